From an optimization exercise on the open Yosys and OpenROAD flow, aimed at small area; shortcuts taken in it are not production practice.
The RTL was checked by simulation tests, not by an equivalence proof against the original design.
The runs stand in the order in which they began. Some may have run side by side, so a run need not build on the results above it, and the first need not be the original design.
The series may have gaps, and a smaller design here may also do less where the tests do not look.
Power and IR drop assume default switching activity.

$ cat design/flow/design.v
module tv80n ( 
  m1_n, mreq_n, iorq_n, rd_n, wr_n, rfsh_n, halt_n, busak_n, A, dout, pc,
  reset_n, clk, wait_n, int_n, nmi_n, busrq_n, di
  );
  parameter Mode = 0;     
  parameter T2Write = 0;  
  parameter IOWait  = 1;  
  input         reset_n; 
  input         clk; 
  input         wait_n; 
  input         int_n; 
  input         nmi_n; 
  input         busrq_n; 
  output        m1_n; 
  output        mreq_n; 
  output        iorq_n; 
  output        rd_n; 
  output        wr_n; 
  output        rfsh_n; 
  output        halt_n; 
  output        busak_n; 
  output [15:0] A;
  input [7:0]   di;
  output [7:0]  dout;
  output [15:0] pc;
  reg           mreq_n; 
  reg           iorq_n; 
  reg           rd_n; 
  reg           wr_n; 
  reg           nxt_mreq_n; 
  reg           nxt_iorq_n; 
  reg           nxt_rd_n; 
  reg           nxt_wr_n; 
  wire          cen;
  wire          intcycle_n;
  wire          no_read;
  wire          write;
  wire          iorq;
  reg [7:0]     di_reg;
  wire [6:0]    mcycle;
  wire [6:0]    tstate;
  assign    cen = 1;
  tv80_core #(Mode, IOWait) i_tv80_core
    (
     .cen (cen),
     .m1_n (m1_n),
     .iorq (iorq),
     .no_read (no_read),
     .write (write),
     .rfsh_n (rfsh_n),
     .halt_n (halt_n),
     .wait_n (wait_n),
     .int_n (int_n),
     .nmi_n (nmi_n),
     .reset_n (reset_n),
     .busrq_n (busrq_n),
     .busak_n (busak_n),
     .clk (clk),
     .IntE (),
     .stop (),
     .A (A),
     .dinst (di),
     .di (di_reg),
     .dout (dout),
     .mc (mcycle),
     .ts (tstate),
     .intcycle_n (intcycle_n),
     .pc(pc)
     );  
  always @*
    begin
      nxt_mreq_n = 1;
      nxt_rd_n   = 1;
      nxt_iorq_n = 1;
      nxt_wr_n   = 1;
      if (mcycle[0])
        begin
	  if (tstate[1] || tstate[2])
            begin
	      nxt_rd_n = ~ intcycle_n;
	      nxt_mreq_n = ~ intcycle_n;
	      nxt_iorq_n = intcycle_n;
	    end
        end  
      else
        begin
	  if ((tstate[1] || tstate[2]) && !no_read && !write)
            begin
	      nxt_rd_n = 1'b0;
	      nxt_iorq_n = ~ iorq;
	      nxt_mreq_n = iorq;
	    end
	  if (T2Write == 0)
            begin                          
	      if (tstate[2] && write)
                begin
		  nxt_wr_n = 1'b0;
		  nxt_iorq_n = ~ iorq;
		  nxt_mreq_n = iorq;
                end
            end
	  else
            begin
	      if ((tstate[1] || (tstate[2] && !wait_n)) && write)
                begin
		  nxt_wr_n = 1'b0;
		  nxt_iorq_n = ~ iorq;
		  nxt_mreq_n = iorq;
		end
	    end  
	end  
    end  
  always @(negedge clk)
    begin
      if (!reset_n)
        begin
	  rd_n   <= 1'b1;
	  wr_n   <= 1'b1;
	  iorq_n <= 1'b1;
	  mreq_n <= 1'b1;
        end
      else
        begin
	  rd_n <= nxt_rd_n;
	  wr_n <= nxt_wr_n;
	  iorq_n <= nxt_iorq_n;
	  mreq_n <= nxt_mreq_n;
	end  
    end  
  always @(posedge clk)
    begin
      if (!reset_n)
        begin
	  di_reg <= 0;
        end
      else
        begin
	  if (tstate[2] && wait_n == 1'b1)
	    di_reg <= di;
	end  
    end  
endmodule  
module tv80_core ( 
  m1_n, iorq, no_read, write, rfsh_n, halt_n, busak_n, A, dout, mc, ts, 
  intcycle_n, IntE, stop, pc, 
  reset_n, clk, cen, wait_n, int_n, nmi_n, busrq_n, dinst, di
  );
  parameter Mode = 1;    
  parameter IOWait = 1;  
  parameter Flag_C = 0;
  parameter Flag_N = 1;
  parameter Flag_P = 2;
  parameter Flag_X = 3;
  parameter Flag_H = 4;
  parameter Flag_Y = 5;
  parameter Flag_Z = 6;
  parameter Flag_S = 7;
  input     reset_n;            
  input     clk;                
  input     cen;                
  input     wait_n;             
  input     int_n;              
  input     nmi_n;              
  input     busrq_n;            
  output    m1_n;               
  output    iorq;               
  output    no_read;            
  output    write;              
  output    rfsh_n;             
  output    halt_n;             
  output    busak_n;            
  output [15:0] A; 
  input [7:0]   dinst;  
  input [7:0]   di;     
  output [7:0]  dout;     
  output [6:0]  mc;     
  output [6:0]  ts;     
  output        intcycle_n;     
  output        IntE;           
  output        stop;        
  output [15:0] pc;  
  reg    m1_n;          
  reg    iorq;          
  reg    rfsh_n;                
  reg    halt_n;                
  reg    busak_n;               
  reg [15:0] A; 
  reg [7:0]  dout;        
  reg [6:0]  mc;        
  reg [6:0]  ts;        
  reg   intcycle_n;     
  reg   IntE;           
  reg   stop;           
  parameter     aNone    = 3'b111;
  parameter     aBC      = 3'b000;
  parameter     aDE      = 3'b001;
  parameter     aXY      = 3'b010;
  parameter     aIOA     = 3'b100;
  parameter     aSP      = 3'b101;
  parameter     aZI      = 3'b110;
  reg [7:0]     ACC, F;
  reg [7:0]     Ap, Fp;
  reg [7:0]     I;
  reg [7:0]     R;
  reg [15:0]    SP, PC;
  reg [7:0]     RegDIH;
  reg [7:0]     RegDIL;
  wire [15:0]   RegBusA;
  wire [15:0]   RegBusB;
  wire [15:0]   RegBusC;
  reg [2:0]     RegAddrA_r;
  reg [2:0]     RegAddrA;
  reg [2:0]     RegAddrB_r;
  reg [2:0]     RegAddrB;
  reg [2:0]     RegAddrC;
  reg           RegWEH;
  reg           RegWEL;
  reg           Alternate;
  reg [15:0]    TmpAddr;         
  reg [7:0]     IR;              
  reg [1:0]     ISet;            
  reg [15:0]    RegBusA_r;
  reg [15:0]    ID16;
  reg [7:0]     Save_Mux;
  reg [6:0]     tstate;
  reg [6:0]     mcycle;
  reg           last_mcycle, last_tstate;
  reg           IntE_FF1;
  reg           IntE_FF2;
  reg           Halt_FF;
  reg           BusReq_s;
  reg           BusAck;
  reg           ClkEn;
  reg           NMI_s;
  reg           INT_s;
  reg [1:0]     IStatus;
  reg [7:0]     DI_Reg;
  reg           T_Res;
  reg [1:0]     XY_State;
  reg [2:0]     Pre_XY_F_M;
  reg           NextIs_XY_Fetch;
  reg           XY_Ind;
  reg           No_BTR;
  reg           BTR_r;
  reg           Auto_Wait;
  reg           Auto_Wait_t1;
  reg           Auto_Wait_t2;
  reg           IncDecZ;
  reg [7:0]     BusB;
  reg [7:0]     BusA;
  wire [7:0]    ALU_Q;
  wire [7:0]    F_Out;
  reg [4:0]     Read_To_Reg_r;
  reg           Arith16_r;
  reg           Z16_r;
  reg [3:0]     ALU_Op_r;
  reg           Save_ALU_r;
  reg           PreserveC_r;
  reg [2:0]     mcycles;
  wire [2:0]    mcycles_d;
  wire [2:0]    tstates;
  reg           IntCycle;
  reg           NMICycle;
  wire          Inc_PC;
  wire          Inc_WZ;
  wire [3:0]    IncDec_16;
  wire [1:0]    Prefix;
  wire          Read_To_Acc;
  wire          Read_To_Reg;
  wire [3:0]     Set_BusB_To;
  wire [3:0]     Set_BusA_To;
  wire [3:0]     ALU_Op;
  wire           Save_ALU;
  wire           PreserveC;
  wire           Arith16;
  wire [2:0]     Set_Addr_To;
  wire           Jump;
  wire           JumpE;
  wire           JumpXY;
  wire           Call;
  wire           RstP;
  wire           LDZ;
  wire           LDW;
  wire           LDSPHL;
  wire           iorq_i;
  wire [2:0]     Special_LD;
  wire           ExchangeDH;
  wire           ExchangeRp;
  wire           ExchangeAF;
  wire           ExchangeRS;
  wire           I_DJNZ;
  wire           I_CPL;
  wire           I_CCF;
  wire           I_SCF;
  wire           I_RETN;
  wire           I_BT;
  wire           I_BC;
  wire           I_BTR;
  wire           I_RLD;
  wire           I_RRD;
  wire           I_INRC;
  wire           SetDI;
  wire           SetEI;
  wire [1:0]     IMode;
  wire           Halt;
  reg [15:0]     PC16;
  reg [15:0]     PC16_B;
  reg [15:0]     SP16, SP16_A, SP16_B;
  reg [15:0]     ID16_B;
  reg            Oldnmi_n;
  assign pc = PC16;
  tv80_mcode #(Mode, Flag_C, Flag_N, Flag_P, Flag_X, Flag_H, Flag_Y, Flag_Z, Flag_S) i_mcode
    (
     .IR                   (IR),
     .ISet                 (ISet),
     .MCycle               (mcycle),
     .F                    (F),
     .NMICycle             (NMICycle),
     .IntCycle             (IntCycle),
     .MCycles              (mcycles_d),
     .TStates              (tstates),
     .Prefix               (Prefix),
     .Inc_PC               (Inc_PC),
     .Inc_WZ               (Inc_WZ),
     .IncDec_16            (IncDec_16),
     .Read_To_Acc          (Read_To_Acc),
     .Read_To_Reg          (Read_To_Reg),
     .Set_BusB_To          (Set_BusB_To),
     .Set_BusA_To          (Set_BusA_To),
     .ALU_Op               (ALU_Op),
     .Save_ALU             (Save_ALU),
     .PreserveC            (PreserveC),
     .Arith16              (Arith16),
     .Set_Addr_To          (Set_Addr_To),
     .IORQ                 (iorq_i),
     .Jump                 (Jump),
     .JumpE                (JumpE),
     .JumpXY               (JumpXY),
     .Call                 (Call),
     .RstP                 (RstP),
     .LDZ                  (LDZ),
     .LDW                  (LDW),
     .LDSPHL               (LDSPHL),
     .Special_LD           (Special_LD),
     .ExchangeDH           (ExchangeDH),
     .ExchangeRp           (ExchangeRp),
     .ExchangeAF           (ExchangeAF),
     .ExchangeRS           (ExchangeRS),
     .I_DJNZ               (I_DJNZ),
     .I_CPL                (I_CPL),
     .I_CCF                (I_CCF),
     .I_SCF                (I_SCF),
     .I_RETN               (I_RETN),
     .I_BT                 (I_BT),
     .I_BC                 (I_BC),
     .I_BTR                (I_BTR),
     .I_RLD                (I_RLD),
     .I_RRD                (I_RRD),
     .I_INRC               (I_INRC),
     .SetDI                (SetDI),
     .SetEI                (SetEI),
     .IMode                (IMode),
     .Halt                 (Halt),
     .NoRead               (no_read),
     .Write                (write)
     );
  tv80_alu #(Mode, Flag_C, Flag_N, Flag_P, Flag_X, Flag_H, Flag_Y, Flag_Z, Flag_S) i_alu
    (
     .Arith16              (Arith16_r),
     .Z16                  (Z16_r),
     .ALU_Op               (ALU_Op_r),
     .IR                   (IR[5:0]),
     .ISet                 (ISet),
     .BusA                 (BusA),
     .BusB                 (BusB),
     .F_In                 (F),
     .Q                    (ALU_Q),
     .F_Out                (F_Out)
     );
  function [6:0] number_to_bitvec;
    input [2:0] num;
    begin
      case (num)
        1 : number_to_bitvec = 7'b0000001;
        2 : number_to_bitvec = 7'b0000010;
        3 : number_to_bitvec = 7'b0000100;
        4 : number_to_bitvec = 7'b0001000;
        5 : number_to_bitvec = 7'b0010000;
        6 : number_to_bitvec = 7'b0100000;
        7 : number_to_bitvec = 7'b1000000;
        default : number_to_bitvec = 7'bx;
      endcase  
    end
  endfunction  
  always @( mcycle or mcycles or tstate or tstates)
    begin
      case (mcycles)
        1 : last_mcycle = mcycle[0];
        2 : last_mcycle = mcycle[1];
        3 : last_mcycle = mcycle[2];
        4 : last_mcycle = mcycle[3];
        5 : last_mcycle = mcycle[4];
        6 : last_mcycle = mcycle[5];
        7 : last_mcycle = mcycle[6];
        default : last_mcycle = 1'bx;
      endcase  
      case (tstates)
        0 : last_tstate = tstate[0];
        1 : last_tstate = tstate[1];
        2 : last_tstate = tstate[2];
        3 : last_tstate = tstate[3];
        4 : last_tstate = tstate[4];
        5 : last_tstate = tstate[5];
        6 : last_tstate = tstate[6];
        default : last_tstate = 1'bx;
      endcase
    end  
  always @( ALU_Q or BusAck or BusB or DI_Reg
           or ExchangeRp or IR or Save_ALU_r or Set_Addr_To or XY_Ind
           or XY_State or cen or last_tstate or mcycle)
    begin
      ClkEn = cen && ~ BusAck;
      if (last_tstate)
        T_Res = 1'b1;
      else T_Res = 1'b0;
      if (XY_State != 2'b00 && XY_Ind == 1'b0 &&
          ((Set_Addr_To == aXY) ||
           (mcycle[0] && IR == 8'b11001011) ||
           (mcycle[0] && IR == 8'b00110110)))
        NextIs_XY_Fetch = 1'b1;
      else 
        NextIs_XY_Fetch = 1'b0;
      if (ExchangeRp)
        Save_Mux = BusB;
      else if (!Save_ALU_r)
        Save_Mux = DI_Reg;
      else
        Save_Mux = ALU_Q;
    end  
  always @ (posedge clk)
    begin
      if (reset_n == 1'b0 ) 
        begin
          PC <= 0;   
          A <= 0;
          TmpAddr <= 0;
          IR <= 8'b00000000;
          ISet <= 2'b00;
          XY_State <= 2'b00;
          IStatus <= 2'b00;
          mcycles <= 3'b000;
          dout <= 8'b00000000;
          ACC <= 8'hFF;
          F <= 8'hFF;
          Ap <= 8'hFF;
          Fp <= 8'hFF;
          I <= 0;
          R <= 0;
          SP <= 16'hFFFF;
          Alternate <= 1'b0;
          Read_To_Reg_r <= 5'b00000;
          Arith16_r <= 1'b0;
          BTR_r <= 1'b0;
          Z16_r <= 1'b0;
          ALU_Op_r <= 4'b0000;
          Save_ALU_r <= 1'b0;
          PreserveC_r <= 1'b0;
          XY_Ind <= 1'b0;
        end 
      else 
        begin
          if (ClkEn == 1'b1 ) 
            begin
              ALU_Op_r <= 4'b0000;
              Save_ALU_r <= 1'b0;
              Read_To_Reg_r <= 5'b00000;
              mcycles <= mcycles_d;
              if (IMode != 2'b11 ) 
                begin
                  IStatus <= IMode;
                end
              Arith16_r <= Arith16;
              PreserveC_r <= PreserveC;
              if (ISet == 2'b10 && ALU_Op[2] == 1'b0 && ALU_Op[0] == 1'b1 && mcycle[2] ) 
                begin
                  Z16_r <= 1'b1;
                end 
              else 
                begin
                  Z16_r <= 1'b0;
                end
              if (mcycle[0] && (tstate[1] | tstate[2] | tstate[3] )) 
                begin
                  if (tstate[2] && wait_n == 1'b1 ) 
                    begin
                      if (Mode < 2 ) 
                        begin
                          A[7:0] <= R;
                          A[15:8] <= I;
                          R[6:0] <= R[6:0] + 1;
                        end
                      if (Jump == 1'b0 && Call == 1'b0 && NMICycle == 1'b0 && IntCycle == 1'b0 && ~ (Halt_FF == 1'b1 || Halt == 1'b1) ) 
                        begin
                          PC <= PC16;
                        end
                      if (IntCycle == 1'b1 && IStatus == 2'b01 ) 
                        begin
                          IR <= 8'b11111111;
                        end 
                      else if (Halt_FF == 1'b1 || (IntCycle == 1'b1 && IStatus == 2'b10) || NMICycle == 1'b1 ) 
                        begin
                          IR <= 8'b00000000;
                        end 
                      else 
                        begin
                          IR <= dinst;
                        end
                      ISet <= 2'b00;
                      if (Prefix != 2'b00 ) 
                        begin
                          if (Prefix == 2'b11 ) 
                            begin
                              if (IR[5] == 1'b1 ) 
                                begin
                                  XY_State <= 2'b10;
                                end 
                              else 
                                begin
                                  XY_State <= 2'b01;
                                end
                            end 
                          else 
                            begin
                              if (Prefix == 2'b10 ) 
                                begin
                                  XY_State <= 2'b00;
                                  XY_Ind <= 1'b0;
                                end
                              ISet <= Prefix;
                            end
                        end 
                      else 
                        begin
                          XY_State <= 2'b00;
                          XY_Ind <= 1'b0;
                        end
                    end  
                end 
              else 
                begin
                  if (mcycle[5] ) 
                    begin
                      XY_Ind <= 1'b1;
                      if (Prefix == 2'b01 ) 
                        begin
                          ISet <= 2'b01;
                        end
                    end
                  if (T_Res == 1'b1 ) 
                    begin
                      BTR_r <= (I_BT || I_BC || I_BTR) && ~ No_BTR;
                      if (Jump == 1'b1 ) 
                        begin
                          A[15:8] <= DI_Reg;
                          A[7:0] <= TmpAddr[7:0];
                          PC[15:8] <= DI_Reg;
                          PC[7:0] <= TmpAddr[7:0];
                        end 
                      else if (JumpXY == 1'b1 ) 
                        begin
                          A <= RegBusC;
                          PC <= RegBusC;
                        end else if (Call == 1'b1 || RstP == 1'b1 ) 
                          begin
                            A <= TmpAddr;
                            PC <= TmpAddr;
                          end 
                        else if (last_mcycle && NMICycle == 1'b1 ) 
                          begin
                            A <= 16'b0000000001100110;
                            PC <= 16'b0000000001100110;
                          end 
                        else if (mcycle[2] && IntCycle == 1'b1 && IStatus == 2'b10 ) 
                          begin
                            A[15:8] <= I;
                            A[7:0] <= TmpAddr[7:0];
                            PC[15:8] <= I;
                            PC[7:0] <= TmpAddr[7:0];
                          end 
                        else 
                          begin
                            case (Set_Addr_To)
                              aXY :
                                begin
                                  if (XY_State == 2'b00 ) 
                                    begin
                                      A <= RegBusC;
                                    end 
                                  else 
                                    begin
                                      if (NextIs_XY_Fetch == 1'b1 )
                                        begin
                                          A <= PC;
                                        end 
                                      else 
                                        begin
                                          A <= TmpAddr;
                                        end
                                    end  
                                end  
                              aIOA :
                                begin
                                  if (Mode == 3 ) 
                                    begin
                                      A[15:8] <= 8'hFF;
                                    end 
                                  else if (Mode == 2 ) 
                                    begin
                                      A[15:8] <= DI_Reg;
                                    end 
                                  else 
                                    begin
                                      A[15:8] <= ACC;
                                    end
                                  A[7:0] <= DI_Reg;
                                end  
                              aSP :
                                begin
                                  A <= SP;
                                end
                              aBC :
                                begin
                                  if (Mode == 3 && iorq_i == 1'b1 ) 
                                    begin
                                      A[15:8] <= 8'hFF;
                                      A[7:0] <= RegBusC[7:0];
                                    end 
                                  else 
                                    begin
                                      A <= RegBusC;
                                    end
                                end  
                              aDE :
                                begin
                                  A <= RegBusC;
                                end
                              aZI :
                                begin                                  
                                  if (Inc_WZ == 1'b1 ) 
                                    begin
                                      A <= TmpAddr + 1;
                                    end 
                                  else 
                                    begin
                                      A[15:8] <= DI_Reg;
                                      A[7:0] <= TmpAddr[7:0];
                                    end
                                end  
                              default   :
                                begin                                    
                                  A <= PC;
                                end
                            endcase  
                          end  
                      Save_ALU_r <= Save_ALU;
                      ALU_Op_r <= ALU_Op;
                      if (I_CPL == 1'b1 ) 
                        begin
                          ACC <= ~ ACC;
                          F[Flag_Y] <= ~ ACC[5];
                          F[Flag_H] <= 1'b1;
                          F[Flag_X] <= ~ ACC[3];
                          F[Flag_N] <= 1'b1;
                        end
                      if (I_CCF == 1'b1 ) 
                        begin
                          F[Flag_C] <= ~ F[Flag_C];
                          F[Flag_Y] <= ACC[5];
                          F[Flag_H] <= F[Flag_C];
                          F[Flag_X] <= ACC[3];
                          F[Flag_N] <= 1'b0;
                        end
                      if (I_SCF == 1'b1 ) 
                        begin
                          F[Flag_C] <= 1'b1;
                          F[Flag_Y] <= ACC[5];
                          F[Flag_H] <= 1'b0;
                          F[Flag_X] <= ACC[3];
                          F[Flag_N] <= 1'b0;
                        end
                    end  
                  if (tstate[2] && wait_n == 1'b1 ) 
                    begin
                      if (ISet == 2'b01 && mcycle[6] ) 
                        begin
                          IR <= dinst;
                        end
                      if (JumpE == 1'b1 ) 
                        begin
                          PC <= PC16;
                        end 
                      else if (Inc_PC == 1'b1 ) 
                        begin
                          PC <= PC16;
                        end
                      if (BTR_r == 1'b1 ) 
                        begin
                          PC <= PC16;
                        end
                      if (RstP == 1'b1 ) 
                        begin
                          TmpAddr <= { 10'h0, IR[5:3], 3'h0 };
                        end
                    end
                  if (tstate[3] && mcycle[5] ) 
                    begin
                      TmpAddr <= SP16;
                    end
                  if ((tstate[2] && wait_n == 1'b1) || (tstate[4] && mcycle[0]) ) 
                    begin
                      if (IncDec_16[2:0] == 3'b111 ) 
                        begin
                          SP <= SP16;
                        end
                    end
                  if (LDSPHL == 1'b1 ) 
                    begin
                      SP <= RegBusC;
                    end
                  if (ExchangeAF == 1'b1 ) 
                    begin
                      Ap <= ACC;
                      ACC <= Ap;
                      Fp <= F;
                      F <= Fp;
                    end
                  if (ExchangeRS == 1'b1 ) 
                    begin
                      Alternate <= ~ Alternate;
                    end
                end  
              if (tstate[3] ) 
                begin
                  if (LDZ == 1'b1 ) 
                    begin
                      TmpAddr[7:0] <= DI_Reg;
                    end
                  if (LDW == 1'b1 ) 
                    begin
                      TmpAddr[15:8] <= DI_Reg;
                    end
                  if (Special_LD[2] == 1'b1 ) 
                    begin
                      case (Special_LD[1:0])
                        2'b00 :
                          begin
                            ACC <= I;
                            F[Flag_P] <= IntE_FF2;
                          end
                        2'b01 :
                          begin
                            ACC <= R;
                            F[Flag_P] <= IntE_FF2;
                          end
                        2'b10 :
                          I <= ACC;
                        default :
                          R <= ACC;
                      endcase
                    end
                end  
              if ((I_DJNZ == 1'b0 && Save_ALU_r == 1'b1) || ALU_Op_r == 4'b1001 ) 
                begin
                  if (Mode == 3 ) 
                    begin
                      F[6] <= F_Out[6];
                      F[5] <= F_Out[5];
                      F[7] <= F_Out[7];
                      if (PreserveC_r == 1'b0 ) 
                        begin
                          F[4] <= F_Out[4];
                        end
                    end 
                  else 
                    begin
                      F[7:1] <= F_Out[7:1];
                      if (PreserveC_r == 1'b0 ) 
                        begin
                          F[Flag_C] <= F_Out[0];
                        end
                    end
                end  
              if (T_Res == 1'b1 && I_INRC == 1'b1 ) 
                begin
                  F[Flag_H] <= 1'b0;
                  F[Flag_N] <= 1'b0;
                  if (DI_Reg[7:0] == 8'b00000000 ) 
                    begin
                      F[Flag_Z] <= 1'b1;
                    end 
                  else 
                    begin
                      F[Flag_Z] <= 1'b0;
                    end
                  F[Flag_S] <= DI_Reg[7];
                  F[Flag_P] <= ~ (^DI_Reg[7:0]);
                end  
              if (tstate[1] && Auto_Wait_t1 == 1'b0 ) 
                begin
                  dout <= BusB;
                  if (I_RLD == 1'b1 ) 
                    begin
                      dout[3:0] <= BusA[3:0];
                      dout[7:4] <= BusB[3:0];
                    end
                  if (I_RRD == 1'b1 ) 
                    begin
                      dout[3:0] <= BusB[7:4];
                      dout[7:4] <= BusA[3:0];
                    end
                end
              if (T_Res == 1'b1 ) 
                begin
                  Read_To_Reg_r[3:0] <= Set_BusA_To;
                  Read_To_Reg_r[4] <= Read_To_Reg;
                  if (Read_To_Acc == 1'b1 ) 
                    begin
                      Read_To_Reg_r[3:0] <= 4'b0111;
                      Read_To_Reg_r[4] <= 1'b1;
                    end
                end
              if (tstate[1] && I_BT == 1'b1 ) 
                begin
                  F[Flag_X] <= ALU_Q[3];
                  F[Flag_Y] <= ALU_Q[1];
                  F[Flag_H] <= 1'b0;
                  F[Flag_N] <= 1'b0;
                end
              if (I_BC == 1'b1 || I_BT == 1'b1 ) 
                begin
                  F[Flag_P] <= IncDecZ;
                end
              if ((tstate[1] && Save_ALU_r == 1'b0 && Auto_Wait_t1 == 1'b0) ||
                  (Save_ALU_r == 1'b1 && ALU_Op_r != 4'b0111) ) 
                begin
                  case (Read_To_Reg_r)
                    5'b10111 :
                      ACC <= Save_Mux;
                    5'b10110 :
                      dout <= Save_Mux;
                    5'b11000 :
                      SP[7:0] <= Save_Mux;
                    5'b11001 :
                      SP[15:8] <= Save_Mux;
                    5'b11011 :
                      F <= Save_Mux;
                  endcase
                end  
            end  
        end  
    end
  always @ (posedge clk)
    begin
      if (ClkEn == 1'b1 ) 
        begin
          RegAddrA_r <= { Alternate, Set_BusA_To[2:1] };
          if (XY_Ind == 1'b0 && XY_State != 2'b00 && Set_BusA_To[2:1] == 2'b10 ) 
            begin
              RegAddrA_r <= { XY_State[1],  2'b11 };
            end
          RegAddrB_r <= { Alternate, Set_BusB_To[2:1] };
          if (XY_Ind == 1'b0 && XY_State != 2'b00 && Set_BusB_To[2:1] == 2'b10 ) 
            begin
              RegAddrB_r <= { XY_State[1],  2'b11 };
            end
          RegAddrC <= { Alternate,  Set_Addr_To[1:0] };
          if ((JumpXY == 1'b1 || LDSPHL == 1'b1) ) 
            begin
              RegAddrC <= { Alternate, 2'b10 };
            end
          if (((JumpXY == 1'b1 || LDSPHL == 1'b1) && XY_State != 2'b00) || (mcycle[5]) ) 
            begin
              RegAddrC <= { XY_State[1],  2'b11 };
            end
          if (I_DJNZ == 1'b1 && Save_ALU_r == 1'b1 && Mode < 2 ) 
            begin
              IncDecZ <= F_Out[Flag_Z];
            end
          if ((tstate[2] || (tstate[3] && mcycle[0])) && IncDec_16[2:0] == 3'b100 ) 
            begin
              if (ID16 == 0 ) 
                begin
                  IncDecZ <= 1'b0;
                end 
              else 
                begin
                  IncDecZ <= 1'b1;
                end
            end
          RegBusA_r <= RegBusA;
        end
    end  
  always @( Alternate or ExchangeDH or IncDec_16
           or RegAddrA_r or RegAddrB_r or XY_State or mcycle or tstate)
    begin
      if ((tstate[2] || (tstate[3] && mcycle[0] && IncDec_16[2] == 1'b1)) && XY_State == 2'b00)
        RegAddrA = { Alternate, IncDec_16[1:0] };
      else if ((tstate[2] || (tstate[3] && mcycle[0] && IncDec_16[2] == 1'b1)) && IncDec_16[1:0] == 2'b10)
        RegAddrA = { XY_State[1], 2'b11 };
      else if (ExchangeDH == 1'b1 && tstate[3])
        RegAddrA = { Alternate, 2'b10 };
      else if (ExchangeDH == 1'b1 && tstate[4])
        RegAddrA = { Alternate, 2'b01 };
      else
        RegAddrA = RegAddrA_r;
      if (ExchangeDH == 1'b1 && tstate[3])
        RegAddrB = { Alternate, 2'b01 };
      else
        RegAddrB = RegAddrB_r;
    end  
  always @( ALU_Op_r or Auto_Wait_t1 or ExchangeDH
           or IncDec_16 or Read_To_Reg_r or Save_ALU_r or mcycle
           or tstate or wait_n)
    begin
      RegWEH = 1'b0;
      RegWEL = 1'b0;
      if ((tstate[1] && Save_ALU_r == 1'b0 && Auto_Wait_t1 == 1'b0) ||
          (Save_ALU_r == 1'b1 && ALU_Op_r != 4'b0111) ) 
        begin
          case (Read_To_Reg_r)
            5'b10000 , 5'b10001 , 5'b10010 , 5'b10011 , 5'b10100 , 5'b10101 :
              begin
                RegWEH = ~ Read_To_Reg_r[0];
                RegWEL = Read_To_Reg_r[0];
              end
          endcase  
        end  
      if (ExchangeDH == 1'b1 && (tstate[3] || tstate[4]) ) 
        begin
          RegWEH = 1'b1;
          RegWEL = 1'b1;
        end
      if (IncDec_16[2] == 1'b1 && ((tstate[2] && wait_n == 1'b1 && mcycle != 3'b001) || (tstate[3] && mcycle[0])) ) 
        begin
          case (IncDec_16[1:0])
            2'b00 , 2'b01 , 2'b10 :
              begin
                RegWEH = 1'b1;
                RegWEL = 1'b1;
              end
          endcase
        end
    end  
  always @( ExchangeDH or ID16 or IncDec_16 or RegBusA_r
           or RegBusB or Save_Mux or mcycle or tstate)
    begin
      RegDIH = Save_Mux;
      RegDIL = Save_Mux;
      if (ExchangeDH == 1'b1 && tstate[3] ) 
        begin
          RegDIH = RegBusB[15:8];
          RegDIL = RegBusB[7:0];
        end
      else if (ExchangeDH == 1'b1 && tstate[4] ) 
        begin
          RegDIH = RegBusA_r[15:8];
          RegDIL = RegBusA_r[7:0];
        end
      else if (IncDec_16[2] == 1'b1 && ((tstate[2] && mcycle != 3'b001) || (tstate[3] && mcycle[0])) ) 
        begin
          RegDIH = ID16[15:8];
          RegDIL = ID16[7:0];
        end
    end
  tv80_reg i_reg
    (
     .clk                  (clk),
     .CEN                  (ClkEn),
     .WEH                  (RegWEH),
     .WEL                  (RegWEL),
     .AddrA                (RegAddrA),
     .AddrB                (RegAddrB),
     .AddrC                (RegAddrC),
     .DIH                  (RegDIH),
     .DIL                  (RegDIL),
     .DOAH                 (RegBusA[15:8]),
     .DOAL                 (RegBusA[7:0]),
     .DOBH                 (RegBusB[15:8]),
     .DOBL                 (RegBusB[7:0]),
     .DOCH                 (RegBusC[15:8]),
     .DOCL                 (RegBusC[7:0])
     );
  always @ (posedge clk)
    begin
      if (ClkEn == 1'b1 ) 
        begin
          case (Set_BusB_To)
            4'b0111 :
              BusB <= ACC;
            4'b0000 , 4'b0001 , 4'b0010 , 4'b0011 , 4'b0100 , 4'b0101 :
              begin
                if (Set_BusB_To[0] == 1'b1 ) 
                  begin
                    BusB <= RegBusB[7:0];
                  end 
                else 
                  begin
                    BusB <= RegBusB[15:8];
                  end
              end
            4'b0110 :
              BusB <= DI_Reg;
            4'b1000 :
              BusB <= SP[7:0];
            4'b1001 :
              BusB <= SP[15:8];
            4'b1010 :
              BusB <= 8'b00000001;
            4'b1011 :
              BusB <= F;
            4'b1100 :
              BusB <= PC[7:0];
            4'b1101 :
              BusB <= PC[15:8];
            4'b1110 :
              BusB <= 8'b00000000;
            default :
              BusB <= 8'hxx;
          endcase
          case (Set_BusA_To)
            4'b0111 :
              BusA <= ACC;
            4'b0000 , 4'b0001 , 4'b0010 , 4'b0011 , 4'b0100 , 4'b0101 :
              begin
                if (Set_BusA_To[0] == 1'b1 )
                  begin
                    BusA <= RegBusA[7:0];
                  end 
                else 
                  begin
                    BusA <= RegBusA[15:8];
                  end
              end
            4'b0110 :
              BusA <= DI_Reg;
            4'b1000 :
              BusA <= SP[7:0];
            4'b1001 :
              BusA <= SP[15:8];
            4'b1010 :
              BusA <= 8'b00000000;
            default :
              BusB <= 8'hxx;
          endcase
        end
    end
  always @ (posedge clk)
    begin
      if (reset_n == 1'b0 ) 
        begin
          rfsh_n <= 1'b1;
        end 
      else
        begin
          if (cen == 1'b1 ) 
            begin
              if (mcycle[0] && ((tstate[2]  && wait_n == 1'b1) || tstate[3]) ) 
                begin
                  rfsh_n <= 1'b0;
                end 
              else 
                begin
                  rfsh_n <= 1'b1;
                end
            end
        end
    end
  always @( BusAck or Halt_FF or I_DJNZ or IntCycle
           or IntE_FF1 or di or iorq_i or mcycle or tstate)
    begin
      mc = mcycle;
      ts = tstate;
      DI_Reg = di;
      halt_n = ~ Halt_FF;
      busak_n = ~ BusAck;
      intcycle_n = ~ IntCycle;
      IntE = IntE_FF1;
      iorq = iorq_i;
      stop = I_DJNZ;
    end
  always @ (posedge clk)
    begin : sync_inputs
      if (reset_n == 1'b0 ) 
        begin
          BusReq_s <= 1'b0;
          INT_s <= 1'b0;
          NMI_s <= 1'b0;
          Oldnmi_n <= 1'b0;
        end 
      else
        begin
          if (cen == 1'b1 ) 
            begin
              BusReq_s <= ~ busrq_n;
              INT_s <= ~ int_n;
              if (NMICycle == 1'b1 ) 
                begin
                  NMI_s <= 1'b0;
                end 
              else if (nmi_n == 1'b0 && Oldnmi_n == 1'b1 ) 
                begin
                  NMI_s <= 1'b1;
                end
              Oldnmi_n <= nmi_n;
            end
        end
    end
  always @ (posedge clk)
    begin
      if (reset_n == 1'b0 ) 
        begin
          mcycle <= 7'b0000001;
          tstate <= 7'b0000001;
          Pre_XY_F_M <= 3'b000;
          Halt_FF <= 1'b0;
          BusAck <= 1'b0;
          NMICycle <= 1'b0;
          IntCycle <= 1'b0;
          IntE_FF1 <= 1'b0;
          IntE_FF2 <= 1'b0;
          No_BTR <= 1'b0;
          Auto_Wait_t1 <= 1'b0;
          Auto_Wait_t2 <= 1'b0;
          m1_n <= 1'b1;
        end 
      else
        begin
          if (cen == 1'b1 ) 
            begin
              if (T_Res == 1'b1 ) 
                begin
                  Auto_Wait_t1 <= 1'b0;
                end 
              else 
                begin
                  Auto_Wait_t1 <= Auto_Wait || iorq_i;
                end
              Auto_Wait_t2 <= Auto_Wait_t1;
              No_BTR <= (I_BT && (~ IR[4] || ~ F[Flag_P])) ||
                        (I_BC && (~ IR[4] || F[Flag_Z] || ~ F[Flag_P])) ||
                        (I_BTR && (~ IR[4] || F[Flag_Z]));
              if (tstate[2] ) 
                begin
                  if (SetEI == 1'b1 ) 
                    begin
                      IntE_FF1 <= 1'b1;
                      IntE_FF2 <= 1'b1;
                    end
                  if (I_RETN == 1'b1 ) 
                    begin
                      IntE_FF1 <= IntE_FF2;
                    end
                end
              if (tstate[3] ) 
                begin
                  if (SetDI == 1'b1 ) 
                    begin
                      IntE_FF1 <= 1'b0;
                      IntE_FF2 <= 1'b0;
                    end
                end
              if (IntCycle == 1'b1 || NMICycle == 1'b1 ) 
                begin
                  Halt_FF <= 1'b0;
                end
              if (mcycle[0] && tstate[2] && wait_n == 1'b1 ) 
                begin
                  m1_n <= 1'b1;
                end
              if (BusReq_s == 1'b1 && BusAck == 1'b1 ) 
                begin
                end 
              else 
                begin
                  BusAck <= 1'b0;
                  if (tstate[2] && wait_n == 1'b0 ) 
                    begin
                    end 
                  else if (T_Res == 1'b1 ) 
                    begin
                      if (Halt == 1'b1 ) 
                        begin
                          Halt_FF <= 1'b1;
                        end
                      if (BusReq_s == 1'b1 ) 
                        begin
                          BusAck <= 1'b1;
                        end 
                      else 
                        begin
                          tstate <= 7'b0000010;
                          if (NextIs_XY_Fetch == 1'b1 ) 
                            begin
                              mcycle <= 7'b0100000;
                              Pre_XY_F_M <= mcycle;
                              if (IR == 8'b00110110 && Mode == 0 ) 
                                begin
                                  Pre_XY_F_M <= 3'b010;
                                end
                            end 
                          else if ((mcycle[6]) || (mcycle[5] && Mode == 1 && ISet != 2'b01) ) 
                            begin
                              mcycle <= number_to_bitvec(Pre_XY_F_M + 1);
                            end 
                          else if ((last_mcycle) ||
                                   No_BTR == 1'b1 ||
                                   (mcycle[1] && I_DJNZ == 1'b1 && IncDecZ == 1'b1) ) 
                            begin
                              m1_n <= 1'b0;
                              mcycle <= 7'b0000001;
                              IntCycle <= 1'b0;
                              NMICycle <= 1'b0;
                              if (NMI_s == 1'b1 && Prefix == 2'b00 ) 
                                begin
                                  NMICycle <= 1'b1;
                                  IntE_FF1 <= 1'b0;
                                end 
                              else if ((IntE_FF1 == 1'b1 && INT_s == 1'b1) && Prefix == 2'b00 && SetEI == 1'b0 ) 
                                begin
                                  IntCycle <= 1'b1;
                                  IntE_FF1 <= 1'b0;
                                  IntE_FF2 <= 1'b0;
                                end
                            end 
                          else 
                            begin
                              mcycle <= { mcycle[5:0], mcycle[6] };
                            end
                        end
                    end 
                  else 
                    begin    
                      if ( ~(Auto_Wait == 1'b1 && Auto_Wait_t2 == 1'b0) &&
                           ~(IOWait == 1 && iorq_i == 1'b1 && Auto_Wait_t1 == 1'b0) ) 
                        begin
                          tstate <= { tstate[5:0], tstate[6] };
                        end
                    end
                end
              if (tstate[0]) 
                begin
                  m1_n <= 1'b0;
                end
            end
        end
    end
  always @( BTR_r or DI_Reg or IncDec_16 or JumpE or PC
           or RegBusA or RegBusC or SP or tstate)
    begin
      if (JumpE == 1'b1 ) 
        begin
          PC16_B = { {8{DI_Reg[7]}}, DI_Reg };
        end 
      else if (BTR_r == 1'b1 ) 
        begin
          PC16_B = -2;
        end
      else
        begin
          PC16_B = 1;
        end
      if (tstate[3])
        begin
          SP16_A = RegBusC;
          SP16_B = { {8{DI_Reg[7]}}, DI_Reg };
        end
      else
        begin
          SP16_A = SP;
          if (IncDec_16[3] == 1'b1)
            SP16_B = -1;
          else
            SP16_B = 1;
        end
      if (IncDec_16[3])  
        ID16_B = -1;
      else
        ID16_B = 1;
      ID16 = RegBusA + ID16_B;
      PC16 = PC + PC16_B;
      SP16 = SP16_A + SP16_B;
    end  
  always @( IntCycle or NMICycle or mcycle)
    begin
      Auto_Wait = 1'b0;
      if (IntCycle == 1'b1 || NMICycle == 1'b1 ) 
        begin
          if (mcycle[0] ) 
            begin
              Auto_Wait = 1'b1;
            end
        end
    end  
endmodule  
module tv80_mcode 
  ( 
   MCycles, TStates, Prefix, Inc_PC, Inc_WZ, IncDec_16, Read_To_Reg, 
   Read_To_Acc, Set_BusA_To, Set_BusB_To, ALU_Op, Save_ALU, PreserveC, 
   Arith16, Set_Addr_To, IORQ, Jump, JumpE, JumpXY, Call, RstP, LDZ, 
   LDW, LDSPHL, Special_LD, ExchangeDH, ExchangeRp, ExchangeAF, 
   ExchangeRS, I_DJNZ, I_CPL, I_CCF, I_SCF, I_RETN, I_BT, I_BC, I_BTR, 
   I_RLD, I_RRD, I_INRC, SetDI, SetEI, IMode, Halt, NoRead, Write, 
   IR, ISet, MCycle, F, NMICycle, IntCycle
   );
  parameter             Mode   = 0;
  parameter             Flag_C = 0;
  parameter             Flag_N = 1;
  parameter             Flag_P = 2;
  parameter             Flag_X = 3;
  parameter             Flag_H = 4;
  parameter             Flag_Y = 5;
  parameter             Flag_Z = 6;
  parameter             Flag_S = 7;
  input [7:0]           IR;
  input [1:0]           ISet                    ;
  input [6:0]           MCycle                  ;
  input [7:0]           F                       ;
  input                 NMICycle                ;
  input                 IntCycle                ;
  output [2:0]          MCycles                 ;
  output [2:0]          TStates                 ;
  output [1:0]          Prefix                  ;  
  output                Inc_PC                  ;
  output                Inc_WZ                  ;
  output [3:0]          IncDec_16               ;  
  output                Read_To_Reg             ;
  output                Read_To_Acc             ;
  output [3:0]          Set_BusA_To     ;  
  output [3:0]          Set_BusB_To     ;  
  output [3:0]          ALU_Op                  ;
  output                Save_ALU                ;
  output                PreserveC               ;
  output                Arith16                 ;
  output [2:0]          Set_Addr_To             ;  
  output                IORQ                    ;
  output                Jump                    ;
  output                JumpE                   ;
  output                JumpXY                  ;
  output                Call                    ;
  output                RstP                    ;
  output                LDZ                     ;
  output                LDW                     ;
  output                LDSPHL                  ;
  output [2:0]          Special_LD              ;  
  output                ExchangeDH              ;
  output                ExchangeRp              ;
  output                ExchangeAF              ;
  output                ExchangeRS              ;
  output                I_DJNZ                  ;
  output                I_CPL                   ;
  output                I_CCF                   ;
  output                I_SCF                   ;
  output                I_RETN                  ;
  output                I_BT                    ;
  output                I_BC                    ;
  output                I_BTR                   ;
  output                I_RLD                   ;
  output                I_RRD                   ;
  output                I_INRC                  ;
  output                SetDI                   ;
  output                SetEI                   ;
  output [1:0]          IMode                   ;
  output                Halt                    ;
  output                NoRead                  ;
  output                Write   ;                
  reg [2:0]             MCycles                 ;
  reg [2:0]             TStates                 ;
  reg [1:0]             Prefix                  ;  
  reg                   Inc_PC                  ;
  reg                   Inc_WZ                  ;
  reg [3:0]             IncDec_16               ;  
  reg                   Read_To_Reg             ;
  reg                   Read_To_Acc             ;
  reg [3:0]             Set_BusA_To     ;  
  reg [3:0]             Set_BusB_To     ;  
  reg [3:0]             ALU_Op                  ;
  reg                   Save_ALU                ;
  reg                   PreserveC               ;
  reg                   Arith16                 ;
  reg [2:0]             Set_Addr_To             ;  
  reg                   IORQ                    ;
  reg                   Jump                    ;
  reg                   JumpE                   ;
  reg                   JumpXY                  ;
  reg                   Call                    ;
  reg                   RstP                    ;
  reg                   LDZ                     ;
  reg                   LDW                     ;
  reg                   LDSPHL                  ;
  reg [2:0]             Special_LD              ;  
  reg                   ExchangeDH              ;
  reg                   ExchangeRp              ;
  reg                   ExchangeAF              ;
  reg                   ExchangeRS              ;
  reg                   I_DJNZ                  ;
  reg                   I_CPL                   ;
  reg                   I_CCF                   ;
  reg                   I_SCF                   ;
  reg                   I_RETN                  ;
  reg                   I_BT                    ;
  reg                   I_BC                    ;
  reg                   I_BTR                   ;
  reg                   I_RLD                   ;
  reg                   I_RRD                   ;
  reg                   I_INRC                  ;
  reg                   SetDI                   ;
  reg                   SetEI                   ;
  reg [1:0]             IMode                   ;
  reg                   Halt                    ;
  reg                   NoRead                  ;
  reg                   Write   ;                
  parameter             aNone   = 3'b111;
  parameter             aBC     = 3'b000;
  parameter             aDE     = 3'b001;
  parameter             aXY     = 3'b010;
  parameter             aIOA    = 3'b100;
  parameter             aSP     = 3'b101;
  parameter             aZI     = 3'b110;
  function is_cc_true;
    input [7:0] F;
    input [2:0] cc;
    begin
      if (Mode == 3 ) 
        begin
          case (cc)
            3'b000  : is_cc_true = F[7] == 1'b0;  
            3'b001  : is_cc_true = F[7] == 1'b1;  
            3'b010  : is_cc_true = F[4] == 1'b0;  
            3'b011  : is_cc_true = F[4] == 1'b1;  
            3'b100  : is_cc_true = 0;
            3'b101  : is_cc_true = 0;
            3'b110  : is_cc_true = 0;
            3'b111  : is_cc_true = 0;
          endcase
        end 
      else 
        begin
          case (cc)
            3'b000  : is_cc_true = F[6] == 1'b0;  
            3'b001  : is_cc_true = F[6] == 1'b1;  
            3'b010  : is_cc_true = F[0] == 1'b0;  
            3'b011  : is_cc_true = F[0] == 1'b1;  
            3'b100  : is_cc_true = F[2] == 1'b0;  
            3'b101  : is_cc_true = F[2] == 1'b1;  
            3'b110  : is_cc_true = F[7] == 1'b0;  
            3'b111  : is_cc_true = F[7] == 1'b1;  
          endcase
        end
    end
  endfunction  
  reg [2:0] DDD;
  reg [2:0] SSS;
  reg [1:0] DPAIR;
  reg [7:0] IRB;
  always @ ( F or IR or ISet or IntCycle or MCycle
            or NMICycle)
    begin
      DDD = IR[5:3];
      SSS = IR[2:0];
      DPAIR = IR[5:4];
      IRB = IR;
      MCycles = 3'b001;
      if (MCycle[0] ) 
        begin
          TStates = 3'b100;
        end 
      else 
        begin
          TStates = 3'b011;
        end
      Prefix = 2'b00;
      Inc_PC = 1'b0;
      Inc_WZ = 1'b0;
      IncDec_16 = 4'b0000;
      Read_To_Acc = 1'b0;
      Read_To_Reg = 1'b0;
      Set_BusB_To = 4'b0000;
      Set_BusA_To = 4'b0000;
      ALU_Op = { 1'b0, IR[5:3] };
      Save_ALU = 1'b0;
      PreserveC = 1'b0;
      Arith16 = 1'b0;
      IORQ = 1'b0;
      Set_Addr_To = aNone;
      Jump = 1'b0;
      JumpE = 1'b0;
      JumpXY = 1'b0;
      Call = 1'b0;
      RstP = 1'b0;
      LDZ = 1'b0;
      LDW = 1'b0;
      LDSPHL = 1'b0;
      Special_LD = 3'b000;
      ExchangeDH = 1'b0;
      ExchangeRp = 1'b0;
      ExchangeAF = 1'b0;
      ExchangeRS = 1'b0;
      I_DJNZ = 1'b0;
      I_CPL = 1'b0;
      I_CCF = 1'b0;
      I_SCF = 1'b0;
      I_RETN = 1'b0;
      I_BT = 1'b0;
      I_BC = 1'b0;
      I_BTR = 1'b0;
      I_RLD = 1'b0;
      I_RRD = 1'b0;
      I_INRC = 1'b0;
      SetDI = 1'b0;
      SetEI = 1'b0;
      IMode = 2'b11;
      Halt = 1'b0;
      NoRead = 1'b0;
      Write = 1'b0;
      case (ISet)
        2'b00  :
          begin
            casex (IRB)
              8'b01xxxxxx :
                begin
                  if (IRB[5:0] == 6'b110110)
                    Halt = 1'b1;
                  else if (IRB[2:0] == 3'b110)
                    begin
                      MCycles = 3'b010;
                      if (MCycle[0])
                        Set_Addr_To = aXY;
                      if (MCycle[1])
                        begin
                          Set_BusA_To[2:0] = DDD;
                          Read_To_Reg = 1'b1;
                        end
                    end  
                  else if (IRB[5:3] == 3'b110)
                    begin
                      MCycles = 3'b010;
                      if (MCycle[0])
                        begin
                          Set_Addr_To = aXY;
                          Set_BusB_To[2:0] = SSS;
                          Set_BusB_To[3] = 1'b0;
                        end
                      if (MCycle[1])
                        Write = 1'b1;
                    end  
                  else
                    begin
                      Set_BusB_To[2:0] = SSS;
                      ExchangeRp = 1'b1;
                      Set_BusA_To[2:0] = DDD;
                      Read_To_Reg = 1'b1;
                    end  
                end  
              8'b00xxx110 :
                begin
                  if (IRB[5:3] == 3'b110)
                    begin
                      MCycles = 3'b011;
                      if (MCycle[1])
                        begin
                          Inc_PC = 1'b1;
                          Set_Addr_To = aXY;
                          Set_BusB_To[2:0] = SSS;
                          Set_BusB_To[3] = 1'b0;
                        end
                      if (MCycle[2])
                        Write = 1'b1;
                    end  
                  else
                    begin
                      MCycles = 3'b010;
                      if (MCycle[1])
                        begin
                          Inc_PC = 1'b1;
                          Set_BusA_To[2:0] = DDD;
                          Read_To_Reg = 1'b1;
                        end
                    end
                end
              8'b00001010  :
                begin
                  MCycles = 3'b010;
                  if (MCycle[0])
                    Set_Addr_To = aBC;
                  if (MCycle[1])
                    Read_To_Acc = 1'b1;
                end  
              8'b00011010  :
                begin
                  MCycles = 3'b010;
                  if (MCycle[0])
                    Set_Addr_To = aDE;
                  if (MCycle[1])
                    Read_To_Acc = 1'b1;
                end  
              8'b00111010  :
                begin
                  if (Mode == 3 ) 
                    begin
                      MCycles = 3'b010;
                      if (MCycle[0])
                        Set_Addr_To = aXY;
                      if (MCycle[1])
                        begin
                          Read_To_Acc = 1'b1;
                          IncDec_16 = 4'b1110;
                        end
                    end 
                  else 
                    begin
                      MCycles = 3'b100;
                      if (MCycle[1])
                        begin
                          Inc_PC = 1'b1;
                          LDZ = 1'b1;
                        end
                      if (MCycle[2])
                        begin
                          Set_Addr_To = aZI;
                          Inc_PC = 1'b1;
                        end
                      if (MCycle[3])
                        begin
                          Read_To_Acc = 1'b1;
                        end
                    end  
                end  
              8'b00000010  :
                begin
                  MCycles = 3'b010;
                  if (MCycle[0])
                    begin
                      Set_Addr_To = aBC;
                      Set_BusB_To = 4'b0111;
                    end
                  if (MCycle[1])
                    begin
                      Write = 1'b1;
                    end
                end  
              8'b00010010  :
                begin
                  MCycles = 3'b010;
                  case (1'b1)  
                    MCycle[0] :
                      begin
                        Set_Addr_To = aDE;
                        Set_BusB_To = 4'b0111;
                      end
                    MCycle[1] :
                      Write = 1'b1;
                    default :;
                  endcase  
                end  
              8'b00110010  :
                begin
                  if (Mode == 3 ) 
                    begin
                      MCycles = 3'b010;
                      case (1'b1)  
                        MCycle[0] :
                          begin
                            Set_Addr_To = aXY;
                            Set_BusB_To = 4'b0111;
                          end
                        MCycle[1] :
                          begin
                            Write = 1'b1;
                            IncDec_16 = 4'b1110;
                          end
                        default :;
                      endcase  
                    end 
                  else 
                    begin
                      MCycles = 3'b100;
                      case (1'b1)  
                        MCycle[1] :
                          begin
                            Inc_PC = 1'b1;
                            LDZ = 1'b1;
                          end
                        MCycle[2] :
                          begin
                            Set_Addr_To = aZI;
                            Inc_PC = 1'b1;
                            Set_BusB_To = 4'b0111;
                          end
                        MCycle[3] :
                          begin
                            Write = 1'b1;
                          end
                        default :;
                      endcase
                    end  
                end  
              8'b00000001,8'b00010001,8'b00100001,8'b00110001  :
                begin
                  MCycles = 3'b011;
                  case (1'b1)  
                    MCycle[1] :
                      begin
                        Inc_PC = 1'b1;
                        Read_To_Reg = 1'b1;
                        if (DPAIR == 2'b11 ) 
                          begin
                            Set_BusA_To[3:0] = 4'b1000;
                          end 
                        else 
                          begin
                            Set_BusA_To[2:1] = DPAIR;
                            Set_BusA_To[0] = 1'b1;
                          end
                      end  
                    MCycle[2] :
                      begin
                        Inc_PC = 1'b1;
                        Read_To_Reg = 1'b1;
                        if (DPAIR == 2'b11 ) 
                          begin
                            Set_BusA_To[3:0] = 4'b1001;
                          end 
                        else 
                          begin
                            Set_BusA_To[2:1] = DPAIR;
                            Set_BusA_To[0] = 1'b0;
                          end
                      end  
                    default :;
                  endcase  
                end  
              8'b00101010  :
                begin
                  if (Mode == 3 ) 
                    begin
                      MCycles = 3'b010;
                      case (1'b1)  
                        MCycle[0] :
                          Set_Addr_To = aXY;
                        MCycle[1] :
                          begin
                            Read_To_Acc = 1'b1;
                            IncDec_16 = 4'b0110;
                          end
                        default :;
                      endcase
                    end 
                  else 
                    begin
                      MCycles = 3'b101;
                      case (1'b1)  
                        MCycle[1] :
                          begin
                            Inc_PC = 1'b1;
                            LDZ = 1'b1;
                          end
                        MCycle[2] :
                          begin
                            Set_Addr_To = aZI;
                            Inc_PC = 1'b1;
                            LDW = 1'b1;
                          end
                        MCycle[3] :
                          begin
                            Set_BusA_To[2:0] = 3'b101;  
                            Read_To_Reg = 1'b1;
                            Inc_WZ = 1'b1;
                            Set_Addr_To = aZI;
                          end
                        MCycle[4] :
                          begin
                            Set_BusA_To[2:0] = 3'b100;  
                            Read_To_Reg = 1'b1;
                          end
                        default :;
                      endcase
                    end  
                end  
              8'b00100010  :
                begin
                  if (Mode == 3 ) 
                    begin
                      MCycles = 3'b010;
                      case (1'b1)  
                        MCycle[0] :
                          begin
                            Set_Addr_To = aXY;
                            Set_BusB_To = 4'b0111;
                          end
                        MCycle[1] :
                          begin
                            Write = 1'b1;
                            IncDec_16 = 4'b0110;
                          end
                        default :;
                      endcase
                    end 
                  else 
                    begin
                      MCycles = 3'b101;
                      case (1'b1)  
                        MCycle[1] :
                          begin
                            Inc_PC = 1'b1;
                            LDZ = 1'b1;
                          end
                        MCycle[2] :
                          begin
                            Set_Addr_To = aZI;
                            Inc_PC = 1'b1;
                            LDW = 1'b1;
                            Set_BusB_To = 4'b0101;  
                          end
                        MCycle[3] :
                          begin
                            Inc_WZ = 1'b1;
                            Set_Addr_To = aZI;
                            Write = 1'b1;
                            Set_BusB_To = 4'b0100;  
                          end
                        MCycle[4] :                          
                          Write = 1'b1;
                        default :;
                      endcase
                    end  
                end  
              8'b11111001  :
                begin
                  TStates = 3'b110;
                  LDSPHL = 1'b1;
                end
              8'b11xx0101 :
                begin
                  MCycles = 3'b011;
                  case (1'b1)  
                    MCycle[0] :
                      begin
                        TStates = 3'b101;
                        IncDec_16 = 4'b1111;
                        Set_Addr_To = aSP;
                        if (DPAIR == 2'b11 ) 
                          begin
                            Set_BusB_To = 4'b0111;
                          end 
                        else
                          begin
                            Set_BusB_To[2:1] = DPAIR;
                            Set_BusB_To[0] = 1'b0;
                            Set_BusB_To[3] = 1'b0;
                          end
                      end  
                    MCycle[1] :
                      begin
                        IncDec_16 = 4'b1111;
                        Set_Addr_To = aSP;
                        if (DPAIR == 2'b11 ) 
                          begin
                            Set_BusB_To = 4'b1011;
                          end 
                        else 
                          begin
                            Set_BusB_To[2:1] = DPAIR;
                            Set_BusB_To[0] = 1'b1;
                            Set_BusB_To[3] = 1'b0;
                          end
                        Write = 1'b1;
                      end  
                    MCycle[2] :
                      Write = 1'b1;
                    default :;
                  endcase  
                end  
              8'b11xx0001 :
                begin
                  MCycles = 3'b011;
                  case (1'b1)  
                    MCycle[0] :
                      Set_Addr_To = aSP;
                    MCycle[1] :
                      begin
                        IncDec_16 = 4'b0111;
                        Set_Addr_To = aSP;
                        Read_To_Reg = 1'b1;
                        if (DPAIR == 2'b11 ) 
                          begin
                            Set_BusA_To[3:0] = 4'b1011;
                          end 
                        else 
                          begin
                            Set_BusA_To[2:1] = DPAIR;
                            Set_BusA_To[0] = 1'b1;
                          end
                      end  
                    MCycle[2] :
                      begin
                        IncDec_16 = 4'b0111;
                        Read_To_Reg = 1'b1;
                        if (DPAIR == 2'b11 ) 
                          begin
                            Set_BusA_To[3:0] = 4'b0111;
                          end 
                        else 
                          begin
                            Set_BusA_To[2:1] = DPAIR;
                            Set_BusA_To[0] = 1'b0;
                          end
                      end  
                    default :;
                  endcase  
                end  
              8'b11101011  :
                begin
                  if (Mode != 3 ) 
                    begin
                      ExchangeDH = 1'b1;
                    end
                end
              8'b00001000  :
                begin
                  if (Mode == 3 ) 
                    begin
                      MCycles = 3'b101;
                      case (1'b1)  
                        MCycle[1] :
                          begin
                            Inc_PC = 1'b1;
                            LDZ = 1'b1;
                          end
                        MCycle[2] :
                          begin
                            Set_Addr_To = aZI;
                            Inc_PC = 1'b1;
                            LDW = 1'b1;
                            Set_BusB_To = 4'b1000;
                          end
                        MCycle[3] :
                          begin
                            Inc_WZ = 1'b1;
                            Set_Addr_To = aZI;
                            Write = 1'b1;
                            Set_BusB_To = 4'b1001;
                          end
                        MCycle[4] :
                          Write = 1'b1;
                        default :;
                      endcase
                    end 
                  else if (Mode < 2 ) 
                    begin
                      ExchangeAF = 1'b1;
                    end
                end  
              8'b11011001  :
                begin
                  if (Mode == 3 ) 
                    begin
                      MCycles = 3'b011;
                      case (1'b1)  
                        MCycle[0] :
                          Set_Addr_To = aSP;
                        MCycle[1] :
                          begin
                            IncDec_16 = 4'b0111;
                            Set_Addr_To = aSP;
                            LDZ = 1'b1;
                          end
                        MCycle[2] :
                          begin
                            Jump = 1'b1;
                            IncDec_16 = 4'b0111;
                            I_RETN = 1'b1;
                            SetEI = 1'b1;
                          end
                        default :;
                      endcase
                    end 
                  else if (Mode < 2 ) 
                    begin
                      ExchangeRS = 1'b1;
                    end
                end  
              8'b11100011  :
                begin
                  if (Mode != 3 ) 
                    begin
                      MCycles = 3'b101;
                      case (1'b1)  
                        MCycle[0] :
                          Set_Addr_To = aSP;
                        MCycle[1] :
                          begin
                            Read_To_Reg = 1'b1;
                            Set_BusA_To = 4'b0101;
                            Set_BusB_To = 4'b0101;
                            Set_Addr_To = aSP;
                          end
                        MCycle[2] :
                          begin
                            IncDec_16 = 4'b0111;
                            Set_Addr_To = aSP;
                            TStates = 3'b100;
                            Write = 1'b1;
                          end
                        MCycle[3] :
                          begin
                            Read_To_Reg = 1'b1;
                            Set_BusA_To = 4'b0100;
                            Set_BusB_To = 4'b0100;
                            Set_Addr_To = aSP;
                          end
                        MCycle[4] :
                          begin
                            IncDec_16 = 4'b1111;
                            TStates = 3'b101;
                            Write = 1'b1;
                          end
                        default :;
                      endcase
                    end  
                end  
              8'b10xxxxxx :
                begin
                  if (IR[2:0] == 3'b110)
                    begin
                      MCycles = 3'b010;
                      case (1'b1)  
                        MCycle[0] :
                          Set_Addr_To = aXY;
                        MCycle[1] :
                          begin
                            Read_To_Reg = 1'b1;
                            Save_ALU = 1'b1;
                            Set_BusB_To[2:0] = SSS;
                            Set_BusA_To[2:0] = 3'b111;
                          end
                        default :;
                      endcase  
                    end  
                  else
                    begin
                      Set_BusB_To[2:0] = SSS;
                      Set_BusA_To[2:0] = 3'b111;
                      Read_To_Reg = 1'b1;
                      Save_ALU = 1'b1;
                    end  
                end  
              8'b11xxx110 :
                begin
                  MCycles = 3'b010;
                  if (MCycle[1] ) 
                    begin
                      Inc_PC = 1'b1;
                      Read_To_Reg = 1'b1;
                      Save_ALU = 1'b1;
                      Set_BusB_To[2:0] = SSS;
                      Set_BusA_To[2:0] = 3'b111;
                    end
                end
              8'b00xxx100 :
                begin
                  if (IRB[5:3] == 3'b110)
                    begin
                      MCycles = 3'b011;
                      case (1'b1)  
                        MCycle[0] :
                          Set_Addr_To = aXY;
                        MCycle[1] :
                          begin
                            TStates = 3'b100;
                            Set_Addr_To = aXY;
                            Read_To_Reg = 1'b1;
                            Save_ALU = 1'b1;
                            PreserveC = 1'b1;
                            ALU_Op = 4'b0000;
                            Set_BusB_To = 4'b1010;
                            Set_BusA_To[2:0] = DDD;
                          end  
                        MCycle[2] :
                          Write = 1'b1;
                        default :;
                      endcase  
                    end  
                  else
                    begin
                      Set_BusB_To = 4'b1010;
                      Set_BusA_To[2:0] = DDD;
                      Read_To_Reg = 1'b1;
                      Save_ALU = 1'b1;
                      PreserveC = 1'b1;
                      ALU_Op = 4'b0000;
                    end
                end
              8'b00xxx101 :
                begin               
                  if (IRB[5:3] == 3'b110)
                    begin
                      MCycles = 3'b011;
                      case (1'b1)  
                        MCycle[0] :
                          Set_Addr_To = aXY;
                        MCycle[1] :
                          begin
                            TStates = 3'b100;
                            Set_Addr_To = aXY;
                            ALU_Op = 4'b0010;
                            Read_To_Reg = 1'b1;
                            Save_ALU = 1'b1;
                            PreserveC = 1'b1;
                            Set_BusB_To = 4'b1010;
                            Set_BusA_To[2:0] = DDD;
                          end  
                        MCycle[2] :
                          Write = 1'b1;
                        default :;
                      endcase  
                    end
                  else
                    begin
                      Set_BusB_To = 4'b1010;
                      Set_BusA_To[2:0] = DDD;
                      Read_To_Reg = 1'b1;
                      Save_ALU = 1'b1;
                      PreserveC = 1'b1;
                      ALU_Op = 4'b0010;
                    end
                end
              8'b00100111  :
                begin
                  Set_BusA_To[2:0] = 3'b111;
                  Read_To_Reg = 1'b1;
                  ALU_Op = 4'b1100;
                  Save_ALU = 1'b1;
                end
              8'b00101111  :
                I_CPL = 1'b1;
              8'b00111111  :
                I_CCF = 1'b1;
              8'b00110111  :
                I_SCF = 1'b1;
              8'b00000000  :
                begin
                  if (NMICycle == 1'b1 ) 
                    begin
                      MCycles = 3'b011;
                      case (1'b1)  
                        MCycle[0] :
                          begin
                            TStates = 3'b101;
                            IncDec_16 = 4'b1111;
                            Set_Addr_To = aSP;
                            Set_BusB_To = 4'b1101;
                          end
                        MCycle[1] :
                          begin
                            TStates = 3'b100;
                            Write = 1'b1;
                            IncDec_16 = 4'b1111;
                            Set_Addr_To = aSP;
                            Set_BusB_To = 4'b1100;
                          end
                        MCycle[2] :
                          begin
                            TStates = 3'b100;
                            Write = 1'b1;
                          end
                        default :;
                      endcase  
                    end 
                  else if (IntCycle == 1'b1 ) 
                    begin
                      MCycles = 3'b101;
                      case (1'b1)  
                        MCycle[0] :
                          begin
                            LDZ = 1'b1;
                            TStates = 3'b101;
                            IncDec_16 = 4'b1111;
                            Set_Addr_To = aSP;
                            Set_BusB_To = 4'b1101;
                          end
                        MCycle[1] :
                          begin
                            TStates = 3'b100;
                            Write = 1'b1;
                            IncDec_16 = 4'b1111;
                            Set_Addr_To = aSP;
                            Set_BusB_To = 4'b1100;
                          end
                        MCycle[2] :
                          begin
                            TStates = 3'b100;
                            Write = 1'b1;
                          end
                        MCycle[3] :
                          begin
                            Inc_PC = 1'b1;
                            LDZ = 1'b1;
                          end
                        MCycle[4] :
                          Jump = 1'b1;
                        default :;
                      endcase
                    end
                end  
              8'b11110011  :
                SetDI = 1'b1;
              8'b11111011  :
                SetEI = 1'b1;
              8'b00001001,8'b00011001,8'b00101001,8'b00111001  :
                begin
                  MCycles = 3'b011;
                  case (1'b1)  
                    MCycle[1] :
                      begin
                        NoRead = 1'b1;
                        ALU_Op = 4'b0000;
                        Read_To_Reg = 1'b1;
                        Save_ALU = 1'b1;
                        Set_BusA_To[2:0] = 3'b101;
                        case (IR[5:4])
                          0,1,2  :
                            begin
                              Set_BusB_To[2:1] = IR[5:4];
                              Set_BusB_To[0] = 1'b1;
                            end
                          default :
                            Set_BusB_To = 4'b1000;
                        endcase  
                        TStates = 3'b100;
                        Arith16 = 1'b1;
                      end  
                    MCycle[2] :
                      begin
                        NoRead = 1'b1;
                        Read_To_Reg = 1'b1;
                        Save_ALU = 1'b1;
                        ALU_Op = 4'b0001;
                        Set_BusA_To[2:0] = 3'b100;
                        case (IR[5:4])
                          0,1,2  :
                            Set_BusB_To[2:1] = IR[5:4];
                          default :
                            Set_BusB_To = 4'b1001;
                        endcase
                        Arith16 = 1'b1;
                      end  
                    default :;
                  endcase  
                end  
              8'b00000011,8'b00010011,8'b00100011,8'b00110011  :
                begin
                  TStates = 3'b110;
                  IncDec_16[3:2] = 2'b01;
                  IncDec_16[1:0] = DPAIR;
                end
              8'b00001011,8'b00011011,8'b00101011,8'b00111011  :
                begin
                  TStates = 3'b110;
                  IncDec_16[3:2] = 2'b11;
                  IncDec_16[1:0] = DPAIR;
                end
              8'b00000111,
                  8'b00010111,
                  8'b00001111,
                  8'b00011111 :
                    begin
                      Set_BusA_To[2:0] = 3'b111;
                      ALU_Op = 4'b1000;
                      Read_To_Reg = 1'b1;
                      Save_ALU = 1'b1;
                    end  
              8'b11000011  :
                begin
                  MCycles = 3'b011;
                  if (MCycle[1])
                    begin
                      Inc_PC = 1'b1;
                      LDZ = 1'b1;
                    end
                  if (MCycle[2])
                    begin
                      Inc_PC = 1'b1;
                      Jump = 1'b1;
                    end
                end  
              8'b11000010,8'b11001010,8'b11010010,8'b11011010,8'b11100010,8'b11101010,8'b11110010,8'b11111010  :
                begin
                  if (IR[5] == 1'b1 && Mode == 3 ) 
                    begin
                      case (IRB[4:3])
                        2'b00  :
                          begin
                            MCycles = 3'b010;
                            case (1'b1)  
                              MCycle[0] :
                                begin
                                  Set_Addr_To = aBC;
                                  Set_BusB_To   = 4'b0111;
                                end
                              MCycle[1] :
                                begin
                                  Write = 1'b1;
                                  IORQ = 1'b1;
                                end
                              default :;
                            endcase  
                          end  
                        2'b01  :
                          begin
                            MCycles = 3'b100;
                            case (1'b1)  
                              MCycle[1] :
                                begin
                                  Inc_PC = 1'b1;
                                  LDZ = 1'b1;
                                end
                              MCycle[2] :
                                begin
                                  Set_Addr_To = aZI;
                                  Inc_PC = 1'b1;
                                  Set_BusB_To = 4'b0111;
                                end
                              MCycle[3] :
                                Write = 1'b1;
                              default :;
                            endcase  
                          end  
                        2'b10  :
                          begin
                            MCycles = 3'b010;
                            case (1'b1)  
                              MCycle[0] :
                                Set_Addr_To = aBC;
                              MCycle[1] :
                                begin
                                  Read_To_Acc = 1'b1;
                                  IORQ = 1'b1;
                                end
                              default :;
                            endcase  
                          end  
                        2'b11  :
                          begin
                            MCycles = 3'b100;
                            case (1'b1)  
                              MCycle[1] :
                                begin
                                  Inc_PC = 1'b1;
                                  LDZ = 1'b1;
                                end
                              MCycle[2] :
                                begin
                                  Set_Addr_To = aZI;
                                  Inc_PC = 1'b1;
                                end
                              MCycle[3] :
                                Read_To_Acc = 1'b1;
                              default :;
                            endcase  
                          end
                      endcase
                    end 
                  else 
                    begin
                      MCycles = 3'b011;
                      case (1'b1)  
                        MCycle[1] :
                          begin
                            Inc_PC = 1'b1;
                            LDZ = 1'b1;
                          end
                        MCycle[2] :
                          begin
                            Inc_PC = 1'b1;
                            if (is_cc_true(F, IR[5:3]) ) 
                              begin
                                Jump = 1'b1;
                              end
                          end
                        default :;
                      endcase
                    end  
                end  
              8'b00011000  :
                begin
                  if (Mode != 2 ) 
                    begin
                      MCycles = 3'b011;
                      case (1'b1)  
                        MCycle[1] :
                          Inc_PC = 1'b1;
                        MCycle[2] :
                          begin
                            NoRead = 1'b1;
                            JumpE = 1'b1;
                            TStates = 3'b101;
                          end
                        default :;
                      endcase
                    end  
                end  
              8'b00111000  :
                begin
                  if (Mode != 2 ) 
                    begin
                      MCycles = 3'b011;
                      case (1'b1)  
                        MCycle[1] :
                          begin
                            Inc_PC = 1'b1;
                            if (F[Flag_C] == 1'b0 ) 
                              begin
                                MCycles = 3'b010;
                              end
                          end
                        MCycle[2] :
                          begin
                            NoRead = 1'b1;
                            JumpE = 1'b1;
                            TStates = 3'b101;
                          end
                        default :;
                      endcase
                    end  
                end  
              8'b00110000  :
                begin
                  if (Mode != 2 ) 
                    begin
                      MCycles = 3'b011;
                      case (1'b1)  
                        MCycle[1] :
                          begin
                            Inc_PC = 1'b1;
                            if (F[Flag_C] == 1'b1 ) 
                              begin
                                MCycles = 3'b010;
                              end
                          end
                        MCycle[2] :
                          begin
                            NoRead = 1'b1;
                            JumpE = 1'b1;
                            TStates = 3'b101;
                          end
                        default :;
                      endcase
                    end  
                end  
              8'b00101000  :
                begin
                  if (Mode != 2 ) 
                    begin
                      MCycles = 3'b011;
                      case (1'b1)  
                        MCycle[1] :
                          begin
                            Inc_PC = 1'b1;
                            if (F[Flag_Z] == 1'b0 ) 
                              begin
                                MCycles = 3'b010;
                              end
                          end
                        MCycle[2] :
                          begin
                            NoRead = 1'b1;
                            JumpE = 1'b1;
                            TStates = 3'b101;
                          end
                        default :;
                      endcase
                    end  
                end  
              8'b00100000  :
                begin
                  if (Mode != 2 ) 
                    begin
                      MCycles = 3'b011;
                      case (1'b1)  
                        MCycle[1] :
                          begin
                            Inc_PC = 1'b1;
                            if (F[Flag_Z] == 1'b1 ) 
                              begin
                                MCycles = 3'b010;
                              end
                          end
                        MCycle[2] :
                          begin                            
                            NoRead = 1'b1;
                            JumpE = 1'b1;
                            TStates = 3'b101;
                          end
                        default :;
                      endcase
                    end  
                end  
              8'b11101001  :
                JumpXY = 1'b1;
              8'b00010000  :
                begin
                  if (Mode == 3 ) 
                    begin
                      I_DJNZ = 1'b1;
                    end 
                  else if (Mode < 2 ) 
                    begin
                      MCycles = 3'b011;
                      case (1'b1)  
                        MCycle[0] :
                          begin
                            TStates = 3'b101;
                            I_DJNZ = 1'b1;
                            Set_BusB_To = 4'b1010;
                            Set_BusA_To[2:0] = 3'b000;
                            Read_To_Reg = 1'b1;
                            Save_ALU = 1'b1;
                            ALU_Op = 4'b0010;
                          end
                        MCycle[1] :
                          begin
                            I_DJNZ = 1'b1;
                            Inc_PC = 1'b1;
                          end
                        MCycle[2] :
                          begin
                            NoRead = 1'b1;
                            JumpE = 1'b1;
                            TStates = 3'b101;
                          end
                        default :;
                      endcase
                    end  
                end  
              8'b11001101  :
                begin
                  MCycles = 3'b101;
                  case (1'b1)  
                    MCycle[1] :
                      begin
                        Inc_PC = 1'b1;
                        LDZ = 1'b1;
                      end
                    MCycle[2] :
                      begin
                        IncDec_16 = 4'b1111;
                        Inc_PC = 1'b1;
                        TStates = 3'b100;
                        Set_Addr_To = aSP;
                        LDW = 1'b1;
                        Set_BusB_To = 4'b1101;
                      end
                    MCycle[3] :
                      begin
                        Write = 1'b1;
                        IncDec_16 = 4'b1111;
                        Set_Addr_To = aSP;
                        Set_BusB_To = 4'b1100;
                      end
                    MCycle[4] :
                      begin
                        Write = 1'b1;
                        Call = 1'b1;
                      end
                    default :;
                  endcase  
                end  
              8'b11000100,8'b11001100,8'b11010100,8'b11011100,8'b11100100,8'b11101100,8'b11110100,8'b11111100  :
                begin
                  if (IR[5] == 1'b0 || Mode != 3 ) 
                    begin
                      MCycles = 3'b101;
                      case (1'b1)  
                        MCycle[1] :
                          begin
                            Inc_PC = 1'b1;
                            LDZ = 1'b1;
                          end
                        MCycle[2] :
                          begin
                            Inc_PC = 1'b1;
                            LDW = 1'b1;
                            if (is_cc_true(F, IR[5:3]) ) 
                              begin
                                IncDec_16 = 4'b1111;
                                Set_Addr_To = aSP;
                                TStates = 3'b100;
                                Set_BusB_To = 4'b1101;
                              end 
                            else 
                              begin
                                MCycles = 3'b011;
                              end  
                          end  
                        MCycle[3] :
                          begin
                            Write = 1'b1;
                            IncDec_16 = 4'b1111;
                            Set_Addr_To = aSP;
                            Set_BusB_To = 4'b1100;
                          end
                        MCycle[4] :
                          begin
                            Write = 1'b1;
                            Call = 1'b1;
                          end
                        default :;
                      endcase
                    end  
                end  
              8'b11001001  :
                begin
                  MCycles = 3'b011;
                  case (1'b1)  
                    MCycle[0] :
                      begin
                        TStates = 3'b101;
                        Set_Addr_To = aSP;
                      end
                    MCycle[1] :
                      begin
                        IncDec_16 = 4'b0111;
                        Set_Addr_To = aSP;
                        LDZ = 1'b1;
                      end
                    MCycle[2] :
                      begin
                        Jump = 1'b1;
                        IncDec_16 = 4'b0111;
                      end
                    default :;
                  endcase  
                end  
              8'b11000000,8'b11001000,8'b11010000,8'b11011000,8'b11100000,8'b11101000,8'b11110000,8'b11111000  :
                begin                  
                  if (IR[5] == 1'b1 && Mode == 3 ) 
                    begin
                      case (IRB[4:3])
                        2'b00  :
                          begin
                            MCycles = 3'b011;
                            case (1'b1)  
                              MCycle[1] :
                                begin
                                  Inc_PC = 1'b1;
                                  Set_Addr_To = aIOA;
                                  Set_BusB_To   = 4'b0111;
                                end
                              MCycle[2] :
                                Write = 1'b1;
                              default :;
                            endcase  
                          end  
                        2'b01  :
                          begin
                            MCycles = 3'b011;
                            case (1'b1)  
                              MCycle[1] :
                                begin
                                  ALU_Op = 4'b0000;
                                  Inc_PC = 1'b1;
                                  Read_To_Reg = 1'b1;
                                  Save_ALU = 1'b1;
                                  Set_BusA_To = 4'b1000;
                                  Set_BusB_To = 4'b0110;
                                end
                              MCycle[2] :
                                begin
                                  NoRead = 1'b1;
                                  Read_To_Reg = 1'b1;
                                  Save_ALU = 1'b1;
                                  ALU_Op = 4'b0001;
                                  Set_BusA_To = 4'b1001;
                                  Set_BusB_To = 4'b1110;         
                                end
                              default :;
                            endcase  
                          end  
                        2'b10  :
                          begin
                            MCycles = 3'b011;
                            case (1'b1)  
                              MCycle[1] :
                                begin
                                  Inc_PC = 1'b1;
                                  Set_Addr_To = aIOA;
                                end
                              MCycle[2] :
                                Read_To_Acc = 1'b1;
                              default :;
                            endcase  
                          end  
                        2'b11  :
                          begin
                            MCycles = 3'b101;
                            case (1'b1)  
                              MCycle[1] :
                                begin
                                  Inc_PC = 1'b1;
                                  LDZ = 1'b1;
                                end
                              MCycle[2] :
                                begin
                                  Set_Addr_To = aZI;
                                  Inc_PC = 1'b1;
                                  LDW = 1'b1;
                                end
                              MCycle[3] :
                                begin
                                  Set_BusA_To[2:0] = 3'b101;  
                                  Read_To_Reg = 1'b1;
                                  Inc_WZ = 1'b1;
                                  Set_Addr_To = aZI;
                                end
                              MCycle[4] :
                                begin
                                  Set_BusA_To[2:0] = 3'b100;  
                                  Read_To_Reg = 1'b1;
                                end
                              default :;
                            endcase  
                          end  
                      endcase  
                    end 
                  else 
                    begin
                      MCycles = 3'b011;
                      case (1'b1)  
                        MCycle[0] :
                          begin
                            if (is_cc_true(F, IR[5:3]) )                              
                              begin
                                Set_Addr_To = aSP;
                              end 
                            else 
                              begin
                                MCycles = 3'b001;
                              end
                            TStates = 3'b101;
                          end  
                        MCycle[1] :
                          begin
                            IncDec_16 = 4'b0111;
                            Set_Addr_To = aSP;
                            LDZ = 1'b1;
                          end
                        MCycle[2] :
                          begin
                            Jump = 1'b1;
                            IncDec_16 = 4'b0111;
                          end
                        default :;
                      endcase
                    end  
                end  
              8'b11000111,8'b11001111,8'b11010111,8'b11011111,8'b11100111,8'b11101111,8'b11110111,8'b11111111  :
                begin
                  MCycles = 3'b011;
                  case (1'b1)  
                    MCycle[0] :
                      begin
                        TStates = 3'b101;
                        IncDec_16 = 4'b1111;
                        Set_Addr_To = aSP;
                        Set_BusB_To = 4'b1101;
                      end
                    MCycle[1] :
                      begin
                        Write = 1'b1;
                        IncDec_16 = 4'b1111;
                        Set_Addr_To = aSP;
                        Set_BusB_To = 4'b1100;
                      end
                    MCycle[2] :
                      begin
                        Write = 1'b1;
                        RstP = 1'b1;
                      end
                    default :;
                  endcase  
                end  
              8'b11011011  :
                begin
                  if (Mode != 3 ) 
                    begin
                      MCycles = 3'b011;
                      case (1'b1)  
                        MCycle[1] :
                          begin
                            Inc_PC = 1'b1;
                            Set_Addr_To = aIOA;
                          end
                        MCycle[2] :
                          begin
                            Read_To_Acc = 1'b1;
                            IORQ = 1'b1;
                          end
                        default :;
                      endcase
                    end  
                end  
              8'b11010011  :
                begin
                  if (Mode != 3 ) 
                    begin
                      MCycles = 3'b011;
                      case (1'b1)  
                        MCycle[1] :
                          begin
                            Inc_PC = 1'b1;
                            Set_Addr_To = aIOA;
                            Set_BusB_To = 4'b0111;
                          end
                        MCycle[2] :
                          begin
                            Write = 1'b1;
                            IORQ = 1'b1;
                          end
                        default :;
                      endcase
                    end  
                end  
              8'b11001011  :
                begin
                  if (Mode != 2 ) 
                    begin
                      Prefix = 2'b01;
                    end
                end              
              8'b11101101  :
                begin
                  if (Mode < 2 ) 
                    begin
                      Prefix = 2'b10;
                    end
                end
              8'b11011101,8'b11111101  :
                begin
                  if (Mode < 2 ) 
                    begin
                      Prefix = 2'b11;
                    end
                end
            endcase  
          end  
        2'b01  :
          begin
            Set_BusA_To[2:0] = IR[2:0];
            Set_BusB_To[2:0] = IR[2:0];
            case (IRB)
              8'b00000000,8'b00000001,8'b00000010,8'b00000011,8'b00000100,8'b00000101,8'b00000111,
              8'b00010000,8'b00010001,8'b00010010,8'b00010011,8'b00010100,8'b00010101,8'b00010111,
              8'b00001000,8'b00001001,8'b00001010,8'b00001011,8'b00001100,8'b00001101,8'b00001111,
              8'b00011000,8'b00011001,8'b00011010,8'b00011011,8'b00011100,8'b00011101,8'b00011111,
              8'b00100000,8'b00100001,8'b00100010,8'b00100011,8'b00100100,8'b00100101,8'b00100111,
              8'b00101000,8'b00101001,8'b00101010,8'b00101011,8'b00101100,8'b00101101,8'b00101111,
              8'b00110000,8'b00110001,8'b00110010,8'b00110011,8'b00110100,8'b00110101,8'b00110111,
              8'b00111000,8'b00111001,8'b00111010,8'b00111011,8'b00111100,8'b00111101,8'b00111111 :
                begin
                  if (MCycle[0] ) begin
                    ALU_Op = 4'b1000;
                    Read_To_Reg = 1'b1;
                    Save_ALU = 1'b1;
                  end
                end  
              8'b00000110,8'b00010110,8'b00001110,8'b00011110,8'b00101110,8'b00111110,8'b00100110,8'b00110110  :
                begin
                  MCycles = 3'b011;
                  case (1'b1)  
                    MCycle[0], MCycle[6] :
                      Set_Addr_To = aXY;
                    MCycle[1] :
                      begin
                        ALU_Op = 4'b1000;
                        Read_To_Reg = 1'b1;
                        Save_ALU = 1'b1;
                        Set_Addr_To = aXY;
                        TStates = 3'b100;
                      end
                    MCycle[2] :
                      Write = 1'b1;
                    default :;
                  endcase  
                end  
              8'b01000000,8'b01000001,8'b01000010,8'b01000011,8'b01000100,8'b01000101,8'b01000111,
                  8'b01001000,8'b01001001,8'b01001010,8'b01001011,8'b01001100,8'b01001101,8'b01001111,
                  8'b01010000,8'b01010001,8'b01010010,8'b01010011,8'b01010100,8'b01010101,8'b01010111,
                  8'b01011000,8'b01011001,8'b01011010,8'b01011011,8'b01011100,8'b01011101,8'b01011111,
                  8'b01100000,8'b01100001,8'b01100010,8'b01100011,8'b01100100,8'b01100101,8'b01100111,
                  8'b01101000,8'b01101001,8'b01101010,8'b01101011,8'b01101100,8'b01101101,8'b01101111,
                  8'b01110000,8'b01110001,8'b01110010,8'b01110011,8'b01110100,8'b01110101,8'b01110111,
                  8'b01111000,8'b01111001,8'b01111010,8'b01111011,8'b01111100,8'b01111101,8'b01111111 :
                    begin
                      if (MCycle[0] )
                        begin
                          Set_BusB_To[2:0] = IR[2:0];
                          ALU_Op = 4'b1001;
                        end
                    end  
              8'b01000110,8'b01001110,8'b01010110,8'b01011110,8'b01100110,8'b01101110,8'b01110110,8'b01111110  :
                begin
                  MCycles = 3'b010;
                  case (1'b1)  
                    MCycle[0], MCycle[6] :
                      Set_Addr_To = aXY;
                    MCycle[1] :
                      begin
                        ALU_Op = 4'b1001;
                        TStates = 3'b100;
                      end
                    default :;
                  endcase  
                end  
              8'b11000000,8'b11000001,8'b11000010,8'b11000011,8'b11000100,8'b11000101,8'b11000111,
                  8'b11001000,8'b11001001,8'b11001010,8'b11001011,8'b11001100,8'b11001101,8'b11001111,
                  8'b11010000,8'b11010001,8'b11010010,8'b11010011,8'b11010100,8'b11010101,8'b11010111,
                  8'b11011000,8'b11011001,8'b11011010,8'b11011011,8'b11011100,8'b11011101,8'b11011111,
                  8'b11100000,8'b11100001,8'b11100010,8'b11100011,8'b11100100,8'b11100101,8'b11100111,
                  8'b11101000,8'b11101001,8'b11101010,8'b11101011,8'b11101100,8'b11101101,8'b11101111,
                  8'b11110000,8'b11110001,8'b11110010,8'b11110011,8'b11110100,8'b11110101,8'b11110111,
                  8'b11111000,8'b11111001,8'b11111010,8'b11111011,8'b11111100,8'b11111101,8'b11111111 :
                    begin
                      if (MCycle[0] ) 
                        begin
                          ALU_Op = 4'b1010;
                          Read_To_Reg = 1'b1;
                          Save_ALU = 1'b1;
                        end
                    end  
              8'b11000110,8'b11001110,8'b11010110,8'b11011110,8'b11100110,8'b11101110,8'b11110110,8'b11111110  :
                begin
                  MCycles = 3'b011;
                  case (1'b1)  
                    MCycle[0], MCycle[6] :
                      Set_Addr_To = aXY;
                    MCycle[1] :
                      begin
                        ALU_Op = 4'b1010;
                        Read_To_Reg = 1'b1;
                        Save_ALU = 1'b1;
                        Set_Addr_To = aXY;
                        TStates = 3'b100;
                      end
                    MCycle[2] :
                      Write = 1'b1;
                    default :;
                  endcase  
                end  
              8'b10000000,8'b10000001,8'b10000010,8'b10000011,8'b10000100,8'b10000101,8'b10000111,
                  8'b10001000,8'b10001001,8'b10001010,8'b10001011,8'b10001100,8'b10001101,8'b10001111,
                  8'b10010000,8'b10010001,8'b10010010,8'b10010011,8'b10010100,8'b10010101,8'b10010111,
                  8'b10011000,8'b10011001,8'b10011010,8'b10011011,8'b10011100,8'b10011101,8'b10011111,
                  8'b10100000,8'b10100001,8'b10100010,8'b10100011,8'b10100100,8'b10100101,8'b10100111,
                  8'b10101000,8'b10101001,8'b10101010,8'b10101011,8'b10101100,8'b10101101,8'b10101111,
                  8'b10110000,8'b10110001,8'b10110010,8'b10110011,8'b10110100,8'b10110101,8'b10110111,
                  8'b10111000,8'b10111001,8'b10111010,8'b10111011,8'b10111100,8'b10111101,8'b10111111 :
                    begin
                      if (MCycle[0] ) 
                        begin
                          ALU_Op = 4'b1011;
                          Read_To_Reg = 1'b1;
                          Save_ALU = 1'b1;
                        end
                    end  
              8'b10000110,8'b10001110,8'b10010110,8'b10011110,8'b10100110,8'b10101110,8'b10110110,8'b10111110  :
                begin
                  MCycles = 3'b011;
                  case (1'b1)  
                    MCycle[0], MCycle[6] :
                      Set_Addr_To = aXY;
                    MCycle[1] :
                      begin
                        ALU_Op = 4'b1011;
                        Read_To_Reg = 1'b1;
                        Save_ALU = 1'b1;
                        Set_Addr_To = aXY;
                        TStates = 3'b100;
                      end
                    MCycle[2] :
                      Write = 1'b1;
                    default :;
                  endcase  
                end  
            endcase  
          end  
        default :
          begin : default_ed_block
            case (IRB)
              8'b00000000,8'b00000001,8'b00000010,8'b00000011,8'b00000100,8'b00000101,8'b00000110,8'b00000111
                ,8'b00001000,8'b00001001,8'b00001010,8'b00001011,8'b00001100,8'b00001101,8'b00001110,8'b00001111
                  ,8'b00010000,8'b00010001,8'b00010010,8'b00010011,8'b00010100,8'b00010101,8'b00010110,8'b00010111
                    ,8'b00011000,8'b00011001,8'b00011010,8'b00011011,8'b00011100,8'b00011101,8'b00011110,8'b00011111
                      ,8'b00100000,8'b00100001,8'b00100010,8'b00100011,8'b00100100,8'b00100101,8'b00100110,8'b00100111
                        ,8'b00101000,8'b00101001,8'b00101010,8'b00101011,8'b00101100,8'b00101101,8'b00101110,8'b00101111
                          ,8'b00110000,8'b00110001,8'b00110010,8'b00110011,8'b00110100,8'b00110101,8'b00110110,8'b00110111
                            ,8'b00111000,8'b00111001,8'b00111010,8'b00111011,8'b00111100,8'b00111101,8'b00111110,8'b00111111
                              ,8'b10000000,8'b10000001,8'b10000010,8'b10000011,8'b10000100,8'b10000101,8'b10000110,8'b10000111
                                ,8'b10001000,8'b10001001,8'b10001010,8'b10001011,8'b10001100,8'b10001101,8'b10001110,8'b10001111
                                  ,8'b10010000,8'b10010001,8'b10010010,8'b10010011,8'b10010100,8'b10010101,8'b10010110,8'b10010111
                                    ,8'b10011000,8'b10011001,8'b10011010,8'b10011011,8'b10011100,8'b10011101,8'b10011110,8'b10011111
                                      ,                                            8'b10100100,8'b10100101,8'b10100110,8'b10100111
                                        ,                                            8'b10101100,8'b10101101,8'b10101110,8'b10101111
                                          ,                                            8'b10110100,8'b10110101,8'b10110110,8'b10110111
                                            ,                                            8'b10111100,8'b10111101,8'b10111110,8'b10111111
                                              ,8'b11000000,8'b11000001,8'b11000010,8'b11000011,8'b11000100,8'b11000101,8'b11000110,8'b11000111
                                                ,8'b11001000,8'b11001001,8'b11001010,8'b11001011,8'b11001100,8'b11001101,8'b11001110,8'b11001111
                                                  ,8'b11010000,8'b11010001,8'b11010010,8'b11010011,8'b11010100,8'b11010101,8'b11010110,8'b11010111
                                                    ,8'b11011000,8'b11011001,8'b11011010,8'b11011011,8'b11011100,8'b11011101,8'b11011110,8'b11011111
                                                      ,8'b11100000,8'b11100001,8'b11100010,8'b11100011,8'b11100100,8'b11100101,8'b11100110,8'b11100111
                                                        ,8'b11101000,8'b11101001,8'b11101010,8'b11101011,8'b11101100,8'b11101101,8'b11101110,8'b11101111
                                                          ,8'b11110000,8'b11110001,8'b11110010,8'b11110011,8'b11110100,8'b11110101,8'b11110110,8'b11110111
                                                            ,8'b11111000,8'b11111001,8'b11111010,8'b11111011,8'b11111100,8'b11111101,8'b11111110,8'b11111111 :
                                                              ;  
              8'b01111110,8'b01111111  :
                ;
              8'b01010111  :
                begin
                  Special_LD = 3'b100;
                  TStates = 3'b101;
                end
              8'b01011111  :
                begin
                  Special_LD = 3'b101;
                  TStates = 3'b101;
                end
              8'b01000111  :
                begin
                  Special_LD = 3'b110;
                  TStates = 3'b101;
                end
              8'b01001111  :
                begin
                  Special_LD = 3'b111;
                  TStates = 3'b101;
                end
              8'b01001011,8'b01011011,8'b01101011,8'b01111011  :
                begin
                  MCycles = 3'b101;
                  case (1'b1)  
                    MCycle[1] :
                      begin
                        Inc_PC = 1'b1;
                        LDZ = 1'b1;
                      end
                    MCycle[2] :
                      begin
                        Set_Addr_To = aZI;
                        Inc_PC = 1'b1;
                        LDW = 1'b1;
                      end
                    MCycle[3] :
                      begin
                        Read_To_Reg = 1'b1;
                        if (IR[5:4] == 2'b11 ) 
                          begin
                            Set_BusA_To = 4'b1000;
                          end 
                        else 
                          begin
                            Set_BusA_To[2:1] = IR[5:4];
                            Set_BusA_To[0] = 1'b1;
                          end
                        Inc_WZ = 1'b1;
                        Set_Addr_To = aZI;
                      end  
                    MCycle[4] :
                      begin
                        Read_To_Reg = 1'b1;
                        if (IR[5:4] == 2'b11 ) 
                          begin
                            Set_BusA_To = 4'b1001;
                          end 
                        else 
                          begin
                            Set_BusA_To[2:1] = IR[5:4];
                            Set_BusA_To[0] = 1'b0;
                          end
                      end  
                    default :;
                  endcase  
                end  
              8'b01000011,8'b01010011,8'b01100011,8'b01110011  :
                begin
                  MCycles = 3'b101;
                  case (1'b1)  
                    MCycle[1] :
                      begin
                        Inc_PC = 1'b1;
                        LDZ = 1'b1;
                      end
                    MCycle[2] :
                      begin
                        Set_Addr_To = aZI;
                        Inc_PC = 1'b1;
                        LDW = 1'b1;
                        if (IR[5:4] == 2'b11 ) 
                          begin
                            Set_BusB_To = 4'b1000;
                          end 
                        else 
                          begin
                            Set_BusB_To[2:1] = IR[5:4];
                            Set_BusB_To[0] = 1'b1;
                            Set_BusB_To[3] = 1'b0;
                          end
                      end  
                    MCycle[3] :
                      begin
                        Inc_WZ = 1'b1;
                        Set_Addr_To = aZI;
                        Write = 1'b1;
                        if (IR[5:4] == 2'b11 ) 
                          begin
                            Set_BusB_To = 4'b1001;
                          end 
                        else 
                          begin
                            Set_BusB_To[2:1] = IR[5:4];
                            Set_BusB_To[0] = 1'b0;
                            Set_BusB_To[3] = 1'b0;
                          end
                      end  
                    MCycle[4] :
                      begin
                        Write = 1'b1;
                      end
                    default :;
                  endcase  
                end  
              8'b10100000 , 8'b10101000 , 8'b10110000 , 8'b10111000  :
                begin
                  MCycles = 3'b100;
                  case (1'b1)  
                    MCycle[0] :
                      begin
                        Set_Addr_To = aXY;
                        IncDec_16 = 4'b1100;  
                      end
                    MCycle[1] :
                      begin
                        Set_BusB_To = 4'b0110;
                        Set_BusA_To[2:0] = 3'b111;
                        ALU_Op = 4'b0000;
                        Set_Addr_To = aDE;
                        if (IR[3] == 1'b0 ) 
                          begin
                            IncDec_16 = 4'b0110;  
                          end 
                        else 
                          begin
                            IncDec_16 = 4'b1110;
                          end
                      end  
                    MCycle[2] :
                      begin
                        I_BT = 1'b1;
                        TStates = 3'b101;
                        Write = 1'b1;
                        if (IR[3] == 1'b0 ) 
                          begin
                            IncDec_16 = 4'b0101;  
                          end 
                        else 
                          begin
                            IncDec_16 = 4'b1101;
                          end
                      end  
                    MCycle[3] :
                      begin
                        NoRead = 1'b1;
                        TStates = 3'b101;
                      end
                    default :;
                  endcase  
                end  
              8'b10100001 , 8'b10101001 , 8'b10110001 , 8'b10111001  :
                begin
                  MCycles = 3'b100;
                  case (1'b1)  
                    MCycle[0] :
                      begin
                        Set_Addr_To = aXY;
                        IncDec_16 = 4'b1100;  
                      end
                    MCycle[1] :
                      begin
                        Set_BusB_To = 4'b0110;
                        Set_BusA_To[2:0] = 3'b111;
                        ALU_Op = 4'b0111;
                        Save_ALU = 1'b1;
                        PreserveC = 1'b1;
                        if (IR[3] == 1'b0 ) 
                          begin
                            IncDec_16 = 4'b0110;
                          end 
                        else 
                          begin
                            IncDec_16 = 4'b1110;
                          end
                      end  
                    MCycle[2] :
                      begin
                        NoRead = 1'b1;
                        I_BC = 1'b1;
                        TStates = 3'b101;
                      end
                    MCycle[3] :
                      begin
                        NoRead = 1'b1;
                        TStates = 3'b101;
                      end
                    default :;
                  endcase  
                end  
              8'b01000100,8'b01001100,8'b01010100,8'b01011100,8'b01100100,8'b01101100,8'b01110100,8'b01111100  :
                begin
                  ALU_Op = 4'b0010;
                  Set_BusB_To = 4'b0111;
                  Set_BusA_To = 4'b1010;
                  Read_To_Acc = 1'b1;
                  Save_ALU = 1'b1;
                end
              8'b01000110,8'b01001110,8'b01100110,8'b01101110  :
                begin
                  IMode = 2'b00;
                end
              8'b01010110,8'b01110110  :
                IMode = 2'b01;
              8'b01011110,8'b01110111  :
                IMode = 2'b10;
              8'b01001010,8'b01011010,8'b01101010,8'b01111010  :
                begin
                  MCycles = 3'b011;
                  case (1'b1)  
                    MCycle[1] :
                      begin
                        NoRead = 1'b1;
                        ALU_Op = 4'b0001;
                        Read_To_Reg = 1'b1;
                        Save_ALU = 1'b1;
                        Set_BusA_To[2:0] = 3'b101;
                        case (IR[5:4])
                          0,1,2  :
                            begin
                              Set_BusB_To[2:1] = IR[5:4];
                              Set_BusB_To[0] = 1'b1;
                            end
                          default :
                            Set_BusB_To = 4'b1000;
                        endcase
                        TStates = 3'b100;
                      end  
                    MCycle[2] :
                      begin
                        NoRead = 1'b1;
                        Read_To_Reg = 1'b1;
                        Save_ALU = 1'b1;
                        ALU_Op = 4'b0001;
                        Set_BusA_To[2:0] = 3'b100;
                        case (IR[5:4])
                          0,1,2  :
                            begin
                              Set_BusB_To[2:1] = IR[5:4];
                              Set_BusB_To[0] = 1'b0;
                            end
                          default :
                            Set_BusB_To = 4'b1001;
                        endcase  
                      end  
                    default :;
                  endcase  
                end  
              8'b01000010,8'b01010010,8'b01100010,8'b01110010  :
                begin
                  MCycles = 3'b011;
                  case (1'b1)  
                    MCycle[1] :
                      begin
                        NoRead = 1'b1;
                        ALU_Op = 4'b0011;
                        Read_To_Reg = 1'b1;
                        Save_ALU = 1'b1;
                        Set_BusA_To[2:0] = 3'b101;
                        case (IR[5:4])
                          0,1,2  :
                            begin
                              Set_BusB_To[2:1] = IR[5:4];
                              Set_BusB_To[0] = 1'b1;
                            end
                          default :
                            Set_BusB_To = 4'b1000;
                        endcase
                        TStates = 3'b100;
                      end  
                    MCycle[2] :
                      begin
                        NoRead = 1'b1;
                        ALU_Op = 4'b0011;
                        Read_To_Reg = 1'b1;
                        Save_ALU = 1'b1;
                        Set_BusA_To[2:0] = 3'b100;
                        case (IR[5:4])
                          0,1,2  :
                            Set_BusB_To[2:1] = IR[5:4];
                          default :
                            Set_BusB_To = 4'b1001;
                        endcase
                      end  
                    default :;
                  endcase  
                end  
              8'b01101111  :
                begin
                  MCycles = 3'b100;
                  case (1'b1)  
                    MCycle[1] :
                      begin
                        NoRead = 1'b1;
                        Set_Addr_To = aXY;
                      end
                    MCycle[2] :
                      begin
                        Read_To_Reg = 1'b1;
                        Set_BusB_To[2:0] = 3'b110;
                        Set_BusA_To[2:0] = 3'b111;
                        ALU_Op = 4'b1101;
                        TStates = 3'b100;
                        Set_Addr_To = aXY;
                        Save_ALU = 1'b1;
                      end
                    MCycle[3] :
                      begin
                        I_RLD = 1'b1;
                        Write = 1'b1;
                      end
                    default :;
                  endcase  
                end  
              8'b01100111  :
                begin
                  MCycles = 3'b100;
                  case (1'b1)  
                    MCycle[1] :
                      Set_Addr_To = aXY;
                    MCycle[2] :
                      begin
                        Read_To_Reg = 1'b1;
                        Set_BusB_To[2:0] = 3'b110;
                        Set_BusA_To[2:0] = 3'b111;
                        ALU_Op = 4'b1110;
                        TStates = 3'b100;
                        Set_Addr_To = aXY;
                        Save_ALU = 1'b1;
                      end
                    MCycle[3] :
                      begin
                        I_RRD = 1'b1;
                        Write = 1'b1;
                      end
                    default :;
                  endcase  
                end  
              8'b01000101,8'b01001101,8'b01010101,8'b01011101,8'b01100101,8'b01101101,8'b01110101,8'b01111101  :
                begin
                  MCycles = 3'b011;
                  case (1'b1)  
                    MCycle[0] :
                      Set_Addr_To = aSP;
                    MCycle[1] :
                      begin
                        IncDec_16 = 4'b0111;
                        Set_Addr_To = aSP;
                        LDZ = 1'b1;
                      end
                    MCycle[2] :
                      begin
                        Jump = 1'b1;
                        IncDec_16 = 4'b0111;
                        I_RETN = 1'b1;
                      end
                    default :;
                  endcase  
                end  
              8'b01000000,8'b01001000,8'b01010000,8'b01011000,8'b01100000,8'b01101000,8'b01110000,8'b01111000  :
                begin
                  MCycles = 3'b010;
                  case (1'b1)  
                    MCycle[0] :
                      Set_Addr_To = aBC;
                    MCycle[1] :
                      begin
                        IORQ = 1'b1;
                        if (IR[5:3] != 3'b110 ) 
                          begin
                            Read_To_Reg = 1'b1;
                            Set_BusA_To[2:0] = IR[5:3];
                          end
                        I_INRC = 1'b1;
                      end
                    default :;
                  endcase  
                end  
              8'b01000001,8'b01001001,8'b01010001,8'b01011001,8'b01100001,8'b01101001,8'b01110001,8'b01111001  :
                begin
                  MCycles = 3'b010;
                  case (1'b1)  
                    MCycle[0] :
                      begin
                        Set_Addr_To = aBC;
                        Set_BusB_To[2:0]        = IR[5:3];
                        if (IR[5:3] == 3'b110 ) 
                          begin
                            Set_BusB_To[3] = 1'b1;
                          end
                      end
                    MCycle[1] :
                      begin
                        Write = 1'b1;
                        IORQ = 1'b1;
                      end
                    default :;
                  endcase  
                end  
              8'b10100010 , 8'b10101010 , 8'b10110010 , 8'b10111010  :
                begin
                  MCycles = 3'b100;
                  case (1'b1)  
                    MCycle[0] :
                      begin
                        Set_Addr_To = aBC;
                        Set_BusB_To = 4'b1010;
                        Set_BusA_To = 4'b0000;
                        Read_To_Reg = 1'b1;
                        Save_ALU = 1'b1;
                        ALU_Op = 4'b0010;
                      end
                    MCycle[1] :
                      begin
                        IORQ = 1'b1;
                        Set_BusB_To = 4'b0110;
                        Set_Addr_To = aXY;
                      end
                    MCycle[2] :
                      begin
                        if (IR[3] == 1'b0 ) 
                          begin
			    IncDec_16 = 4'b0110;
                          end 
                        else 
                          begin
			    IncDec_16 = 4'b1110;
                          end
                        TStates = 3'b100;
                        Write = 1'b1;
                        I_BTR = 1'b1;
                      end  
                    MCycle[3] :
                      begin
                        NoRead = 1'b1;
                        TStates = 3'b101;
                      end
                    default :;
                  endcase  
                end  
              8'b10100011 , 8'b10101011 , 8'b10110011 , 8'b10111011  :
                begin
                  MCycles = 3'b100;
                  case (1'b1)  
                    MCycle[0] :
                      begin
                        TStates = 3'b101;
                        Set_Addr_To = aXY;
                        Set_BusB_To = 4'b1010;
                        Set_BusA_To = 4'b0000;
                        Read_To_Reg = 1'b1;
                        Save_ALU = 1'b1;
                        ALU_Op = 4'b0010;
                      end
                    MCycle[1] :
                      begin
                        Set_BusB_To = 4'b0110;
                        Set_Addr_To = aBC;
                        if (IR[3] == 1'b0 ) 
                          begin
                            IncDec_16 = 4'b0110;
                          end 
                        else 
                          begin
                            IncDec_16 = 4'b1110;
                          end
                      end
                    MCycle[2] :
                      begin
                        if (IR[3] == 1'b0 ) 
                          begin
                            IncDec_16 = 4'b0010;
                          end 
                        else 
                          begin
                            IncDec_16 = 4'b1010;
                          end
                        IORQ = 1'b1;
                        Write = 1'b1;
                        I_BTR = 1'b1;
                      end  
                    MCycle[3] :
                      begin
                        NoRead = 1'b1;
                        TStates = 3'b101;
                      end
                    default :;
                  endcase  
                end  
            endcase  
          end  
      endcase  
      if (Mode == 1 ) 
        begin
          if (MCycle[0] ) 
            begin
            end 
          else 
            begin
              TStates = 3'b011;
            end
        end
      if (Mode == 3 ) 
        begin
          if (MCycle[0] ) 
            begin
            end 
          else 
            begin
              TStates = 3'b100;
            end
        end
      if (Mode < 2 ) 
        begin
          if (MCycle[5] ) 
            begin
              Inc_PC = 1'b1;
              if (Mode == 1 ) 
                begin
                  Set_Addr_To = aXY;
                  TStates = 3'b100;
                  Set_BusB_To[2:0] = SSS;
                  Set_BusB_To[3] = 1'b0;
                end
              if (IRB == 8'b00110110 || IRB == 8'b11001011 ) 
                begin
                  Set_Addr_To = aNone;
                end
            end
          if (MCycle[6] ) 
            begin
              if (Mode == 0 ) 
                begin
                  TStates = 3'b101;
                end
              if (ISet != 2'b01 ) 
                begin
                  Set_Addr_To = aXY;
                end
              Set_BusB_To[2:0] = SSS;
              Set_BusB_To[3] = 1'b0;
              if (IRB == 8'b00110110 || ISet == 2'b01 ) 
                begin
                  Inc_PC = 1'b1;
                end 
              else 
                begin
                  NoRead = 1'b1;
                end
            end
        end  
    end  
endmodule  
module tv80_reg ( 
  DOBH, DOAL, DOCL, DOBL, DOCH, DOAH, 
  AddrC, AddrA, AddrB, DIH, DIL, clk, CEN, WEH, WEL
  );
    input  [2:0] AddrC;
    output [7:0] DOBH;
    input  [2:0] AddrA;
    input  [2:0] AddrB;
    input  [7:0] DIH;
    output [7:0] DOAL;
    output [7:0] DOCL;
    input  [7:0] DIL;
    output [7:0] DOBL;
    output [7:0] DOCH;
    output [7:0] DOAH;
    input  clk, CEN, WEH, WEL;
  reg [7:0] RegsH [0:7];
  reg [7:0] RegsL [0:7];
  always @(posedge clk)
    begin
      if (CEN)
        begin
          if (WEH) RegsH[AddrA] <= DIH;
          if (WEL) RegsL[AddrA] <= DIL;
        end
    end
  assign DOAH = RegsH[AddrA];
  assign DOAL = RegsL[AddrA];
  assign DOBH = RegsH[AddrB];
  assign DOBL = RegsL[AddrB];
  assign DOCH = RegsH[AddrC];
  assign DOCL = RegsL[AddrC];
  wire [7:0] H = RegsH[2];
  wire [7:0] L = RegsL[2];
endmodule
module tv80_alu ( 
  Q, F_Out, 
  Arith16, Z16, ALU_Op, IR, ISet, BusA, BusB, F_In
  );
  parameter		Mode   = 0;
  parameter		Flag_C = 0;
  parameter		Flag_N = 1;
  parameter		Flag_P = 2;
  parameter		Flag_X = 3;
  parameter		Flag_H = 4;
  parameter		Flag_Y = 5;
  parameter		Flag_Z = 6;
  parameter		Flag_S = 7;
  input 		Arith16;
  input 		Z16;
  input [3:0]           ALU_Op ;
  input [5:0]           IR;
  input [1:0]           ISet;
  input [7:0]           BusA;
  input [7:0]           BusB;
  input [7:0]           F_In;
  output [7:0]          Q;
  output [7:0]          F_Out;
  reg [7:0]             Q;
  reg [7:0]             F_Out;
  function [4:0] AddSub4;
    input [3:0] A;
    input [3:0] B;
    input Sub;
    input Carry_In;
    begin
      AddSub4 = { 1'b0, A } + { 1'b0, (Sub)?~B:B } + Carry_In;
    end
  endfunction  
  function [3:0] AddSub3;
    input [2:0] A;
    input [2:0] B;
    input Sub;
    input Carry_In;
    begin
      AddSub3 = { 1'b0, A } + { 1'b0, (Sub)?~B:B } + Carry_In;
    end
  endfunction  
  function [1:0] AddSub1;
    input A;
    input B;
    input Sub;
    input Carry_In;
    begin
      AddSub1 = { 1'b0, A } + { 1'b0, (Sub)?~B:B } + Carry_In;
    end
  endfunction  
  reg UseCarry;
  reg Carry7_v;
  reg OverFlow_v;
  reg HalfCarry_v;
  reg Carry_v;
  reg [7:0] Q_v;
  reg [7:0] BitMask;
  always @( ALU_Op or BusA or BusB or F_In or IR)
    begin
      case (IR[5:3])
        3'b000 : BitMask = 8'b00000001;
        3'b001 : BitMask = 8'b00000010;
        3'b010 : BitMask = 8'b00000100; 
        3'b011 : BitMask = 8'b00001000; 
        3'b100 : BitMask = 8'b00010000; 
        3'b101 : BitMask = 8'b00100000; 
        3'b110 : BitMask = 8'b01000000; 
        default: BitMask = 8'b10000000; 
      endcase  
      UseCarry = ~ ALU_Op[2] && ALU_Op[0];
      { HalfCarry_v, Q_v[3:0] } = AddSub4(BusA[3:0], BusB[3:0], ALU_Op[1], ALU_Op[1] ^ (UseCarry && F_In[Flag_C]) );
      { Carry7_v, Q_v[6:4]  } = AddSub3(BusA[6:4], BusB[6:4], ALU_Op[1], HalfCarry_v);
      { Carry_v, Q_v[7] } = AddSub1(BusA[7], BusB[7], ALU_Op[1], Carry7_v);
      OverFlow_v = Carry_v ^ Carry7_v;
    end  
  reg [7:0] Q_t;
  reg [8:0] DAA_Q;
  always @ ( ALU_Op or Arith16 or BitMask or BusA or BusB
	    or Carry_v or F_In or HalfCarry_v or IR or ISet
	    or OverFlow_v or Q_v or Z16)
    begin
      Q_t = 8'hxx;
      DAA_Q = {9{1'bx}};
      F_Out = F_In;
      case (ALU_Op)
	4'b0000, 4'b0001,  4'b0010, 4'b0011, 4'b0100, 4'b0101, 4'b0110, 4'b0111 :
          begin
	    F_Out[Flag_N] = 1'b0;
	    F_Out[Flag_C] = 1'b0;
	    case (ALU_Op[2:0])
	      3'b000, 3'b001 :  
                begin
		  Q_t = Q_v;
		  F_Out[Flag_C] = Carry_v;
		  F_Out[Flag_H] = HalfCarry_v;
		  F_Out[Flag_P] = OverFlow_v;
                end
	      3'b010, 3'b011, 3'b111 :  
                begin
		  Q_t = Q_v;
		  F_Out[Flag_N] = 1'b1;
		  F_Out[Flag_C] = ~ Carry_v;
		  F_Out[Flag_H] = ~ HalfCarry_v;
		  F_Out[Flag_P] = OverFlow_v;
                end
	      3'b100 :  
                begin
		  Q_t[7:0] = BusA & BusB;
		  F_Out[Flag_H] = 1'b1;
                end
	      3'b101 :  
                begin
		  Q_t[7:0] = BusA ^ BusB;
		  F_Out[Flag_H] = 1'b0;
                end
	      default :  
                begin
		  Q_t[7:0] = BusA | BusB;
		  F_Out[Flag_H] = 1'b0;
                end
	    endcase  
	    if (ALU_Op[2:0] == 3'b111 ) 
              begin  
		F_Out[Flag_X] = BusB[3];
		F_Out[Flag_Y] = BusB[5];
	      end 
            else 
              begin
		F_Out[Flag_X] = Q_t[3];
		F_Out[Flag_Y] = Q_t[5];
	      end
	    if (Q_t[7:0] == 8'b00000000 ) 
              begin
		F_Out[Flag_Z] = 1'b1;
		if (Z16 == 1'b1 ) 
                  begin
		    F_Out[Flag_Z] = F_In[Flag_Z];	 
		  end
	      end 
            else 
              begin
		F_Out[Flag_Z] = 1'b0;
	      end  
	    F_Out[Flag_S] = Q_t[7];
	    case (ALU_Op[2:0])
	      3'b000, 3'b001, 3'b010, 3'b011, 3'b111 :  
                ;
	      default :
	        F_Out[Flag_P] = ~(^Q_t);                    
	    endcase  
	    if (Arith16 == 1'b1 ) 
              begin
		F_Out[Flag_S] = F_In[Flag_S];
		F_Out[Flag_Z] = F_In[Flag_Z];
		F_Out[Flag_P] = F_In[Flag_P];
	      end
          end  
	4'b1100 :
          begin
	    F_Out[Flag_H] = F_In[Flag_H];
	    F_Out[Flag_C] = F_In[Flag_C];
	    DAA_Q[7:0] = BusA;
	    DAA_Q[8] = 1'b0;
	    if (F_In[Flag_N] == 1'b0 ) 
              begin
		if (DAA_Q[3:0] > 9 || F_In[Flag_H] == 1'b1 ) 
                  begin
		    if ((DAA_Q[3:0] > 9) ) 
                      begin
			F_Out[Flag_H] = 1'b1;
		      end 
                    else 
                      begin
			F_Out[Flag_H] = 1'b0;
		      end
		    DAA_Q = DAA_Q + 6;
		  end  
		if (DAA_Q[8:4] > 9 || F_In[Flag_C] == 1'b1 ) 
                  begin
		    DAA_Q = DAA_Q + 96;  
		  end
	      end 
            else 
              begin
		if (DAA_Q[3:0] > 9 || F_In[Flag_H] == 1'b1 ) 
                  begin
		    if (DAA_Q[3:0] > 5 ) 
                      begin
			F_Out[Flag_H] = 1'b0;
		      end
		    DAA_Q[7:0] = DAA_Q[7:0] - 6;
		  end
		if (BusA > 153 || F_In[Flag_C] == 1'b1 ) 
                  begin
		    DAA_Q = DAA_Q - 352;  
		  end
	      end  
	    F_Out[Flag_X] = DAA_Q[3];
	    F_Out[Flag_Y] = DAA_Q[5];
	    F_Out[Flag_C] = F_In[Flag_C] || DAA_Q[8];
	    Q_t = DAA_Q[7:0];
	    if (DAA_Q[7:0] == 8'b00000000 ) 
              begin
		F_Out[Flag_Z] = 1'b1;
	      end 
            else 
              begin
		F_Out[Flag_Z] = 1'b0;
	      end
	    F_Out[Flag_S] = DAA_Q[7];
	    F_Out[Flag_P] = ~ (^DAA_Q);
          end  
	4'b1101, 4'b1110 :
          begin
	    Q_t[7:4] = BusA[7:4];
	    if (ALU_Op[0] == 1'b1 ) 
              begin
		Q_t[3:0] = BusB[7:4];
	      end 
            else 
              begin
		Q_t[3:0] = BusB[3:0];
	      end
	    F_Out[Flag_H] = 1'b0;
	    F_Out[Flag_N] = 1'b0;
	    F_Out[Flag_X] = Q_t[3];
	    F_Out[Flag_Y] = Q_t[5];
	    if (Q_t[7:0] == 8'b00000000 ) 
              begin
		F_Out[Flag_Z] = 1'b1;
	      end 
            else 
              begin
		F_Out[Flag_Z] = 1'b0;
	      end
	    F_Out[Flag_S] = Q_t[7];
            F_Out[Flag_P] = ~(^Q_t);
          end  
	4'b1001 :
          begin
	    Q_t[7:0] = BusB & BitMask;
	    F_Out[Flag_S] = Q_t[7];
	    if (Q_t[7:0] == 8'b00000000 ) 
              begin
		F_Out[Flag_Z] = 1'b1;
		F_Out[Flag_P] = 1'b1;
	      end 
            else 
              begin
		F_Out[Flag_Z] = 1'b0;
		F_Out[Flag_P] = 1'b0;
	      end
	    F_Out[Flag_H] = 1'b1;
	    F_Out[Flag_N] = 1'b0;
	    F_Out[Flag_X] = 1'b0;
	    F_Out[Flag_Y] = 1'b0;
	    if (IR[2:0] != 3'b110 ) 
              begin
		F_Out[Flag_X] = BusB[3];
		F_Out[Flag_Y] = BusB[5];
	      end
          end  
	4'b1010 :
	  Q_t[7:0] = BusB | BitMask;
	4'b1011 :
	  Q_t[7:0] = BusB & ~ BitMask;
	4'b1000 :
          begin
	    case (IR[5:3])
	      3'b000 :  
                begin
		  Q_t[7:1] = BusA[6:0];
		  Q_t[0] = BusA[7];
		  F_Out[Flag_C] = BusA[7];
                end
	      3'b010 :  
                begin
		  Q_t[7:1] = BusA[6:0];
		  Q_t[0] = F_In[Flag_C];
		  F_Out[Flag_C] = BusA[7];
                end
	      3'b001 :  
                begin
		  Q_t[6:0] = BusA[7:1];
		  Q_t[7] = BusA[0];
		  F_Out[Flag_C] = BusA[0];
                end
	      3'b011 :  
                begin                        
		  Q_t[6:0] = BusA[7:1];
		  Q_t[7] = F_In[Flag_C];
		  F_Out[Flag_C] = BusA[0];
                end
	      3'b100 :  
                begin
		  Q_t[7:1] = BusA[6:0];
		  Q_t[0] = 1'b0;
		  F_Out[Flag_C] = BusA[7];
                end
	      3'b110 :  
                begin
		  if (Mode == 3 ) 
                    begin
		      Q_t[7:4] = BusA[3:0];
		      Q_t[3:0] = BusA[7:4];
		      F_Out[Flag_C] = 1'b0;                            
		    end 
                  else 
                    begin
		      Q_t[7:1] = BusA[6:0];
		      Q_t[0] = 1'b1;
		      F_Out[Flag_C] = BusA[7];
		    end  
                end  
	      3'b101 :  
                begin
		  Q_t[6:0] = BusA[7:1];
		  Q_t[7] = BusA[7];
		  F_Out[Flag_C] = BusA[0];
                end
	      default :  
                begin
		  Q_t[6:0] = BusA[7:1];
		  Q_t[7] = 1'b0;
		  F_Out[Flag_C] = BusA[0];
                end
	    endcase  
	    F_Out[Flag_H] = 1'b0;
	    F_Out[Flag_N] = 1'b0;
	    F_Out[Flag_X] = Q_t[3];
	    F_Out[Flag_Y] = Q_t[5];
	    F_Out[Flag_S] = Q_t[7];
	    if (Q_t[7:0] == 8'b00000000 ) 
              begin
		F_Out[Flag_Z] = 1'b1;
	      end 
            else 
              begin
		F_Out[Flag_Z] = 1'b0;
	      end
            F_Out[Flag_P] = ~(^Q_t);
	    if (ISet == 2'b00 ) 
              begin
		F_Out[Flag_P] = F_In[Flag_P];
		F_Out[Flag_S] = F_In[Flag_S];
		F_Out[Flag_Z] = F_In[Flag_Z];
	      end
          end  
	default :
	  ;
      endcase  
      Q = Q_t;
    end  
endmodule  
$ cat design/flow/run.sh
#!/bin/bash
# synth_recipe.tcl (not shown) runs the flow's synth.tcl, then flattens the netlist and writes it again
# the make line also repeats each setting of config.mk as NAME=value (left out here)
make -C /OpenROAD-flow-scripts/flow DESIGN_CONFIG=/design/flow/config.mk WORK_HOME=/design/flow/orfs CLKGATE_MAP_FILE= SYNTH_SCRIPT=/design/flow/synth_recipe.tcl finish
$ cat design/flow/config.mk
export PLATFORM = sky130hd
export DESIGN_NAME = tv80n
export DESIGN_NICKNAME = tv80n
export VERILOG_FILES = /design/flow/design.v
export SDC_FILE = /design/flow/constraint.sdc
export NUM_CORES = 4
export LEC_CHECK = 0
export CAP_MARGIN = 20
export CORE_MARGIN = 2
export CORE_UTILIZATION = 40
export SLEW_MARGIN = 20
$ cat design/flow/constraint.sdc
create_clock -name core_clock -period 12.0 [get_ports {clk}]
set_input_delay 2.4000 -clock core_clock [delete_from_list [all_inputs] [get_ports {clk}]]
set_output_delay 2.4000 -clock core_clock [all_outputs]
set_load 0.01 [all_outputs]
==> results by group, run 1 <==
Route
  • Total iterations of the first detailed-routing run: 10
  • Starting DRT DRC Count: 8782
  • Remaining DRCs: 0
  • Final ANT Viol Nets: 0
  • Vias: ~46000
  • Post-DR vias/cell: 7.521
  • Routed wire length: 246100 µm
  • Wire per inst: 40.16 µm

Synthesis
  • Syn avg cell area: 7.383 µm²
  • Yosys cell types: 119
  • Post-Synthesis Cell Area: 36580 µm²
  • Syn nets: 5075
  • Ys flop type: dfxtp_1
  • Synth warnings: 5
  • Seq cells post-synth: ~370
  • Sequential element share of the synthesized area: 0.2473
  • Post-Syn Instances: 4955
  • Post-synth EDFFs: 170
  • Async set-reset flop share out of synthesis: 0

Worst setup path
  • Crit path launch type: flop
  • Max FO, Critical Path: 60
  • Arrival time worst endpoint: approximately 11 ns
  • Sum of buffers and inverters on the critical path: 1
  • Slowest cell delay on critical path: roughly 1.2 ns
  • Critical Path RT: around 12 ns
  • Slowest CP cell: o311ai_1
  • Most frequent CP cell: o21ai_0
  • Crit. End Element: flop
  • Crit path max-delay family: compound AO/OA/AOI/OAI gates
  • Worst Path Class, Setup: flop to flop

Outcome
  • Run status: timing/DRC/antenna clean

CTS
  • CTS max path bufs: 3
  • Resized cells post-CTS: 0
  • Clock-pin slew on the worst setup and hold paths: 0.06 ns
  • Number of buffers created by CTS: 45
  • CTS tree: yes
  • Clock sink count: 367
  • Post-CTS setup buffers: 0
  • Root Driver: clkbuf_16
  • CTS hold repair buffers: 0
  • H-tree level count: 2
  • Worst skew pair latency: 0.66 ns

Die
  • Num rows: 110
  • Io pins: 62
  • Die X: around 310 µm
  • Die Area: 93890 µm²
  • Starting Density: 0.4052
  • Die height: 306.4 µm
  • Core area: 90290 µm²

Timing
  • Worst rel slew slack: 0.06721
  • Final setup violation count: 0
  • Clock skew: between 0.02 and 0.03 ns
  • Final period utilization: 0.9074
  • Worst Max-Slew Pin Slew: 1.382 ns
  • Max frequency: approximately 90 MHz
  • Hold Vio Cnt, Final: 0
  • Setup repair after global routing missed its margin: false
  • Final Max Slew Viols: 0
  • Setup TNS: 0 ns
  • Tmin final: about 11 ns
  • Hold WS: 0.4560 ns

Placement
  • Buffers on Ports: 61
  • Final GP Congestion: 1.125
  • Hpwl dp: 185200 µm

Min path
  • HP Class: flop to flop

GRT
  • Initial antenna violation count: 23
  • Tot GR Track Use: 0.5043
  • Largest net degree at the start of global routing: 81
  • Grt ovf: 0
  • Vias in the first global route: about 42000
  • First-pass GRT wire length: 338100 µm

Job
  • Max Cap Viol: 0

Pwr
  • PD cells: roughly 170 nW/µm²
  • Lkg Pwr: 14.81 nW
  • Peak VDD IR: between 0.00015 and 0.0002 V

Finish
  • Fraction of layout instances using a drive strength above 1: 0.1146
  • Top Registers: i_tv80_core.i_reg.RegsH x64, i_tv80_core.i_reg.RegsL x64
  • Nets@finish: 5015
  • P&R area growth vs syn: 11.44%
==> layout make-up <==
| cell class | instances | area, µm² |
|---|---|---|
| clock buffers | 59 | 1230 |
| diodes | 19 | 47.55 |
| clock inverters | 29 | 306.5 |
| inverters | 123 | 464.2 |
| fillers | 9210 | 49520 |
| repair buffers | 344 | 2743 |
| well taps | 1176 | 1471 |
| multi-input cells | 4010 | 25430 |
| flip-flops and latches | 367 | 9075 |
==> stage by stage <==
step	instances	utilization	area, µm²	power (mW)	setup slack [ns]
6_report	6127	0.4515	40770	7.131	1.112
5_1_grt	6108	0.4510	40720	7.327	1.049
4_1_cts	6105	0.4503	40660	6.909	1.594
3_5_place_dp	6018	0.4333	39120	5.460	1.592
3_3_place_gp	6018	0.4331	39110	5.424	1.500
2_1_floorplan	4955	-	36580	4.015	2.484
==> layer usage <==
metal / wire length (µm) / track usage / share of wire / up-vias
li1: - / - / - / 18646
met1: 92510 / 0.6313 / 0.38 / 22214
met3: 37530 / 0.2261 / 0.15 / 1025
met5: 345 / 0.01550 / 0.0014 / -
met2: 96590 / 0.7008 / 0.39 / 4171
met4: 19110 / 0.3102 / 0.078 / 26
==> worst register-to-register path, delay by kind of cell, from the launching register on <==
kind | cells | cell delay, ns
AO/OA/AOI/OAI | 18 | 5.21
adder cells (fa/ha/maj) | 1 | 0.46
buffers and inverters | 1 | 0.50
flip-flops | 1 | 0.85
multiplexers | 1 | 0.53
AND/OR/NAND/NOR | 9 | 3.07
==> synth_stat cells (18+ instances only) <==
cell type	n	area share
dfxtp_1	197	0.11
nand2_1	608	0.062
inv_1	114	0.012
a2111oi_0	22	0.0053
nor3_1	131	0.018
and2_1	29	0.0050
nor4_1	32	0.0055
edfxtp_1	170	0.14
o21a_1	25	0.0051
mux4_2	33	0.020
a21oi_1	451	0.062
a221oi_1	65	0.016
nand2b_1	27	0.0046
mux2i_1	122	0.033
buf_2	59	0.0081
o31ai_1	22	0.0045
and3_1	40	0.0068
a211oi_1	102	0.021
o21ai_0	365	0.050
a22o_1	21	0.0050
a31oi_1	71	0.012
nor2_1	487	0.050
nand4_1	54	0.0092
a32oi_1	18	0.0043
o22ai_1	100	0.017
or3_1	35	0.0060
o221ai_1	37	0.0089
a22oi_1	76	0.016
xnor2_1	66	0.016
mux2_2	37	0.011
o2111ai_1	24	0.0057
nand3_1	173	0.024
xor2_1	24	0.0057
o211ai_1	107	0.022
clkbuf_1	323	0.033
ha_1	98	0.034
a21o_1	36	0.0074
nor2b_1	59	0.010
a311oi_1	19	0.0045
buf_1	46	0.0047
==> logic make-up after synthesis <==
family,count (synthesis),share of synthesized area
buf+inv,578,0.06474
simple gates,1831,0.2392
xor+xnor,90,0.02155
flops,367,0.2473
mux,192,0.06509
compound gates,1790,0.3239
fa+ha+maj,107,0.03817
==> cells in the final DEF, fill, tap and decap left out, drive strengths merged, types with 40 or more instances in the layout <==
master / count
a221oi: 65
nor2b: 59
nand2: 608
ha: 98
inv: 119
clkbuf: 60
nand3: 174
a21oi: 453
o21ai: 379
clkdlybuf4s50: 60
dfxtp: 197
o211ai: 108
a31oi: 71
a22oi: 77
buf: 283
nor2: 487
a211oi: 104
edfxtp: 170
nor3: 133
xnor2: 66
and3: 40
mux2i: 122
o22ai: 100
nand4: 55
==> worst paths after layout <==
check	slack (ns)	depth (start not counted)	start	endpoint
worst max register to register	1.11	30	i_tv80_core.IR[4]$_SDFFE_PN0P_	i_tv80_core.i_reg.RegsH[5][6]$_DFFE_PP_
worst min-delay path	0.46	2	i_tv80_core.tstate[2]$_SDFFE_PN0P_	i_tv80_core.tstate[3]$_SDFFE_PN0P_
worst min register to register	0.46	2	i_tv80_core.tstate[2]$_SDFFE_PN0P_	i_tv80_core.tstate[3]$_SDFFE_PN0P_
worst max-delay path	1.11	30	i_tv80_core.IR[4]$_SDFFE_PN0P_	i_tv80_core.i_reg.RegsH[5][6]$_DFFE_PP_
==> where the power goes <==
part	leakage [nW]	switching (mW)	internal, mW
Clock	0.741	0.617	0.836
Combinational	10.8	2.53	1.37
Sequential	3.24	0.288	1.50
--- run 2: outline of the changes from run 1 ---
design/flow/design.v: 3978 -> 10018 lines; modules unchanged: 0
  tv80n: edited, 142 -> 10018 lines, shown in part
  removed: tv80_core, tv80_mcode, tv80_reg, tv80_alu
==> module tv80n, changes in run 2, first 72 of 10158 lines <==
@@ -1,142 +1,10018 @@
-module tv80n ( 
-  m1_n, mreq_n, iorq_n, rd_n, wr_n, rfsh_n, halt_n, busak_n, A, dout, pc,
-  reset_n, clk, wait_n, int_n, nmi_n, busrq_n, di
-  );
-  parameter Mode = 0;     
-  parameter T2Write = 0;  
-  parameter IOWait  = 1;  
-  input         reset_n; 
-  input         clk; 
-  input         wait_n; 
-  input         int_n; 
-  input         nmi_n; 
-  input         busrq_n; 
-  output        m1_n; 
-  output        mreq_n; 
-  output        iorq_n; 
-  output        rd_n; 
-  output        wr_n; 
-  output        rfsh_n; 
-  output        halt_n; 
-  output        busak_n; 
+module tv80n(m1_n, mreq_n, iorq_n, rd_n, wr_n, rfsh_n, halt_n, busak_n, A, dout, pc, reset_n, clk, wait_n, int_n, nmi_n, busrq_n, di);
+  output m1_n;
+  reg m1_n;
+  output mreq_n;
+  reg mreq_n;
+  output iorq_n;
+  reg iorq_n;
+  output rd_n;
+  reg rd_n;
+  output wr_n;
+  reg wr_n;
+  output rfsh_n;
+  reg rfsh_n;
+  output halt_n;
+  wire halt_n;
+  output busak_n;
+  wire busak_n;
   output [15:0] A;
-  input [7:0]   di;
-  output [7:0]  dout;
+  reg [15:0] A;
+  output [7:0] dout;
+  reg [7:0] dout;
   output [15:0] pc;
-  reg           mreq_n; 
-  reg           iorq_n; 
-  reg           rd_n; 
-  reg           wr_n; 
-  reg           nxt_mreq_n; 
-  reg           nxt_iorq_n; 
-  reg           nxt_rd_n; 
-  reg           nxt_wr_n; 
-  wire          cen;
-  wire          intcycle_n;
-  wire          no_read;
-  wire          write;
-  wire          iorq;
-  reg [7:0]     di_reg;
-  wire [6:0]    mcycle;
-  wire [6:0]    tstate;
-  assign    cen = 1;
-  tv80_core #(Mode, IOWait) i_tv80_core
-    (
-     .cen (cen),
-     .m1_n (m1_n),
-     .iorq (iorq),
-     .no_read (no_read),
-     .write (write),
-     .rfsh_n (rfsh_n),
-     .halt_n (halt_n),
--- a/design/flow/config.mk
+++ b/design/flow/config.mk
@@ -7,2 +7,3 @@
 export LEC_CHECK = 0
+export ABC_AREA = 1
 export CAP_MARGIN = 20
==> results by group, run 2 <==
Worst setup path
  • Crit. End Element: output port
  • Worst R2R Setup Slack: 2.27 ns
  • Slowest cell delay on critical path: 0.95 ns
  • FF-to-FF End: i_tv80_core.i_reg.RegsH[6][6]$_DFFE_PN_
  • Worst Path Class, Setup: flop to output port
  • Most frequent CP cell: inv_1
  • Max FO, Critical Path: 15
  • Crit path launch type: flop
  • Critical Path RT: 9.60 ns
  • Setup crit start: i_tv80_core.IR[4]$_SDFFE_PN0P_
  • Arrival time worst endpoint: 7.73 ns
  • Crit path to: pc[15]
  • Worst r2r src: i_tv80_core.ISet[1]$_SDFFE_PN0P_
  • Slowest CP cell: dfxtp_1
  • Reg2reg path depth: 40

CTS
  • Clock-pin slew on the worst setup and hold paths: about 0.07 ns
  • Resized cells post-CTS: 0
  • CTS max path bufs: 3
  • Clock sink count: 367
  • Worst skew pair latency: 0.64 ns
  • Number of buffers created by CTS: 46
  • Post-CTS setup buffers: 0
  • CTS tree: yes
  • H-tree level count: 2
  • Root Driver: clkbuf_16
  • CTS hold repair buffers: 0

Finish
  • Top Registers: i_tv80_core.i_reg.RegsH x64, i_tv80_core.i_reg.RegsL x64
  • P&R area growth vs syn: 11.47%
  • Most frequent cells in the layout: nand2_1 (758), inv_1 (533), nor2_1 (393), o21ai_0 (348), a21oi_1 (300)
  • Fraction of layout instances using a drive strength above 1: 0.07159
  • Leading cell type in the layout, fill and taps excluded: nand2_1
  • Nets@finish: between 4000 and 5000
  • Fillers: about 7300
  • Non-Filler Instances: 5014

Timing
  • Hold WS: 0.4637 ns
  • Setup TNS: 0 ns
  • Hold Vio Cnt, Final: 0
  • Final setup violation count: 0
  • Worst rel slew slack: 0.1281
  • Setup repair after global routing missed its margin: false
  • Max frequency: 98.67 MHz
  • Final Max Slew Viols: 0
  • Clock skew: 0.05163 ns
  • Worst Max-Slew Pin Slew: 1.299 ns
  • Tmin final: between 10 and 15 ns
  • Final period utilization: 0.8445

Die
  • Io pins: 62
  • Die X: roughly 270 µm
  • Starting Density: 0.4060
  • Num rows: 96
  • Core area: 68830 µm²
  • Die height: 268.3 µm
  • Die Area: slightly above 70000 µm²

Placement
  • Buffers on Ports: 61
  • Dpl cells: 4922
  • Hpwl dp: 130700 µm
  • Final GP Congestion: 1.136

GRT
  • Vias in the first global route: between 30000 and 40000
  • Largest net degree at the start of global routing: 59
  • Grt ovf: 0
  • First-pass GRT wire length: 233800 µm
  • Initial antenna violation count: 7
  • Tot GR Track Use: 0.4593

Route
  • Wire per inst: 33.66 µm
  • Routed wire length: 168800 µm
  • Final ANT Viol Nets: 0
  • Starting DRT DRC Count: 5436
  • Remaining DRCs: 0
  • Vias: 33138
  • Total iterations of the first detailed-routing run: 7
  • Post-DR vias/cell: 6.609

Outcome
  • Run status: timing/DRC/antenna clean

Synthesis
  • Syn nets: 4127
  • Area leader, netlist: edfxtp_1
  • Synth area leaders: edfxtp_1 (18%), dfxtp_1 (14%), nand2_1 (10%)
  • Post-synth EDFFs: 170
  • Commonest cells in the netlist: nand2_1 (758), inv_1 (532), nor2_1 (394), o21ai_0 (349), a21oi_1 (300)
  • Post-Syn Instances: 4026
  • Yosys cell types: 82
  • Synth warnings: 1
  • Seq cells post-synth: between 300 and 400
  • Most frequent cell after synthesis: nand2_1
  • Yosys top cell area share: 0.1827
  • Ys flop type: dfxtp_1
  • Post-Synthesis Cell Area: 27940 µm²
  • Syn avg cell area: 6.941 µm²
  • Async set-reset flop share out of synthesis: 0
  • Sequential element share of the synthesized area: 0.3238

Min path
  • HP Class: flop to flop
  • HP Start: i_tv80_core.Fp[5]$_SDFFE_PN1P_

Pwr
  • Lkg Pwr: 12.91 nW
  • Peak VDD IR: 0.0001873 V
  • PD cells: 296.5 nW/µm²

Job
  • Max Cap Viol: 0
[run 2: changes by cell type after synthesis, moves of 42 or more]
cell      change
inv_1       +418
clkbuf_1    -209
a21oi_1     -151
nand2_1     +150
mux2i_1     -120
nor2_1       -93
a211oi_1     -78
a22oi_1      -60
nor2b_1      -59
xnor2_1      -51
nor3_1       -48
o211ai_1     -47
buf_2        -42
[run 2: final cells by class]
type                            instances  area, µm²  share of cell area
Antenna cell                            4      10.01           0.0003213
Inverter                              591       2232             0.07166
Multi-Input combinational cell       2917      16050              0.5152
Clock buffer                           56       1249             0.04009
Sequential cell                       367       9052              0.2906
Timing Repair Buffer                  115       1013             0.03254
Tap cell                              931       1165             0.03740
Clock inverter                         33      379.1             0.01217
[run 2: worst min-delay path by stage]
stage | slack, ns | depth (start not counted) | end
final | 0.46 | 2 | i_tv80_core.Fp[5]$_SDFFE_PN1P_
after global routing | 0.49 | 2 | i_tv80_core.Fp[3]$_SDFFE_PN1P_
after CTS | 0.46 | 2 | i_tv80_core.Fp[3]$_SDFFE_PN1P_
after detailed placement | 0.45 | 2 | i_tv80_core.Fp[3]$_SDFFE_PN1P_
after global placement | 0.45 | 2 | i_tv80_core.Fp[5]$_SDFFE_PN1P_
after floorplan | 0.43 | 2 | i_tv80_core.Fp[5]$_SDFFE_PN1P_
[run 2: kinds of logic (layout without fill, tap and decap cells)]
logic type | count (synthesis) | after routing | synth area share
flops | 367 | 367 | 0.3238
fa+ha+maj | 87 | 87 | 0.04406
buf+inv | 742 | 795 | 0.1029
compound gates | 1205 | 1205 | 0.2692
xor+xnor | 53 | 53 | 0.01661
other cells | 0 | 4 | 0
mux | 2 | 2 | 0.0007165
simple gates | 1570 | 1570 | 0.2427
[run 2: power breakdown]
part	switching [mW]	internal, mW	leakage, nW
sequential	0.350	1.62	3.23
combinational	4.22	1.54	8.88
clock	0.638	0.863	0.792
[run 2: worst max-delay path, delay by kind of cell (launching register included)]
family	cells	cell delay [ns]
and+or+nand+nor	9	1.98
xor gates and xnor gates	1	0.23
buffers and inverters	10	1.58
AOI/OAI and AO/OA	2	0.65
adders and majority gates	6	1.75
DFF	1	0.95
[run 2: metrics by stage]
step / total power, mW / area, µm² / setup WS, ns / utilization
2_1_floorplan: 5.120 / 27940 / 2.774 / -
4_1_cts: 8.869 / 31130 / 2.116 / 0.4524
3_3_place_gp: 7.414 / 29500 / 2.565 / 0.4286
3_5_place_dp: 7.369 / 29510 / 2.571 / 0.4288
6_report: 9.236 / 31150 / 1.865 / 0.4526
5_1_grt: 9.537 / 31140 / 1.566 / 0.4525
[run 2: layer usage]
layer	track usage	part of all wire
met3	0.1254	0.12
met2	0.6945	0.42
met1	0.5630	0.37
met5	0	0.000065
met4	0.3311	0.089
--- run 3: outline of the changes from run 2 ---
design/flow/design.v: 10018 -> 9470 lines; modules unchanged: 0
  tv80n: edited, 10018 -> 9470 lines, shown in part
==> module tv80n as of run 3, first 110 of 9470 lines <==
module tv80n(m1_n, mreq_n, iorq_n, rd_n, wr_n, rfsh_n, halt_n, busak_n, A, dout, pc, reset_n, clk, wait_n, int_n, nmi_n, busrq_n, di);
  output m1_n;
  reg m1_n;
  output mreq_n;
  reg mreq_n;
  output iorq_n;
  reg iorq_n;
  output rd_n;
  reg rd_n;
  output wr_n;
  reg wr_n;
  output rfsh_n;
  reg rfsh_n;
  output halt_n;
  wire halt_n;
  output busak_n;
  wire busak_n;
  output [15:0] A;
  reg [15:0] A;
  output [7:0] dout;
  reg [7:0] dout;
  output [15:0] pc;
  wire [15:0] pc;
  input reset_n;
  wire reset_n;
  input clk;
  wire clk;
  input wait_n;
  wire wait_n;
  input int_n;
  wire int_n;
  input nmi_n;
  wire nmi_n;
  input busrq_n;
  wire busrq_n;
  input [7:0] di;
  wire [7:0] di;
  wire _0000_;
  wire _0001_;
  wire _0002_;
  wire _0003_;
  wire _0004_;
  wire _0005_;
  wire _0006_;
  wire _0007_;
  wire _0008_;
  wire _0009_;
  wire _0010_;
  wire _0011_;
  wire _0012_;
  wire _0013_;
  wire _0014_;
  wire _0015_;
  wire _0016_;
  wire _0017_;
  wire _0018_;
  wire _0019_;
  wire _0020_;
  wire _0021_;
  wire _0022_;
  wire _0023_;
  wire _0024_;
  wire _0025_;
  wire _0026_;
  wire _0027_;
  wire _0028_;
  wire _0029_;
  wire _0030_;
  wire _0031_;
  wire _0032_;
  wire _0033_;
  wire _0034_;
  wire _0035_;
  wire _0036_;
  wire _0037_;
  wire _0038_;
  wire _0039_;
  wire _0040_;
  wire _0041_;
  wire _0042_;
  wire _0043_;
  wire _0044_;
  wire _0045_;
  wire _0046_;
  wire _0047_;
  wire _0048_;
  wire _0049_;
  wire _0050_;
  wire _0051_;
  wire _0052_;
  wire _0053_;
  wire _0054_;
  wire _0055_;
  wire _0056_;
  wire _0057_;
  wire _0058_;
  wire _0059_;
  wire _0060_;
  wire _0061_;
  wire _0062_;
  wire _0063_;
  wire _0064_;
  wire _0065_;
  wire _0066_;
  wire _0067_;
  wire _0068_;
  wire _0069_;
  wire _0070_;
  wire _0071_;
  wire _0072_;
removed: design/flow/run.sh
==> design/flow/flow/run.sh (new file) <==
#!/bin/bash
# Own layout flow: the standard ORFS flow (standard.sh) with three changes
#  1. synthesis: the standard synthesis script, except that ABC maps the logic with
#     flow/nf.abc (&nf, area-oriented) instead of ORFS's abc script; flip-flops are
#     mapped by the standard dfflibmap step, so the registers are the standard ones
#  2. port buffers use sky130_fd_sc_hd__buf_1 (every port still gets its buffer)
#  3. CTS: clkbuf_8 leaf clusters of at most 12 sinks, no dummy loads
# Each step's full output goes to a log file in the work folder.
set -euo pipefail
W=$(pwd)
{
  cat <<'TCL'
proc abc {args} {
  set i [lsearch -exact $args -script]
  if {$i >= 0} { lset args [expr {$i + 1}] $::env(MY_ABC_SCRIPT) }
  yosys abc {*}$args
}
TCL
  cat "$W/synth_recipe.tcl"
} > "$W/own_synth.tcl"
export MY_ABC_SCRIPT="$W/flow/nf.abc"
bash "$W/standard.sh" "SYNTH_SCRIPT=$W/own_synth.tcl" synth > "$W/synth.log" 2>&1
bash "$W/standard.sh" "SYNTH_SCRIPT=$W/own_synth.tcl" \
  "BUFFER_PORTS_ARGS=-buffer_cell sky130_fd_sc_hd__buf_1" \
  "CTS_ARGS=-sink_clustering_enable -repair_clock_nets -dont_use_dummy_load -buf_list sky130_fd_sc_hd__clkbuf_8 -sink_clustering_size 12 -sink_clustering_max_diameter 60" \
  finish > "$W/layout.log" 2>&1
==> design/flow/flow/nf.abc (new file) <==
strash
&get -n
&st
&dch
&nf -R 1000
&put
==> design/flow/standard.sh (new file) <==
#!/bin/bash
# synth_recipe.tcl (not shown) runs the flow's synth.tcl, then flattens the netlist and writes it again
# the make line also repeats each setting of config.mk as NAME=value (left out here)
make -C /OpenROAD-flow-scripts/flow DESIGN_CONFIG=/design/flow/config.mk WORK_HOME=/design/flow/orfs CLKGATE_MAP_FILE= SYNTH_SCRIPT=/design/flow/synth_recipe.tcl "${@:-finish}"
--- a/design/flow/config.mk
+++ b/design/flow/config.mk
@@ -7,6 +7,5 @@
 export LEC_CHECK = 0
-export ABC_AREA = 1
 export CAP_MARGIN = 20
 export CORE_MARGIN = 2
-export CORE_UTILIZATION = 40
+export CORE_UTILIZATION = 70
 export SLEW_MARGIN = 20
==> results by group, run 3 <==
Synthesis
  • Area leader, netlist: edfxtp_1
  • Ys flop type: dfxtp_1
  • Post-Syn Instances: 3060
  • Yosys top cell area share: 0.1920
  • Sequential element share of the synthesized area: 0.3471
  • Most frequent cell after synthesis: nand2_1
  • Syn nets: 3172
  • Post-Synthesis Cell Area: 24390 µm²
  • Post-synth EDFFs: about 160
  • Seq cells post-synth: 345
  • Commonest cells in the netlist: nand2_1 (423), nor2_1 (408), o21ai_0 (287), a21oi_1 (241), dfxtp_1 (189)
  • Async set-reset flop share out of synthesis: 0
  • Syn avg cell area: 7.972 µm²
  • Synth area leaders: edfxtp_1 (19%), dfxtp_1 (16%), nand2_1 (6.5%)
  • Yosys cell types: 64
  • Synth warnings: 1

Outcome
  • Stop stage: global routing (5_1_grt)
  • Log Error: [ERROR GRT-0116] Global routing finished with congestion. Check the congestion regions in the DRC Viewer.
  • Run status: aborted with a tool error

CTS
  • CTS max path bufs: 3
  • Resized cells post-CTS: 0
  • Post-CTS setup buffers: 0
  • H-tree level count: 2
  • Clock sink count: 345
  • Root Driver: clkbuf_8
  • Number of buffers created by CTS: 37
  • CTS hold repair buffers: 0

Placement
  • Cell Area, Placed: 25760 µm²
  • Final GP Congestion: 1.692
  • Buffers on Ports: 61
  • Hpwl dp: 83080 µm
  • Place WS: slightly above 0.9 ns
  • Dpl cells: 3643

GRT
  • Largest net degree at the start of global routing: just over 80

Die
  • Io pins: 62
  • Num rows: 68
  • Die height: 190.7 µm
  • Starting Density: 0.7080
  • Die X: 190.7 µm
[run 3: cell types whose count changed after synthesis, sizes merged, moves of 29 or more]
cell | before | now
a222oi | 0 | 46
nand2 | 788 | 423
clkbuf | 114 | 0
o21ai | 374 | 287
xnor2 | 15 | 45
a22oi | 17 | 69
clkinv | 23 | 95
a21oi | 304 | 241
nor2b | 0 | 29
nand3 | 190 | 106
inv | 569 | 0
nand2b | 0 | 37
buf | 36 | 0
[run 3: how the worst min path moves through the flow]
stage / from / to / depth (start not counted)
after global placement: i_tv80_core.Fp[2]$_SDFFE_PN1P_ / i_tv80_core.Fp[2]$_SDFFE_PN1P_ / 2
after CTS: i_tv80_core.Fp[6]$_SDFFE_PN1P_ / i_tv80_core.Fp[6]$_SDFFE_PN1P_ / 2
after detailed placement: i_tv80_core.Fp[6]$_SDFFE_PN1P_ / i_tv80_core.Fp[6]$_SDFFE_PN1P_ / 2
after floorplan: i_tv80_core.Ap[2]$_SDFFE_PN1P_ / i_tv80_core.Ap[2]$_SDFFE_PN1P_ / 2
[run 3: cell families after synthesis]
kind of cell / Yosys count / share of synthesized area
buffers and inverters: 95 / 0.01462
AND/OR/NAND/NOR: 1259 / 0.2280
multiplexers: 34 / 0.01487
AO/OA/AOI/OAI: 1152 / 0.3128
flip-flops: 345 / 0.3471
adder cells (fa/ha/maj): 99 / 0.05529
XOR/XNOR: 76 / 0.02729
[run 3: power by group through the flow]
| stage | logic [mW] | clock network (mW) | registers, mW |
|---|---|---|---|
| after detailed placement | 3.61 | 0.00268 | 1.71 |
| after floorplan | 2.37 | 0.00268 | 1.65 |
| after global placement | 3.53 | 0.00268 | 1.70 |
| after CTS | 3.64 | 0.680 | 1.69 |
==> run 4: changes to the inputs <==
==> design/flow/run.sh (new file) <==
#!/bin/bash
# synth_recipe.tcl (not shown) runs the flow's synth.tcl, then flattens the netlist and writes it again
# the make line also repeats each setting of config.mk as NAME=value (left out here)
make -C /OpenROAD-flow-scripts/flow DESIGN_CONFIG=/design/flow/config.mk WORK_HOME=/design/flow/orfs CLKGATE_MAP_FILE= SYNTH_SCRIPT=/design/flow/synth_recipe.tcl finish
--- a/design/flow/config.mk
+++ b/design/flow/config.mk
@@ -7,5 +7,9 @@
 export LEC_CHECK = 0
+export ABC_AREA = 1
 export CAP_MARGIN = 20
 export CORE_MARGIN = 2
-export CORE_UTILIZATION = 70
+export CORE_UTILIZATION = 50
+export CTS_BUF_LIST = sky130_fd_sc_hd__clkbuf_8
+export CTS_CLUSTER_DIAMETER = 60
+export CTS_CLUSTER_SIZE = 12
 export SLEW_MARGIN = 20
removed: design/flow/flow/run.sh
removed: design/flow/flow/nf.abc
removed: design/flow/standard.sh
==> results by group, run 4 <==
GRT
  • Vias in the first global route: 30325
  • Grt ovf: 0
  • Largest net degree at the start of global routing: 92
  • Tot GR Track Use: 0.5234
  • Initial antenna violation count: 16
  • First-pass GRT wire length: 212200 µm

Timing
  • Worst rel slew slack: 0.09048
  • Setup repair after global routing missed its margin: false
  • Clock skew: just under 0.05 ns
  • Final Max Slew Viols: 0
  • Hold WS: about 0.47 ns
  • Worst setup margin: 1.946 ns
  • Tmin final: 10.05 ns
  • Final setup violation count: 0
  • Max frequency: 99.46 MHz
  • Setup TNS: 0 ns
  • Final period utilization: 0.8378
  • Worst Max-Slew Pin Slew: 1.350 ns
  • Hold Vio Cnt, Final: 0

Synthesis
  • Yosys top cell area share: 0.1749
  • Yosys cell types: 82
  • Sequential element share of the synthesized area: 0.3161
  • Ys flop type: dfxtp_1
  • Post-Syn Instances: 3795
  • Synth area leaders: edfxtp_1 (17%), dfxtp_1 (14%), nand2_1 (9.8%)
  • Seq cells post-synth: approximately 350
  • Most frequent cell after synthesis: nand2_1
  • Post-Synthesis Cell Area: 26790 µm²
  • Commonest cells in the netlist: nand2_1 (696), inv_1 (488), nor2_1 (397), o21ai_0 (303), a21oi_1 (254)
  • Syn nets: 3907
  • Async set-reset flop share out of synthesis: 0
  • Area leader, netlist: edfxtp_1
  • Post-synth EDFFs: 156
  • Synth warnings: 1
  • Syn avg cell area: 7.058 µm²

CTS
  • H-tree level count: 2
  • Clock sink count: ~350
  • Post-CTS setup buffers: 0
  • CTS max path bufs: 3
  • Clock-pin slew on the worst setup and hold paths: 0.09 ns
  • Number of buffers created by CTS: 41
  • Worst skew pair latency: 0.71 ns
  • Root Driver: clkbuf_8
  • CTS hold repair buffers: 0
  • CTS tree: yes
  • Resized cells post-CTS: 0

Route
  • Routed wire length: 149800 µm
  • Starting DRT DRC Count: between 6000 and 7000
  • Wire per inst: approximately 33 µm
  • Total iterations of the first detailed-routing run: 12
  • Final ANT Viol Nets: 0
  • Remaining DRCs: 0
  • Post-DR vias/cell: around 7.3
  • Vias: 33029

Die
  • Die height: 235.5 µm
  • Io pins: 62
  • Starting Density: 0.5077
  • Die Area: 55440 µm²
  • Die X: 235.5 µm
  • Core area: 52760 µm²
  • Num rows: 84

Placement
  • Buffers on Ports: 61
  • Hpwl dp: 111300 µm
  • Place WS: 2.215 ns
  • Final GP Congestion: roughly 1.1
  • Cell Area, Placed: 27920 µm²

Finish
  • Most frequent cells in the layout: nand2_1 (696), inv_1 (492), nor2_1 (391), o21ai_0 (302), a21oi_1 (254)
  • Seq. cell area: about 8500 µm²
  • Nets@finish: between 3000 and 4000
  • Finished Cell Area: 28780 µm²
  • Area of the multi-input gates: 15650 µm²
  • P&R area growth vs syn: 7.451%
  • Fillers: 5081
  • Leading cell type in the layout, fill and taps excluded: nand2_1
  • Fraction of layout instances using a drive strength above 1: 0.07650
  • Top Registers: i_tv80_core.i_reg.RegsH x64, i_tv80_core.i_reg.RegsL x64

Worst setup path
  • Most frequent CP cell: inv_1
  • Critical Path RT: about 9.6 ns
  • Crit path launch type: flop
  • Max FO, Critical Path: 17
  • Slowest CP cell: nor2_2
  • Arrival time worst endpoint: 7.65 ns
  • Worst Path Class, Setup: flop to output port
  • Crit. End Element: output port
  • Sum of buffers and inverters on the critical path: 9
  • Crit path max-delay family: simple AND/OR/NAND/NOR gates
  • Slowest cell delay on critical path: around 0.62 ns

Outcome
  • Run status: timing/DRC/antenna clean

Pwr
  • PD cells: between 200 and 250 nW/µm²
  • Peak VDD IR: 0.0001684 V
  • Lkg Pwr: 11.78 nW

Min path
  • HP Class: flop to flop

Job
  • Max Cap Viol: 0
-- run 4: cell count changes after synthesis, sizes merged, moves of 50 or more --
cell / before / now
clkinv: 95 / 12
buf: 0 / 50
nand3: 106 / 185
inv: 0 / 528
nand2: 423 / 735
o21ai: 287 / 342
clkbuf: 0 / 89
-- run 4: cells by family after synthesis --
family | count (synthesis) | synth area share
AOI/OAI and AO/OA | 1138 | 0.2739
xor gates and xnor gates | 48 | 0.01569
adders and majority gates | 98 | 0.04998
buffers and inverters | 679 | 0.1024
DFF | 345 | 0.3161
muxes | 1 | 0.0004204
and+or+nand+nor | 1486 | 0.2415
-- run 4: metrics by stage --
step                std cells  power [mW]    util
CTS                      4516       6.615  0.5437
detailed placement       4451       5.758  0.5292
global placement         4450       5.673  0.5289
global route             4522       7.187  0.5452
floorplan                3795       4.150       -
finish                   4529       7.048  0.5455
-- run 4: final timing paths --
check / start / to / slack [ns] / cells after the start
setup / recovery: i_tv80_core.ISet[1]$_SDFFE_PN0P_ / pc[15] / 1.95 / 26
hold / removal: i_tv80_core.PC[2]$_SDFFE_PN0P_ / i_tv80_core.PC[2]$_SDFFE_PN0P_ / 0.47 / 2
setup reg to reg: i_tv80_core.IR[7]$_SDFFE_PN0P_ / iorq_n$_SDFF_NN1_ / 2.30 / 13
hold reg to reg: i_tv80_core.PC[2]$_SDFFE_PN0P_ / i_tv80_core.PC[2]$_SDFFE_PN0P_ / 0.47 / 2
-- run 4: report_power, final --
| group | internal, mW | switching (mW) |
|---|---|---|
| clock network | 0.356 | 0.531 |
| logic | 1.22 | 3.27 |
| registers | 1.43 | 0.251 |
-- run 4: area by class of cell --
| type | count | area share |
|---|---|---|
| flip-flops and latches | 345 | 0.2944 |
| multi-input cells | 2771 | 0.5436 |
| clock buffers | 41 | 0.01961 |
| well taps | 688 | 0.02991 |
| clock inverters | 25 | 0.007043 |
| repair buffers | 109 | 0.03369 |
| inverters | 539 | 0.07086 |
| diodes | 11 | 0.0009564 |
-- run 4: routing by layer --
metal	routed length, µm	GRT usage	vias up	part of all wire
met5	296	0.01732	-	0.0020
met4	14930	0.3837	22	0.10
met3	25220	0.2341	1030	0.17
met2	59040	0.7394	3393	0.39
met1	50300	0.6251	15235	0.34
li1	-	-	13349	-
-- run 4: tightest hold or removal path, stage by stage (launching register included) --
cell	delay (ns)
dfxtp_1	0.32
nand2_1	0.06
a21oi_1	0.06
==> run 5: changes to the inputs <==
==> design/flow/flow/run.sh (new file) <==
#!/bin/bash
# Own layout flow: the standard ORFS flow (standard.sh) with three changes
#  1. synthesis: the standard synthesis script, except that ABC maps the logic with
#     flow/nf.abc (&nf, area-oriented) instead of ORFS's abc script; flip-flops are
#     mapped by the standard dfflibmap step, so the registers are the standard ones
#  2. port buffers use sky130_fd_sc_hd__buf_1 (every port still gets its buffer)
#  3. CTS: clkbuf_8 leaf clusters of at most 12 sinks, no dummy loads
# Each step's full output goes to a log file in the work folder.
set -euo pipefail
W=$(pwd)
{
  cat <<'TCL'
proc abc {args} {
  set i [lsearch -exact $args -script]
  if {$i >= 0} { lset args [expr {$i + 1}] $::env(MY_ABC_SCRIPT) }
  yosys abc {*}$args
}
TCL
  cat "$W/synth_recipe.tcl"
} > "$W/own_synth.tcl"
export MY_ABC_SCRIPT="$W/flow/nf.abc"
bash "$W/standard.sh" "SYNTH_SCRIPT=$W/own_synth.tcl" synth > "$W/synth.log" 2>&1
bash "$W/standard.sh" "SYNTH_SCRIPT=$W/own_synth.tcl" \
  "BUFFER_PORTS_ARGS=-buffer_cell sky130_fd_sc_hd__buf_1" \
  "CTS_ARGS=-sink_clustering_enable -repair_clock_nets -dont_use_dummy_load -buf_list sky130_fd_sc_hd__clkbuf_8 -sink_clustering_size 12 -sink_clustering_max_diameter 60" \
  finish > "$W/layout.log" 2>&1
==> design/flow/flow/nf.abc (new file) <==
strash
&get -n
&st
&dch
&nf -R 1000
&put
==> design/flow/standard.sh (new file) <==
#!/bin/bash
# synth_recipe.tcl (not shown) runs the flow's synth.tcl, then flattens the netlist and writes it again
# the make line also repeats each setting of config.mk as NAME=value (left out here)
make -C /OpenROAD-flow-scripts/flow DESIGN_CONFIG=/design/flow/config.mk WORK_HOME=/design/flow/orfs CLKGATE_MAP_FILE= SYNTH_SCRIPT=/design/flow/synth_recipe.tcl "${@:-finish}"
==> design/flow/config.mk (replaced) <==
export PLATFORM = sky130hd
export DESIGN_NAME = tv80n
export DESIGN_NICKNAME = tv80n
export VERILOG_FILES = /design/flow/design.v
export SDC_FILE = /design/flow/constraint.sdc
export NUM_CORES = 4
export LEC_CHECK = 0
export CAP_MARGIN = 20
export CORE_MARGIN = 2
export CORE_UTILIZATION = 40
export GPL_TIMING_DRIVEN = 0
export SLEW_MARGIN = 20
removed: design/flow/run.sh
==> results by group, run 5 <==
GRT
  • Tot GR Track Use: 0.4404
  • Largest net degree at the start of global routing: 69
  • Grt ovf: 0
  • Initial antenna violation count: 5
  • First-pass GRT wire length: 201800 µm
  • Vias in the first global route: ~27000

Die
  • Die height: 251.0 µm
  • Starting Density: 0.4042
  • Num rows: 90
  • Core area: about 60000 µm²
  • Io pins: 62
  • Die X: 251.0 µm
  • Die Area: 62980 µm²

Worst setup path
  • Worst R2R Setup Slack: approximately 0.36 ns
  • Most frequent CP cell: fa_1
  • Slowest cell delay on critical path: 0.55 ns
  • FF-to-FF End: i_tv80_core.IncDecZ$_DFFE_PP_
  • Reg2reg path depth: 40
  • Worst r2r src: i_tv80_core.IR[5]$_SDFFE_PN0P_
  • Max FO, Critical Path: 28
  • Slowest CP cell: fa_1
  • Crit path launch type: flop
  • Critical Path RT: 12.36 ns
  • Arrival time worst endpoint: 12.00 ns
  • Crit. End Element: flop
  • Worst Path Class, Setup: flop to flop

Route
  • Routed wire length: ~140000 µm
  • Post-DR vias/cell: approximately 7.3
  • Vias: just under 30000
  • Top sig layer: met5
  • Final ANT Viol Nets: 0
  • WL met3: between 15000 and 20000 µm
  • Met2 WL: 61930 µm
  • Remaining DRCs: 0
  • M1 WL: around 52000 µm
  • Wire per inst: ~36 µm
  • Total iterations of the first detailed-routing run: 8
  • Starting DRT DRC Count: around 4600

CTS
  • CTS max path bufs: 3
  • Clock sink count: 345
  • CTS hold repair buffers: 0
  • Number of buffers created by CTS: between 40 and 50
  • Post-CTS setup buffers: 0
  • CTS tree: yes
  • Root Driver: clkbuf_8
  • Worst skew pair latency: 0.65 ns
  • H-tree level count: 2
  • Clock-pin slew on the worst setup and hold paths: 0.08 ns

Timing
  • Max frequency: 85.92 MHz
  • Tmin final: between 10 and 15 ns
  • Clock skew: 0.04871 ns
  • Worst setup margin: about 0.36 ns
  • Hold Vio Cnt, Final: 0
  • Worst rel slew slack: 0.1145
  • Final Max Slew Viols: 0
  • Final setup violation count: 0
  • Setup repair after global routing missed its margin: false
  • Final period utilization: 0.9698
  • Worst Max-Slew Pin Slew: 1.328 ns
  • Setup TNS: 0 ns

Synthesis
  • Yosys cell types: 64
  • Async set-reset flop share out of synthesis: 0
  • Main combinational cell family by area after synthesis: compound AO/OA/AOI/OAI gates
  • Yosys top cell area share: 0.1920
  • Post-Synth Simple-Gate Area: 0.2280
  • Post-synthesis mux area share: 0.01487
  • Post-Synthesis Cell Area: 24390 µm²
  • Post-Syn Instances: 3060
  • Ys flop type: dfxtp_1
  • Syn nets: 3172
  • Synthesized-area fraction occupied by adder cells: 0.05529
  • Synth warnings: 1
  • Seq cells post-synth: 345
  • Synth area leaders: edfxtp_1 (19%), dfxtp_1 (16%), nand2_1 (6.5%)
  • Xor-xnor portion of the synthesized cell area: 0.02729
  • Post-synth EDFFs: 156
  • Synth Area in Compound Gates: 0.3128
  • Area leader, netlist: edfxtp_1
  • Syn avg cell area: 7.972 µm²
  • Sequential element share of the synthesized area: 0.3471
  • Commonest cells in the netlist: nand2_1 (423), nor2_1 (408), o21ai_0 (287), a21oi_1 (241), dfxtp_1 (189)
  • Most frequent cell after synthesis: nand2_1

Finish
  • Leading cell type in the layout, fill and taps excluded: nand2_1
  • Nets@finish: 3319
  • Non-Filler Instances: 3989
  • Top Registers: i_tv80_core.i_reg.RegsH x64, i_tv80_core.i_reg.RegsL x64
  • Fraction of layout instances using a drive strength above 1: 0.05179
  • Seq. cell area: 8491 µm²
  • Post-Route Utilization: 0.4492
  • P&R area growth vs syn: 11.14%
  • Most frequent cells in the layout: nand2_1 (419), nor2_1 (389), o21ai_0 (274), a21oi_1 (237), dfxtp_1 (177)
  • Area of the multi-input gates: 15880 µm²
  • Fillers: ~6100

Pwr
  • PD cells: approximately 250 nW/µm²
  • Peak VDD IR: between 0.00015 and 0.0002 V
  • Power Total: 6.704 mW
  • Lkg Pwr: 9.296 nW

Placement
  • Place WS: -1.928 ns
  • Dpl cells: 3942
  • Hpwl dp: approximately 110000 µm
  • Final GP Congestion: roughly 1.1
  • Buffers on Ports: 61

Min path
  • Hold Path Cell Cnt: 2
  • HP Start: i_tv80_core.Fp[7]$_SDFFE_PN1P_
  • HP Class: flop to flop
  • Worst hold endpoint: i_tv80_core.Fp[7]$_SDFFE_PN1P_

Job
  • Max Cap Viol: 0

Outcome
  • Run status: timing/DRC/antenna clean
==> run 5: repair_timing <==
action,in CTS,in global routing
resized for setup,21,13
pin swaps,0,0
endpoints found under the setup margin,81,65
==> run 5: layer usage <==
layer,global-route usage,vias up
li1,-,12206
met1,0.5404,14063
met2,0.6865,2344
met3,0.1072,588
met4,0.2971,2
met5,0,-
==> run 5: cells by family (layout without fill, tap and decap cells) <==
logic type	Yosys count	in the layout
compound gates	1152	1152
other cells	0	2
fa+ha+maj	99	99
xor+xnor	76	76
flops	345	345
buf+inv	95	240
simple gates	1259	1259
mux	34	34
==> run 5: area by class of cell <==
type / count / area share
Timing Repair Buffer: 100 / 0.02917
Antenna cell: 2 / 0.0001846
Clock buffer: 42 / 0.02132
Inverter: 94 / 0.01366
Multi-Input combinational cell: 2620 / 0.5859
Tap cell: 782 / 0.03609
Clock inverter: 4 / 0.0005538
Sequential cell: 345 / 0.3132
==> run 5: how the worst max path moves through the flow <==
stage	from	end	slack [ns]	cells past startpoint
CTS	i_tv80_core.mcycle_b[0]$_SDFFE_PN0P_	i_tv80_core.IncDecZ$_DFFE_PP_	0.02	34
global route	i_tv80_core.IR[5]$_SDFFE_PN0P_	i_tv80_core.IncDecZ$_DFFE_PP_	0.03	40
finish	i_tv80_core.IR[5]$_SDFFE_PN0P_	i_tv80_core.IncDecZ$_DFFE_PP_	0.36	40
detailed placement	i_tv80_core.IR[4]$_SDFFE_PN0P_	i_tv80_core.i_reg.RegsH[3][7]$_DFFE_PN_	-1.93	38
global placement	i_tv80_core.IR[3]$_SDFFE_PN0P_	i_tv80_core.i_reg.RegsH[2][7]$_DFFE_PN_	-4.83	37
floorplan	i_tv80_core.IR[3]$_SDFFE_PN0P_	i_tv80_core.i_reg.RegsH[0][7]$_DFFE_PN_	1.03	36
==> run 5: where the power goes <==
group          internal (mW)  switching, mW  leakage (nW)
clock network          0.312          0.450         0.308
registers               1.43          0.390          3.02
logic                   1.31           2.81          5.97
==> run 5: metrics by stage <==
step	hold WS (ns)	cell area, µm²
5_1_grt	0.4870	27110
2_1_floorplan	0.4374	24390
3_3_place_gp	0.4500	25600
6_report	0.4732	27110
4_1_cts	0.4724	27020
3_5_place_dp	0.4564	26380
==> run 5: critical path, delay by kind of cell (launching register included) <==
| family | cells | cell delay [ns] |
|---|---|---|
| compound gates | 10 | 2.90 |
| xor+xnor | 1 | 0.22 |
| fa+ha+maj | 8 | 3.01 |
| buf+inv | 5 | 0.78 |
| flops | 1 | 0.47 |
| mux | 2 | 0.53 |
| simple gates | 14 | 3.42 |
==> run 6: changes to the inputs <==
--- a/design/flow/flow/run.sh
+++ b/design/flow/flow/run.sh
@@ -3,3 +3,4 @@
 #  1. synthesis: the standard synthesis script, except that ABC maps the logic with
-#     flow/nf.abc (&nf, area-oriented) instead of ORFS's abc script; flip-flops are
+#     flow/nf.abc (&nf, area-oriented) instead of ORFS's abc script, and adders are
+#     left to ABC (no ADDER_MAP_FILE half/full-adder extraction); flip-flops are
 #     mapped by the standard dfflibmap step, so the registers are the standard ones
@@ -21,4 +22,4 @@
 export MY_ABC_SCRIPT="$W/flow/nf.abc"
-bash "$W/standard.sh" "SYNTH_SCRIPT=$W/own_synth.tcl" synth > "$W/synth.log" 2>&1
-bash "$W/standard.sh" "SYNTH_SCRIPT=$W/own_synth.tcl" \
+bash "$W/standard.sh" "SYNTH_SCRIPT=$W/own_synth.tcl" "ADDER_MAP_FILE=" synth > "$W/synth.log" 2>&1
+bash "$W/standard.sh" "SYNTH_SCRIPT=$W/own_synth.tcl" "ADDER_MAP_FILE=" \
   "BUFFER_PORTS_ARGS=-buffer_cell sky130_fd_sc_hd__buf_1" \
==> results by group, run 6 <==
Outcome
  • Run status: timing/DRC/antenna clean

Timing
  • Final setup violation count: 0
  • Clock skew: 0.05770 ns
  • Setup TNS: 0 ns
  • Final period utilization: 0.9661
  • Worst Max-Slew Pin Slew: 1.239 ns
  • Worst setup margin: 0.4072 ns
  • Setup repair after global routing missed its margin: false
  • Worst rel slew slack: 0.1661
  • Hold WS: 0.4760 ns
  • Tmin final: 11.59 ns
  • Max frequency: 86.26 MHz
  • Final Max Slew Viols: 0
  • Hold Vio Cnt, Final: 0

Placement
  • Hpwl dp: 100800 µm
  • Buffers on Ports: slightly above 60
  • Place WS: -1.367 ns
  • Final GP Congestion: between 1 and 1.5
  • Dpl cells: 3948

CTS
  • Worst skew pair latency: 0.66 ns
  • Number of buffers created by CTS: 43
  • H-tree level count: 2
  • CTS hold repair buffers: 0
  • CTS tree: yes
  • Clock-pin slew on the worst setup and hold paths: 0.07 ns
  • CTS max path bufs: 3
  • Clock sink count: 345
  • Post-CTS setup buffers: 0
  • Root Driver: clkbuf_8

Pwr
  • Sw frac: 0.5483
  • Psw: 3.760 mW
  • Lkg Pwr: between 8 and 9 nW
  • Power Internal: 3.098 mW
  • Sequential Power Share: 0.275
  • Peak VDD IR: 0.0001864 V
  • Clock power share: 0.112
  • Gate power share: 0.614
  • PD cells: between 200 and 300 nW/µm²

Synthesis
  • Seq cells post-synth: between 300 and 400
  • Most frequent cell after synthesis: nor2_1
  • Post-synth EDFFs: 156
  • Post-Synthesis Cell Area: roughly 24000 µm²
  • Area leader, netlist: edfxtp_1
  • Post-Syn Instances: 3084
  • Sequential element share of the synthesized area: 0.3531
  • Async set-reset flop share out of synthesis: 0
  • Yosys cell types: 63
  • Ys flop type: dfxtp_1
  • Syn avg cell area: between 7 and 8 µm²
  • Commonest cells in the netlist: nor2_1 (432), nand2_1 (423), o21ai_0 (281), a21oi_1 (267), dfxtp_1 (189)
  • Synth warnings: 1
  • Syn nets: 3098
  • Synth area leaders: edfxtp_1 (20%), dfxtp_1 (16%), nor2_1 (6.8%)
  • Yosys top cell area share: 0.1953

Finish
  • Most frequent cells in the layout: nand2_1 (419), nor2_1 (419), o21ai_0 (269), a21oi_1 (261), dfxtp_1 (180)
  • P&R area growth vs syn: 11.06%
  • Non-Filler Instances: 4001
  • Nets@finish: 3240
  • Post-Route Utilization: 0.4505
  • Fraction of layout instances using a drive strength above 1: 0.04591
  • Fillers: 5974
  • Top Registers: i_tv80_core.i_reg.RegsH x64, i_tv80_core.i_reg.RegsL x64

Die
  • Die Area: 61940 µm²
  • Io pins: 62
  • Num rows: between 80 and 90
  • Core area: approximately 60000 µm²
  • Die X: 248.9 µm
  • Starting Density: 0.4056
  • Die height: 248.9 µm

Worst setup path
  • Most frequent CP cell: nor2_1
  • Crit. End Element: flop
  • Worst R2R Setup Slack: a little over 0.4 ns
  • Crit path launch type: flop
  • Crit path to: i_tv80_core.i_reg.RegsH[3][6]$_DFFE_PN_
  • Slowest cell delay on critical path: 1.11 ns
  • FF-to-FF End: i_tv80_core.i_reg.RegsH[3][6]$_DFFE_PN_
  • Setup crit start: i_tv80_core.mcycle_b[1]$_SDFFE_PN0P_
  • Critical Path RT: 12.37 ns
  • Arrival time worst endpoint: 11.97 ns
  • Slowest CP cell: dfxtp_1
  • Worst Path Class, Setup: flop to flop
  • Reg2reg path depth: 37
  • Worst r2r src: i_tv80_core.mcycle_b[1]$_SDFFE_PN0P_
  • Max FO, Critical Path: 30

Route
  • Routed wire length: roughly 140000 µm
  • Final ANT Viol Nets: 0
  • Wire per inst: 34.54 µm
  • Total iterations of the first detailed-routing run: 12
  • Post-DR vias/cell: 7.360
  • Remaining DRCs: 0
  • Vias: roughly 29000
  • Starting DRT DRC Count: 5415

GRT
  • Vias in the first global route: 26930
  • Tot GR Track Use: 0.4287
  • Initial antenna violation count: 7
  • First-pass GRT wire length: just under 200000 µm
  • Largest net degree at the start of global routing: 63
  • Grt ovf: 0

Job
  • Max Cap Viol: 0

Min path
  • HP Class: flop to flop
==> run 6: worst min-delay path by stage <==
stage | from | end | slack (ns) | cells past startpoint
6_report | i_tv80_core.Ap[5]$_SDFFE_PN1P_ | i_tv80_core.Ap[5]$_SDFFE_PN1P_ | 0.48 | 2
5_1_grt | i_tv80_core.Fp[2]$_SDFFE_PN1P_ | i_tv80_core.Fp[2]$_SDFFE_PN1P_ | 0.49 | 2
4_1_cts | i_tv80_core.Fp[2]$_SDFFE_PN1P_ | i_tv80_core.Fp[2]$_SDFFE_PN1P_ | 0.47 | 2
3_5_place_dp | i_tv80_core.Ap[2]$_SDFFE_PN1P_ | i_tv80_core.Ap[2]$_SDFFE_PN1P_ | 0.46 | 2
3_3_place_gp | i_tv80_core.Ap[1]$_SDFFE_PN1P_ | i_tv80_core.Ap[1]$_SDFFE_PN1P_ | 0.45 | 2
2_1_floorplan | i_tv80_core.Ap[0]$_SDFFE_PN1P_ | i_tv80_core.Ap[0]$_SDFFE_PN1P_ | 0.44 | 2
==> run 6: cell type report <==
class	instances	area, µm²	area share
multi-input cells	2682	15540	0.5836
repair buffers	94	794.5	0.02983
clock buffers	43	591.8	0.02222
flip-flops and latches	345	8487	0.3186
well taps	773	967.2	0.03631
clock inverters	4	15.01	0.0005637
inverters	56	226.5	0.008502
diodes	4	10.01	0.0003758
==> run 6: cells by family (layout without fill, tap and decap cells) <==
group / Yosys count / in the layout / synth area share
AO/OA/AOI/OAI: 1186 / 1186 / 0.3247
XOR/XNOR: 140 / 140 / 0.05112
adder cells (fa/ha/maj): 7 / 7 / 0.002922
buffers and inverters: 57 / 197 / 0.008921
flip-flops: 345 / 345 / 0.3531
multiplexers: 38 / 38 / 0.01685
other: 0 / 4 / 0
AND/OR/NAND/NOR: 1311 / 1311 / 0.2424
==> run 6: critical path, delay by kind of cell, from the launching register on <==
kind / cells / cell delay, ns
mux: 3 / 1.02
flops: 1 / 1.11
xor+xnor: 2 / 0.29
fa+ha+maj: 2 / 0.79
simple gates: 19 / 4.65
buf+inv: 2 / 0.30
compound gates: 9 / 3.11
==> run 6: timing repair <==
| action | in CTS | in global routing |
|---|---|---|
| hold endpoints to repair | 0 | 0 |
| pin swaps | 0 | 0 |
| gates resized for setup | 13 | 8 |
| cloned | 0 | 0 |
| endpoints found under the setup margin | 57 | 50 |
==> run 6: layer usage <==
metal | track usage | part of all wire | vias to the layer above
met5 | 0 | 0.00083 | -
met4 | 0.2083 | 0.058 | 12
met3 | 0.1352 | 0.14 | 478
met2 | 0.6352 | 0.42 | 2366
met1 | 0.5639 | 0.39 | 14292
li1 | - | - | 12300
==> run 6: power by group through the flow <==
stage | registers, mW | clock network, mW | logic (mW)
floorplan | 1.68 | 0.00268 | 2.48
global placement | 1.89 | 0.00268 | 3.81
detailed placement | 1.87 | 0.00268 | 3.99
CTS | 1.85 | 0.768 | 4.02
global route | 1.88 | 0.812 | 4.41
finish | 1.88 | 0.767 | 4.21
==> run 6: per-stage QoR <==
step	instance area (µm²)	power (mW)
after floorplan	23980	4.166
after global placement	25180	5.697
after detailed placement	25900	5.866
after CTS	26540	6.635
after global routing	26630	7.102
final	26640	6.859
--- run 7: outline of the changes from run 6 ---
design/flow/design.v: 9470 -> 9554 lines; modules unchanged: 0
  tv80n: edited, 9470 -> 9554 lines, shown in part
==> module tv80n, changes in run 7, first 72 of 9449 lines <==
@@ -4235,5 +4235,47 @@
   wire _4197_;
-  wire [1:0] _4198_;
-  wire [7:0] _4199_;
-  wire [7:0] _4200_;
+  wire _4198_;
+  wire _4199_;
+  wire _4200_;
+  wire _4201_;
+  wire _4202_;
+  wire _4203_;
+  wire _4204_;
+  wire _4205_;
+  wire _4206_;
+  wire _4207_;
+  wire _4208_;
+  wire _4209_;
+  wire _4210_;
+  wire _4211_;
+  wire _4212_;
+  wire _4213_;
+  wire _4214_;
+  wire _4215_;
+  wire _4216_;
+  wire _4217_;
+  wire _4218_;
+  wire _4219_;
+  wire _4220_;
+  wire _4221_;
+  wire _4222_;
+  wire _4223_;
+  wire _4224_;
+  wire _4225_;
+  wire _4226_;
+  wire _4227_;
+  wire _4228_;
+  wire _4229_;
+  wire _4230_;
+  wire _4231_;
+  wire _4232_;
+  wire _4233_;
+  wire _4234_;
+  wire _4235_;
+  wire _4236_;
+  wire _4237_;
+  wire _4238_;
+  wire _4239_;
+  wire [1:0] _4240_;
+  wire [7:0] _4241_;
+  wire [7:0] _4242_;
   reg [7:0] di_reg;
@@ -4277,3 +4319,3 @@
   reg [2:0] \i_tv80_core.RegAddrA_r ;
-  reg [2:0] \i_tv80_core.RegAddrB_r ;
+  reg [2:0] \i_tv80_core.RegAddrB ;
   reg [2:0] \i_tv80_core.RegAddrC ;
@@ -4313,2192 +4355,2190 @@
   wire nxt_rd_n;
-  assign _3802_ = ~(\i_tv80_core.IR [1] & \i_tv80_core.IR [0]);
-  assign _3803_ = ~\i_tv80_core.IR [2];
-  assign _3804_ = ~(\i_tv80_core.IR [7] & \i_tv80_core.IR [6]);
-  assign _3805_ = _3803_ & ~(_3804_);
-  assign _3806_ = _3805_ & ~(_3802_);
-  assign _3807_ = \i_tv80_core.IR [4] | ~(\i_tv80_core.IR [5]);
-  assign _3808_ = _3807_ | \i_tv80_core.IR [3];
-  assign _3809_ = _3806_ & ~(_3808_);
-  assign _3810_ = ~\i_tv80_core.mcycle_b [1];
-  assign _3811_ = ~\i_tv80_core.IR [3];
-  assign _3812_ = ~\i_tv80_core.F [6];
-  assign _3813_ = \i_tv80_core.IR [5] | \i_tv80_core.IR [4];
-  assign _3814_ = _3813_ | _3812_;
-  assign _3815_ = ~(\i_tv80_core.IR [5] & \i_tv80_core.IR [4]);
--- a/design/flow/flow/run.sh
+++ b/design/flow/flow/run.sh
@@ -7,3 +7,3 @@
 #  2. port buffers use sky130_fd_sc_hd__buf_1 (every port still gets its buffer)
-#  3. CTS: clkbuf_8 leaf clusters of at most 12 sinks, no dummy loads
+#  3. CTS: clkbuf_4 leaf clusters of at most 8 sinks, no dummy loads
 # Each step's full output goes to a log file in the work folder.
@@ -25,3 +25,3 @@
   "BUFFER_PORTS_ARGS=-buffer_cell sky130_fd_sc_hd__buf_1" \
-  "CTS_ARGS=-sink_clustering_enable -repair_clock_nets -dont_use_dummy_load -buf_list sky130_fd_sc_hd__clkbuf_8 -sink_clustering_size 12 -sink_clustering_max_diameter 60" \
+  "CTS_ARGS=-sink_clustering_enable -repair_clock_nets -dont_use_dummy_load -buf_list sky130_fd_sc_hd__clkbuf_4 -sink_clustering_size 8 -sink_clustering_max_diameter 50" \
   finish > "$W/layout.log" 2>&1
--- a/design/flow/config.mk
+++ b/design/flow/config.mk
@@ -11,2 +11,3 @@
 export GPL_TIMING_DRIVEN = 0
+export SETUP_SLACK_MARGIN = 0.1
 export SLEW_MARGIN = 20
==> results by group, run 7 <==
Worst setup path
  • Arrival time worst endpoint: 11.78 ns
  • Max FO, Critical Path: 44
  • Critical Path RT: 12.54 ns
  • Slowest cell delay on critical path: 1.09 ns
  • Most frequent CP cell: nand2_1
  • Crit path launch type: flop
  • Crit. End Element: flop
  • Worst Path Class, Setup: flop to flop
  • Slowest CP cell: clkinv_1

Timing
  • Clock skew: 0.08006 ns
  • Worst rel slew slack: 0.1635
  • Setup repair after global routing missed its margin: false
  • Final Max Slew Viols: 0
  • Worst setup margin: between 0.7 and 0.8 ns
  • Worst Max-Slew Pin Slew: 1.250 ns
  • Max frequency: 88.98 MHz
  • Tmin final: 11.24 ns
  • Final period utilization: 0.9365
  • Hold Vio Cnt, Final: 0
  • Final setup violation count: 0

Finish
  • Most frequent cells in the layout: nand2_1 (429), nor2_1 (381), o21ai_0 (306), a21oi_1 (300), dfxtp_1 (180)
  • Fraction of layout instances using a drive strength above 1: 0.05276
  • Leading cell type in the layout, fill and taps excluded: nand2_1
  • Top Registers: i_tv80_core.i_reg.RegsH x64, i_tv80_core.i_reg.RegsL x64
  • Nets@finish: ~3300
  • Area of the multi-input gates: 15520 µm²
  • Seq. cell area: 8484 µm²
  • Fillers: roughly 6100
  • P&R area growth vs syn: 10.96%

CTS
  • CTS max path bufs: 3
  • CTS hold repair buffers: 0
  • Resized cells post-CTS: 0
  • Clock-pin slew on the worst setup and hold paths: 0.10 ns
  • Clock sink count: about 350
  • H-tree level count: 2
  • Root Driver: clkbuf_4
  • Post-CTS setup buffers: 0
  • Number of buffers created by CTS: 57
  • Worst skew pair latency: 0.90 ns
  • CTS tree: yes

Die
  • Die height: 248.5 µm
  • Die Area: 61770 µm²
  • Io pins: 62
  • Die X: between 200 and 250 µm
  • Num rows: between 80 and 90
  • Starting Density: 0.4053
  • Core area: roughly 60000 µm²

GRT
  • Tot GR Track Use: 0.4295
  • Largest net degree at the start of global routing: 68
  • Grt ovf: 0
  • Initial antenna violation count: 6
  • First-pass GRT wire length: 196400 µm
  • Vias in the first global route: 27078

Synthesis
  • Post-Synthesis Cell Area: about 24000 µm²
  • Seq cells post-synth: approximately 350
  • Post-synth EDFFs: 156
  • Ys flop type: dfxtp_1
  • Synthesized-area fraction occupied by adder cells: 0.004185
  • Post-synthesis mux area share: 0.008318
  • Area leader, netlist: edfxtp_1
  • Yosys top cell area share: 0.1959
  • Post-Synth Simple-Gate Area: 0.2449
  • Commonest cells in the netlist: nand2_1 (431), nor2_1 (390), o21ai_0 (319), a21oi_1 (304), dfxtp_1 (189)
  • Main combinational cell family by area after synthesis: compound AO/OA/AOI/OAI gates
  • Xor-xnor portion of the synthesized cell area: 0.04944
  • Post-Syn Instances: roughly 3000
  • Yosys cell types: 66
  • Syn avg cell area: 7.788 µm²
  • Most frequent cell after synthesis: nand2_1
  • Synth warnings: 1
  • Async set-reset flop share out of synthesis: 0
  • Syn nets: 3085
  • Sequential element share of the synthesized area: 0.3540
  • Synth area leaders: edfxtp_1 (20%), dfxtp_1 (16%), nand2_1 (6.8%)
  • Synth Area in Compound Gates: 0.3318

Route
  • Wire per inst: 34.65 µm
  • Final ANT Viol Nets: 0
  • Post-DR vias/cell: between 7 and 8
  • Total iterations of the first detailed-routing run: 10
  • Vias: 29487
  • Starting DRT DRC Count: 4557
  • Remaining DRCs: 0
  • Routed wire length: 139200 µm

Outcome
  • Run status: timing/DRC/antenna clean

Pwr
  • Sw frac: 0.5453
  • Gate power share: 0.600
  • Lkg Pwr: 8.652 nW
  • Sequential Power Share: 0.297
  • Power Total: 6.405 mW
  • Clock power share: 0.104
  • Power Internal: 2.912 mW
  • Psw: 3.493 mW
  • PD cells: 241.3 nW/µm²
  • Peak VDD IR: around 0.00017 V

Placement
  • Hpwl dp: between 100000 and 150000 µm
  • Buffers on Ports: 61
  • Place WS: 1.032 ns
  • Final GP Congestion: 1.051

Min path
  • HP Class: flop to flop

Job
  • Max Cap Viol: 0
==> run 7: power by group through the flow <==
stage / Clock [mW] / Sequential, mW / Combinational, mW
finish: 0.664 / 1.90 / 3.84
global route: 0.708 / 1.89 / 4.02
CTS: 0.666 / 1.86 / 3.65
detailed placement: 0.00268 / 1.89 / 3.63
global placement: 0.00268 / 1.91 / 3.45
floorplan: 0.00268 / 1.68 / 2.28
==> run 7: final timing paths <==
path | slack (ns) | depth (start not counted) | from | to
worst max-delay path | 0.76 | 31 | i_tv80_core.IR[3]$_SDFFE_PN0P_ | i_tv80_core.i_reg.RegsH[6][7]$_DFFE_PN_
worst min-delay path | 0.47 | 2 | i_tv80_core.Ap[0]$_SDFFE_PN1P_ | i_tv80_core.Ap[0]$_SDFFE_PN1P_
worst max register to register | 0.76 | 31 | i_tv80_core.IR[3]$_SDFFE_PN0P_ | i_tv80_core.i_reg.RegsH[6][7]$_DFFE_PN_
worst min register to register | 0.47 | 2 | i_tv80_core.Ap[0]$_SDFFE_PN1P_ | i_tv80_core.Ap[0]$_SDFFE_PN1P_
==> run 7: cell families after synthesis <==
kind of cell	Yosys count
buf+inv	47
flops	345
simple gates	1300
fa+ha+maj	10
xor+xnor	135
compound gates	1215
mux	19
==> run 7: through the flow <==
stage	setup TNS, ns	hold slack [ns]	instances	instance area, µm²	util
2_1_floorplan	0	0.4331	3071	23920	-
3_3_place_gp	-481.93	0.4485	3905	25110	0.4255
3_5_place_dp	0	0.4555	3951	26040	0.4412
4_1_cts	0	0.4756	4011	26480	0.4487
5_1_grt	0	0.4888	4015	26530	0.4495
6_report	0	0.4750	4018	26540	0.4497
==> run 7: final cells by class <==
cell class / instances / share of cell area
well taps: 773 / 0.03644
repair buffers: 110 / 0.03526
diodes: 4 / 0.0003772
clock inverters: 4 / 0.0005657
clock buffers: 57 / 0.01612
inverters: 46 / 0.006742
multi-input cells: 2679 / 0.5848
flip-flops and latches: 345 / 0.3197
==> run 7: critical path, delay by kind of cell (launching register included) <==
family | cells | cell delay (ns)
DFF | 1 | 0.84
AOI/OAI and AO/OA | 10 | 3.66
muxes | 2 | 0.64
adders and majority gates | 1 | 0.40
and+or+nand+nor | 12 | 2.89
buffers and inverters | 3 | 1.44
xor gates and xnor gates | 3 | 1.00
==> run 7: metal layers <==
layer	wire, µm	vias up	global-route usage	share of wire
li1	-	12348	-	-
met1	50920	14170	0.5357	0.37
met2	59300	2412	0.6480	0.43
met3	18460	551	0.1304	0.13
met4	10490	6	0.2667	0.075
met5	32	-	0	0.00023
## Run 8: large edit since run 7, in outline
design/flow/design.v: 9554 -> 9882 lines; modules unchanged: 0
  tv80n: edited, 9554 -> 9882 lines, shown in part
==> module tv80n, changes in run 8, first 110 of 10202 lines <==
@@ -4277,5 +4277,147 @@
   wire _4239_;
-  wire [1:0] _4240_;
-  wire [7:0] _4241_;
-  wire [7:0] _4242_;
+  wire _4240_;
+  wire _4241_;
+  wire _4242_;
+  wire _4243_;
+  wire _4244_;
+  wire _4245_;
+  wire _4246_;
+  wire _4247_;
+  wire _4248_;
+  wire _4249_;
+  wire _4250_;
+  wire _4251_;
+  wire _4252_;
+  wire _4253_;
+  wire _4254_;
+  wire _4255_;
+  wire _4256_;
+  wire _4257_;
+  wire _4258_;
+  wire _4259_;
+  wire _4260_;
+  wire _4261_;
+  wire _4262_;
+  wire _4263_;
+  wire _4264_;
+  wire _4265_;
+  wire _4266_;
+  wire _4267_;
+  wire _4268_;
+  wire _4269_;
+  wire _4270_;
+  wire _4271_;
+  wire _4272_;
+  wire _4273_;
+  wire _4274_;
+  wire _4275_;
+  wire _4276_;
+  wire _4277_;
+  wire _4278_;
+  wire _4279_;
+  wire _4280_;
+  wire _4281_;
+  wire _4282_;
+  wire _4283_;
+  wire _4284_;
+  wire _4285_;
+  wire _4286_;
+  wire _4287_;
+  wire _4288_;
+  wire _4289_;
+  wire _4290_;
+  wire _4291_;
+  wire _4292_;
+  wire _4293_;
+  wire _4294_;
+  wire _4295_;
+  wire _4296_;
+  wire _4297_;
+  wire _4298_;
+  wire _4299_;
+  wire _4300_;
+  wire _4301_;
+  wire _4302_;
+  wire _4303_;
+  wire _4304_;
+  wire _4305_;
+  wire _4306_;
+  wire _4307_;
+  wire _4308_;
+  wire _4309_;
+  wire _4310_;
+  wire _4311_;
+  wire _4312_;
+  wire _4313_;
+  wire _4314_;
+  wire _4315_;
+  wire _4316_;
+  wire _4317_;
+  wire _4318_;
+  wire _4319_;
+  wire _4320_;
+  wire _4321_;
+  wire _4322_;
+  wire _4323_;
+  wire _4324_;
+  wire _4325_;
+  wire _4326_;
+  wire _4327_;
+  wire _4328_;
+  wire _4329_;
+  wire _4330_;
+  wire _4331_;
+  wire _4332_;
+  wire _4333_;
+  wire _4334_;
+  wire _4335_;
+  wire _4336_;
+  wire _4337_;
+  wire _4338_;
+  wire _4339_;
+  wire _4340_;
+  wire _4341_;
+  wire _4342_;
+  wire _4343_;
+  wire _4344_;
--- a/design/flow/flow/run.sh
+++ b/design/flow/flow/run.sh
@@ -7,3 +7,3 @@
 #  2. port buffers use sky130_fd_sc_hd__buf_1 (every port still gets its buffer)
-#  3. CTS: clkbuf_4 leaf clusters of at most 8 sinks, no dummy loads
+#  3. CTS: clkbuf_8 leaf clusters of at most 12 sinks, no dummy loads
 # Each step's full output goes to a log file in the work folder.
@@ -25,3 +25,3 @@
   "BUFFER_PORTS_ARGS=-buffer_cell sky130_fd_sc_hd__buf_1" \
-  "CTS_ARGS=-sink_clustering_enable -repair_clock_nets -dont_use_dummy_load -buf_list sky130_fd_sc_hd__clkbuf_4 -sink_clustering_size 8 -sink_clustering_max_diameter 50" \
+  "CTS_ARGS=-sink_clustering_enable -repair_clock_nets -dont_use_dummy_load -buf_list sky130_fd_sc_hd__clkbuf_8 -sink_clustering_size 12 -sink_clustering_max_diameter 60" \
   finish > "$W/layout.log" 2>&1
==> results by group, run 8 <==
CTS
  • Worst skew pair latency: 0.71 ns
  • Number of buffers created by CTS: 42
  • CTS tree: yes
  • CTS max path bufs: 3
  • Post-CTS setup buffers: 0
  • Clock sink count: 359
  • Resized cells post-CTS: 6
  • Root Driver: clkbuf_8
  • Clock-pin slew on the worst setup and hold paths: ~0.080 ns
  • H-tree level count: 2
  • CTS hold repair buffers: 0

Placement
  • Final GP Congestion: 1.024
  • Buffers on Ports: 61
  • Hpwl dp: slightly above 100000 µm
  • Cell Area, Placed: 26710 µm²

Finish
  • Finished Cell Area: 27390 µm²
  • Fraction of layout instances using a drive strength above 1: 0.04506
  • Nets@finish: 3345
  • Top Registers: i_tv80_core.i_reg.RegsH x64, i_tv80_core.i_reg.RegsL x64
  • Leading cell type in the layout, fill and taps excluded: nor2_1
  • P&R area growth vs syn: 11.25%
  • Fillers: 6144
  • Most frequent cells in the layout: nor2_1 (475), nand2_1 (414), o21ai_0 (316), a21oi_1 (298), dfxtp_1 (181)

Route
  • Routed wire length: 140300 µm
  • Post-DR vias/cell: around 7.4
  • Remaining DRCs: 0
  • Starting DRT DRC Count: between 5000 and 6000
  • Final ANT Viol Nets: 0
  • Total iterations of the first detailed-routing run: 8
  • Vias: approximately 30000
  • Wire per inst: 34.10 µm

Die
  • Num rows: 90
  • Starting Density: 0.4064
  • Die height: 252.1 µm
  • Die Area: 63550 µm²
  • Die X: ~250 µm
  • Io pins: 62
  • Core area: 60580 µm²

GRT
  • Met2 usage in global routing: 0.6392
  • Initial antenna violation count: 2
  • First-pass GRT wire length: 199200 µm
  • Grt ovf: 0
  • Tot GR Track Use: 0.4274
  • Met1 usage: 0.5673
  • Grt met3 use: 0.1131
  • Vias in the first global route: 27804
  • Top Usage Layer GRT: met2
  • Largest net degree at the start of global routing: 75

Worst setup path
  • Worst Path Class, Setup: flop to flop
  • Setup crit start: i_tv80_core.IR[5]$_SDFFE_PN0P_
  • Max FO, Critical Path: 36
  • Crit path launch type: flop
  • Crit. End Element: flop
  • Worst r2r src: i_tv80_core.IR[5]$_SDFFE_PN0P_
  • Slowest cell delay on critical path: 0.67 ns
  • Worst R2R Setup Slack: ~0.62 ns
  • Slowest CP cell: nor4_2
  • FF-to-FF End: i_tv80_core.i_reg.RegsH[5][7]$_DFFE_PN_
  • Arrival time worst endpoint: approximately 12 ns
  • Reg2reg path depth: 44
  • Critical Path RT: 12.40 ns

Timing
  • Final period utilization: 0.9481
  • Final Max Slew Viols: 0
  • Hold Vio Cnt, Final: 0
  • Tmin final: ~11 ns
  • Final setup violation count: 0
  • Setup repair after global routing missed its margin: false
  • Clock skew: 0.1172 ns
  • Worst rel slew slack: 0.1388
  • Hold WS: 0.4685 ns
  • Max frequency: 87.89 MHz
  • Worst Max-Slew Pin Slew: 1.287 ns
  • Setup TNS: 0 ns

Synthesis
  • Yosys cell types: 66
  • Ys flop type: dfxtp_1
  • Syn nets: 3194
  • Post-Synthesis Cell Area: 24620 µm²
  • Synth area leaders: edfxtp_1 (21%), dfxtp_1 (15%), nor2_1 (7.4%)
  • Commonest cells in the netlist: nor2_1 (484), nand2_1 (419), o21ai_0 (336), a21oi_1 (300), dfxtp_1 (189)
  • Post-Syn Instances: 3180
  • Seq cells post-synth: ~360
  • Yosys top cell area share: 0.2073
  • Most frequent cell after synthesis: nor2_1
  • Syn avg cell area: 7.742 µm²
  • Synth warnings: 1
  • Sequential element share of the synthesized area: 0.3610
  • Post-synth EDFFs: 170
  • Async set-reset flop share out of synthesis: 0
  • Area leader, netlist: edfxtp_1

Outcome
  • Run status: timing/DRC/antenna clean

Min path
  • HP Start: i_tv80_core.Z16_r$_SDFFE_PN0N_
  • HP Class: flop to flop
  • Worst hold endpoint: i_tv80_core.Z16_r$_SDFFE_PN0N_
  • Hold Path Cell Cnt: 2

Pwr
  • PD cells: 269.9 nW/µm²
  • Lkg Pwr: between 9 and 10 nW
  • Peak VDD IR: between 0.0001 and 0.00015 V

Job
  • Max Cap Viol: 0
## run 8: worst max-delay path: cells and delay by family, from the launching register on
family,cells,cell delay [ns]
DFF,1,0.60
adders and majority gates,1,0.47
buffers and inverters,2,0.47
AOI/OAI and AO/OA,18,3.83
and+or+nand+nor,19,4.76
muxes,1,0.17
xor gates and xnor gates,3,0.73
## run 8: worst max path at each step
stage,to,slack [ns],depth (start not counted)
finish,i_tv80_core.i_reg.RegsH[5][7]$_DFFE_PN_,0.62,44
global placement,mreq_n$_SDFF_NN1_,-6.14,4
floorplan,mreq_n$_SDFF_NN1_,2.28,3
global route,i_tv80_core.i_reg.RegsH[5][7]$_DFFE_PN_,0.11,43
CTS,i_tv80_core.i_reg.RegsH[5][7]$_DFFE_PN_,0.27,40
detailed placement,i_tv80_core.i_reg.RegsH[2][7]$_DFFE_PN_,-0.95,41
## run 8: metrics by stage
step           worst slack, ns  instances  total power, mW    util
4_1_cts                 0.2722       4109            7.158  0.4508
3_3_place_gp            -6.143       4023            6.201  0.4263
5_1_grt                 0.1105       4111            7.664  0.4520
6_report                0.6227       4114            7.394  0.4521
3_5_place_dp           -0.9545       4064            6.382  0.4409
2_1_floorplan            2.277       3180            4.496       -
## run 8: per-layer routing
layer | up-vias | wire [µm]
met4 | 0 | 8620
met2 | 2543 | 59130
met1 | 14629 | 53490
met3 | 531 | 19040
met5 | - | 0
li1 | 12724 | -
## run 8: where the power goes
group	leakage, nW	total (mW)	internal, mW	switching, mW
Combinational	5.64	4.60	1.45	3.16
Clock	0.308	0.775	0.312	0.463
Sequential	3.16	2.02	1.55	0.462
Total	9.11	7.39	3.31	4.08
## run 8: cell type report
class / instances / area [µm²] / share of cell area
tap: 782 / 978.4 / 0.03572
multi-input combinational: 2779 / 15840 / 0.5784
inverter: 41 / 162.7 / 0.005938
sequential: 359 / 8901 / 0.3250
timing repair buffer: 104 / 905.9 / 0.03307
clock buffer: 42 / 578.1 / 0.02110
clock inverter: 4 / 15.01 / 0.0005481
antenna: 3 / 7.507 / 0.0002741
## run 8: kinds of logic (layout without fill, tap and decap cells)
logic type               count (synthesis)  after routing  share of synthesized area
AO/OA/AOI/OAI                         1267           1267                     0.3319
XOR/XNOR                               127            127                    0.04518
adder cells (fa/ha/maj)                  8              8                   0.003252
buffers and inverters                   42            191                   0.006403
flip-flops                             359            359                     0.3610
multiplexers                            13             13                   0.005488
other                                    0              3                          0
AND/OR/NAND/NOR                       1364           1364                     0.2467
==> run 9: changes to the inputs <==
==> design/flow/design.v: back to that of run 7 <==
--- a/design/flow/flow/run.sh
+++ b/design/flow/flow/run.sh
@@ -7,3 +7,3 @@
 #  2. port buffers use sky130_fd_sc_hd__buf_1 (every port still gets its buffer)
-#  3. CTS: clkbuf_8 leaf clusters of at most 12 sinks, no dummy loads
+#  3. CTS: clkbuf_4 leaf clusters of at most 8 sinks, no dummy loads
 # Each step's full output goes to a log file in the work folder.
@@ -25,3 +25,3 @@
   "BUFFER_PORTS_ARGS=-buffer_cell sky130_fd_sc_hd__buf_1" \
-  "CTS_ARGS=-sink_clustering_enable -repair_clock_nets -dont_use_dummy_load -buf_list sky130_fd_sc_hd__clkbuf_8 -sink_clustering_size 12 -sink_clustering_max_diameter 60" \
+  "CTS_ARGS=-sink_clustering_enable -repair_clock_nets -dont_use_dummy_load -buf_list sky130_fd_sc_hd__clkbuf_4 -sink_clustering_size 8 -sink_clustering_max_diameter 50" \
   finish > "$W/layout.log" 2>&1
--- a/design/flow/config.mk
+++ b/design/flow/config.mk
@@ -7,3 +7,3 @@
 export LEC_CHECK = 0
-export CAP_MARGIN = 20
+export CAP_MARGIN = 15
 export CORE_MARGIN = 2
@@ -12,2 +12,2 @@
 export SETUP_SLACK_MARGIN = 0.1
-export SLEW_MARGIN = 20
+export SLEW_MARGIN = 15
==> results by group, run 9 <==
Route
  • Wire per inst: 34.63 µm
  • Vias: ~30000
  • Post-DR vias/cell: 7.301
  • Remaining DRCs: 0
  • Starting DRT DRC Count: around 4700
  • Total iterations of the first detailed-routing run: 19
  • Routed wire length: 139100 µm
  • Final ANT Viol Nets: 0

Worst setup path
  • Critical Path RT: 6.66 ns
  • Arrival time worst endpoint: 5.79 ns
  • Worst R2R Setup Slack: 0.86 ns
  • Worst Path Class, Setup: flop to flop
  • Critical-path cell list: nand2_1, nor2_1, nand2_1, nor2_1, nor3_1, a2111oi_0, nand3_1, nand2_1, nand3_1
  • Crit. End Element: flop
  • Reg2reg path depth: 9
  • Crit path launch type: flop
  • Most frequent CP cell: nand2_1
  • FF-to-FF End: mreq_n$_SDFF_NN1_
  • Slowest cell delay on critical path: 0.90 ns
  • Worst r2r src: i_tv80_core.IR[5]$_SDFFE_PN0P_
  • Max FO, Critical Path: 26
  • Slowest CP cell: dfxtp_2
  • Crit path max-delay family: simple AND/OR/NAND/NOR gates
  • Sum of buffers and inverters on the critical path: 0

Timing
  • Max frequency: 89.93 MHz
  • Final Max Slew Viols: 0
  • Final period utilization: 0.9281
  • Hold Vio Cnt, Final: 0
  • Clock skew: 0.1037 ns
  • Worst Max-Slew Pin Slew: 1.377 ns
  • Tmin final: 11.14 ns
  • Setup repair after global routing missed its margin: false
  • Hold WS: 0.4686 ns
  • Worst rel slew slack: 0.07499
  • Final setup violation count: 0
  • Worst setup margin: 0.8624 ns

CTS
  • Clock-pin slew on the worst setup and hold paths: 0.08 ns
  • Clock sink count: 345
  • CTS hold repair buffers: 0
  • Post-CTS setup buffers: 0
  • H-tree level count: 2
  • CTS tree: yes
  • CTS max path bufs: 3
  • Worst skew pair latency: approximately 0.90 ns
  • Number of buffers created by CTS: 57
  • Root Driver: clkbuf_4
  • Resized cells post-CTS: 0

Synthesis
  • Most frequent cell after synthesis: nand2_1
  • Main combinational cell family by area after synthesis: compound AO/OA/AOI/OAI gates
  • Synth Area in Compound Gates: 0.3318
  • Post-Syn Instances: 3071
  • Synth warnings: 1
  • Area leader, netlist: edfxtp_1
  • Synth area leaders: edfxtp_1 (20%), dfxtp_1 (16%), nand2_1 (6.8%)
  • Xor-xnor portion of the synthesized cell area: 0.04944
  • Yosys top cell area share: 0.1959
  • Post-synthesis mux area share: 0.008318
  • Post-Synth Simple-Gate Area: 0.2449
  • Post-Synthesis Cell Area: 23920 µm²
  • Sequential element share of the synthesized area: 0.3540
  • Post-synth EDFFs: 156
  • Async set-reset flop share out of synthesis: 0
  • Syn avg cell area: 7.788 µm²
  • Commonest cells in the netlist: nand2_1 (431), nor2_1 (390), o21ai_0 (319), a21oi_1 (304), dfxtp_1 (189)
  • Syn nets: about 3000
  • Yosys cell types: 66
  • Seq cells post-synth: around 350
  • Synthesized-area fraction occupied by adder cells: 0.004185
  • Ys flop type: dfxtp_1

Job
  • Max Cap Viol: 0

Finish
  • P&R area growth vs syn: 10.65%
  • Leading cell type in the layout, fill and taps excluded: nand2_1
  • Fraction of layout instances using a drive strength above 1: 0.04968
  • Top Registers: i_tv80_core.i_reg.RegsH x64, i_tv80_core.i_reg.RegsL x64
  • Non-Filler Instances: 4017
  • Nets@finish: 3257
  • Post-Route Utilization: 0.4484
  • Fillers: 6001
  • Seq. cell area: ~8500 µm²
  • Most frequent cells in the layout: nand2_1 (429), nor2_1 (383), o21ai_0 (311), a21oi_1 (301), dfxtp_1 (181)
  • Area of the multi-input gates: 15470 µm²

Min path
  • HP Class: flop to flop
  • Hold Path Cell Cnt: 2
  • Worst hold endpoint: i_tv80_core.Z16_r$_SDFFE_PN0N_
  • HP Start: i_tv80_core.Z16_r$_SDFFE_PN0N_

Die
  • Io pins: 62
  • Die Area: 61770 µm²
  • Die height: 248.5 µm
  • Core area: approximately 59000 µm²
  • Starting Density: 0.4053
  • Num rows: 89
  • Die X: 248.5 µm

Pwr
  • Sw frac: 0.5457
  • Peak VDD IR: 0.0001794 V
  • Clock power share: 0.105
  • Sequential Power Share: 0.297
  • PD cells: 241.5 nW/µm²
  • Gate power share: 0.598
  • Psw: ~3.5 mW
  • Lkg Pwr: 8.626 nW
  • Power Internal: 2.903 mW

GRT
  • First-pass GRT wire length: between 150000 and 200000 µm
  • Largest net degree at the start of global routing: 72
  • Grt ovf: 0
  • Vias in the first global route: 26922
  • Initial antenna violation count: 9
  • Tot GR Track Use: 0.4294

Placement
  • Hpwl dp: 103800 µm
  • Buffers on Ports: 61
  • Dpl cells: about 4000
  • Final GP Congestion: 1.051
  • Place WS: roughly 1.2 ns

Outcome
  • Run status: timing/DRC/antenna clean
run 9: changes by cell type after synthesis, sizes merged, moves of 10 or more:
| cell | before | now |
|---|---|---|
| a211oi | 29 | 41 |
| a222oi | 49 | 61 |
| a31oi | 53 | 40 |
| a32oi | 12 | 2 |
| edfxtp | 170 | 156 |
| nand2 | 419 | 431 |
| nor2 | 484 | 390 |
| nor3 | 102 | 119 |
| o21ai | 336 | 319 |
| o221a | 5 | 21 |
| o221ai | 50 | 72 |
| o22ai | 124 | 89 |
run 9: stage by stage:
stage	TNS (ns)	cell area, µm²	power, mW
after floorplan	0	23920	3.962
after global placement	-481.93	25110	5.361
after detailed placement	0	26000	5.510
after CTS	0	26440	6.177
after global routing	0	26460	6.590
final	0	26470	6.391
run 9: layer usage:
metal  share of wire  up-vias  global-route usage  wire length, µm
li1                -    12372                   -                -
met1            0.37    14017              0.5395            51570
met2            0.42     2333              0.6494            59110
met3            0.13      587              0.1258            17850
met5         0.00098        -                   0              137
met4           0.075       19              0.2602            10430
run 9: power by group through the flow:
stage	registers, mW	logic, mW	clock network (mW)
after detailed placement	1.89	3.62	0.00268
after global placement	1.91	3.45	0.00268
after CTS	1.86	3.64	0.673
after floorplan	1.68	2.28	0.00268
after global routing	1.89	3.98	0.715
final	1.90	3.82	0.672
run 9: cells by family (layout without fill, tap and decap cells):
logic type      after synthesis  count (layout)
other cells                   0               3
fa+ha+maj                    10              10
simple gates               1300            1300
flops                       345             345
xor+xnor                    135             135
buf+inv                      47             217
compound gates             1215            1215
mux                          19              19
run 9: worst reg2reg max path: stages (launching register included):
cell and delay (ns):
dfxtp_2 0.90, nand2_1 0.64, nor2_1 0.74, nand2_1 0.39
nor2_1 0.85, nor3_1 0.32, a2111oi_0 0.76, nand3_1 0.15
nand2_1 0.12, nand3_1 0.08
run 9: final cells by class:
type | count | area share
Sequential cell | 345 | 0.3204
Clock inverter | 4 | 0.0005673
Multi-Input combinational cell | 2679 | 0.5847
Tap cell | 773 | 0.03654
Antenna cell | 3 | 0.0002837
Inverter | 46 | 0.006761
Timing Repair Buffer | 110 | 0.03451
Clock buffer | 57 | 0.01617
run 9: worst max path at each step:
stage / slack, ns / from / cells after the start / end
after floorplan: 2.03 / reset_n / 4 / mreq_n$_SDFF_NN1_
after detailed placement: 1.22 / i_tv80_core.IR[5]$_SDFFE_PN0P_ / 9 / mreq_n$_SDFF_NN1_
final: 0.86 / i_tv80_core.IR[5]$_SDFFE_PN0P_ / 9 / mreq_n$_SDFF_NN1_
after global placement: -6.00 / reset_n / 5 / mreq_n$_SDFF_NN1_
after CTS: 1.12 / i_tv80_core.IR[5]$_SDFFE_PN0P_ / 9 / mreq_n$_SDFF_NN1_
after global routing: 0.76 / i_tv80_core.IR[3]$_SDFFE_PN0P_ / 33 / i_tv80_core.i_reg.RegsH[6][7]$_DFFE_PN_
